Background: an optimization exercise with open tools, aiming at small area and a short achievable clock period. Do not read the settings as production practice.
At most, simulation tests tie the RTL to the original design; equivalence was not proved.
Order is by start time. A run may have started before the one above it ended, and the first run may already hold edits.
Some runs may be left out. An edit can pass the tests and still lose a function that they never use.
Function not checked in runs 1 and 4: the RTL went through the layout flow alone.

[flow/run.sh]
#!/bin/bash
# synth_recipe.tcl (not shown) runs the flow's synth.tcl, then flattens the netlist and writes it again
# the make line also repeats each setting of config.mk as NAME=value (left out here)
make -C /OpenROAD-flow-scripts/flow DESIGN_CONFIG=/design/flow/config.mk WORK_HOME=/design/flow/orfs CLKGATE_MAP_FILE= SYNTH_SCRIPT=/design/flow/synth_recipe.tcl finish
[flow/config.mk]
export PLATFORM = sky130hd
export DESIGN_NAME = mac_array
export DESIGN_NICKNAME = mac_array
export VERILOG_FILES = /design/flow/design.v
export SDC_FILE = /design/flow/constraint.sdc
export NUM_CORES = 4
export LEC_CHECK = 0
export CAP_MARGIN = 20
export CORE_MARGIN = 2
export CORE_UTILIZATION = 40
export SLEW_MARGIN = 20
[flow/constraint.sdc]
create_clock -name core_clock -period 15.0 [get_ports {clk}]
set_input_delay 3.0000 -clock core_clock [delete_from_list [all_inputs] [get_ports {clk}]]
set_output_delay 3.0000 -clock core_clock [all_outputs]
set_load 0.01 [all_outputs]
[flow/design.v]
`timescale 1ns / 1ps
module fpmul_seq_pipeline(
    input clk,
    input rst_n,  
    input [31:0] A,
    input [31:0] B,
    output reg [31:0] O  
);
    reg [31:0] s0_result_comb;  
    reg [31:0] s1_result_reg;   
    wire a_sign, b_sign;
    wire [7:0] a_exponent, b_exponent;
    wire [22:0] a_fraction, b_fraction;
    assign a_sign = A[31];
    assign a_exponent = A[30:23];
    assign a_fraction = A[22:0];
    assign b_sign = B[31];
    assign b_exponent = B[30:23];
    assign b_fraction = B[22:0];
    wire [31:0] multiplier_out;
    gMultiplier M1 (
        .a(A),
        .b(B),
        .out(multiplier_out)
    );
    always @(*) begin
        if ((a_exponent == 8'hFF && a_fraction != 0) || (b_exponent == 8'hFF && b_fraction != 0)) begin
            s0_result_comb = 32'h7FC00000;  
        end else if (a_exponent == 8'hFF || b_exponent == 8'hFF) begin
            s0_result_comb = {(a_sign ^ b_sign), 8'hFF, 23'd0};
        end else if ((a_exponent == 0 && a_fraction == 0) || (b_exponent == 0 && b_fraction == 0)) begin
            s0_result_comb = {(a_sign ^ b_sign), 31'd0};
        end else begin
            s0_result_comb = multiplier_out;
        end
    end
    always @(posedge clk) begin
        if (!rst_n) begin
            s1_result_reg <= 32'd0;
        end else begin
            s1_result_reg <= s0_result_comb;
        end
    end
    always @(posedge clk) begin
        if (!rst_n) begin
            O <= 32'd0;
        end else begin
            O <= s1_result_reg;
        end
    end
endmodule
module gMultiplier(a, b, out);
    input  [31:0] a, b;
    output [31:0] out;
    wire [31:0] out;
    reg a_sign;
    reg [7:0] a_exponent;
    reg [23:0] a_mantissa;
    reg b_sign;
    reg [7:0] b_exponent;
    reg [23:0] b_mantissa;
    reg o_sign;
    reg [7:0] o_exponent;
    reg [24:0] o_mantissa;
    reg [47:0] product;
    assign out[31] = o_sign;
    assign out[30:23] = o_exponent;
    assign out[22:0] = o_mantissa[22:0];	 
    reg  [7:0] i_e;
    reg  [47:0] i_m;
    wire [7:0] o_e;
    wire [47:0] o_m;
    multiplication_normaliser norm1
    (
        .in_e(i_e),
        .in_m(i_m),
        .out_e(o_e),
        .out_m(o_m)
    );
    always @ ( * ) begin
        i_e = 8'd0;
        i_m = 48'd0;
        a_sign = a[31];
        if(a[30:23] == 0) begin
            a_exponent = 8'b00000001;
            a_mantissa = {1'b0, a[22:0]};
        end else begin
            a_exponent = a[30:23];
            a_mantissa = {1'b1, a[22:0]};
        end
        b_sign = b[31];
        if(b[30:23] == 0) begin
            b_exponent = 8'b00000001;
            b_mantissa = {1'b0, b[22:0]};
        end else begin
            b_exponent = b[30:23];
            b_mantissa = {1'b1, b[22:0]};
        end
        o_sign = a_sign ^ b_sign;
        o_exponent = a_exponent + b_exponent - 127;
        product = a_mantissa * b_mantissa;
        if(product[47] == 1) begin
            o_exponent = o_exponent + 1;
            product = product >> 1;
        end else if((product[46] != 1) && (o_exponent != 0)) begin
            i_e = o_exponent;
            i_m = product;
            o_exponent = o_e;
            product = o_m;
        end
        o_mantissa = product[47:23];
    end
endmodule
module multiplication_normaliser(in_e, in_m, out_e, out_m);
    input [7:0] in_e;
    input [47:0] in_m;
    output reg [7:0] out_e;
    output reg [47:0] out_m;
    always @ ( * ) begin
        if (in_m[46:41] == 6'b000001) begin
            out_e = in_e - 5;
            out_m = in_m << 5;
        end else if (in_m[46:42] == 5'b00001) begin
            out_e = in_e - 4;
            out_m = in_m << 4;
        end else if (in_m[46:43] == 4'b0001) begin
            out_e = in_e - 3;
            out_m = in_m << 3;
        end else if (in_m[46:44] == 3'b001) begin
            out_e = in_e - 2;
            out_m = in_m << 2;
        end else if (in_m[46:45] == 2'b01) begin
            out_e = in_e - 1;
            out_m = in_m << 1;
        end else begin
            out_e = in_e;
            out_m = in_m;
        end
    end
endmodule
`timescale 1ns / 1ps
module fpadd_seq(clk, rst_n, A, B, O);
  input [31:0] A, B;
  input clk;
  input rst_n;
  output reg [31:0] O;
  wire a_sign;
  wire b_sign;
  wire [7:0] a_exponent;
  wire [7:0] b_exponent; 
  wire [23:0] a_mantissa;  
  wire [23:0] b_mantissa;  
  reg o_sign;
  reg [7:0] o_exponent;
  reg [24:0] o_mantissa;   
  wire [31:0] adder_a_in;
  wire [31:0] adder_b_in;
  wire [31:0] adder_out;
  assign a_sign = A[31];
  assign a_exponent[7:0] = A[30:23];
  assign a_mantissa[23:0] = {1'b1, A[22:0]};
  assign b_sign = B[31];
  assign b_exponent[7:0] = B[30:23];
  assign b_mantissa[23:0] = {1'b1, B[22:0]};
  generalAdder gAdder (
    .a(adder_a_in),
    .b(adder_b_in),
    .out(adder_out)
  );
  assign adder_a_in = A;
  assign adder_b_in = B;
  always @ ( posedge clk ) begin
	if (rst_n == 1'b0) begin
		O <= 32'd0;
	end else begin
		if ((a_exponent == 255 && a_mantissa[22:0] != 0) || (b_exponent == 0) && (b_mantissa[22:0] == 0)) begin
			o_sign = a_sign;
			o_exponent = a_exponent;
			o_mantissa = a_mantissa;
			O <= {o_sign, o_exponent, o_mantissa[22:0]};
		end else if ((b_exponent == 255 && b_mantissa[22:0] != 0) || (a_exponent == 0) && (a_mantissa[22:0] == 0)) begin
			o_sign = b_sign;
			o_exponent = b_exponent;
			o_mantissa = b_mantissa;
			O <= {o_sign, o_exponent, o_mantissa[22:0]};
		end else if ((a_exponent == 255) || (b_exponent == 255)) begin
			o_sign = a_sign ^ b_sign;
			o_exponent = 255;
			o_mantissa = 0;
			O <= {o_sign, o_exponent, o_mantissa[22:0]};
		end else begin  
			o_sign = adder_out[31];
			o_exponent = adder_out[30:23];
			o_mantissa = adder_out[22:0];
			O <= {o_sign, o_exponent, o_mantissa[22:0]};
		end
	end
  end  
endmodule
module generalAdder(a, b, out);
  input [31:0] a, b;
  output [31:0] out;   
  wire [31:0] out;
  reg a_sign;
  reg b_sign;
  reg [7:0] a_exponent;
  reg [7:0] b_exponent;
  reg [23:0] a_mantissa;
  reg [23:0] b_mantissa;   
  reg o_sign;
  reg [7:0] o_exponent;
  reg [24:0] o_mantissa; 
  reg [7:0] diff;
  reg [23:0] tmp_mantissa;
  reg [7:0] i_e;
  reg [24:0] i_m;
  wire [7:0] o_e;
  wire [24:0] o_m;
  addition_normaliser norm1(
    .in_e(i_e),
    .in_m(i_m),
    .out_e(o_e),
    .out_m(o_m)
  );
  assign out[31] = o_sign;
  assign out[30:23] = o_exponent;
  assign out[22:0] = o_mantissa[22:0];
  always @ (*) begin
	  diff = 8'd0;
	  tmp_mantissa = 24'd0;
	  i_e = 8'd0;
	  i_m = 25'd0;
	  o_sign = 1'b0;
	  o_exponent = 8'd0;
	  o_mantissa = 25'd0;
	  a_sign = a[31];
	  if(a[30:23] == 0) begin
		  a_exponent = 8'b00000001;
		  a_mantissa = {1'b0, a[22:0]};
	  end else begin
		  a_exponent = a[30:23];
		  a_mantissa = {1'b1, a[22:0]};
	  end
	  b_sign = b[31];
	  if(b[30:23] == 0) begin
		  b_exponent = 8'b00000001;
		  b_mantissa = {1'b0, b[22:0]};
	  end else begin
		  b_exponent = b[30:23];
		  b_mantissa = {1'b1, b[22:0]};
	  end
    if (a_exponent == b_exponent) begin  
      	o_exponent = a_exponent;
      	if (a_sign == b_sign) begin  
        	o_mantissa = a_mantissa + b_mantissa;
        	o_mantissa[24] = 1;
        	o_sign = a_sign;
      	end else begin  
        	if(a_mantissa > b_mantissa) begin
          	o_mantissa = a_mantissa - b_mantissa;
          	o_sign = a_sign;
        	end else begin
       		  o_mantissa = b_mantissa - a_mantissa;
     		    o_sign = b_sign;
        	end
      	end
    end else begin  
      	if (a_exponent > b_exponent) begin  
        	o_exponent = a_exponent;
        	o_sign = a_sign;
			    diff = a_exponent - b_exponent;
        	tmp_mantissa = b_mantissa >> diff;
        	if (a_sign == b_sign)
          		o_mantissa = a_mantissa + tmp_mantissa;
        	else
          		o_mantissa = a_mantissa - tmp_mantissa;
     		end else if (a_exponent < b_exponent) begin  
     		  o_exponent = b_exponent;
     		  o_sign = b_sign;
       		diff = b_exponent - a_exponent;
       		tmp_mantissa = a_mantissa >> diff;
        	if (a_sign == b_sign)
          		o_mantissa = b_mantissa + tmp_mantissa;
     		  else
				      o_mantissa = b_mantissa - tmp_mantissa;
      	end
    end
    if(o_mantissa[24] == 1) begin
      	o_exponent = o_exponent + 1;
      	o_mantissa = o_mantissa >> 1;
    end else if((o_mantissa[23] != 1) && (o_exponent != 0)) begin
      	i_e = o_exponent;
      	i_m = o_mantissa;
      	o_exponent = o_e;
      	o_mantissa = o_m;
    end
  end
endmodule 
module addition_normaliser(in_e, in_m, out_e, out_m);
  input [7:0] in_e;
  input [24:0] in_m;
  output [7:0] out_e;
  output [24:0] out_m;
  wire [7:0] in_e;
  wire [24:0] in_m;
  reg [7:0] out_e;
  reg [24:0] out_m;
  always @ ( * ) begin
    out_e = in_e;
    out_m = in_m;
    if (in_m[23:3] == 21'b000000000000000000001) begin
	  out_e = in_e - 20;
	  out_m = in_m << 20;
	end else if (in_m[23:4] == 20'b00000000000000000001) begin
	  out_e = in_e - 19;
	  out_m = in_m << 19;
	end else if (in_m[23:5] == 19'b0000000000000000001) begin
	  out_e = in_e - 18;
	  out_m = in_m << 18;
	end else if (in_m[23:6] == 18'b000000000000000001) begin
	  out_e = in_e - 17;
	  out_m = in_m << 17;
	end else if (in_m[23:7] == 17'b00000000000000001) begin
	  out_e = in_e - 16;
	  out_m = in_m << 16;
	end else if (in_m[23:8] == 16'b0000000000000001) begin
	  out_e = in_e - 15;
	  out_m = in_m << 15;
	end else if (in_m[23:9] == 15'b000000000000001) begin
	  out_e = in_e - 14;
	  out_m = in_m << 14;
	end else if (in_m[23:10] == 14'b00000000000001) begin
	  out_e = in_e - 13;
	  out_m = in_m << 13;
	end else if (in_m[23:11] == 13'b0000000000001) begin
	  out_e = in_e - 12;
	  out_m = in_m << 12;
	end else if (in_m[23:12] == 12'b000000000001) begin
	  out_e = in_e - 11;
	  out_m = in_m << 11;
	end else if (in_m[23:13] == 11'b00000000001) begin
	  out_e = in_e - 10;
      out_m = in_m << 10;
	end else if (in_m[23:14] == 10'b0000000001) begin
	  out_e = in_e - 9;
	  out_m = in_m << 9;
	end else if (in_m[23:15] == 9'b000000001) begin
	  out_e = in_e - 8;
	  out_m = in_m << 8;
	end else if (in_m[23:16] == 8'b00000001) begin
	  out_e = in_e - 7;
	  out_m = in_m << 7;
	end else if (in_m[23:17] == 7'b0000001) begin
	  out_e = in_e - 6;
      out_m = in_m << 6;
	end else if (in_m[23:18] == 6'b000001) begin
	  out_e = in_e - 5;
	  out_m = in_m << 5;
	end else if (in_m[23:19] == 5'b00001) begin
	  out_e = in_e - 4;
	  out_m = in_m << 4;
	end else if (in_m[23:20] == 4'b0001) begin
	  out_e = in_e - 3;
	  out_m = in_m << 3;
	end else if (in_m[23:21] == 3'b001) begin
	  out_e = in_e - 2;
	  out_m = in_m << 2;
	end else if (in_m[23:22] == 2'b01) begin
	  out_e = in_e - 1;
	  out_m = in_m << 1;
	end
  end
endmodule
`timescale 1ns / 1ps
module PE_core#(
    parameter ARRAY_SIZE = 32,
    parameter SRAM_DATA_WIDTH = 1024,
    parameter DATA_WIDTH = 32,
    parameter K_ACCUM_DEPTH = 64,
    parameter OUTCOME_WIDTH = 32,
    parameter MAC_LATENCY = 4
)
(
    input clk,
    input srstn,  
    input alu_start,
    input [8:0] cycle_num,
    input [SRAM_DATA_WIDTH-1:0] sram_rdata_w,
    input [DATA_WIDTH-1:0] sram_rdata_v,
    output [(ARRAY_SIZE * OUTCOME_WIDTH) - 1:0] mul_outcome
);
    reg [DATA_WIDTH-1:0] weight_queue [0:ARRAY_SIZE-1];
    reg [DATA_WIDTH-1:0] vec_reg;
    integer i;
    always @(posedge clk) begin
        if (~srstn) begin
            for (i = 0; i < ARRAY_SIZE; i = i + 1) begin
                weight_queue[i] <= 32'b0;
            end
            vec_reg <= 32'b0;
        end else if (alu_start) begin
            for (i = 0; i < ARRAY_SIZE; i = i + 1) begin
                weight_queue[i] <= sram_rdata_w[i*DATA_WIDTH +: DATA_WIDTH];
            end
            vec_reg <= sram_rdata_v;
        end
    end
    reg rst_acc_pulse;
    always @(posedge clk) begin
        if (~srstn) begin
            rst_acc_pulse <= 1'b0;
        end else begin
            rst_acc_pulse <= (cycle_num == 0);
        end
    end
    wire [OUTCOME_WIDTH-1:0] mac_results_wire [0:ARRAY_SIZE-1];
    genvar gi;
    generate
        for (gi = 0; gi < ARRAY_SIZE; gi = gi + 1) begin: MAC_PIPE_INST
            fp_mac_pipelined_acc u_fp_mac_acc (
                .clk(clk),
                .rstn(srstn),
                .en(alu_start),
                .rst_acc(rst_acc_pulse),
                .a(weight_queue[gi]),
                .b(vec_reg),
                .result(mac_results_wire[gi])
            );
        end
    endgenerate
    reg [(ARRAY_SIZE * OUTCOME_WIDTH) - 1:0] mul_outcome_reg;
    always @(posedge clk) begin
        if (~srstn) begin
            mul_outcome_reg <= 0;
        end else if (cycle_num == K_ACCUM_DEPTH + MAC_LATENCY) begin
            for(i=0; i<ARRAY_SIZE; i=i+1) begin
                mul_outcome_reg[((ARRAY_SIZE-i) * OUTCOME_WIDTH) - 1 -: OUTCOME_WIDTH] <= mac_results_wire[i];
            end
        end
    end
    assign mul_outcome = mul_outcome_reg;
endmodule
module fp_mac_pipelined_acc (
    input clk,
    input rstn,       
    input en,         
    input rst_acc,    
    input [31:0] a,
    input [31:0] b,
    output [31:0] result
);
    wire [31:0] mul_out_wire;
    wire [31:0] add_out_wire;
    reg [31:0] acc_reg;
    fpmul_seq_pipeline u_multiplier (
        .clk(clk),
        .rst_n(rstn),  
        .A(a),
        .B(b),
        .O(mul_out_wire)
    );
    fpadd_seq u_adder (
        .clk(clk),
        .rst_n(rstn),
        .A(mul_out_wire),  
        .B(acc_reg),       
        .O(add_out_wire)   
    );
    always @(posedge clk) begin
        if (!rstn) begin
            acc_reg <= 32'b0;
        end else if (rst_acc) begin
            acc_reg <= 32'b0;
        end else if (en) begin
            acc_reg <= add_out_wire;
        end
    end
    assign result = acc_reg;
endmodule
module write_out#(
    parameter ARRAY_SIZE = 32,
    parameter DATA_WIDTH = 32,  
    parameter K_ACCUM_DEPTH = 64,
    parameter MAC_LATENCY = 4
)
(
    input clk,
    input srstn,
    input sram_write_enable,  
    input [8:0] cycle_num,    
    input [(ARRAY_SIZE*DATA_WIDTH)-1:0] parallel_data_in, 
    output reg sram_we,
    output reg [(ARRAY_SIZE*DATA_WIDTH)-1:0] sram_wdata,
    output reg [$clog2(ARRAY_SIZE)-1:0] sram_waddr
);
    always @(posedge clk or negedge srstn) begin
        if (~srstn) begin
            sram_we    <= 1'b0;
            sram_wdata <= 0;
            sram_waddr <= 0;
        end else begin
            sram_we <= 1'b0;
            if (sram_write_enable && (cycle_num == K_ACCUM_DEPTH + MAC_LATENCY + 1)) begin
                sram_we <= 1'b1;
                sram_waddr <=  0;
                sram_wdata <= parallel_data_in;
            end
        end
    end
endmodule
`timescale 1ns / 1ps
module mac_array #(
    parameter ARRAY_SIZE      = 4,
    parameter DATA_WIDTH      = 32,            
    parameter SRAM_DATA_WIDTH = ARRAY_SIZE*DATA_WIDTH,
    parameter K_ACCUM_DEPTH   = 64,            
    parameter OUTCOME_WIDTH   = 32,            
    parameter SRAM_W_DEPTH    = K_ACCUM_DEPTH, 
    parameter SRAM_V_DEPTH    = K_ACCUM_DEPTH,  
    parameter MAC_LATENCY = 4
)
(
    input  clk,
    input  srstn,
    input  start_processing,  
    output processing_done,
    output reg [$clog2(SRAM_W_DEPTH)-1:0] sram_w_addr,
    output reg [$clog2(SRAM_V_DEPTH)-1:0] sram_v_addr,
    input  [SRAM_DATA_WIDTH-1:0] sram_rdata_w,
    input  [DATA_WIDTH-1:0]      sram_rdata_v,
    output result_we,
    output [(ARRAY_SIZE * OUTCOME_WIDTH) - 1:0] result_data
);
    reg         alu_start_reg;
    reg  [8:0]  cycle_num_reg;
    wire [(ARRAY_SIZE * OUTCOME_WIDTH) - 1:0] final_result_wire;
    wire [$clog2(ARRAY_SIZE)-1:0] sram_waddr_wire;
    PE_core #(
        .ARRAY_SIZE(ARRAY_SIZE),
        .SRAM_DATA_WIDTH(SRAM_DATA_WIDTH),
        .DATA_WIDTH(DATA_WIDTH),
        .K_ACCUM_DEPTH(K_ACCUM_DEPTH),
        .OUTCOME_WIDTH(OUTCOME_WIDTH),
        .MAC_LATENCY(MAC_LATENCY)
    ) PE_core_inst (
        .clk(clk),
        .srstn(srstn),
        .alu_start(alu_start_reg),
        .cycle_num(cycle_num_reg),
        .sram_rdata_w(sram_rdata_w),
        .sram_rdata_v(sram_rdata_v),
        .mul_outcome(final_result_wire)
    );
    write_out #(
        .ARRAY_SIZE(ARRAY_SIZE),
        .DATA_WIDTH(DATA_WIDTH),
        .K_ACCUM_DEPTH(K_ACCUM_DEPTH),
        .MAC_LATENCY(MAC_LATENCY)
    ) write_out_inst (
        .clk(clk),
        .srstn(srstn),
        .sram_write_enable(alu_start_reg),
        .cycle_num(cycle_num_reg),
        .parallel_data_in(final_result_wire),
        .sram_we(result_we),
        .sram_wdata(result_data),
        .sram_waddr(sram_waddr_wire)
    );
    localparam ACCUM_DONE_CYCLE = K_ACCUM_DEPTH;
    localparam WRITE_DONE_CYCLE = K_ACCUM_DEPTH + MAC_LATENCY + 2;
    assign processing_done = (cycle_num_reg == WRITE_DONE_CYCLE);
    always @(posedge clk or negedge srstn) begin
        if (!srstn) begin
            cycle_num_reg <= 0;
            alu_start_reg <= 0;
            sram_w_addr   <= 0;
            sram_v_addr   <= 0;
        end else begin
            if (start_processing && cycle_num_reg == 0) begin
                alu_start_reg <= 1'b1;
                cycle_num_reg <= cycle_num_reg + 1;
                sram_w_addr   <= sram_w_addr + 1;
                sram_v_addr   <= sram_v_addr + 1;
            end else if (alu_start_reg) begin
                if (cycle_num_reg == WRITE_DONE_CYCLE) begin
                    alu_start_reg <= 1'b0;
                    cycle_num_reg <= 0;
                end else if (cycle_num_reg < ACCUM_DONE_CYCLE) begin
                    cycle_num_reg <= cycle_num_reg + 1;
                    sram_w_addr   <= sram_w_addr + 1;
                    sram_v_addr   <= sram_v_addr + 1;
                end else begin
                    cycle_num_reg <= cycle_num_reg + 1;
                end
            end
        end
    end
endmodule
==> results of run 1 <==
==> synthesized netlist by cell type, drive strengths merged, types with 48 or more instances <==
cell	n	area, µm²
nand2	3415	12800
inv	2583	9700
fa	1956	39200
nor2	1661	6260
clkbuf	1589	5970
a21oi	1581	7950
ha	1390	17400
o21ai	1262	6340
and2	980	6130
dfxtp	801	16000
mux2i	628	6300
xnor2	583	5150
nand3	511	2570
nor3	481	2580
a211oi	339	2580
buf	301	1540
o211ai	298	2240
a21o	296	2220
a31oi	276	1740
nor4	243	1690
o22ai	236	1480
nand4	233	1480
a221oi	217	1930
xor2	215	1980
mux2	213	2410
o31ai	166	1280
o221ai	157	1380
dfrtp	151	3780
o21a	143	1070
and3	140	876
nand2b	138	863
or3	127	795
a2111oi	124	1180
a22oi	117	878
nor2b	117	732
or2	92	576
o21bai	87	657
a211o	86	753
mux4	74	1670
o2111ai	71	622
or4	63	480
o311ai	58	508
a221o	56	561
o31a	48	420
==> area by class of cell <==
| cell class | instances | area share (%) |
|---|---|---|
| Multi-Input combinational cell | 19600 | 75.1 |
| Sequential cell | 952 | 9.61 |
| Inverter | 2591 | 4.70 |
| Timing Repair Buffer | 1167 | 4.60 |
| Tap cell | 6400 | 3.86 |
| Clock buffer | 161 | 1.71 |
| Clock inverter | 68 | 0.400 |
| Antenna cell | 35 | 0.0423 |
==> how the worst min path moves through the flow <==
stage	startpoint	to	slack, ps	depth (start not counted)
after global placement	flop	flop	420	1
after floorplan	flop	flop	410	1
after CTS	flop	flop	390	1
after detailed placement	flop	flop	420	1
after global routing	flop	flop	400	1
final	flop	flop	370	1
==> worst max-delay path, delay by kind of cell, from the launching register on <==
family	cells	cell delay (ps)
AO/OA/AOI/OAI	14	3840
XOR/XNOR	2	840
adder cells (fa/ha/maj)	4	1160
buffers and inverters	8	1390
flip-flops	1	370
multiplexers	2	1110
AND/OR/NAND/NOR	19	4770
==> stage by stage <==
stage / worst slack [ps] / instance area [µm²] / instances / util (%)
floorplan: 4320 / 192000 / 25100 / -
global placement: 1590 / 203000 / 30700 / 42.4
detailed placement: 1760 / 203000 / 30700 / 42.4
CTS: 1740 / 207000 / 31000 / 43.3
global route: 567 / 207000 / 31000 / 43.3
finish: 1370 / 207000 / 31000 / 43.4
==> cells by family (layout without fill, tap and decap cells) <==
group	Yosys count	in the layout	synth area share, %
flip-flops	952	952	10.3
XOR/XNOR	798	798	3.71
multiplexers	915	915	5.41
buffers and inverters	4481	3987	8.98
AND/OR/NAND/NOR	8397	8397	20.6
adder cells (fa/ha/maj)	3346	3346	29.5
AO/OA/AOI/OAI	6183	6183	21.4
other	0	35	0
==> metal layers <==
layer / vias up / global-route usage, %
met5: - / 0
met4: 28 / 17.6
met3: 2615 / 10.0
met2: 12500 / 52.6
met1: 96900 / 48.7
li1: 85200 / -
==> qor.csv, run 1 <==
stage;metric;value;unit
outcome;status;finished clean;
route;Via Count;197000;
cts;CTS root buf;clkbuf_16;
worst_setup_path;Worst Path Arrival;14460;ps
worst_setup_path;Startpoint Class;flop;
route;number of routed nets with antenna violations;0;
timing;final worst path period need;13630;ps
placed_design;port bufs;304;
route;met3 wire length;108000;µm
route;DRT Pass-1 Iters;10;
cts;Hold-fix buffers, CTS;0;
hold_path;HP Class;flop to flop;
cts;clk sinks;952;
timing;hold slack;369;ps
timing;Worst Clk Skew;158;ps
cts;TritonCTS Buffers;124;
timing;headroom to the max-slew limit;10.9;%
worst_setup_path;CP Class;flop to flop;
timing;Final setup viols;0;
yosys;#FFs+latches synth;952;
worst_setup_path;top fanout value on the critical path;17;
route;DRT met1 WL;370000;µm
timing;Final Cycle Share;90.8;%
timing;setup TNS;0;ps
placed_design;DP HPWL;676000;µm
cts;Clock Latency Late Sink;1000;ps
floorplan;Die Wd;696;µm
global_routing;vias in the first global route;190000;
timing;Hold Vio Cnt, Final;0;
global_routing;largest net degree at the start of global routing;98;
run;max-cap violations;0;
yosys;Post-synth ARST share;15.9;%
finish;P&R area growth vs syn;8.06;%
cts;TritonCTS clock tree;done;
route;routed length per instance;29.2;µm
timing;Final Max Tran Viols;0;
route;Initial DRC Count;25200;
cts;htree depth;3;
timing;Worst-Margin Slew;1330;ps
route;# DRC;0;
yosys;Synthesized Nets;28600;
yosys;post-synthesis sequential area ratio;10.3;%
route;vias per cell;6.36;
placed_design;gpl congestion;1.06;
timing;fmax;73.4;MHz
floorplan;FP Rows;254;
yosys;EDFF count, synth;0;
global_routing;gr usage total;36.0;%
yosys;Synth Flop Type;dfxtp_1;
finish;final net count;28000;
yosys;Cells after Synth;25100;
yosys;Mean Syn Cell Area;7.65;µm²
cts;setup bufs post-CTS;0;
floorplan;full die area;485000;µm²
yosys;Yosys cell types;141;
floorplan;Floorplan Core Area;478000;µm²
worst_setup_path;slowest stage delay, CP;690;ps
global_routing;remaining global-route overflow;0;
finish;most common cell after layout, fill and taps aside;nand2_1;
worst_setup_path;Most Frequent Cell on Critical Path;inv_1;
finish;layout cell share with drive strength beyond 1;7.47;%
finish;most frequent cells in the layout;3410 x nand2_1, 2573 x inv_1, 1954 x fa_1, 1644 x nor2_1, 1564 x a21oi_1;
timing;RSZ-0062 raised after global routing;no;
route;routed length on met2;372000;µm
worst_setup_path;Worst path slowest cell;xor2_2;
worst_setup_path;worst reg-to-reg setup slack;1370;ps
cts;Clock transition at path regs;70;ps
finish;Storage cell area;19900;µm²
route;Top Layer Used;met5;
finish;fill cell count;49000;
route;Final Routed Wirelength;904000;µm
floorplan;Chip Height;696;µm
yosys;cell area after synthesis;192000;µm²
worst_setup_path;reg2reg path depth;49;
worst_setup_path;CP Capture Type;flop;
global_routing;initial antenna violation count;45;
finish;area of the multi-input gates;156000;µm²
floorplan;io pins;305;
global_routing;first-pass GRT wire length;1320000;µm
cts;post-CTS sizing;0;
cts;Longest Clk Path Bufs;4;
worst_setup_path;worst path required time;15830;ps
floorplan;Initial Util;40.1;%
yosys;Synth warnings;12;
Power of run 1 is not shown: default switching activity piles up to over one toggle a cycle in this logic, so the estimate is an artifact.
==> run 2, diff against run 1 <==
==> flow/design.v (replaced) <==
`timescale 1ns / 1ps
module fpmul_seq_pipeline (
    input clk,
    input  [31:0] A,
    input  [31:0] B,
    output reg [31:0] O
);
    wire [41:0] m1;
    reg  [41:0] q1;
    wire [31:0] m2;
    fpmul_st1 u1 (.A(A), .B(B), .O(m1));
    fpmul_st2 u2 (.I(q1), .O(m2));
    always @(posedge clk) begin
        q1 <= m1;
        O  <= m2;
    end
endmodule
module fpmul_st1 (
    input  [31:0] A,
    input  [31:0] B,
    output [41:0] O
);
    wire [7:0] ae = A[30:23], be = B[30:23];
    wire a_ez = (ae == 8'd0), b_ez = (be == 8'd0);
    wire a_e1 = (ae == 8'hFF), b_e1 = (be == 8'hFF);
    wire a_fz = (A[22:0] == 23'd0), b_fz = (B[22:0] == 23'd0);
    wire nan  = (a_e1 & ~a_fz) | (b_e1 & ~b_fz);
    wire inf  = a_e1 | b_e1;
    wire zero = (a_ez & a_fz) | (b_ez & b_fz);
    wire [23:0] am = {~a_ez, A[22:0]};
    wire [23:0] bm = {~b_ez, B[22:0]};
    wire [7:0]  e0 = {ae[7:1], ae[0] | a_ez} + {be[7:1], be[0] | b_ez} + 8'd129;
    wire [47:0] p  = am * bm;
    assign O = {nan, inf, zero, A[31] ^ B[31], e0, p[47:18]};
endmodule
module fpmul_st2 (
    input  [41:0] I,
    output [31:0] O
);
    wire        nan = I[41], inf = I[40], zero = I[39], s = I[38];
    wire [7:0]  e0 = I[37:30];
    wire [29:0] p  = I[29:0];    
    reg  [7:0]  e;
    reg  [22:0] f;
    always @(*) begin
        e = e0;
        f = p[27:5];                              
        if (p[29]) begin                          
            e = e0 + 8'd1;
            f = p[28:6];
        end else if (!p[28] && e0 != 8'd0) begin
            if (p[27])      begin e = e0 - 8'd1; f = p[26:4]; end
            else if (p[26]) begin e = e0 - 8'd2; f = p[25:3]; end
            else if (p[25]) begin e = e0 - 8'd3; f = p[24:2]; end
            else if (p[24]) begin e = e0 - 8'd4; f = p[23:1]; end
            else if (p[23]) begin e = e0 - 8'd5; f = p[22:0]; end
        end
    end
    assign O = nan ? 32'h7FC00000 : inf ? {s, 8'hFF, 23'd0} : zero ? {s, 31'd0} : {s, e, f};
endmodule
`timescale 1ns / 1ps
module fpadd_st1 (
    input  [31:0] A,
    input  [31:0] B,
    input  pass_a,
    input  pass_b,
    output reg [33:0] O
);
    wire [7:0] ae = A[30:23], be = B[30:23];
    wire a_fz = (A[22:0] == 23'd0), b_fz = (B[22:0] == 23'd0);
    wire a_nan  = (ae == 8'hFF) & ~a_fz;
    wire b_nan  = (be == 8'hFF) & ~b_fz;
    wire a_zero = (ae == 8'd0) & a_fz;
    wire b_zero = (be == 8'd0) & b_fz;
    wire inf    = (ae == 8'hFF) | (be == 8'hFF);
    wire a_big = (A[30:0] > B[30:0]);
    wire [30:0] bg = a_big ? A[30:0] : B[30:0];
    wire [30:0] sm = a_big ? B[30:0] : A[30:0];
    wire        s  = a_big ? A[31] : B[31];
    wire [7:0]  eg = {bg[30:24], bg[23] | (bg[30:23] == 8'd0)};
    wire [7:0]  es = {sm[30:24], sm[23] | (sm[30:23] == 8'd0)};
    wire [23:0] mg = {(bg[30:23] != 8'd0), bg[22:0]};
    wire [23:0] ms = {(sm[30:23] != 8'd0), sm[22:0]};
    wire [7:0]  d  = eg - es;
    wire [23:0] t  = ms >> d;
    wire        same = (A[31] == B[31]);
    wire [24:0] m  = same ? ({1'b0, mg} + {1'b0, t}) : ({1'b0, mg} - {1'b0, t});
    always @(*) begin
        if (pass_a || (!pass_b && (a_nan || b_zero)))
            O = {A[31], ae, 2'b01, A[22:0]};
        else if (pass_b || b_nan || a_zero)
            O = {B[31], be, 2'b01, B[22:0]};
        else if (inf)
            O = {A[31] ^ B[31], 8'hFF, 2'b01, 23'd0};
        else
            O = {s, eg, m[24] | (same && d == 8'd0), m[23:0]};
    end
endmodule
module fpadd_st2 (
    input  [33:0] I,
    output reg [31:0] O
);
    wire        s = I[33];
    wire [7:0]  e = I[32:25];
    wire [24:0] m = I[24:0];
    integer k;
    reg [4:0] sh;
    always @(*) begin
        sh = 5'd0;
        for (k = 3; k <= 22; k = k + 1)
            if (m[k]) sh = 23 - k;
        if (m[24])
            O = {s, e + 8'd1, m[23:1]};
        else if (m[23] || sh == 5'd0)
            O = {s, e, m[22:0]};
        else
            O = {s, e - {3'd0, sh}, m[22:0] << sh};
    end
endmodule
`timescale 1ns / 1ps
module PE_core (
    input clk,
    input srstn,
    input cap,
    input sel_y,
    input pass_a,
    input pass_b,
    input wr,
    input  [31:0] in_x,
    input  [31:0] in_y,
    input  [31:0] vq,
    output [31:0] res_x,
    output [31:0] res_y
);
    reg [31:0] wx, wy;
    always @(posedge clk) begin
        if (!srstn) begin
            wx <= 32'd0;
            wy <= 32'd0;
        end else if (cap) begin
            wx <= in_x;
            wy <= in_y;
        end
    end
    wire [31:0] opa = sel_y ? wy : wx;
    wire [31:0] pr;
    fpmul_seq_pipeline u_mul (.clk(clk), .A(opa), .B(vq), .O(pr));
    wire [33:0] st1;
    reg  [33:0] r1;
    reg  [31:0] r2;
    wire [31:0] st2;
    fpadd_st1 u_add1 (.A(pr), .B(r2), .pass_a(pass_a), .pass_b(pass_b), .O(st1));
    fpadd_st2 u_add2 (.I(r1), .O(st2));
    always @(posedge clk) begin
        r1 <= st1;
        r2 <= st2;
    end
    write_out u_out (.clk(clk), .srstn(srstn), .wr(wr), .dx(st2), .dy(r2), .qx(res_x), .qy(res_y));
endmodule
`timescale 1ns / 1ps
module write_out (
    input clk,
    input srstn,
    input wr,
    input  [31:0] dx,
    input  [31:0] dy,
    output reg [31:0] qx,
    output reg [31:0] qy
);
    always @(posedge clk or negedge srstn) begin
        if (!srstn) begin
            qx <= 32'd0;
            qy <= 32'd0;
        end else if (wr) begin
            qx <= dx;
            qy <= dy;
        end
    end
endmodule
`timescale 1ns / 1ps
module mac_array (
    input  clk,
    input  srstn,
    input  start_processing,
    output processing_done,
    output [5:0] sram_w_addr,
    output [5:0] sram_v_addr,
    input  [127:0] sram_rdata_w,
    input  [31:0]  sram_rdata_v,
    output result_we,
    output [127:0] result_data
);
    reg [6:0] cyc;       
    reg [5:0] addr;      
    reg       done_r;    
    always @(posedge clk or negedge srstn) begin
        if (!srstn) begin
            cyc    <= 7'd0;
            addr   <= 6'd0;
            done_r <= 1'b0;
        end else begin
            done_r <= (cyc == 7'd69);
            if (cyc == 7'd0) begin
                if (start_processing) begin
                    cyc  <= 7'd1;
                    addr <= addr + 6'd1;
                end
            end else if (cyc == 7'd70) begin
                cyc <= 7'd0;
            end else begin
                cyc <= cyc + 7'd1;
                if (cyc < 7'd64) addr <= addr + 6'd1;
            end
        end
    end
    assign sram_w_addr     = addr;
    assign sram_v_addr     = addr;
    assign processing_done = done_r;
    assign result_we       = done_r;
    wire cap    = cyc[0] | done_r;      
    wire sel_y  = cyc[0];               
    wire pass_a = (cyc < 7'd4);         
    wire pass_b = (cyc >= 7'd68);       
    wire wr     = (cyc == 7'd69);
    reg [31:0] vq;
    always @(posedge clk) begin
        if (!srstn) vq <= 32'd0;
        else if (cap) vq <= sram_rdata_v;
    end
    PE_core pair0 (
        .clk(clk), .srstn(srstn), .cap(cap), .sel_y(sel_y),
        .pass_a(pass_a), .pass_b(pass_b), .wr(wr),
        .in_x(sram_rdata_w[31:0]), .in_y(sram_rdata_w[63:32]), .vq(vq),
        .res_x(result_data[127:96]), .res_y(result_data[95:64])
    );
    PE_core pair1 (
        .clk(clk), .srstn(srstn), .cap(cap), .sel_y(sel_y),
        .pass_a(pass_a), .pass_b(pass_b), .wr(wr),
        .in_x(sram_rdata_w[95:64]), .in_y(sram_rdata_w[127:96]), .vq(vq),
        .res_x(result_data[63:32]), .res_y(result_data[31:0])
    );
endmodule
==> qor.csv, run 2 <==
stage;metric;value;unit;change
worst_setup_path;Most Frequent Cell on Critical Path;o21ai_0;;
yosys;#FFs+latches synth;582;;-39%
route;DRT Pass-1 Iters;6;;-4
route;vias per cell;5.58;;-12%
floorplan;full die area;189000;µm²;-61%
floorplan;FP Rows;158;;-38%
timing;Final setup viols;0;;unchanged
cts;post-CTS sizing;0;;unchanged
worst_setup_path;CP Class;flop to flop;;
timing;Hold Vio Cnt, Final;0;;unchanged
finish;layout cell share with drive strength beyond 1;6.09;%;-1.4 points
global_routing;initial antenna violation count;16;;-64%
outcome;status;finished clean;;
floorplan;Floorplan Core Area;185000;µm²;-61%
cts;clk sinks;582;;-39%
cts;Hold-fix buffers, CTS;0;;unchanged
timing;final worst path period need;11050;ps;-2580 ps
timing;Final Max Tran Viols;0;;unchanged
finish;P&R area growth vs syn;10.1;%;
cts;Longest Clk Path Bufs;3;;-1
hold_path;HP Class;flop to flop;;
worst_setup_path;top fanout value on the critical path;65;;+48
global_routing;gr usage total;27.2;%;-8.8 points
cts;TritonCTS Buffers;73;;-41%
global_routing;remaining global-route overflow;0;;unchanged
timing;fmax;90.5;MHz;+23%
yosys;Synth Flop Type;dfxtp_1;;
global_routing;vias in the first global route;64300;;-66%
yosys;Cells after Synth;8815;;-65%
cts;CTS root buf;clkbuf_16;;
worst_setup_path;cell family with most CP delay;compound AO/OA/AOI/OAI gates;;
yosys;cell taking the most area after synthesis;fa_1;;
worst_setup_path;CP Capture Type;flop;;
yosys;Post-synth ARST share;24.4;%;+8.5 points
route;number of routed nets with antenna violations;0;;unchanged
finish;final net count;10400;;-63%
timing;Final Cycle Share;73.7;%;-17 points
cts;Clock Latency Late Sink;690;ps;-310 ps
placed_design;gpl congestion;0.966;;-9.2%
cts;htree depth;3;;unchanged
route;Final Routed Wirelength;259000;µm;-71%
placed_design;DP HPWL;194000;µm;-71%
global_routing;largest net degree at the start of global routing;162;;+65%
worst_setup_path;slowest stage delay, CP;760;ps;+70 ps
route;Initial DRC Count;5168;;-79%
cts;TritonCTS clock tree;done;;
finish;top flop regs;pair0.u_mul.q1 (42), pair1.u_mul.q1 (42);;
yosys;Synthesized Nets;10500;;-63%
worst_setup_path;Worst Path Arrival;11630;ps;-2830 ps
route;# DRC;0;;unchanged
worst_setup_path;worst path required time;15580;ps;-250 ps
worst_setup_path;Worst path slowest cell;nor2_1;;
global_routing;first-pass GRT wire length;398000;µm;-70%
floorplan;io pins;305;;unchanged
finish;fill cell count;18300;;-63%
worst_setup_path;Startpoint Class;flop;;
yosys;Mean Syn Cell Area;8.43;µm²;+10%
route;routed length per instance;23.0;µm;-21%
yosys;Yosys cell types;111;;-21%
cts;setup bufs post-CTS;0;;unchanged
yosys;post-synthesis sequential area ratio;16.6;%;+6.3 points
cts;Clock transition at path regs;60;ps;about the same
run;max-cap violations;0;;unchanged
floorplan;Initial Util;40.2;%;about the same
timing;RSZ-0062 raised after global routing;no;;
finish;most common cell after layout, fill and taps aside;nand2_1;;
placed_design;port bufs;304;;unchanged
yosys;EDFF count, synth;0;;unchanged
worst_setup_path;Buf+Inv Stages, Crit Path;3;;-5
yosys;Synth top area share;26.1;%;+5.7 points
yosys;most numerous cell in the Yosys netlist;nand2_1;;
yosys;cell area after synthesis;74300;µm²;-61%
route;Via Count;63000;;-68%
floorplan;Die Wd;435;µm;-38%
timing;Worst-Margin Slew;1100;ps;-226 ps
floorplan;Chip Height;435;µm;-38%
timing;headroom to the max-slew limit;26.6;%;+16 points
yosys;Post-synth top cells;1543 x nand2_1, 1143 x inv_1, 968 x fa_1, 521 x ha_1, 509 x clkbuf_1;;
yosys;Synth warnings;7;;-5
timing;setup TNS;0;ps;unchanged
timing;Worst Clk Skew;32.0;ps;-126 ps
finish;most frequent cells in the layout;1542 x nand2_1, 1142 x inv_1, 968 x fa_1, 520 x ha_1, 505 x nor2_1;;
yosys;cells taking the most area after synthesis;fa_1 26%, dfxtp_1 12%, ha_1 8.8%;;
[run 2: cell types whose count changed after synthesis, sizes merged, moves of 576 or more]
cell and change:
a21oi -1155, fa -988, ha -869, nor2 -1149, inv -1436, nand2 -1871
and2 -576, o21ai -931, clkbuf -1080
[run 2: path summary, 6_finish.rpt]
path | start | end | slack, ps | cells past startpoint
setup / recovery | pair0.r2[10] | pair0.r1[24] | 3950 | 42
hold / removal | pair1.r1[33] | pair1.r2[31] | 360 | 0
setup reg to reg | pair0.r2[10] | pair0.r1[24] | 3950 | 42
hold reg to reg | pair1.r1[33] | pair1.r2[31] | 360 | 0
max in group asynchronous | srstn | pair1.u_out.qy[7] | 10570 | 3
min in group asynchronous | srstn | pair0.u_out.qy[14] | 2260 | 1
[run 2: cell families (layout without fill, tap and decap cells)]
| kind of cell | count (synthesis) | in the layout | synth area share, % |
|---|---|---|---|
| compound gates | 1510 | 1510 | 13.2 |
| xor+xnor | 188 | 188 | 2.24 |
| fa+ha+maj | 1491 | 1491 | 34.9 |
| buf+inv | 1720 | 1691 | 8.85 |
| flops | 582 | 582 | 16.6 |
| mux | 337 | 337 | 6.09 |
| other cells | 0 | 11 | 0 |
| simple gates | 2987 | 2987 | 18.1 |
[run 2: area by class of cell]
| class | count | area [µm²] | area share, % |
|---|---|---|---|
| Antenna cell | 11 | 27.5 | 0.0337 |
| Inverter | 1148 | 4310 | 5.27 |
| Sequential cell | 582 | 12400 | 15.2 |
| Clock buffer | 96 | 2040 | 2.50 |
| Timing Repair Buffer | 407 | 3850 | 4.71 |
| Clock inverter | 40 | 609 | 0.745 |
| Tap cell | 2480 | 3100 | 3.79 |
| Multi-Input combinational cell | 6513 | 55500 | 67.8 |
[run 2: metal layers]
layer / track usage [%] / routed length [µm]
met3: 3.67 / 16800
met1: 36.2 / 110000
met5: 0 / 33
met4: 9.96 / 9920
met2: 45.1 / 122000
[run 2: metrics by stage]
stage,hold slack (ps),instance area (µm²),setup slack (ps),cells,utilization (%)
global route,371,81800,3150,11300,44.2
global placement,344,79100,4240,11100,42.7
detailed placement,346,79100,4160,11100,42.7
finish,357,81800,3950,11300,44.2
floorplan,331,74300,5710,8815,-
CTS,359,81700,4130,11300,44.2
Power of run 2 is not shown: the default activity estimate is doubtful for this run.
==> run 3, diff against run 2 <==
==> flow/design.v (replaced) <==
`timescale 1ns / 1ps
module fpmul_seq_pipeline (
    input clk,
    input  [31:0] A,
    input  [31:0] B,
    output reg [31:0] O
);
    wire [107:0] m1;
    reg  [107:0] q1;
    wire [31:0]  m2;
    fpmul_st1 u1 (.A(A), .B(B), .O(m1));
    fpmul_st2 u2 (.I(q1), .O(m2));
    always @(posedge clk) begin
        q1 <= m1;
        O  <= m2;
    end
endmodule
module fpmul_st1 (
    input  [31:0] A,
    input  [31:0] B,
    output [107:0] O
);
    wire [7:0] ae = A[30:23], be = B[30:23];
    wire a_ez = (ae == 8'd0), b_ez = (be == 8'd0);
    wire a_e1 = (ae == 8'hFF), b_e1 = (be == 8'hFF);
    wire a_fz = (A[22:0] == 23'd0), b_fz = (B[22:0] == 23'd0);
    wire nan  = (a_e1 & ~a_fz) | (b_e1 & ~b_fz);
    wire inf  = a_e1 | b_e1;
    wire zero = (a_ez & a_fz) | (b_ez & b_fz);
    wire [23:0] am = {~a_ez, A[22:0]};
    wire [23:0] bm = {~b_ez, B[22:0]};
    wire [7:0]  e0 = {ae[7:1], ae[0] | a_ez} + {be[7:1], be[0] | b_ez} + 8'd129;
    wire [47:0] ps, pc;
    mul24_rows u_rows (.a(am), .b(bm), .s(ps), .c(pc));
    assign O = {nan, inf, zero, A[31] ^ B[31], e0, ps, pc};
endmodule
module fpmul_st2 (
    input  [107:0] I,
    output [31:0] O
);
    wire        nan = I[107], inf = I[106], zero = I[105], s = I[104];
    wire [7:0]  e0  = I[103:96];
    wire [47:0] pf  = I[95:48] + I[47:0];
    wire [29:0] p   = pf[47:18];
    reg  [7:0]  e;
    reg  [22:0] f;
    always @(*) begin
        e = e0;
        f = p[27:5];                              
        if (p[29]) begin                          
            e = e0 + 8'd1;
            f = p[28:6];
        end else if (!p[28] && e0 != 8'd0) begin
            if (p[27])      begin e = e0 - 8'd1; f = p[26:4]; end
            else if (p[26]) begin e = e0 - 8'd2; f = p[25:3]; end
            else if (p[25]) begin e = e0 - 8'd3; f = p[24:2]; end
            else if (p[24]) begin e = e0 - 8'd4; f = p[23:1]; end
            else if (p[23]) begin e = e0 - 8'd5; f = p[22:0]; end
        end
    end
    assign O = nan ? 32'h7FC00000 : inf ? {s, 8'hFF, 23'd0} : zero ? {s, 31'd0} : {s, e, f};
endmodule
module mul24_rows (
    input  [23:0] a,
    input  [23:0] b,
    output [47:0] s,
    output [47:0] c
);
    wire one1 = b[0] ^ 1'b0;
    wire two2 = (b[1] & ~b[0] & ~1'b0) | (~b[1] & b[0] & 1'b0);
    wire neg3 = b[1];
    wire pp4 = ((one1 & a[0]) | (two2 & 1'b0)) ^ neg3;
    wire pp5 = ((one1 & a[1]) | (two2 & a[0])) ^ neg3;
    wire pp6 = ((one1 & a[2]) | (two2 & a[1])) ^ neg3;
    wire pp7 = ((one1 & a[3]) | (two2 & a[2])) ^ neg3;
    wire pp8 = ((one1 & a[4]) | (two2 & a[3])) ^ neg3;
    wire pp9 = ((one1 & a[5]) | (two2 & a[4])) ^ neg3;
    wire pp10 = ((one1 & a[6]) | (two2 & a[5])) ^ neg3;
    wire pp11 = ((one1 & a[7]) | (two2 & a[6])) ^ neg3;
    wire pp12 = ((one1 & a[8]) | (two2 & a[7])) ^ neg3;
    wire pp13 = ((one1 & a[9]) | (two2 & a[8])) ^ neg3;
    wire pp14 = ((one1 & a[10]) | (two2 & a[9])) ^ neg3;
    wire pp15 = ((one1 & a[11]) | (two2 & a[10])) ^ neg3;
    wire pp16 = ((one1 & a[12]) | (two2 & a[11])) ^ neg3;
    wire pp17 = ((one1 & a[13]) | (two2 & a[12])) ^ neg3;
    wire pp18 = ((one1 & a[14]) | (two2 & a[13])) ^ neg3;
    wire pp19 = ((one1 & a[15]) | (two2 & a[14])) ^ neg3;
    wire pp20 = ((one1 & a[16]) | (two2 & a[15])) ^ neg3;
    wire pp21 = ((one1 & a[17]) | (two2 & a[16])) ^ neg3;
    wire pp22 = ((one1 & a[18]) | (two2 & a[17])) ^ neg3;
    wire pp23 = ((one1 & a[19]) | (two2 & a[18])) ^ neg3;
    wire pp24 = ((one1 & a[20]) | (two2 & a[19])) ^ neg3;
    wire pp25 = ((one1 & a[21]) | (two2 & a[20])) ^ neg3;
    wire pp26 = ((one1 & a[22]) | (two2 & a[21])) ^ neg3;
    wire pp27 = ((one1 & a[23]) | (two2 & a[22])) ^ neg3;
    wire pp28 = ((one1 & 1'b0) | (two2 & a[23])) ^ neg3;
    wire nn29 = ~neg3;
    wire one30 = b[2] ^ b[1];
    wire two31 = (b[3] & ~b[2] & ~b[1]) | (~b[3] & b[2] & b[1]);
    wire neg32 = b[3];
    wire pp33 = ((one30 & a[0]) | (two31 & 1'b0)) ^ neg32;
    wire pp34 = ((one30 & a[1]) | (two31 & a[0])) ^ neg32;
    wire pp35 = ((one30 & a[2]) | (two31 & a[1])) ^ neg32;
    wire pp36 = ((one30 & a[3]) | (two31 & a[2])) ^ neg32;
    wire pp37 = ((one30 & a[4]) | (two31 & a[3])) ^ neg32;
    wire pp38 = ((one30 & a[5]) | (two31 & a[4])) ^ neg32;
    wire pp39 = ((one30 & a[6]) | (two31 & a[5])) ^ neg32;
    wire pp40 = ((one30 & a[7]) | (two31 & a[6])) ^ neg32;
    wire pp41 = ((one30 & a[8]) | (two31 & a[7])) ^ neg32;
    wire pp42 = ((one30 & a[9]) | (two31 & a[8])) ^ neg32;
    wire pp43 = ((one30 & a[10]) | (two31 & a[9])) ^ neg32;
    wire pp44 = ((one30 & a[11]) | (two31 & a[10])) ^ neg32;
    wire pp45 = ((one30 & a[12]) | (two31 & a[11])) ^ neg32;
    wire pp46 = ((one30 & a[13]) | (two31 & a[12])) ^ neg32;
    wire pp47 = ((one30 & a[14]) | (two31 & a[13])) ^ neg32;
    wire pp48 = ((one30 & a[15]) | (two31 & a[14])) ^ neg32;
    wire pp49 = ((one30 & a[16]) | (two31 & a[15])) ^ neg32;
    wire pp50 = ((one30 & a[17]) | (two31 & a[16])) ^ neg32;
    wire pp51 = ((one30 & a[18]) | (two31 & a[17])) ^ neg32;
    wire pp52 = ((one30 & a[19]) | (two31 & a[18])) ^ neg32;
    wire pp53 = ((one30 & a[20]) | (two31 & a[19])) ^ neg32;
    wire pp54 = ((one30 & a[21]) | (two31 & a[20])) ^ neg32;
    wire pp55 = ((one30 & a[22]) | (two31 & a[21])) ^ neg32;
    wire pp56 = ((one30 & a[23]) | (two31 & a[22])) ^ neg32;
    wire pp57 = ((one30 & 1'b0) | (two31 & a[23])) ^ neg32;
    wire nn58 = ~neg32;
    wire one59 = b[4] ^ b[3];
    wire two60 = (b[5] & ~b[4] & ~b[3]) | (~b[5] & b[4] & b[3]);
    wire neg61 = b[5];
    wire pp62 = ((one59 & a[0]) | (two60 & 1'b0)) ^ neg61;
    wire pp63 = ((one59 & a[1]) | (two60 & a[0])) ^ neg61;
    wire pp64 = ((one59 & a[2]) | (two60 & a[1])) ^ neg61;
    wire pp65 = ((one59 & a[3]) | (two60 & a[2])) ^ neg61;
    wire pp66 = ((one59 & a[4]) | (two60 & a[3])) ^ neg61;
    wire pp67 = ((one59 & a[5]) | (two60 & a[4])) ^ neg61;
    wire pp68 = ((one59 & a[6]) | (two60 & a[5])) ^ neg61;
    wire pp69 = ((one59 & a[7]) | (two60 & a[6])) ^ neg61;
    wire pp70 = ((one59 & a[8]) | (two60 & a[7])) ^ neg61;
    wire pp71 = ((one59 & a[9]) | (two60 & a[8])) ^ neg61;
    wire pp72 = ((one59 & a[10]) | (two60 & a[9])) ^ neg61;
    wire pp73 = ((one59 & a[11]) | (two60 & a[10])) ^ neg61;
    wire pp74 = ((one59 & a[12]) | (two60 & a[11])) ^ neg61;
    wire pp75 = ((one59 & a[13]) | (two60 & a[12])) ^ neg61;
    wire pp76 = ((one59 & a[14]) | (two60 & a[13])) ^ neg61;
    wire pp77 = ((one59 & a[15]) | (two60 & a[14])) ^ neg61;
    wire pp78 = ((one59 & a[16]) | (two60 & a[15])) ^ neg61;
    wire pp79 = ((one59 & a[17]) | (two60 & a[16])) ^ neg61;
    wire pp80 = ((one59 & a[18]) | (two60 & a[17])) ^ neg61;
    wire pp81 = ((one59 & a[19]) | (two60 & a[18])) ^ neg61;
    wire pp82 = ((one59 & a[20]) | (two60 & a[19])) ^ neg61;
    wire pp83 = ((one59 & a[21]) | (two60 & a[20])) ^ neg61;
    wire pp84 = ((one59 & a[22]) | (two60 & a[21])) ^ neg61;
    wire pp85 = ((one59 & a[23]) | (two60 & a[22])) ^ neg61;
    wire pp86 = ((one59 & 1'b0) | (two60 & a[23])) ^ neg61;
    wire nn87 = ~neg61;
    wire one88 = b[6] ^ b[5];
    wire two89 = (b[7] & ~b[6] & ~b[5]) | (~b[7] & b[6] & b[5]);
    wire neg90 = b[7];
    wire pp91 = ((one88 & a[0]) | (two89 & 1'b0)) ^ neg90;
    wire pp92 = ((one88 & a[1]) | (two89 & a[0])) ^ neg90;
    wire pp93 = ((one88 & a[2]) | (two89 & a[1])) ^ neg90;
    wire pp94 = ((one88 & a[3]) | (two89 & a[2])) ^ neg90;
    wire pp95 = ((one88 & a[4]) | (two89 & a[3])) ^ neg90;
    wire pp96 = ((one88 & a[5]) | (two89 & a[4])) ^ neg90;
    wire pp97 = ((one88 & a[6]) | (two89 & a[5])) ^ neg90;
    wire pp98 = ((one88 & a[7]) | (two89 & a[6])) ^ neg90;
    wire pp99 = ((one88 & a[8]) | (two89 & a[7])) ^ neg90;
    wire pp100 = ((one88 & a[9]) | (two89 & a[8])) ^ neg90;
    wire pp101 = ((one88 & a[10]) | (two89 & a[9])) ^ neg90;
    wire pp102 = ((one88 & a[11]) | (two89 & a[10])) ^ neg90;
    wire pp103 = ((one88 & a[12]) | (two89 & a[11])) ^ neg90;
    wire pp104 = ((one88 & a[13]) | (two89 & a[12])) ^ neg90;
    wire pp105 = ((one88 & a[14]) | (two89 & a[13])) ^ neg90;
    wire pp106 = ((one88 & a[15]) | (two89 & a[14])) ^ neg90;
    wire pp107 = ((one88 & a[16]) | (two89 & a[15])) ^ neg90;
    wire pp108 = ((one88 & a[17]) | (two89 & a[16])) ^ neg90;
    wire pp109 = ((one88 & a[18]) | (two89 & a[17])) ^ neg90;
    wire pp110 = ((one88 & a[19]) | (two89 & a[18])) ^ neg90;
    wire pp111 = ((one88 & a[20]) | (two89 & a[19])) ^ neg90;
    wire pp112 = ((one88 & a[21]) | (two89 & a[20])) ^ neg90;
    wire pp113 = ((one88 & a[22]) | (two89 & a[21])) ^ neg90;
    wire pp114 = ((one88 & a[23]) | (two89 & a[22])) ^ neg90;
    wire pp115 = ((one88 & 1'b0) | (two89 & a[23])) ^ neg90;
    wire nn116 = ~neg90;
    wire one117 = b[8] ^ b[7];
    wire two118 = (b[9] & ~b[8] & ~b[7]) | (~b[9] & b[8] & b[7]);
    wire neg119 = b[9];
    wire pp120 = ((one117 & a[0]) | (two118 & 1'b0)) ^ neg119;
    wire pp121 = ((one117 & a[1]) | (two118 & a[0])) ^ neg119;
    wire pp122 = ((one117 & a[2]) | (two118 & a[1])) ^ neg119;
    wire pp123 = ((one117 & a[3]) | (two118 & a[2])) ^ neg119;
    wire pp124 = ((one117 & a[4]) | (two118 & a[3])) ^ neg119;
    wire pp125 = ((one117 & a[5]) | (two118 & a[4])) ^ neg119;
    wire pp126 = ((one117 & a[6]) | (two118 & a[5])) ^ neg119;
    wire pp127 = ((one117 & a[7]) | (two118 & a[6])) ^ neg119;
    wire pp128 = ((one117 & a[8]) | (two118 & a[7])) ^ neg119;
    wire pp129 = ((one117 & a[9]) | (two118 & a[8])) ^ neg119;
    wire pp130 = ((one117 & a[10]) | (two118 & a[9])) ^ neg119;
    wire pp131 = ((one117 & a[11]) | (two118 & a[10])) ^ neg119;
    wire pp132 = ((one117 & a[12]) | (two118 & a[11])) ^ neg119;
    wire pp133 = ((one117 & a[13]) | (two118 & a[12])) ^ neg119;
    wire pp134 = ((one117 & a[14]) | (two118 & a[13])) ^ neg119;
    wire pp135 = ((one117 & a[15]) | (two118 & a[14])) ^ neg119;
    wire pp136 = ((one117 & a[16]) | (two118 & a[15])) ^ neg119;
    wire pp137 = ((one117 & a[17]) | (two118 & a[16])) ^ neg119;
    wire pp138 = ((one117 & a[18]) | (two118 & a[17])) ^ neg119;
    wire pp139 = ((one117 & a[19]) | (two118 & a[18])) ^ neg119;
    wire pp140 = ((one117 & a[20]) | (two118 & a[19])) ^ neg119;
    wire pp141 = ((one117 & a[21]) | (two118 & a[20])) ^ neg119;
    wire pp142 = ((one117 & a[22]) | (two118 & a[21])) ^ neg119;
    wire pp143 = ((one117 & a[23]) | (two118 & a[22])) ^ neg119;
    wire pp144 = ((one117 & 1'b0) | (two118 & a[23])) ^ neg119;
    wire nn145 = ~neg119;
    wire one146 = b[10] ^ b[9];
    wire two147 = (b[11] & ~b[10] & ~b[9]) | (~b[11] & b[10] & b[9]);
    wire neg148 = b[11];
    wire pp149 = ((one146 & a[0]) | (two147 & 1'b0)) ^ neg148;
    wire pp150 = ((one146 & a[1]) | (two147 & a[0])) ^ neg148;
    wire pp151 = ((one146 & a[2]) | (two147 & a[1])) ^ neg148;
    wire pp152 = ((one146 & a[3]) | (two147 & a[2])) ^ neg148;
    wire pp153 = ((one146 & a[4]) | (two147 & a[3])) ^ neg148;
    wire pp154 = ((one146 & a[5]) | (two147 & a[4])) ^ neg148;
    wire pp155 = ((one146 & a[6]) | (two147 & a[5])) ^ neg148;
    wire pp156 = ((one146 & a[7]) | (two147 & a[6])) ^ neg148;
    wire pp157 = ((one146 & a[8]) | (two147 & a[7])) ^ neg148;
    wire pp158 = ((one146 & a[9]) | (two147 & a[8])) ^ neg148;
    wire pp159 = ((one146 & a[10]) | (two147 & a[9])) ^ neg148;
    wire pp160 = ((one146 & a[11]) | (two147 & a[10])) ^ neg148;
    wire pp161 = ((one146 & a[12]) | (two147 & a[11])) ^ neg148;
    wire pp162 = ((one146 & a[13]) | (two147 & a[12])) ^ neg148;
    wire pp163 = ((one146 & a[14]) | (two147 & a[13])) ^ neg148;
    wire pp164 = ((one146 & a[15]) | (two147 & a[14])) ^ neg148;
    wire pp165 = ((one146 & a[16]) | (two147 & a[15])) ^ neg148;
    wire pp166 = ((one146 & a[17]) | (two147 & a[16])) ^ neg148;
    wire pp167 = ((one146 & a[18]) | (two147 & a[17])) ^ neg148;
    wire pp168 = ((one146 & a[19]) | (two147 & a[18])) ^ neg148;
    wire pp169 = ((one146 & a[20]) | (two147 & a[19])) ^ neg148;
    wire pp170 = ((one146 & a[21]) | (two147 & a[20])) ^ neg148;
    wire pp171 = ((one146 & a[22]) | (two147 & a[21])) ^ neg148;
    wire pp172 = ((one146 & a[23]) | (two147 & a[22])) ^ neg148;
    wire pp173 = ((one146 & 1'b0) | (two147 & a[23])) ^ neg148;
    wire nn174 = ~neg148;
    wire one175 = b[12] ^ b[11];
    wire two176 = (b[13] & ~b[12] & ~b[11]) | (~b[13] & b[12] & b[11]);
    wire neg177 = b[13];
    wire pp178 = ((one175 & a[0]) | (two176 & 1'b0)) ^ neg177;
    wire pp179 = ((one175 & a[1]) | (two176 & a[0])) ^ neg177;
    wire pp180 = ((one175 & a[2]) | (two176 & a[1])) ^ neg177;
    wire pp181 = ((one175 & a[3]) | (two176 & a[2])) ^ neg177;
    wire pp182 = ((one175 & a[4]) | (two176 & a[3])) ^ neg177;
    wire pp183 = ((one175 & a[5]) | (two176 & a[4])) ^ neg177;
    wire pp184 = ((one175 & a[6]) | (two176 & a[5])) ^ neg177;
    wire pp185 = ((one175 & a[7]) | (two176 & a[6])) ^ neg177;
    wire pp186 = ((one175 & a[8]) | (two176 & a[7])) ^ neg177;
    wire pp187 = ((one175 & a[9]) | (two176 & a[8])) ^ neg177;
    wire pp188 = ((one175 & a[10]) | (two176 & a[9])) ^ neg177;
    wire pp189 = ((one175 & a[11]) | (two176 & a[10])) ^ neg177;
    wire pp190 = ((one175 & a[12]) | (two176 & a[11])) ^ neg177;
    wire pp191 = ((one175 & a[13]) | (two176 & a[12])) ^ neg177;
    wire pp192 = ((one175 & a[14]) | (two176 & a[13])) ^ neg177;
    wire pp193 = ((one175 & a[15]) | (two176 & a[14])) ^ neg177;
    wire pp194 = ((one175 & a[16]) | (two176 & a[15])) ^ neg177;
    wire pp195 = ((one175 & a[17]) | (two176 & a[16])) ^ neg177;
    wire pp196 = ((one175 & a[18]) | (two176 & a[17])) ^ neg177;
    wire pp197 = ((one175 & a[19]) | (two176 & a[18])) ^ neg177;
    wire pp198 = ((one175 & a[20]) | (two176 & a[19])) ^ neg177;
    wire pp199 = ((one175 & a[21]) | (two176 & a[20])) ^ neg177;
    wire pp200 = ((one175 & a[22]) | (two176 & a[21])) ^ neg177;
    wire pp201 = ((one175 & a[23]) | (two176 & a[22])) ^ neg177;
    wire pp202 = ((one175 & 1'b0) | (two176 & a[23])) ^ neg177;
    wire nn203 = ~neg177;
    wire one204 = b[14] ^ b[13];
    wire two205 = (b[15] & ~b[14] & ~b[13]) | (~b[15] & b[14] & b[13]);
    wire neg206 = b[15];
    wire pp207 = ((one204 & a[0]) | (two205 & 1'b0)) ^ neg206;
    wire pp208 = ((one204 & a[1]) | (two205 & a[0])) ^ neg206;
    wire pp209 = ((one204 & a[2]) | (two205 & a[1])) ^ neg206;
    wire pp210 = ((one204 & a[3]) | (two205 & a[2])) ^ neg206;
    wire pp211 = ((one204 & a[4]) | (two205 & a[3])) ^ neg206;
    wire pp212 = ((one204 & a[5]) | (two205 & a[4])) ^ neg206;
    wire pp213 = ((one204 & a[6]) | (two205 & a[5])) ^ neg206;
    wire pp214 = ((one204 & a[7]) | (two205 & a[6])) ^ neg206;
    wire pp215 = ((one204 & a[8]) | (two205 & a[7])) ^ neg206;
    wire pp216 = ((one204 & a[9]) | (two205 & a[8])) ^ neg206;
    wire pp217 = ((one204 & a[10]) | (two205 & a[9])) ^ neg206;
    wire pp218 = ((one204 & a[11]) | (two205 & a[10])) ^ neg206;
    wire pp219 = ((one204 & a[12]) | (two205 & a[11])) ^ neg206;
    wire pp220 = ((one204 & a[13]) | (two205 & a[12])) ^ neg206;
    wire pp221 = ((one204 & a[14]) | (two205 & a[13])) ^ neg206;
    wire pp222 = ((one204 & a[15]) | (two205 & a[14])) ^ neg206;
    wire pp223 = ((one204 & a[16]) | (two205 & a[15])) ^ neg206;
    wire pp224 = ((one204 & a[17]) | (two205 & a[16])) ^ neg206;
    wire pp225 = ((one204 & a[18]) | (two205 & a[17])) ^ neg206;
    wire pp226 = ((one204 & a[19]) | (two205 & a[18])) ^ neg206;
    wire pp227 = ((one204 & a[20]) | (two205 & a[19])) ^ neg206;
    wire pp228 = ((one204 & a[21]) | (two205 & a[20])) ^ neg206;
    wire pp229 = ((one204 & a[22]) | (two205 & a[21])) ^ neg206;
    wire pp230 = ((one204 & a[23]) | (two205 & a[22])) ^ neg206;
    wire pp231 = ((one204 & 1'b0) | (two205 & a[23])) ^ neg206;
    wire nn232 = ~neg206;
    wire one233 = b[16] ^ b[15];
    wire two234 = (b[17] & ~b[16] & ~b[15]) | (~b[17] & b[16] & b[15]);
    wire neg235 = b[17];
    wire pp236 = ((one233 & a[0]) | (two234 & 1'b0)) ^ neg235;
    wire pp237 = ((one233 & a[1]) | (two234 & a[0])) ^ neg235;
    wire pp238 = ((one233 & a[2]) | (two234 & a[1])) ^ neg235;
    wire pp239 = ((one233 & a[3]) | (two234 & a[2])) ^ neg235;
    wire pp240 = ((one233 & a[4]) | (two234 & a[3])) ^ neg235;
    wire pp241 = ((one233 & a[5]) | (two234 & a[4])) ^ neg235;
    wire pp242 = ((one233 & a[6]) | (two234 & a[5])) ^ neg235;
    wire pp243 = ((one233 & a[7]) | (two234 & a[6])) ^ neg235;
    wire pp244 = ((one233 & a[8]) | (two234 & a[7])) ^ neg235;
    wire pp245 = ((one233 & a[9]) | (two234 & a[8])) ^ neg235;
    wire pp246 = ((one233 & a[10]) | (two234 & a[9])) ^ neg235;
    wire pp247 = ((one233 & a[11]) | (two234 & a[10])) ^ neg235;
    wire pp248 = ((one233 & a[12]) | (two234 & a[11])) ^ neg235;
    wire pp249 = ((one233 & a[13]) | (two234 & a[12])) ^ neg235;
    wire pp250 = ((one233 & a[14]) | (two234 & a[13])) ^ neg235;
    wire pp251 = ((one233 & a[15]) | (two234 & a[14])) ^ neg235;
    wire pp252 = ((one233 & a[16]) | (two234 & a[15])) ^ neg235;
    wire pp253 = ((one233 & a[17]) | (two234 & a[16])) ^ neg235;
    wire pp254 = ((one233 & a[18]) | (two234 & a[17])) ^ neg235;
    wire pp255 = ((one233 & a[19]) | (two234 & a[18])) ^ neg235;
    wire pp256 = ((one233 & a[20]) | (two234 & a[19])) ^ neg235;
    wire pp257 = ((one233 & a[21]) | (two234 & a[20])) ^ neg235;
    wire pp258 = ((one233 & a[22]) | (two234 & a[21])) ^ neg235;
    wire pp259 = ((one233 & a[23]) | (two234 & a[22])) ^ neg235;
    wire pp260 = ((one233 & 1'b0) | (two234 & a[23])) ^ neg235;
    wire nn261 = ~neg235;
    wire one262 = b[18] ^ b[17];
    wire two263 = (b[19] & ~b[18] & ~b[17]) | (~b[19] & b[18] & b[17]);
    wire neg264 = b[19];
    wire pp265 = ((one262 & a[0]) | (two263 & 1'b0)) ^ neg264;
    wire pp266 = ((one262 & a[1]) | (two263 & a[0])) ^ neg264;
    wire pp267 = ((one262 & a[2]) | (two263 & a[1])) ^ neg264;
    wire pp268 = ((one262 & a[3]) | (two263 & a[2])) ^ neg264;
    wire pp269 = ((one262 & a[4]) | (two263 & a[3])) ^ neg264;
    wire pp270 = ((one262 & a[5]) | (two263 & a[4])) ^ neg264;
    wire pp271 = ((one262 & a[6]) | (two263 & a[5])) ^ neg264;
    wire pp272 = ((one262 & a[7]) | (two263 & a[6])) ^ neg264;
    wire pp273 = ((one262 & a[8]) | (two263 & a[7])) ^ neg264;
    wire pp274 = ((one262 & a[9]) | (two263 & a[8])) ^ neg264;
    wire pp275 = ((one262 & a[10]) | (two263 & a[9])) ^ neg264;
    wire pp276 = ((one262 & a[11]) | (two263 & a[10])) ^ neg264;
    wire pp277 = ((one262 & a[12]) | (two263 & a[11])) ^ neg264;
    wire pp278 = ((one262 & a[13]) | (two263 & a[12])) ^ neg264;
    wire pp279 = ((one262 & a[14]) | (two263 & a[13])) ^ neg264;
    wire pp280 = ((one262 & a[15]) | (two263 & a[14])) ^ neg264;
    wire pp281 = ((one262 & a[16]) | (two263 & a[15])) ^ neg264;
    wire pp282 = ((one262 & a[17]) | (two263 & a[16])) ^ neg264;
    wire pp283 = ((one262 & a[18]) | (two263 & a[17])) ^ neg264;
    wire pp284 = ((one262 & a[19]) | (two263 & a[18])) ^ neg264;
    wire pp285 = ((one262 & a[20]) | (two263 & a[19])) ^ neg264;
    wire pp286 = ((one262 & a[21]) | (two263 & a[20])) ^ neg264;
    wire pp287 = ((one262 & a[22]) | (two263 & a[21])) ^ neg264;
    wire pp288 = ((one262 & a[23]) | (two263 & a[22])) ^ neg264;
    wire pp289 = ((one262 & 1'b0) | (two263 & a[23])) ^ neg264;
    wire nn290 = ~neg264;
    wire one291 = b[20] ^ b[19];
    wire two292 = (b[21] & ~b[20] & ~b[19]) | (~b[21] & b[20] & b[19]);
    wire neg293 = b[21];
    wire pp294 = ((one291 & a[0]) | (two292 & 1'b0)) ^ neg293;
    wire pp295 = ((one291 & a[1]) | (two292 & a[0])) ^ neg293;
    wire pp296 = ((one291 & a[2]) | (two292 & a[1])) ^ neg293;
    wire pp297 = ((one291 & a[3]) | (two292 & a[2])) ^ neg293;
    wire pp298 = ((one291 & a[4]) | (two292 & a[3])) ^ neg293;
    wire pp299 = ((one291 & a[5]) | (two292 & a[4])) ^ neg293;
    wire pp300 = ((one291 & a[6]) | (two292 & a[5])) ^ neg293;
    wire pp301 = ((one291 & a[7]) | (two292 & a[6])) ^ neg293;
    wire pp302 = ((one291 & a[8]) | (two292 & a[7])) ^ neg293;
    wire pp303 = ((one291 & a[9]) | (two292 & a[8])) ^ neg293;
    wire pp304 = ((one291 & a[10]) | (two292 & a[9])) ^ neg293;
    wire pp305 = ((one291 & a[11]) | (two292 & a[10])) ^ neg293;
    wire pp306 = ((one291 & a[12]) | (two292 & a[11])) ^ neg293;
    wire pp307 = ((one291 & a[13]) | (two292 & a[12])) ^ neg293;
    wire pp308 = ((one291 & a[14]) | (two292 & a[13])) ^ neg293;
    wire pp309 = ((one291 & a[15]) | (two292 & a[14])) ^ neg293;
    wire pp310 = ((one291 & a[16]) | (two292 & a[15])) ^ neg293;
    wire pp311 = ((one291 & a[17]) | (two292 & a[16])) ^ neg293;
    wire pp312 = ((one291 & a[18]) | (two292 & a[17])) ^ neg293;
    wire pp313 = ((one291 & a[19]) | (two292 & a[18])) ^ neg293;
    wire pp314 = ((one291 & a[20]) | (two292 & a[19])) ^ neg293;
    wire pp315 = ((one291 & a[21]) | (two292 & a[20])) ^ neg293;
    wire pp316 = ((one291 & a[22]) | (two292 & a[21])) ^ neg293;
    wire pp317 = ((one291 & a[23]) | (two292 & a[22])) ^ neg293;
    wire pp318 = ((one291 & 1'b0) | (two292 & a[23])) ^ neg293;
    wire nn319 = ~neg293;
    wire one320 = b[22] ^ b[21];
    wire two321 = (b[23] & ~b[22] & ~b[21]) | (~b[23] & b[22] & b[21]);
    wire neg322 = b[23];
    wire pp323 = ((one320 & a[0]) | (two321 & 1'b0)) ^ neg322;
    wire pp324 = ((one320 & a[1]) | (two321 & a[0])) ^ neg322;
    wire pp325 = ((one320 & a[2]) | (two321 & a[1])) ^ neg322;
    wire pp326 = ((one320 & a[3]) | (two321 & a[2])) ^ neg322;
    wire pp327 = ((one320 & a[4]) | (two321 & a[3])) ^ neg322;
    wire pp328 = ((one320 & a[5]) | (two321 & a[4])) ^ neg322;
    wire pp329 = ((one320 & a[6]) | (two321 & a[5])) ^ neg322;
    wire pp330 = ((one320 & a[7]) | (two321 & a[6])) ^ neg322;
    wire pp331 = ((one320 & a[8]) | (two321 & a[7])) ^ neg322;
    wire pp332 = ((one320 & a[9]) | (two321 & a[8])) ^ neg322;
    wire pp333 = ((one320 & a[10]) | (two321 & a[9])) ^ neg322;
    wire pp334 = ((one320 & a[11]) | (two321 & a[10])) ^ neg322;
    wire pp335 = ((one320 & a[12]) | (two321 & a[11])) ^ neg322;
    wire pp336 = ((one320 & a[13]) | (two321 & a[12])) ^ neg322;
    wire pp337 = ((one320 & a[14]) | (two321 & a[13])) ^ neg322;
    wire pp338 = ((one320 & a[15]) | (two321 & a[14])) ^ neg322;
    wire pp339 = ((one320 & a[16]) | (two321 & a[15])) ^ neg322;
    wire pp340 = ((one320 & a[17]) | (two321 & a[16])) ^ neg322;
    wire pp341 = ((one320 & a[18]) | (two321 & a[17])) ^ neg322;
    wire pp342 = ((one320 & a[19]) | (two321 & a[18])) ^ neg322;
    wire pp343 = ((one320 & a[20]) | (two321 & a[19])) ^ neg322;
    wire pp344 = ((one320 & a[21]) | (two321 & a[20])) ^ neg322;
    wire pp345 = ((one320 & a[22]) | (two321 & a[21])) ^ neg322;
    wire pp346 = ((one320 & a[23]) | (two321 & a[22])) ^ neg322;
    wire pp347 = ((one320 & 1'b0) | (two321 & a[23])) ^ neg322;
    wire nn348 = ~neg322;
    wire one349 = 1'b0 ^ b[23];
    wire two350 = (1'b0 & ~1'b0 & ~b[23]) | (~1'b0 & 1'b0 & b[23]);
    wire pp351 = ((one349 & a[0]) | (two350 & 1'b0));
    wire pp352 = ((one349 & a[1]) | (two350 & a[0]));
    wire pp353 = ((one349 & a[2]) | (two350 & a[1]));
    wire pp354 = ((one349 & a[3]) | (two350 & a[2]));
    wire pp355 = ((one349 & a[4]) | (two350 & a[3]));
    wire pp356 = ((one349 & a[5]) | (two350 & a[4]));
    wire pp357 = ((one349 & a[6]) | (two350 & a[5]));
    wire pp358 = ((one349 & a[7]) | (two350 & a[6]));
    wire pp359 = ((one349 & a[8]) | (two350 & a[7]));
    wire pp360 = ((one349 & a[9]) | (two350 & a[8]));
    wire pp361 = ((one349 & a[10]) | (two350 & a[9]));
    wire pp362 = ((one349 & a[11]) | (two350 & a[10]));
    wire pp363 = ((one349 & a[12]) | (two350 & a[11]));
    wire pp364 = ((one349 & a[13]) | (two350 & a[12]));
    wire pp365 = ((one349 & a[14]) | (two350 & a[13]));
    wire pp366 = ((one349 & a[15]) | (two350 & a[14]));
    wire pp367 = ((one349 & a[16]) | (two350 & a[15]));
    wire pp368 = ((one349 & a[17]) | (two350 & a[16]));
    wire pp369 = ((one349 & a[18]) | (two350 & a[17]));
    wire pp370 = ((one349 & a[19]) | (two350 & a[18]));
    wire pp371 = ((one349 & a[20]) | (two350 & a[19]));
    wire pp372 = ((one349 & a[21]) | (two350 & a[20]));
    wire pp373 = ((one349 & a[22]) | (two350 & a[21]));
    wire pp374 = ((one349 & a[23]) | (two350 & a[22]));
    wire s375 = nn29 ^ pp56;
    wire c376 = nn29 & pp56;
    wire s377 = pp57 ^ pp84;
    wire c378 = pp57 & pp84;
    wire s379 = pp20 ^ pp47;
    wire c380 = pp20 & pp47;
    wire s381 = pp21 ^ pp48;
    wire c382 = pp21 & pp48;
    wire s383 = pp22 ^ pp49 ^ pp76;
    wire c384 = (pp22 & pp49) | (pp76 & (pp22 ^ pp49));
    wire s385 = pp103 ^ pp130;
    wire c386 = pp103 & pp130;
    wire s387 = pp23 ^ pp50 ^ pp77;
    wire c388 = (pp23 & pp50) | (pp77 & (pp23 ^ pp50));
    wire s389 = pp104 ^ pp131;
    wire c390 = pp104 & pp131;
    wire s391 = pp24 ^ pp51 ^ pp78;
    wire c392 = (pp24 & pp51) | (pp78 & (pp24 ^ pp51));
    wire s393 = pp105 ^ pp132 ^ pp159;
    wire c394 = (pp105 & pp132) | (pp159 & (pp105 ^ pp132));
    wire s395 = pp186 ^ pp213;
    wire c396 = pp186 & pp213;
    wire s397 = pp25 ^ pp52 ^ pp79;
    wire c398 = (pp25 & pp52) | (pp79 & (pp25 ^ pp52));
    wire s399 = pp106 ^ pp133 ^ pp160;
    wire c400 = (pp106 & pp133) | (pp160 & (pp106 ^ pp133));
    wire s401 = pp187 ^ pp214;
    wire c402 = pp187 & pp214;
    wire s403 = pp26 ^ pp53 ^ pp80;
    wire c404 = (pp26 & pp53) | (pp80 & (pp26 ^ pp53));
    wire s405 = pp107 ^ pp134 ^ pp161;
    wire c406 = (pp107 & pp134) | (pp161 & (pp107 ^ pp134));
    wire s407 = pp188 ^ pp215 ^ pp242;
    wire c408 = (pp188 & pp215) | (pp242 & (pp188 ^ pp215));
    wire s409 = pp269 ^ pp296;
    wire c410 = pp269 & pp296;
    wire s411 = pp27 ^ pp54 ^ pp81;
    wire c412 = (pp27 & pp54) | (pp81 & (pp27 ^ pp54));
    wire s413 = pp108 ^ pp135 ^ pp162;
    wire c414 = (pp108 & pp135) | (pp162 & (pp108 ^ pp135));
    wire s415 = pp189 ^ pp216 ^ pp243;
    wire c416 = (pp189 & pp216) | (pp243 & (pp189 ^ pp216));
    wire s417 = pp270 ^ pp297;
    wire c418 = pp270 & pp297;
    wire s419 = pp28 ^ pp55 ^ pp82;
    wire c420 = (pp28 & pp55) | (pp82 & (pp28 ^ pp55));
    wire s421 = pp109 ^ pp136 ^ pp163;
    wire c422 = (pp109 & pp136) | (pp163 & (pp109 ^ pp136));
    wire s423 = pp190 ^ pp217 ^ pp244;
    wire c424 = (pp190 & pp217) | (pp244 & (pp190 ^ pp217));
    wire s425 = pp271 ^ pp298 ^ pp325;
    wire c426 = (pp271 & pp298) | (pp325 & (pp271 ^ pp298));
    wire s427 = pp83 ^ pp110 ^ pp137;
    wire c428 = (pp83 & pp110) | (pp137 & (pp83 ^ pp110));
    wire s429 = pp164 ^ pp191 ^ pp218;
    wire c430 = (pp164 & pp191) | (pp218 & (pp164 ^ pp191));
    wire s431 = pp245 ^ pp272 ^ pp299;
    wire c432 = (pp245 & pp272) | (pp299 & (pp245 ^ pp272));
    wire s433 = pp326 ^ pp352 ^ 1'b1;
    wire c434 = (pp326 & pp352) | (1'b1 & (pp326 ^ pp352));
    wire s435 = pp111 ^ pp138 ^ pp165;
    wire c436 = (pp111 & pp138) | (pp165 & (pp111 ^ pp138));
    wire s437 = pp192 ^ pp219 ^ pp246;
    wire c438 = (pp192 & pp219) | (pp246 & (pp192 ^ pp219));
    wire s439 = pp273 ^ pp300 ^ pp327;
    wire c440 = (pp273 & pp300) | (pp327 & (pp273 ^ pp300));
    wire s441 = pp353 ^ 1'b1 ^ c376;
    wire c442 = (pp353 & 1'b1) | (c376 & (pp353 ^ 1'b1));
    wire s443 = nn58 ^ pp85 ^ pp112;
    wire c444 = (nn58 & pp85) | (pp112 & (nn58 ^ pp85));
    wire s445 = pp139 ^ pp166 ^ pp193;
    wire c446 = (pp139 & pp166) | (pp193 & (pp139 ^ pp166));
    wire s447 = pp220 ^ pp247 ^ pp274;
    wire c448 = (pp220 & pp247) | (pp274 & (pp220 ^ pp247));
    wire s449 = pp301 ^ pp328 ^ pp354;
    wire c450 = (pp301 & pp328) | (pp354 & (pp301 ^ pp328));
    wire s451 = pp86 ^ pp113 ^ pp140;
    wire c452 = (pp86 & pp113) | (pp140 & (pp86 ^ pp113));
    wire s453 = pp167 ^ pp194 ^ pp221;
    wire c454 = (pp167 & pp194) | (pp221 & (pp167 ^ pp194));
    wire s455 = pp248 ^ pp275 ^ pp302;
    wire c456 = (pp248 & pp275) | (pp302 & (pp248 ^ pp275));
    wire s457 = pp329 ^ pp355;
    wire c458 = pp329 & pp355;
    wire s459 = nn87 ^ pp114 ^ pp141;
    wire c460 = (nn87 & pp114) | (pp141 & (nn87 ^ pp114));
    wire s461 = pp168 ^ pp195 ^ pp222;
    wire c462 = (pp168 & pp195) | (pp222 & (pp168 ^ pp195));
    wire s463 = pp249 ^ pp276 ^ pp303;
    wire c464 = (pp249 & pp276) | (pp303 & (pp249 ^ pp276));
    wire s465 = pp115 ^ pp142 ^ pp169;
    wire c466 = (pp115 & pp142) | (pp169 & (pp115 ^ pp142));
    wire s467 = pp196 ^ pp223 ^ pp250;
    wire c468 = (pp196 & pp223) | (pp250 & (pp196 ^ pp223));
    wire s469 = pp277 ^ pp304;
    wire c470 = pp277 & pp304;
    wire s471 = nn116 ^ pp143 ^ pp170;
    wire c472 = (nn116 & pp143) | (pp170 & (nn116 ^ pp143));
    wire s473 = pp197 ^ pp224 ^ pp251;
    wire c474 = (pp197 & pp224) | (pp251 & (pp197 ^ pp224));
    wire s475 = pp144 ^ pp171 ^ pp198;
    wire c476 = (pp144 & pp171) | (pp198 & (pp144 ^ pp171));
    wire s477 = pp225 ^ pp252;
    wire c478 = pp225 & pp252;
    wire s479 = nn145 ^ pp172 ^ pp199;
    wire c480 = (nn145 & pp172) | (pp199 & (nn145 ^ pp172));
    wire s481 = pp173 ^ pp200;
    wire c482 = pp173 & pp200;
    wire s483 = pp14 ^ pp41;
    wire c484 = pp14 & pp41;
    wire s485 = pp15 ^ pp42;
    wire c486 = pp15 & pp42;
    wire s487 = pp16 ^ pp43 ^ pp70;
    wire c488 = (pp16 & pp43) | (pp70 & (pp16 ^ pp43));
    wire s489 = pp97 ^ pp124;
    wire c490 = pp97 & pp124;
    wire s491 = pp17 ^ pp44 ^ pp71;
    wire c492 = (pp17 & pp44) | (pp71 & (pp17 ^ pp44));
    wire s493 = pp98 ^ pp125;
    wire c494 = pp98 & pp125;
    wire s495 = pp18 ^ pp45 ^ pp72;
    wire c496 = (pp18 & pp45) | (pp72 & (pp18 ^ pp45));
    wire s497 = pp99 ^ pp126 ^ pp153;
    wire c498 = (pp99 & pp126) | (pp153 & (pp99 ^ pp126));
    wire s499 = pp180 ^ pp207;
    wire c500 = pp180 & pp207;
    wire s501 = pp19 ^ pp46 ^ pp73;
    wire c502 = (pp19 & pp46) | (pp73 & (pp19 ^ pp46));
    wire s503 = pp100 ^ pp127 ^ pp154;
    wire c504 = (pp100 & pp127) | (pp154 & (pp100 ^ pp127));
    wire s505 = pp181 ^ pp208;
    wire c506 = pp181 & pp208;
    wire s507 = pp74 ^ pp101 ^ pp128;
    wire c508 = (pp74 & pp101) | (pp128 & (pp74 ^ pp101));
    wire s509 = pp155 ^ pp182 ^ pp209;
    wire c510 = (pp155 & pp182) | (pp209 & (pp155 ^ pp182));
    wire s511 = pp236 ^ neg235 ^ s379;
    wire c512 = (pp236 & neg235) | (s379 & (pp236 ^ neg235));
    wire s513 = pp75 ^ pp102 ^ pp129;
    wire c514 = (pp75 & pp102) | (pp129 & (pp75 ^ pp102));
    wire s515 = pp156 ^ pp183 ^ pp210;
    wire c516 = (pp156 & pp183) | (pp210 & (pp156 ^ pp183));
    wire s517 = pp237 ^ c380 ^ s381;
    wire c518 = (pp237 & c380) | (s381 & (pp237 ^ c380));
    wire s519 = pp157 ^ pp184 ^ pp211;
    wire c520 = (pp157 & pp184) | (pp211 & (pp157 ^ pp184));
    wire s521 = pp238 ^ pp265 ^ neg264;
    wire c522 = (pp238 & pp265) | (neg264 & (pp238 ^ pp265));
    wire s523 = c382 ^ s383 ^ s385;
    wire c524 = (c382 & s383) | (s385 & (c382 ^ s383));
    wire s525 = pp158 ^ pp185 ^ pp212;
    wire c526 = (pp158 & pp185) | (pp212 & (pp158 ^ pp185));
    wire s527 = pp239 ^ pp266 ^ c384;
    wire c528 = (pp239 & pp266) | (c384 & (pp239 ^ pp266));
    wire s529 = c386 ^ s387 ^ s389;
    wire c530 = (c386 & s387) | (s389 & (c386 ^ s387));
    wire s531 = pp240 ^ pp267 ^ pp294;
    wire c532 = (pp240 & pp267) | (pp294 & (pp240 ^ pp267));
    wire s533 = neg293 ^ c388 ^ c390;
    wire c534 = (neg293 & c388) | (c390 & (neg293 ^ c388));
    wire s535 = s391 ^ s393 ^ s395;
    wire c536 = (s391 & s393) | (s395 & (s391 ^ s393));
    wire s537 = pp241 ^ pp268 ^ pp295;
    wire c538 = (pp241 & pp268) | (pp295 & (pp241 ^ pp268));
    wire s539 = c392 ^ c394 ^ c396;
    wire c540 = (c392 & c394) | (c396 & (c392 ^ c394));
    wire s541 = s397 ^ s399 ^ s401;
    wire c542 = (s397 & s399) | (s401 & (s397 ^ s399));
    wire s543 = pp323 ^ neg322 ^ c398;
    wire c544 = (pp323 & neg322) | (c398 & (pp323 ^ neg322));
    wire s545 = c400 ^ c402 ^ s403;
    wire c546 = (c400 & c402) | (s403 & (c400 ^ c402));
    wire s547 = s405 ^ s407 ^ s409;
    wire c548 = (s405 & s407) | (s409 & (s405 ^ s407));
    wire s549 = pp324 ^ c404 ^ c406;
    wire c550 = (pp324 & c404) | (c406 & (pp324 ^ c404));
    wire s551 = c408 ^ c410 ^ s411;
    wire c552 = (c408 & c410) | (s411 & (c408 ^ c410));
    wire s553 = s413 ^ s415 ^ s417;
    wire c554 = (s413 & s415) | (s417 & (s413 ^ s415));
    wire s555 = pp351 ^ c412 ^ c414;
    wire c556 = (pp351 & c412) | (c414 & (pp351 ^ c412));
    wire s557 = c416 ^ c418 ^ s419;
    wire c558 = (c416 & c418) | (s419 & (c416 ^ c418));
    wire s559 = s421 ^ s423 ^ s425;
    wire c560 = (s421 & s423) | (s425 & (s421 ^ s423));
    wire s561 = s375 ^ c420 ^ c422;
    wire c562 = (s375 & c420) | (c422 & (s375 ^ c420));
    wire s563 = c424 ^ c426 ^ s427;
    wire c564 = (c424 & c426) | (s427 & (c424 ^ c426));
    wire s565 = s429 ^ s431 ^ s433;
    wire c566 = (s429 & s431) | (s433 & (s429 ^ s431));
    wire s567 = s377 ^ c428 ^ c430;
    wire c568 = (s377 & c428) | (c430 & (s377 ^ c428));
    wire s569 = c432 ^ c434 ^ s435;
    wire c570 = (c432 & c434) | (s435 & (c432 ^ c434));
    wire s571 = s437 ^ s439 ^ s441;
    wire c572 = (s437 & s439) | (s441 & (s437 ^ s439));
    wire s573 = c378 ^ c436 ^ c438;
    wire c574 = (c378 & c436) | (c438 & (c378 ^ c436));
    wire s575 = c440 ^ c442 ^ s443;
    wire c576 = (c440 & c442) | (s443 & (c440 ^ c442));
    wire s577 = s445 ^ s447 ^ s449;
    wire c578 = (s445 & s447) | (s449 & (s445 ^ s447));
    wire s579 = 1'b1 ^ c444 ^ c446;
    wire c580 = (1'b1 & c444) | (c446 & (1'b1 ^ c444));
    wire s581 = c448 ^ c450 ^ s451;
    wire c582 = (c448 & c450) | (s451 & (c448 ^ c450));
    wire s583 = s453 ^ s455 ^ s457;
    wire c584 = (s453 & s455) | (s457 & (s453 ^ s455));
    wire s585 = pp330 ^ pp356 ^ c452;
    wire c586 = (pp330 & pp356) | (c452 & (pp330 ^ pp356));
    wire s587 = c454 ^ c456 ^ c458;
    wire c588 = (c454 & c456) | (c458 & (c454 ^ c456));
    wire s589 = s459 ^ s461 ^ s463;
    wire c590 = (s459 & s461) | (s463 & (s459 ^ s461));
    wire s591 = pp331 ^ pp357 ^ 1'b1;
    wire c592 = (pp331 & pp357) | (1'b1 & (pp331 ^ pp357));
    wire s593 = c460 ^ c462 ^ c464;
    wire c594 = (c460 & c462) | (c464 & (c460 ^ c462));
    wire s595 = s465 ^ s467 ^ s469;
    wire c596 = (s465 & s467) | (s469 & (s465 ^ s467));
    wire s597 = pp278 ^ pp305 ^ pp332;
    wire c598 = (pp278 & pp305) | (pp332 & (pp278 ^ pp305));
    wire s599 = pp358 ^ c466 ^ c468;
    wire c600 = (pp358 & c466) | (c468 & (pp358 ^ c466));
    wire s601 = c470 ^ s471 ^ s473;
    wire c602 = (c470 & s471) | (s473 & (c470 ^ s471));
    wire s603 = pp279 ^ pp306 ^ pp333;
    wire c604 = (pp279 & pp306) | (pp333 & (pp279 ^ pp306));
    wire s605 = pp359 ^ 1'b1 ^ c472;
    wire c606 = (pp359 & 1'b1) | (c472 & (pp359 ^ 1'b1));
    wire s607 = c474 ^ s475 ^ s477;
    wire c608 = (c474 & s475) | (s477 & (c474 ^ s475));
    wire s609 = pp226 ^ pp253 ^ pp280;
    wire c610 = (pp226 & pp253) | (pp280 & (pp226 ^ pp253));
    wire s611 = pp307 ^ pp334 ^ pp360;
    wire c612 = (pp307 & pp334) | (pp360 & (pp307 ^ pp334));
    wire s613 = c476 ^ c478 ^ s479;
    wire c614 = (c476 & c478) | (s479 & (c476 ^ c478));
    wire s615 = pp227 ^ pp254 ^ pp281;
    wire c616 = (pp227 & pp254) | (pp281 & (pp227 ^ pp254));
    wire s617 = pp308 ^ pp335 ^ pp361;
    wire c618 = (pp308 & pp335) | (pp361 & (pp308 ^ pp335));
    wire s619 = 1'b1 ^ c480 ^ s481;
    wire c620 = (1'b1 & c480) | (s481 & (1'b1 ^ c480));
    wire s621 = nn174 ^ pp201 ^ pp228;
    wire c622 = (nn174 & pp201) | (pp228 & (nn174 ^ pp201));
    wire s623 = pp255 ^ pp282 ^ pp309;
    wire c624 = (pp255 & pp282) | (pp309 & (pp255 ^ pp282));
    wire s625 = pp336 ^ pp362 ^ c482;
    wire c626 = (pp336 & pp362) | (c482 & (pp336 ^ pp362));
    wire s627 = pp202 ^ pp229 ^ pp256;
    wire c628 = (pp202 & pp229) | (pp256 & (pp202 ^ pp229));
    wire s629 = pp283 ^ pp310 ^ pp337;
    wire c630 = (pp283 & pp310) | (pp337 & (pp283 ^ pp310));
    wire s631 = pp363 ^ 1'b1;
    wire c632 = pp363 & 1'b1;
    wire s633 = nn203 ^ pp230 ^ pp257;
    wire c634 = (nn203 & pp230) | (pp257 & (nn203 ^ pp230));
    wire s635 = pp284 ^ pp311 ^ pp338;
    wire c636 = (pp284 & pp311) | (pp338 & (pp284 ^ pp311));
    wire s637 = pp231 ^ pp258 ^ pp285;
    wire c638 = (pp231 & pp258) | (pp285 & (pp231 ^ pp258));
    wire s639 = pp312 ^ pp339;
    wire c640 = pp312 & pp339;
    wire s641 = nn232 ^ pp259 ^ pp286;
    wire c642 = (nn232 & pp259) | (pp286 & (nn232 ^ pp259));
    wire s643 = pp260 ^ pp287;
    wire c644 = pp260 & pp287;
    wire s645 = pp10 ^ pp37;
    wire c646 = pp10 & pp37;
    wire s647 = pp11 ^ pp38;
    wire c648 = pp11 & pp38;
    wire s649 = pp12 ^ pp39 ^ pp66;
    wire c650 = (pp12 & pp39) | (pp66 & (pp12 ^ pp39));
    wire s651 = pp93 ^ pp120;
    wire c652 = pp93 & pp120;
    wire s653 = pp13 ^ pp40 ^ pp67;
    wire c654 = (pp13 & pp40) | (pp67 & (pp13 ^ pp40));
    wire s655 = pp94 ^ pp121;
    wire c656 = pp94 & pp121;
    wire s657 = pp68 ^ pp95 ^ pp122;
    wire c658 = (pp68 & pp95) | (pp122 & (pp68 ^ pp95));
    wire s659 = pp149 ^ neg148 ^ s483;
    wire c660 = (pp149 & neg148) | (s483 & (pp149 ^ neg148));
    wire s661 = pp69 ^ pp96 ^ pp123;
    wire c662 = (pp69 & pp96) | (pp123 & (pp69 ^ pp96));
    wire s663 = pp150 ^ c484 ^ s485;
    wire c664 = (pp150 & c484) | (s485 & (pp150 ^ c484));
    wire s665 = pp151 ^ pp178 ^ neg177;
    wire c666 = (pp151 & pp178) | (neg177 & (pp151 ^ pp178));
    wire s667 = c486 ^ s487 ^ s489;
    wire c668 = (c486 & s487) | (s489 & (c486 ^ s487));
    wire s669 = pp152 ^ pp179 ^ c488;
    wire c670 = (pp152 & pp179) | (c488 & (pp152 ^ pp179));
    wire s671 = c490 ^ s491 ^ s493;
    wire c672 = (c490 & s491) | (s493 & (c490 ^ s491));
    wire s673 = neg206 ^ c492 ^ c494;
    wire c674 = (neg206 & c492) | (c494 & (neg206 ^ c492));
    wire s675 = s495 ^ s497 ^ s499;
    wire c676 = (s495 & s497) | (s499 & (s495 ^ s497));
    wire s677 = c496 ^ c498 ^ c500;
    wire c678 = (c496 & c498) | (c500 & (c496 ^ c498));
    wire s679 = s501 ^ s503 ^ s505;
    wire c680 = (s501 & s503) | (s505 & (s501 ^ s503));
    wire s681 = c502 ^ c504 ^ c506;
    wire c682 = (c502 & c504) | (c506 & (c502 ^ c504));
    wire s683 = s507 ^ s509 ^ s511;
    wire c684 = (s507 & s509) | (s511 & (s507 ^ s509));
    wire s685 = c508 ^ c510 ^ c512;
    wire c686 = (c508 & c510) | (c512 & (c508 ^ c510));
    wire s687 = s513 ^ s515 ^ s517;
    wire c688 = (s513 & s515) | (s517 & (s513 ^ s515));
    wire s689 = c514 ^ c516 ^ c518;
    wire c690 = (c514 & c516) | (c518 & (c514 ^ c516));
    wire s691 = s519 ^ s521 ^ s523;
    wire c692 = (s519 & s521) | (s523 & (s519 ^ s521));
    wire s693 = c520 ^ c522 ^ c524;
    wire c694 = (c520 & c522) | (c524 & (c520 ^ c522));
    wire s695 = s525 ^ s527 ^ s529;
    wire c696 = (s525 & s527) | (s529 & (s525 ^ s527));
    wire s697 = c526 ^ c528 ^ c530;
    wire c698 = (c526 & c528) | (c530 & (c526 ^ c528));
    wire s699 = s531 ^ s533 ^ s535;
    wire c700 = (s531 & s533) | (s535 & (s531 ^ s533));
    wire s701 = c532 ^ c534 ^ c536;
    wire c702 = (c532 & c534) | (c536 & (c532 ^ c534));
    wire s703 = s537 ^ s539 ^ s541;
    wire c704 = (s537 & s539) | (s541 & (s537 ^ s539));
    wire s705 = c538 ^ c540 ^ c542;
    wire c706 = (c538 & c540) | (c542 & (c538 ^ c540));
    wire s707 = s543 ^ s545 ^ s547;
    wire c708 = (s543 & s545) | (s547 & (s543 ^ s545));
    wire s709 = c544 ^ c546 ^ c548;
    wire c710 = (c544 & c546) | (c548 & (c544 ^ c546));
    wire s711 = s549 ^ s551 ^ s553;
    wire c712 = (s549 & s551) | (s553 & (s549 ^ s551));
    wire s713 = c550 ^ c552 ^ c554;
    wire c714 = (c550 & c552) | (c554 & (c550 ^ c552));
    wire s715 = s555 ^ s557 ^ s559;
    wire c716 = (s555 & s557) | (s559 & (s555 ^ s557));
    wire s717 = c556 ^ c558 ^ c560;
    wire c718 = (c556 & c558) | (c560 & (c556 ^ c558));
    wire s719 = s561 ^ s563 ^ s565;
    wire c720 = (s561 & s563) | (s565 & (s561 ^ s563));
    wire s721 = c562 ^ c564 ^ c566;
    wire c722 = (c562 & c564) | (c566 & (c562 ^ c564));
    wire s723 = s567 ^ s569 ^ s571;
    wire c724 = (s567 & s569) | (s571 & (s567 ^ s569));
    wire s725 = c568 ^ c570 ^ c572;
    wire c726 = (c568 & c570) | (c572 & (c568 ^ c570));
    wire s727 = s573 ^ s575 ^ s577;
    wire c728 = (s573 & s575) | (s577 & (s573 ^ s575));
    wire s729 = c574 ^ c576 ^ c578;
    wire c730 = (c574 & c576) | (c578 & (c574 ^ c576));
    wire s731 = s579 ^ s581 ^ s583;
    wire c732 = (s579 & s581) | (s583 & (s579 ^ s581));
    wire s733 = c580 ^ c582 ^ c584;
    wire c734 = (c580 & c582) | (c584 & (c580 ^ c582));
    wire s735 = s585 ^ s587 ^ s589;
    wire c736 = (s585 & s587) | (s589 & (s585 ^ s587));
    wire s737 = c586 ^ c588 ^ c590;
    wire c738 = (c586 & c588) | (c590 & (c586 ^ c588));
    wire s739 = s591 ^ s593 ^ s595;
    wire c740 = (s591 & s593) | (s595 & (s591 ^ s593));
    wire s741 = c592 ^ c594 ^ c596;
    wire c742 = (c592 & c594) | (c596 & (c592 ^ c594));
    wire s743 = s597 ^ s599 ^ s601;
    wire c744 = (s597 & s599) | (s601 & (s597 ^ s599));
    wire s745 = c598 ^ c600 ^ c602;
    wire c746 = (c598 & c600) | (c602 & (c598 ^ c600));
    wire s747 = s603 ^ s605 ^ s607;
    wire c748 = (s603 & s605) | (s607 & (s603 ^ s605));
    wire s749 = c604 ^ c606 ^ c608;
    wire c750 = (c604 & c606) | (c608 & (c604 ^ c606));
    wire s751 = s609 ^ s611 ^ s613;
    wire c752 = (s609 & s611) | (s613 & (s609 ^ s611));
    wire s753 = c610 ^ c612 ^ c614;
    wire c754 = (c610 & c612) | (c614 & (c610 ^ c612));
    wire s755 = s615 ^ s617 ^ s619;
    wire c756 = (s615 & s617) | (s619 & (s615 ^ s617));
    wire s757 = c616 ^ c618 ^ c620;
    wire c758 = (c616 & c618) | (c620 & (c616 ^ c618));
    wire s759 = s621 ^ s623 ^ s625;
    wire c760 = (s621 & s623) | (s625 & (s621 ^ s623));
    wire s761 = c622 ^ c624 ^ c626;
    wire c762 = (c622 & c624) | (c626 & (c622 ^ c624));
    wire s763 = s627 ^ s629 ^ s631;
    wire c764 = (s627 & s629) | (s631 & (s627 ^ s629));
    wire s765 = pp364 ^ c628 ^ c630;
    wire c766 = (pp364 & c628) | (c630 & (pp364 ^ c628));
    wire s767 = c632 ^ s633 ^ s635;
    wire c768 = (c632 & s633) | (s635 & (c632 ^ s633));
    wire s769 = pp365 ^ 1'b1 ^ c634;
    wire c770 = (pp365 & 1'b1) | (c634 & (pp365 ^ 1'b1));
    wire s771 = c636 ^ s637 ^ s639;
    wire c772 = (c636 & s637) | (s639 & (c636 ^ s637));
    wire s773 = pp313 ^ pp340 ^ pp366;
    wire c774 = (pp313 & pp340) | (pp366 & (pp313 ^ pp340));
    wire s775 = c638 ^ c640 ^ s641;
    wire c776 = (c638 & c640) | (s641 & (c638 ^ c640));
    wire s777 = pp314 ^ pp341 ^ pp367;
    wire c778 = (pp314 & pp341) | (pp367 & (pp314 ^ pp341));
    wire s779 = 1'b1 ^ c642 ^ s643;
    wire c780 = (1'b1 & c642) | (s643 & (1'b1 ^ c642));
    wire s781 = nn261 ^ pp288 ^ pp315;
    wire c782 = (nn261 & pp288) | (pp315 & (nn261 ^ pp288));
    wire s783 = pp342 ^ pp368 ^ c644;
    wire c784 = (pp342 & pp368) | (c644 & (pp342 ^ pp368));
    wire s785 = pp289 ^ pp316 ^ pp343;
    wire c786 = (pp289 & pp316) | (pp343 & (pp289 ^ pp316));
    wire s787 = pp369 ^ 1'b1;
    wire c788 = pp369 & 1'b1;
    wire s789 = nn290 ^ pp317 ^ pp344;
    wire c790 = (nn290 & pp317) | (pp344 & (nn290 ^ pp317));
    wire s791 = pp318 ^ pp345;
    wire c792 = pp318 & pp345;
    wire s793 = pp8 ^ pp35;
    wire c794 = pp8 & pp35;
    wire s795 = pp9 ^ pp36;
    wire c796 = pp9 & pp36;
    wire s797 = pp64 ^ pp91 ^ neg90;
    wire c798 = (pp64 & pp91) | (neg90 & (pp64 ^ pp91));
    wire s799 = pp65 ^ pp92 ^ c646;
    wire c800 = (pp65 & pp92) | (c646 & (pp65 ^ pp92));
    wire s801 = neg119 ^ c648 ^ s649;
    wire c802 = (neg119 & c648) | (s649 & (neg119 ^ c648));
    wire s803 = c650 ^ c652 ^ s653;
    wire c804 = (c650 & c652) | (s653 & (c650 ^ c652));
    wire s805 = c654 ^ c656 ^ s657;
    wire c806 = (c654 & c656) | (s657 & (c654 ^ c656));
    wire s807 = c658 ^ c660 ^ s661;
    wire c808 = (c658 & c660) | (s661 & (c658 ^ c660));
    wire s809 = c662 ^ c664 ^ s665;
    wire c810 = (c662 & c664) | (s665 & (c662 ^ c664));
    wire s811 = c666 ^ c668 ^ s669;
    wire c812 = (c666 & c668) | (s669 & (c666 ^ c668));
    wire s813 = c670 ^ c672 ^ s673;
    wire c814 = (c670 & c672) | (s673 & (c670 ^ c672));
    wire s815 = c674 ^ c676 ^ s677;
    wire c816 = (c674 & c676) | (s677 & (c674 ^ c676));
    wire s817 = c678 ^ c680 ^ s681;
    wire c818 = (c678 & c680) | (s681 & (c678 ^ c680));
    wire s819 = c682 ^ c684 ^ s685;
    wire c820 = (c682 & c684) | (s685 & (c682 ^ c684));
    wire s821 = c686 ^ c688 ^ s689;
    wire c822 = (c686 & c688) | (s689 & (c686 ^ c688));
    wire s823 = c690 ^ c692 ^ s693;
    wire c824 = (c690 & c692) | (s693 & (c690 ^ c692));
    wire s825 = c694 ^ c696 ^ s697;
    wire c826 = (c694 & c696) | (s697 & (c694 ^ c696));
    wire s827 = c698 ^ c700 ^ s701;
    wire c828 = (c698 & c700) | (s701 & (c698 ^ c700));
    wire s829 = c702 ^ c704 ^ s705;
    wire c830 = (c702 & c704) | (s705 & (c702 ^ c704));
    wire s831 = c706 ^ c708 ^ s709;
    wire c832 = (c706 & c708) | (s709 & (c706 ^ c708));
    wire s833 = c710 ^ c712 ^ s713;
    wire c834 = (c710 & c712) | (s713 & (c710 ^ c712));
    wire s835 = c714 ^ c716 ^ s717;
    wire c836 = (c714 & c716) | (s717 & (c714 ^ c716));
    wire s837 = c718 ^ c720 ^ s721;
    wire c838 = (c718 & c720) | (s721 & (c718 ^ c720));
    wire s839 = c722 ^ c724 ^ s725;
    wire c840 = (c722 & c724) | (s725 & (c722 ^ c724));
    wire s841 = c726 ^ c728 ^ s729;
    wire c842 = (c726 & c728) | (s729 & (c726 ^ c728));
    wire s843 = c730 ^ c732 ^ s733;
    wire c844 = (c730 & c732) | (s733 & (c730 ^ c732));
    wire s845 = c734 ^ c736 ^ s737;
    wire c846 = (c734 & c736) | (s737 & (c734 ^ c736));
    wire s847 = c738 ^ c740 ^ s741;
    wire c848 = (c738 & c740) | (s741 & (c738 ^ c740));
    wire s849 = c742 ^ c744 ^ s745;
    wire c850 = (c742 & c744) | (s745 & (c742 ^ c744));
    wire s851 = c746 ^ c748 ^ s749;
    wire c852 = (c746 & c748) | (s749 & (c746 ^ c748));
    wire s853 = c750 ^ c752 ^ s753;
    wire c854 = (c750 & c752) | (s753 & (c750 ^ c752));
    wire s855 = c754 ^ c756 ^ s757;
    wire c856 = (c754 & c756) | (s757 & (c754 ^ c756));
    wire s857 = c758 ^ c760 ^ s761;
    wire c858 = (c758 & c760) | (s761 & (c758 ^ c760));
    wire s859 = c762 ^ c764 ^ s765;
    wire c860 = (c762 & c764) | (s765 & (c762 ^ c764));
    wire s861 = c766 ^ c768 ^ s769;
    wire c862 = (c766 & c768) | (s769 & (c766 ^ c768));
    wire s863 = c770 ^ c772 ^ s773;
    wire c864 = (c770 & c772) | (s773 & (c770 ^ c772));
    wire s865 = c774 ^ c776 ^ s777;
    wire c866 = (c774 & c776) | (s777 & (c774 ^ c776));
    wire s867 = c778 ^ c780 ^ s781;
    wire c868 = (c778 & c780) | (s781 & (c778 ^ c780));
    wire s869 = c782 ^ c784 ^ s785;
    wire c870 = (c782 & c784) | (s785 & (c782 ^ c784));
    wire s871 = pp370 ^ c786 ^ c788;
    wire c872 = (pp370 & c786) | (c788 & (pp370 ^ c786));
    wire s873 = pp371 ^ 1'b1 ^ c790;
    wire c874 = (pp371 & 1'b1) | (c790 & (pp371 ^ 1'b1));
    wire s875 = nn319 ^ pp346 ^ pp372;
    wire c876 = (nn319 & pp346) | (pp372 & (nn319 ^ pp346));
    wire s877 = pp347 ^ pp373;
    wire c878 = pp347 & pp373;
    wire s879 = pp6 ^ pp33;
    wire c880 = pp6 & pp33;
    wire s881 = pp7 ^ pp34;
    wire c882 = pp7 & pp34;
    wire s883 = pp62 ^ neg61 ^ s793;
    wire c884 = (pp62 & neg61) | (s793 & (pp62 ^ neg61));
    wire s885 = pp63 ^ c794 ^ s795;
    wire c886 = (pp63 & c794) | (s795 & (pp63 ^ c794));
    wire s887 = s645 ^ c796 ^ s797;
    wire c888 = (s645 & c796) | (s797 & (s645 ^ c796));
    wire s889 = s647 ^ c798 ^ s799;
    wire c890 = (s647 & c798) | (s799 & (s647 ^ c798));
    wire s891 = s651 ^ c800 ^ s801;
    wire c892 = (s651 & c800) | (s801 & (s651 ^ c800));
    wire s893 = s655 ^ c802 ^ s803;
    wire c894 = (s655 & c802) | (s803 & (s655 ^ c802));
    wire s895 = s659 ^ c804 ^ s805;
    wire c896 = (s659 & c804) | (s805 & (s659 ^ c804));
    wire s897 = s663 ^ c806 ^ s807;
    wire c898 = (s663 & c806) | (s807 & (s663 ^ c806));
    wire s899 = s667 ^ c808 ^ s809;
    wire c900 = (s667 & c808) | (s809 & (s667 ^ c808));
    wire s901 = s671 ^ c810 ^ s811;
    wire c902 = (s671 & c810) | (s811 & (s671 ^ c810));
    wire s903 = s675 ^ c812 ^ s813;
    wire c904 = (s675 & c812) | (s813 & (s675 ^ c812));
    wire s905 = s679 ^ c814 ^ s815;
    wire c906 = (s679 & c814) | (s815 & (s679 ^ c814));
    wire s907 = s683 ^ c816 ^ s817;
    wire c908 = (s683 & c816) | (s817 & (s683 ^ c816));
    wire s909 = s687 ^ c818 ^ s819;
    wire c910 = (s687 & c818) | (s819 & (s687 ^ c818));
    wire s911 = s691 ^ c820 ^ s821;
    wire c912 = (s691 & c820) | (s821 & (s691 ^ c820));
    wire s913 = s695 ^ c822 ^ s823;
    wire c914 = (s695 & c822) | (s823 & (s695 ^ c822));
    wire s915 = s699 ^ c824 ^ s825;
    wire c916 = (s699 & c824) | (s825 & (s699 ^ c824));
    wire s917 = s703 ^ c826 ^ s827;
    wire c918 = (s703 & c826) | (s827 & (s703 ^ c826));
    wire s919 = s707 ^ c828 ^ s829;
    wire c920 = (s707 & c828) | (s829 & (s707 ^ c828));
    wire s921 = s711 ^ c830 ^ s831;
    wire c922 = (s711 & c830) | (s831 & (s711 ^ c830));
    wire s923 = s715 ^ c832 ^ s833;
    wire c924 = (s715 & c832) | (s833 & (s715 ^ c832));
    wire s925 = s719 ^ c834 ^ s835;
    wire c926 = (s719 & c834) | (s835 & (s719 ^ c834));
    wire s927 = s723 ^ c836 ^ s837;
    wire c928 = (s723 & c836) | (s837 & (s723 ^ c836));
    wire s929 = s727 ^ c838 ^ s839;
    wire c930 = (s727 & c838) | (s839 & (s727 ^ c838));
    wire s931 = s731 ^ c840 ^ s841;
    wire c932 = (s731 & c840) | (s841 & (s731 ^ c840));
    wire s933 = s735 ^ c842 ^ s843;
    wire c934 = (s735 & c842) | (s843 & (s735 ^ c842));
    wire s935 = s739 ^ c844 ^ s845;
    wire c936 = (s739 & c844) | (s845 & (s739 ^ c844));
    wire s937 = s743 ^ c846 ^ s847;
    wire c938 = (s743 & c846) | (s847 & (s743 ^ c846));
    wire s939 = s747 ^ c848 ^ s849;
    wire c940 = (s747 & c848) | (s849 & (s747 ^ c848));
    wire s941 = s751 ^ c850 ^ s851;
    wire c942 = (s751 & c850) | (s851 & (s751 ^ c850));
    wire s943 = s755 ^ c852 ^ s853;
    wire c944 = (s755 & c852) | (s853 & (s755 ^ c852));
    wire s945 = s759 ^ c854 ^ s855;
    wire c946 = (s759 & c854) | (s855 & (s759 ^ c854));
    wire s947 = s763 ^ c856 ^ s857;
    wire c948 = (s763 & c856) | (s857 & (s763 ^ c856));
    wire s949 = s767 ^ c858 ^ s859;
    wire c950 = (s767 & c858) | (s859 & (s767 ^ c858));
    wire s951 = s771 ^ c860 ^ s861;
    wire c952 = (s771 & c860) | (s861 & (s771 ^ c860));
    wire s953 = s775 ^ c862 ^ s863;
    wire c954 = (s775 & c862) | (s863 & (s775 ^ c862));
    wire s955 = s779 ^ c864 ^ s865;
    wire c956 = (s779 & c864) | (s865 & (s779 ^ c864));
    wire s957 = s783 ^ c866 ^ s867;
    wire c958 = (s783 & c866) | (s867 & (s783 ^ c866));
    wire s959 = s787 ^ c868 ^ s869;
    wire c960 = (s787 & c868) | (s869 & (s787 ^ c868));
    wire s961 = s789 ^ c870 ^ s871;
    wire c962 = (s789 & c870) | (s871 & (s789 ^ c870));
    wire s963 = s791 ^ c872 ^ s873;
    wire c964 = (s791 & c872) | (s873 & (s791 ^ c872));
    wire s965 = c792 ^ c874 ^ s875;
    wire c966 = (c792 & c874) | (s875 & (c792 ^ c874));
    wire s967 = 1'b1 ^ c876 ^ s877;
    wire c968 = (1'b1 & c876) | (s877 & (1'b1 ^ c876));
    wire s969 = nn348 ^ pp374 ^ c878;
    wire c970 = (nn348 & pp374) | (c878 & (nn348 ^ pp374));
    assign s[0] = pp4;
    assign c[0] = neg3;
    assign s[1] = pp5;
    assign c[1] = 1'b0;
    assign s[2] = neg32;
    assign c[2] = s879;
    assign s[3] = c880;
    assign c[3] = s881;
    assign s[4] = c882;
    assign c[4] = s883;
    assign s[5] = c884;
    assign c[5] = s885;
    assign s[6] = c886;
    assign c[6] = s887;
    assign s[7] = c888;
    assign c[7] = s889;
    assign s[8] = c890;
    assign c[8] = s891;
    assign s[9] = c892;
    assign c[9] = s893;
    assign s[10] = c894;
    assign c[10] = s895;
    assign s[11] = c896;
    assign c[11] = s897;
    assign s[12] = c898;
    assign c[12] = s899;
    assign s[13] = c900;
    assign c[13] = s901;
    assign s[14] = c902;
    assign c[14] = s903;
    assign s[15] = c904;
    assign c[15] = s905;
    assign s[16] = c906;
    assign c[16] = s907;
    assign s[17] = c908;
    assign c[17] = s909;
    assign s[18] = c910;
    assign c[18] = s911;
    assign s[19] = c912;
    assign c[19] = s913;
    assign s[20] = c914;
    assign c[20] = s915;
    assign s[21] = c916;
    assign c[21] = s917;
    assign s[22] = c918;
    assign c[22] = s919;
    assign s[23] = c920;
    assign c[23] = s921;
    assign s[24] = c922;
    assign c[24] = s923;
    assign s[25] = c924;
    assign c[25] = s925;
    assign s[26] = c926;
    assign c[26] = s927;
    assign s[27] = c928;
    assign c[27] = s929;
    assign s[28] = c930;
    assign c[28] = s931;
    assign s[29] = c932;
    assign c[29] = s933;
    assign s[30] = c934;
    assign c[30] = s935;
    assign s[31] = c936;
    assign c[31] = s937;
    assign s[32] = c938;
    assign c[32] = s939;
    assign s[33] = c940;
    assign c[33] = s941;
    assign s[34] = c942;
    assign c[34] = s943;
    assign s[35] = c944;
    assign c[35] = s945;
    assign s[36] = c946;
    assign c[36] = s947;
    assign s[37] = c948;
    assign c[37] = s949;
    assign s[38] = c950;
    assign c[38] = s951;
    assign s[39] = c952;
    assign c[39] = s953;
    assign s[40] = c954;
    assign c[40] = s955;
    assign s[41] = c956;
    assign c[41] = s957;
    assign s[42] = c958;
    assign c[42] = s959;
    assign s[43] = c960;
    assign c[43] = s961;
    assign s[44] = c962;
    assign c[44] = s963;
    assign s[45] = c964;
    assign c[45] = s965;
    assign s[46] = c966;
    assign c[46] = s967;
    assign s[47] = c968;
    assign c[47] = s969;
endmodule
`timescale 1ns / 1ps
module fpadd_st1 (
    input  [31:0] A,
    input  [31:0] B,
    input  pass_a,
    input  pass_b,
    output [58:0] O
);
    wire [7:0] ae = A[30:23], be = B[30:23];
    wire a_ez = (ae == 8'd0), b_ez = (be == 8'd0);
    wire a_fz = (A[22:0] == 23'd0), b_fz = (B[22:0] == 23'd0);
    wire a_nan  = (ae == 8'hFF) & ~a_fz;
    wire b_nan  = (be == 8'hFF) & ~b_fz;
    wire a_zero = a_ez & a_fz;
    wire b_zero = b_ez & b_fz;
    wire inf    = (ae == 8'hFF) | (be == 8'hFF);
    wire sel_a = pass_a | (~pass_b & (a_nan | b_zero));
    wire sel_b = ~sel_a & (pass_b | b_nan | a_zero);
    wire spec  = sel_a | sel_b | inf;
    wire [7:0]  ea = {ae[7:1], ae[0] | a_ez};
    wire [7:0]  eb = {be[7:1], be[0] | b_ez};
    wire [23:0] ma = {~a_ez, A[22:0]};
    wire [23:0] mb = {~b_ez, B[22:0]};
    wire        a_gt = (A[30:0] > B[30:0]);
    wire [8:0]  dab  = {1'b0, ea} - {1'b0, eb};
    wire [7:0]  dba  = eb - ea;
    wire [7:0]  d    = dab[8] ? dba : dab[7:0];
    wire [23:0] mg   = a_gt ? ma : mb;
    wire [23:0] ms   = a_gt ? mb : ma;
    wire [7:0]  eg   = a_gt ? ea : eb;
    wire        sg   = a_gt ? A[31] : B[31];
    wire        same = (A[31] == B[31]);
    wire [23:0] t = (spec || d[7:5] != 3'd0) ? 24'd0 : (ms >> d[4:0]);
    wire [22:0] fx = sel_a ? A[22:0] : sel_b ? B[22:0] : 23'd0;
    wire [7:0]  ex = sel_a ? ae : sel_b ? be : 8'hFF;
    wire        sx = sel_a ? A[31] : sel_b ? B[31] : (A[31] ^ B[31]);
    wire        sub   = ~spec & ~same;
    wire        frc = ~spec & same & (d == 8'd0);
    assign O = {sub, frc, spec ? sx : sg, spec ? ex : eg, spec ? {1'b1, fx} : mg, t};
endmodule
module fpadd_st2 (
    input  [58:0] I,
    output reg [31:0] O
);
    wire        sub   = I[58];
    wire        frc = I[57];
    wire        s     = I[56];
    wire [7:0]  e     = I[55:48];
    wire [23:0] x     = I[47:24];
    wire [23:0] y     = I[23:0];
    wire [24:0] m     = sub ? ({1'b0, x} - {1'b0, y}) : ({1'b0, x} + {1'b0, y});
    integer k;
    reg [4:0] sh;
    always @(*) begin
        sh = 5'd0;
        for (k = 3; k <= 22; k = k + 1)
            if (m[k]) sh = 23 - k;
        if (m[24] | frc)
            O = {s, e + 8'd1, m[23:1]};
        else if (m[23] || sh == 5'd0)
            O = {s, e, m[22:0]};
        else
            O = {s, e - {3'd0, sh}, m[22:0] << sh};
    end
endmodule
`timescale 1ns / 1ps
module PE_core (
    input clk,
    input srstn,
    input cap,
    input adv,
    input pass_a,
    input pass_b,
    input wr,
    input  [31:0] in_x,
    input  [31:0] in_y,
    input  [31:0] vq,
    output [31:0] res_x,
    output [31:0] res_y
);
    reg [31:0] wa, wy;
    always @(posedge clk) begin
        if (!srstn) begin
            wa <= 32'd0;
            wy <= 32'd0;
        end else if (cap) begin
            wa <= in_x;
            wy <= in_y;
        end else if (adv) begin
            wa <= wy;
        end
    end
    wire [31:0] pr;
    fpmul_seq_pipeline u_mul (.clk(clk), .A(wa), .B(vq), .O(pr));
    wire [58:0] st1;
    reg  [58:0] r1;
    reg  [31:0] r2;
    wire [31:0] st2;
    fpadd_st1 u_add1 (.A(pr), .B(r2), .pass_a(pass_a), .pass_b(pass_b), .O(st1));
    fpadd_st2 u_add2 (.I(r1), .O(st2));
    always @(posedge clk) begin
        r1 <= st1;
        r2 <= st2;
    end
    write_out u_out (.clk(clk), .srstn(srstn), .wr(wr), .dx(st2), .dy(r2), .qx(res_x), .qy(res_y));
endmodule
`timescale 1ns / 1ps
module write_out (
    input clk,
    input srstn,
    input wr,
    input  [31:0] dx,
    input  [31:0] dy,
    output reg [31:0] qx,
    output reg [31:0] qy
);
    always @(posedge clk or negedge srstn) begin
        if (!srstn) begin
            qx <= 32'd0;
            qy <= 32'd0;
        end else if (wr) begin
            qx <= dx;
            qy <= dy;
        end
    end
endmodule
`timescale 1ns / 1ps
module mac_array (
    input  clk,
    input  srstn,
    input  start_processing,
    output processing_done,
    output [5:0] sram_w_addr,
    output [5:0] sram_v_addr,
    input  [127:0] sram_rdata_w,
    input  [31:0]  sram_rdata_v,
    output result_we,
    output [127:0] result_data
);
    reg [6:0] cyc;       
    reg [5:0] addr;      
    reg       done_r;    
    always @(posedge clk or negedge srstn) begin
        if (!srstn) begin
            cyc    <= 7'd0;
            addr   <= 6'd0;
            done_r <= 1'b0;
        end else begin
            done_r <= (cyc == 7'd69);
            if (cyc == 7'd0) begin
                if (start_processing) begin
                    cyc  <= 7'd1;
                    addr <= addr + 6'd1;
                end
            end else if (cyc == 7'd70) begin
                cyc <= 7'd0;
            end else begin
                cyc <= cyc + 7'd1;
                if (cyc < 7'd64) addr <= addr + 6'd1;
            end
        end
    end
    assign sram_w_addr     = addr;
    assign sram_v_addr     = addr;
    assign processing_done = done_r;
    assign result_we       = done_r;
    wire cap    = cyc[0] | done_r;                  
    wire adv    = (cyc != 7'd0) | start_processing;  
    wire pass_a = (cyc < 7'd4);                     
    wire pass_b = (cyc >= 7'd68);                   
    wire wr     = (cyc == 7'd69);
    reg [31:0] vq;
    always @(posedge clk) begin
        if (!srstn) vq <= 32'd0;
        else if (cap) vq <= sram_rdata_v;
    end
    PE_core pair0 (
        .clk(clk), .srstn(srstn), .cap(cap), .adv(adv),
        .pass_a(pass_a), .pass_b(pass_b), .wr(wr),
        .in_x(sram_rdata_w[31:0]), .in_y(sram_rdata_w[63:32]), .vq(vq),
        .res_x(result_data[127:96]), .res_y(result_data[95:64])
    );
    PE_core pair1 (
        .clk(clk), .srstn(srstn), .cap(cap), .adv(adv),
        .pass_a(pass_a), .pass_b(pass_b), .wr(wr),
        .in_x(sram_rdata_w[95:64]), .in_y(sram_rdata_w[127:96]), .vq(vq),
        .res_x(result_data[63:32]), .res_y(result_data[31:0])
    );
endmodule
--- a/flow/config.mk
+++ b/flow/config.mk
@@ -5,6 +5,7 @@
 export SDC_FILE = /design/flow/constraint.sdc
 export NUM_CORES = 4
 export LEC_CHECK = 0
+export ABC_AREA = 1
 export CAP_MARGIN = 20
 export CORE_MARGIN = 2
 export CORE_UTILIZATION = 40
==> qor.csv, run 3 <==
stage;metric;value;unit;change
floorplan;Die Wd;421;µm;-3.2%
yosys;Post-synth top cells;1751 x nand2_1, 1170 x inv_1, 688 x xor2_1, 649 x o21ai_0, 618 x dfxtp_1;;
route;Via Count;67200;;+6.7%
floorplan;full die area;177000;µm²;-6.2%
timing;fmax;142;MHz;+57%
run;max-cap violations;0;;unchanged
timing;Final Cycle Share;46.9;%;-27 points
cts;clk sinks;760;;+31%
worst_setup_path;Worst path slowest cell;nand2_1;;
global_routing;largest net degree at the start of global routing;105;;-35%
placed_design;DP HPWL;194000;µm;-0.16%
route;met3 wire length;22100;µm;+32%
worst_setup_path;CP Class;flop to flop;;
finish;most frequent cells in the layout;1748 x nand2_1, 1164 x inv_1, 686 x xor2_1, 648 x o21ai_0, 614 x dfxtp_1;;
yosys;Synth Flop Type;dfxtp_1;;
yosys;Synthesized Nets;10400;;-0.61%
finish;most common cell after layout, fill and taps aside;nand2_1;;
floorplan;io pins;305;;unchanged
global_routing;gr usage total;29.1;%;+1.9 points
route;Top Layer Used;met4;;
worst_setup_path;slowest stage delay, CP;730;ps;-30 ps
timing;final setup margin;7960;ps;+4010 ps
yosys;cell taking the most area after synthesis;dfxtp_1;;
floorplan;Floorplan Core Area;173000;µm²;-6.3%
worst_setup_path;Worst R2R End;pair1.u_out.qx[29];;
yosys;Cells after Synth;9371;;+6.3%
cts;Clock Latency Late Sink;750;ps;+60 ps
route;Initial DRC Count;6601;;+28%
worst_setup_path;Reg2Reg Launch Point;pair1.r1[1];;
worst_setup_path;reg2reg path depth;33;;-21%
cts;TritonCTS Buffers;93;;+27%
worst_setup_path;CP Launch Point;pair1.r1[1];;
global_routing;initial antenna violation count;1;;-15
yosys;Synth top area share;17.8;%;-8.3 points
yosys;cells taking the most area after synthesis;dfxtp_1 18%, fa_1 14%, nand2_1 9.4%;;
yosys;Post-synth ARST share;18.7;%;-5.7 points
timing;Worst-Margin Slew;1160;ps;+62.0 ps
timing;Worst Clk Skew;37.2;ps;+5.12 ps
cts;CTS root buf;clkbuf_16;;
cts;Longest Clk Path Bufs;3;;unchanged
worst_setup_path;Worst Path Arrival;7650;ps;-3980 ps
route;vias per cell;5.73;;+2.6%
global_routing;vias in the first global route;66300;;+3.2%
cts;Clock transition at path regs;60;ps;about the same
finish;Reg with most FFs;pair1.u_mul.q1;;
worst_setup_path;CP Capture Type;flop;;
route;DRT Pass-1 Iters;8;;+2
placed_design;gpl congestion;0.972;;+0.69%
timing;RSZ-0062 raised after global routing;no;;
cts;setup bufs post-CTS;0;;unchanged
hold_path;HP Class;flop to flop;;
worst_setup_path;Startpoint Class;flop;;
yosys;#FFs+latches synth;760;;+31%
floorplan;Initial Util;40.2;%;about the same
cts;post-CTS sizing;0;;unchanged
cts;TritonCTS clock tree;done;;
yosys;EDFF count, synth;0;;unchanged
finish;P&R area growth vs syn;11.6;%;
timing;headroom to the max-slew limit;22.0;%;-4.6 points
worst_setup_path;worst reg-to-reg setup slack;7960;ps;+4010 ps
timing;Hold Vio Cnt, Final;0;;unchanged
route;Final Routed Wirelength;266000;µm;+2.6%
yosys;Mean Syn Cell Area;7.43;µm²;-12%
outcome;status;finished clean;;
yosys;most numerous cell in the Yosys netlist;nand2_1;;
floorplan;Chip Height;421;µm;-3.2%
route;routed length per instance;22.7;µm;-1.4%
yosys;Yosys cell types;77;;-31%
route;DRT met1 WL;110000;µm;-0.80%
timing;Final Max Tran Viols;0;;unchanged
timing;Final setup viols;0;;unchanged
timing;hold slack;363;ps;+6.15 ps
placed_design;Post-Place Setup Slack;8030;ps;+3870 ps
route;routed length on met2;118000;µm;-3.2%
floorplan;FP Rows;153;;-3.2%
cts;htree depth;3;;unchanged
worst_setup_path;Critical Path Sink;pair1.u_out.qx[29];;
route;number of routed nets with antenna violations;0;;unchanged
worst_setup_path;worst path required time;15620;ps;+40 ps
finish;top flop regs;pair1.u_mul.q1 (107), pair0.u_mul.q1 (105);;
finish;max reg flops;107;;
placed_design;port bufs;304;;unchanged
timing;final worst path period need;7040;ps;-4010 ps
global_routing;remaining global-route overflow;0;;unchanged
cts;Hold-fix buffers, CTS;0;;unchanged
finish;final net count;10400;;-0.20%
yosys;Synth warnings;6;;-1
worst_setup_path;Most Frequent Cell on Critical Path;nand2_1;;
global_routing;first-pass GRT wire length;403000;µm;+1.1%
yosys;cell area after synthesis;69600;µm²;-6.3%
worst_setup_path;top fanout value on the critical path;23;;-65%
timing;setup TNS;0;ps;unchanged
finish;layout cell share with drive strength beyond 1;4.51;%;-1.6 points
yosys;post-synthesis sequential area ratio;22.9;%;+6.2 points
route;# DRC;0;;unchanged
-- run 3: how the worst min path moves through the flow --
stage,from,cells past startpoint,slack (ps),endpoint
2_1_floorplan,vq[1],0,330,pair1.u_mul.q1[0]
3_3_place_gp,pair1.r1[56],0,350,pair1.r2[31]
3_5_place_dp,pair1.r1[56],0,360,pair1.r2[31]
4_1_cts,pair1.r1[56],0,370,pair1.r2[31]
5_1_grt,pair1.r1[56],0,370,pair1.r2[31]
6_report,pair1.r1[56],0,360,pair1.r2[31]
-- run 3: area by class of cell --
class                           count  area [µm²]
Sequential cell                   760       15900
Tap cell                         2325        2910
Clock buffer                      130        2640
Multi-Input combinational cell   6807       47100
Inverter                         1233        4640
Clock inverter                     41         529
Fill cell                       17700       95700
Antenna cell                        3        7.51
Timing Repair Buffer              429        4010
-- run 3: critical path, delay by kind of cell (launching register included) --
| kind | cells | cell delay, ps |
|---|---|---|
| flip-flops | 1 | 300 |
| AND/OR/NAND/NOR | 21 | 3940 |
| buffers and inverters | 3 | 280 |
| XOR/XNOR | 2 | 330 |
| AO/OA/AOI/OAI | 3 | 510 |
| adder cells (fa/ha/maj) | 4 | 1530 |
-- run 3: per-stage QoR --
step / cells / utilization [%] / area, µm²
final: 11700 / 44.8 / 77700
after global placement: 11600 / 43.0 / 74500
after CTS: 11700 / 44.8 / 77700
after global routing: 11700 / 44.8 / 77700
after detailed placement: 11600 / 43.0 / 74500
after floorplan: 9371 / - / 69600
-- run 3: per-layer routing --
metal / vias up / GRT usage [%]
met5: - / 0
met4: 0 / 15.5
met3: 785 / 5.17
met2: 3315 / 46.1
met1: 32100 / 37.7
li1: 31000 / -
-- run 3: cells by family (layout without fill, tap and decap cells) --
group,Yosys count,after routing,share of synthesized area [%]
simple gates,2931,2931,17.6
flops,760,760,22.9
buf+inv,1804,1833,9.85
mux,20,20,0.289
fa+ha+maj,869,869,21.0
other cells,0,3,0
xor+xnor,754,754,9.56
compound gates,2233,2233,18.8
Power of run 3 is not shown: default switching activity piles up to over one toggle a cycle in this logic, so the estimate is an artifact.
==> run 4, diff against run 3 <==
==> flow/design.v (replaced) <==
`timescale 1ns / 1ps
module fpmul_seq_pipeline (
    input clk,
    input  [31:0] A,
    input  [47:0] B,
    output reg [31:0] O
);
    wire [107:0] m1;
    reg  [107:0] q1;
    wire [31:0]  m2;
    fpmul_st1 u1 (.A(A), .B(B), .O(m1));
    fpmul_st2 u2 (.I(q1), .O(m2));
    always @(posedge clk) begin
        q1 <= m1;
        O  <= m2;
    end
endmodule
module fpmul_st1 (
    input  [31:0] A,
    input  [47:0] B,
    output [107:0] O
);
    wire        bs   = B[47];
    wire [7:0]  beff = B[46:39];
    wire        b_h  = B[38];           
    wire        b_e1 = B[37];
    wire        b_nf = B[36];           
    wire [11:0] bneg = B[35:24];
    wire [11:0] btwo = B[23:12];
    wire [11:0] bone = B[11:0];
    wire [7:0] ae = A[30:23];
    wire a_ez = (ae == 8'd0);
    wire a_e1 = (ae == 8'hFF);
    wire a_fz = (A[22:0] == 23'd0);
    wire nan  = (a_e1 & ~a_fz) | (b_e1 & b_nf);
    wire inf  = a_e1 | b_e1;
    wire zero = (a_ez & a_fz) | (~b_h & ~b_nf);
    wire [23:0] am = {~a_ez, A[22:0]};
    wire [7:0]  e0 = {ae[7:1], ae[0] | a_ez} + beff + 8'd129;
    wire [47:0] ps, pc;
    mul24_rows u_rows (.a(am), .bone({b_h, bone}), .btwo({1'b0, btwo}), .bneg(bneg), .s(ps), .c(pc));
    assign O = {nan, inf, zero, A[31] ^ bs, e0, ps, pc};
endmodule
module fpmul_st2 (
    input  [107:0] I,
    output [31:0] O
);
    wire        nan = I[107], inf = I[106], zero = I[105], s = I[104];
    wire [7:0]  e0  = I[103:96];
    wire [47:0] pf  = I[95:48] + I[47:0];
    wire [29:0] p   = pf[47:18];
    reg  [7:0]  e;
    reg  [22:0] f;
    always @(*) begin
        e = e0;
        f = p[27:5];                              
        if (p[29]) begin                          
            e = e0 + 8'd1;
            f = p[28:6];
        end else if (!p[28] && e0 != 8'd0) begin
            if (p[27])      begin e = e0 - 8'd1; f = p[26:4]; end
            else if (p[26]) begin e = e0 - 8'd2; f = p[25:3]; end
            else if (p[25]) begin e = e0 - 8'd3; f = p[24:2]; end
            else if (p[24]) begin e = e0 - 8'd4; f = p[23:1]; end
            else if (p[23]) begin e = e0 - 8'd5; f = p[22:0]; end
        end
    end
    assign O = nan ? 32'h7FC00000 : inf ? {s, 8'hFF, 23'd0} : zero ? {s, 31'd0} : {s, e, f};
endmodule
module mul24_rows (
    input  [23:0] a,
    input  [12:0] bone,
    input  [12:0] btwo,
    input  [11:0] bneg,
    output [47:0] s,
    output [47:0] c
);
    wire pp1 = ((bone[0] & a[0]) | (btwo[0] & 1'b0)) ^ bneg[0];
    wire pp2 = ((bone[0] & a[1]) | (btwo[0] & a[0])) ^ bneg[0];
    wire pp3 = ((bone[0] & a[2]) | (btwo[0] & a[1])) ^ bneg[0];
    wire pp4 = ((bone[0] & a[3]) | (btwo[0] & a[2])) ^ bneg[0];
    wire pp5 = ((bone[0] & a[4]) | (btwo[0] & a[3])) ^ bneg[0];
    wire pp6 = ((bone[0] & a[5]) | (btwo[0] & a[4])) ^ bneg[0];
    wire pp7 = ((bone[0] & a[6]) | (btwo[0] & a[5])) ^ bneg[0];
    wire pp8 = ((bone[0] & a[7]) | (btwo[0] & a[6])) ^ bneg[0];
    wire pp9 = ((bone[0] & a[8]) | (btwo[0] & a[7])) ^ bneg[0];
    wire pp10 = ((bone[0] & a[9]) | (btwo[0] & a[8])) ^ bneg[0];
    wire pp11 = ((bone[0] & a[10]) | (btwo[0] & a[9])) ^ bneg[0];
    wire pp12 = ((bone[0] & a[11]) | (btwo[0] & a[10])) ^ bneg[0];
    wire pp13 = ((bone[0] & a[12]) | (btwo[0] & a[11])) ^ bneg[0];
    wire pp14 = ((bone[0] & a[13]) | (btwo[0] & a[12])) ^ bneg[0];
    wire pp15 = ((bone[0] & a[14]) | (btwo[0] & a[13])) ^ bneg[0];
    wire pp16 = ((bone[0] & a[15]) | (btwo[0] & a[14])) ^ bneg[0];
    wire pp17 = ((bone[0] & a[16]) | (btwo[0] & a[15])) ^ bneg[0];
    wire pp18 = ((bone[0] & a[17]) | (btwo[0] & a[16])) ^ bneg[0];
    wire pp19 = ((bone[0] & a[18]) | (btwo[0] & a[17])) ^ bneg[0];
    wire pp20 = ((bone[0] & a[19]) | (btwo[0] & a[18])) ^ bneg[0];
    wire pp21 = ((bone[0] & a[20]) | (btwo[0] & a[19])) ^ bneg[0];
    wire pp22 = ((bone[0] & a[21]) | (btwo[0] & a[20])) ^ bneg[0];
    wire pp23 = ((bone[0] & a[22]) | (btwo[0] & a[21])) ^ bneg[0];
    wire pp24 = ((bone[0] & a[23]) | (btwo[0] & a[22])) ^ bneg[0];
    wire pp25 = ((bone[0] & 1'b0) | (btwo[0] & a[23])) ^ bneg[0];
    wire nn26 = ~bneg[0];
    wire pp27 = ((bone[1] & a[0]) | (btwo[1] & 1'b0)) ^ bneg[1];
    wire pp28 = ((bone[1] & a[1]) | (btwo[1] & a[0])) ^ bneg[1];
    wire pp29 = ((bone[1] & a[2]) | (btwo[1] & a[1])) ^ bneg[1];
    wire pp30 = ((bone[1] & a[3]) | (btwo[1] & a[2])) ^ bneg[1];
    wire pp31 = ((bone[1] & a[4]) | (btwo[1] & a[3])) ^ bneg[1];
    wire pp32 = ((bone[1] & a[5]) | (btwo[1] & a[4])) ^ bneg[1];
    wire pp33 = ((bone[1] & a[6]) | (btwo[1] & a[5])) ^ bneg[1];
    wire pp34 = ((bone[1] & a[7]) | (btwo[1] & a[6])) ^ bneg[1];
    wire pp35 = ((bone[1] & a[8]) | (btwo[1] & a[7])) ^ bneg[1];
    wire pp36 = ((bone[1] & a[9]) | (btwo[1] & a[8])) ^ bneg[1];
    wire pp37 = ((bone[1] & a[10]) | (btwo[1] & a[9])) ^ bneg[1];
    wire pp38 = ((bone[1] & a[11]) | (btwo[1] & a[10])) ^ bneg[1];
    wire pp39 = ((bone[1] & a[12]) | (btwo[1] & a[11])) ^ bneg[1];
    wire pp40 = ((bone[1] & a[13]) | (btwo[1] & a[12])) ^ bneg[1];
    wire pp41 = ((bone[1] & a[14]) | (btwo[1] & a[13])) ^ bneg[1];
    wire pp42 = ((bone[1] & a[15]) | (btwo[1] & a[14])) ^ bneg[1];
    wire pp43 = ((bone[1] & a[16]) | (btwo[1] & a[15])) ^ bneg[1];
    wire pp44 = ((bone[1] & a[17]) | (btwo[1] & a[16])) ^ bneg[1];
    wire pp45 = ((bone[1] & a[18]) | (btwo[1] & a[17])) ^ bneg[1];
    wire pp46 = ((bone[1] & a[19]) | (btwo[1] & a[18])) ^ bneg[1];
    wire pp47 = ((bone[1] & a[20]) | (btwo[1] & a[19])) ^ bneg[1];
    wire pp48 = ((bone[1] & a[21]) | (btwo[1] & a[20])) ^ bneg[1];
    wire pp49 = ((bone[1] & a[22]) | (btwo[1] & a[21])) ^ bneg[1];
    wire pp50 = ((bone[1] & a[23]) | (btwo[1] & a[22])) ^ bneg[1];
    wire pp51 = ((bone[1] & 1'b0) | (btwo[1] & a[23])) ^ bneg[1];
    wire nn52 = ~bneg[1];
    wire pp53 = ((bone[2] & a[0]) | (btwo[2] & 1'b0)) ^ bneg[2];
    wire pp54 = ((bone[2] & a[1]) | (btwo[2] & a[0])) ^ bneg[2];
    wire pp55 = ((bone[2] & a[2]) | (btwo[2] & a[1])) ^ bneg[2];
    wire pp56 = ((bone[2] & a[3]) | (btwo[2] & a[2])) ^ bneg[2];
    wire pp57 = ((bone[2] & a[4]) | (btwo[2] & a[3])) ^ bneg[2];
    wire pp58 = ((bone[2] & a[5]) | (btwo[2] & a[4])) ^ bneg[2];
    wire pp59 = ((bone[2] & a[6]) | (btwo[2] & a[5])) ^ bneg[2];
    wire pp60 = ((bone[2] & a[7]) | (btwo[2] & a[6])) ^ bneg[2];
    wire pp61 = ((bone[2] & a[8]) | (btwo[2] & a[7])) ^ bneg[2];
    wire pp62 = ((bone[2] & a[9]) | (btwo[2] & a[8])) ^ bneg[2];
    wire pp63 = ((bone[2] & a[10]) | (btwo[2] & a[9])) ^ bneg[2];
    wire pp64 = ((bone[2] & a[11]) | (btwo[2] & a[10])) ^ bneg[2];
    wire pp65 = ((bone[2] & a[12]) | (btwo[2] & a[11])) ^ bneg[2];
    wire pp66 = ((bone[2] & a[13]) | (btwo[2] & a[12])) ^ bneg[2];
    wire pp67 = ((bone[2] & a[14]) | (btwo[2] & a[13])) ^ bneg[2];
    wire pp68 = ((bone[2] & a[15]) | (btwo[2] & a[14])) ^ bneg[2];
    wire pp69 = ((bone[2] & a[16]) | (btwo[2] & a[15])) ^ bneg[2];
    wire pp70 = ((bone[2] & a[17]) | (btwo[2] & a[16])) ^ bneg[2];
    wire pp71 = ((bone[2] & a[18]) | (btwo[2] & a[17])) ^ bneg[2];
    wire pp72 = ((bone[2] & a[19]) | (btwo[2] & a[18])) ^ bneg[2];
    wire pp73 = ((bone[2] & a[20]) | (btwo[2] & a[19])) ^ bneg[2];
    wire pp74 = ((bone[2] & a[21]) | (btwo[2] & a[20])) ^ bneg[2];
    wire pp75 = ((bone[2] & a[22]) | (btwo[2] & a[21])) ^ bneg[2];
    wire pp76 = ((bone[2] & a[23]) | (btwo[2] & a[22])) ^ bneg[2];
    wire pp77 = ((bone[2] & 1'b0) | (btwo[2] & a[23])) ^ bneg[2];
    wire nn78 = ~bneg[2];
    wire pp79 = ((bone[3] & a[0]) | (btwo[3] & 1'b0)) ^ bneg[3];
    wire pp80 = ((bone[3] & a[1]) | (btwo[3] & a[0])) ^ bneg[3];
    wire pp81 = ((bone[3] & a[2]) | (btwo[3] & a[1])) ^ bneg[3];
    wire pp82 = ((bone[3] & a[3]) | (btwo[3] & a[2])) ^ bneg[3];
    wire pp83 = ((bone[3] & a[4]) | (btwo[3] & a[3])) ^ bneg[3];
    wire pp84 = ((bone[3] & a[5]) | (btwo[3] & a[4])) ^ bneg[3];
    wire pp85 = ((bone[3] & a[6]) | (btwo[3] & a[5])) ^ bneg[3];
    wire pp86 = ((bone[3] & a[7]) | (btwo[3] & a[6])) ^ bneg[3];
    wire pp87 = ((bone[3] & a[8]) | (btwo[3] & a[7])) ^ bneg[3];
    wire pp88 = ((bone[3] & a[9]) | (btwo[3] & a[8])) ^ bneg[3];
    wire pp89 = ((bone[3] & a[10]) | (btwo[3] & a[9])) ^ bneg[3];
    wire pp90 = ((bone[3] & a[11]) | (btwo[3] & a[10])) ^ bneg[3];
    wire pp91 = ((bone[3] & a[12]) | (btwo[3] & a[11])) ^ bneg[3];
    wire pp92 = ((bone[3] & a[13]) | (btwo[3] & a[12])) ^ bneg[3];
    wire pp93 = ((bone[3] & a[14]) | (btwo[3] & a[13])) ^ bneg[3];
    wire pp94 = ((bone[3] & a[15]) | (btwo[3] & a[14])) ^ bneg[3];
    wire pp95 = ((bone[3] & a[16]) | (btwo[3] & a[15])) ^ bneg[3];
    wire pp96 = ((bone[3] & a[17]) | (btwo[3] & a[16])) ^ bneg[3];
    wire pp97 = ((bone[3] & a[18]) | (btwo[3] & a[17])) ^ bneg[3];
    wire pp98 = ((bone[3] & a[19]) | (btwo[3] & a[18])) ^ bneg[3];
    wire pp99 = ((bone[3] & a[20]) | (btwo[3] & a[19])) ^ bneg[3];
    wire pp100 = ((bone[3] & a[21]) | (btwo[3] & a[20])) ^ bneg[3];
    wire pp101 = ((bone[3] & a[22]) | (btwo[3] & a[21])) ^ bneg[3];
    wire pp102 = ((bone[3] & a[23]) | (btwo[3] & a[22])) ^ bneg[3];
    wire pp103 = ((bone[3] & 1'b0) | (btwo[3] & a[23])) ^ bneg[3];
    wire nn104 = ~bneg[3];
    wire pp105 = ((bone[4] & a[0]) | (btwo[4] & 1'b0)) ^ bneg[4];
    wire pp106 = ((bone[4] & a[1]) | (btwo[4] & a[0])) ^ bneg[4];
    wire pp107 = ((bone[4] & a[2]) | (btwo[4] & a[1])) ^ bneg[4];
    wire pp108 = ((bone[4] & a[3]) | (btwo[4] & a[2])) ^ bneg[4];
    wire pp109 = ((bone[4] & a[4]) | (btwo[4] & a[3])) ^ bneg[4];
    wire pp110 = ((bone[4] & a[5]) | (btwo[4] & a[4])) ^ bneg[4];
    wire pp111 = ((bone[4] & a[6]) | (btwo[4] & a[5])) ^ bneg[4];
    wire pp112 = ((bone[4] & a[7]) | (btwo[4] & a[6])) ^ bneg[4];
    wire pp113 = ((bone[4] & a[8]) | (btwo[4] & a[7])) ^ bneg[4];
    wire pp114 = ((bone[4] & a[9]) | (btwo[4] & a[8])) ^ bneg[4];
    wire pp115 = ((bone[4] & a[10]) | (btwo[4] & a[9])) ^ bneg[4];
    wire pp116 = ((bone[4] & a[11]) | (btwo[4] & a[10])) ^ bneg[4];
    wire pp117 = ((bone[4] & a[12]) | (btwo[4] & a[11])) ^ bneg[4];
    wire pp118 = ((bone[4] & a[13]) | (btwo[4] & a[12])) ^ bneg[4];
    wire pp119 = ((bone[4] & a[14]) | (btwo[4] & a[13])) ^ bneg[4];
    wire pp120 = ((bone[4] & a[15]) | (btwo[4] & a[14])) ^ bneg[4];
    wire pp121 = ((bone[4] & a[16]) | (btwo[4] & a[15])) ^ bneg[4];
    wire pp122 = ((bone[4] & a[17]) | (btwo[4] & a[16])) ^ bneg[4];
    wire pp123 = ((bone[4] & a[18]) | (btwo[4] & a[17])) ^ bneg[4];
    wire pp124 = ((bone[4] & a[19]) | (btwo[4] & a[18])) ^ bneg[4];
    wire pp125 = ((bone[4] & a[20]) | (btwo[4] & a[19])) ^ bneg[4];
    wire pp126 = ((bone[4] & a[21]) | (btwo[4] & a[20])) ^ bneg[4];
    wire pp127 = ((bone[4] & a[22]) | (btwo[4] & a[21])) ^ bneg[4];
    wire pp128 = ((bone[4] & a[23]) | (btwo[4] & a[22])) ^ bneg[4];
    wire pp129 = ((bone[4] & 1'b0) | (btwo[4] & a[23])) ^ bneg[4];
    wire nn130 = ~bneg[4];
    wire pp131 = ((bone[5] & a[0]) | (btwo[5] & 1'b0)) ^ bneg[5];
    wire pp132 = ((bone[5] & a[1]) | (btwo[5] & a[0])) ^ bneg[5];
    wire pp133 = ((bone[5] & a[2]) | (btwo[5] & a[1])) ^ bneg[5];
    wire pp134 = ((bone[5] & a[3]) | (btwo[5] & a[2])) ^ bneg[5];
    wire pp135 = ((bone[5] & a[4]) | (btwo[5] & a[3])) ^ bneg[5];
    wire pp136 = ((bone[5] & a[5]) | (btwo[5] & a[4])) ^ bneg[5];
    wire pp137 = ((bone[5] & a[6]) | (btwo[5] & a[5])) ^ bneg[5];
    wire pp138 = ((bone[5] & a[7]) | (btwo[5] & a[6])) ^ bneg[5];
    wire pp139 = ((bone[5] & a[8]) | (btwo[5] & a[7])) ^ bneg[5];
    wire pp140 = ((bone[5] & a[9]) | (btwo[5] & a[8])) ^ bneg[5];
    wire pp141 = ((bone[5] & a[10]) | (btwo[5] & a[9])) ^ bneg[5];
    wire pp142 = ((bone[5] & a[11]) | (btwo[5] & a[10])) ^ bneg[5];
    wire pp143 = ((bone[5] & a[12]) | (btwo[5] & a[11])) ^ bneg[5];
    wire pp144 = ((bone[5] & a[13]) | (btwo[5] & a[12])) ^ bneg[5];
    wire pp145 = ((bone[5] & a[14]) | (btwo[5] & a[13])) ^ bneg[5];
    wire pp146 = ((bone[5] & a[15]) | (btwo[5] & a[14])) ^ bneg[5];
    wire pp147 = ((bone[5] & a[16]) | (btwo[5] & a[15])) ^ bneg[5];
    wire pp148 = ((bone[5] & a[17]) | (btwo[5] & a[16])) ^ bneg[5];
    wire pp149 = ((bone[5] & a[18]) | (btwo[5] & a[17])) ^ bneg[5];
    wire pp150 = ((bone[5] & a[19]) | (btwo[5] & a[18])) ^ bneg[5];
    wire pp151 = ((bone[5] & a[20]) | (btwo[5] & a[19])) ^ bneg[5];
    wire pp152 = ((bone[5] & a[21]) | (btwo[5] & a[20])) ^ bneg[5];
    wire pp153 = ((bone[5] & a[22]) | (btwo[5] & a[21])) ^ bneg[5];
    wire pp154 = ((bone[5] & a[23]) | (btwo[5] & a[22])) ^ bneg[5];
    wire pp155 = ((bone[5] & 1'b0) | (btwo[5] & a[23])) ^ bneg[5];
    wire nn156 = ~bneg[5];
    wire pp157 = ((bone[6] & a[0]) | (btwo[6] & 1'b0)) ^ bneg[6];
    wire pp158 = ((bone[6] & a[1]) | (btwo[6] & a[0])) ^ bneg[6];
    wire pp159 = ((bone[6] & a[2]) | (btwo[6] & a[1])) ^ bneg[6];
    wire pp160 = ((bone[6] & a[3]) | (btwo[6] & a[2])) ^ bneg[6];
    wire pp161 = ((bone[6] & a[4]) | (btwo[6] & a[3])) ^ bneg[6];
    wire pp162 = ((bone[6] & a[5]) | (btwo[6] & a[4])) ^ bneg[6];
    wire pp163 = ((bone[6] & a[6]) | (btwo[6] & a[5])) ^ bneg[6];
    wire pp164 = ((bone[6] & a[7]) | (btwo[6] & a[6])) ^ bneg[6];
    wire pp165 = ((bone[6] & a[8]) | (btwo[6] & a[7])) ^ bneg[6];
    wire pp166 = ((bone[6] & a[9]) | (btwo[6] & a[8])) ^ bneg[6];
    wire pp167 = ((bone[6] & a[10]) | (btwo[6] & a[9])) ^ bneg[6];
    wire pp168 = ((bone[6] & a[11]) | (btwo[6] & a[10])) ^ bneg[6];
    wire pp169 = ((bone[6] & a[12]) | (btwo[6] & a[11])) ^ bneg[6];
    wire pp170 = ((bone[6] & a[13]) | (btwo[6] & a[12])) ^ bneg[6];
    wire pp171 = ((bone[6] & a[14]) | (btwo[6] & a[13])) ^ bneg[6];
    wire pp172 = ((bone[6] & a[15]) | (btwo[6] & a[14])) ^ bneg[6];
    wire pp173 = ((bone[6] & a[16]) | (btwo[6] & a[15])) ^ bneg[6];
    wire pp174 = ((bone[6] & a[17]) | (btwo[6] & a[16])) ^ bneg[6];
    wire pp175 = ((bone[6] & a[18]) | (btwo[6] & a[17])) ^ bneg[6];
    wire pp176 = ((bone[6] & a[19]) | (btwo[6] & a[18])) ^ bneg[6];
    wire pp177 = ((bone[6] & a[20]) | (btwo[6] & a[19])) ^ bneg[6];
    wire pp178 = ((bone[6] & a[21]) | (btwo[6] & a[20])) ^ bneg[6];
    wire pp179 = ((bone[6] & a[22]) | (btwo[6] & a[21])) ^ bneg[6];
    wire pp180 = ((bone[6] & a[23]) | (btwo[6] & a[22])) ^ bneg[6];
    wire pp181 = ((bone[6] & 1'b0) | (btwo[6] & a[23])) ^ bneg[6];
    wire nn182 = ~bneg[6];
    wire pp183 = ((bone[7] & a[0]) | (btwo[7] & 1'b0)) ^ bneg[7];
    wire pp184 = ((bone[7] & a[1]) | (btwo[7] & a[0])) ^ bneg[7];
    wire pp185 = ((bone[7] & a[2]) | (btwo[7] & a[1])) ^ bneg[7];
    wire pp186 = ((bone[7] & a[3]) | (btwo[7] & a[2])) ^ bneg[7];
    wire pp187 = ((bone[7] & a[4]) | (btwo[7] & a[3])) ^ bneg[7];
    wire pp188 = ((bone[7] & a[5]) | (btwo[7] & a[4])) ^ bneg[7];
    wire pp189 = ((bone[7] & a[6]) | (btwo[7] & a[5])) ^ bneg[7];
    wire pp190 = ((bone[7] & a[7]) | (btwo[7] & a[6])) ^ bneg[7];
    wire pp191 = ((bone[7] & a[8]) | (btwo[7] & a[7])) ^ bneg[7];
    wire pp192 = ((bone[7] & a[9]) | (btwo[7] & a[8])) ^ bneg[7];
    wire pp193 = ((bone[7] & a[10]) | (btwo[7] & a[9])) ^ bneg[7];
    wire pp194 = ((bone[7] & a[11]) | (btwo[7] & a[10])) ^ bneg[7];
    wire pp195 = ((bone[7] & a[12]) | (btwo[7] & a[11])) ^ bneg[7];
    wire pp196 = ((bone[7] & a[13]) | (btwo[7] & a[12])) ^ bneg[7];
    wire pp197 = ((bone[7] & a[14]) | (btwo[7] & a[13])) ^ bneg[7];
    wire pp198 = ((bone[7] & a[15]) | (btwo[7] & a[14])) ^ bneg[7];
    wire pp199 = ((bone[7] & a[16]) | (btwo[7] & a[15])) ^ bneg[7];
    wire pp200 = ((bone[7] & a[17]) | (btwo[7] & a[16])) ^ bneg[7];
    wire pp201 = ((bone[7] & a[18]) | (btwo[7] & a[17])) ^ bneg[7];
    wire pp202 = ((bone[7] & a[19]) | (btwo[7] & a[18])) ^ bneg[7];
    wire pp203 = ((bone[7] & a[20]) | (btwo[7] & a[19])) ^ bneg[7];
    wire pp204 = ((bone[7] & a[21]) | (btwo[7] & a[20])) ^ bneg[7];
    wire pp205 = ((bone[7] & a[22]) | (btwo[7] & a[21])) ^ bneg[7];
    wire pp206 = ((bone[7] & a[23]) | (btwo[7] & a[22])) ^ bneg[7];
    wire pp207 = ((bone[7] & 1'b0) | (btwo[7] & a[23])) ^ bneg[7];
    wire nn208 = ~bneg[7];
    wire pp209 = ((bone[8] & a[0]) | (btwo[8] & 1'b0)) ^ bneg[8];
    wire pp210 = ((bone[8] & a[1]) | (btwo[8] & a[0])) ^ bneg[8];
    wire pp211 = ((bone[8] & a[2]) | (btwo[8] & a[1])) ^ bneg[8];
    wire pp212 = ((bone[8] & a[3]) | (btwo[8] & a[2])) ^ bneg[8];
    wire pp213 = ((bone[8] & a[4]) | (btwo[8] & a[3])) ^ bneg[8];
    wire pp214 = ((bone[8] & a[5]) | (btwo[8] & a[4])) ^ bneg[8];
    wire pp215 = ((bone[8] & a[6]) | (btwo[8] & a[5])) ^ bneg[8];
    wire pp216 = ((bone[8] & a[7]) | (btwo[8] & a[6])) ^ bneg[8];
    wire pp217 = ((bone[8] & a[8]) | (btwo[8] & a[7])) ^ bneg[8];
    wire pp218 = ((bone[8] & a[9]) | (btwo[8] & a[8])) ^ bneg[8];
    wire pp219 = ((bone[8] & a[10]) | (btwo[8] & a[9])) ^ bneg[8];
    wire pp220 = ((bone[8] & a[11]) | (btwo[8] & a[10])) ^ bneg[8];
    wire pp221 = ((bone[8] & a[12]) | (btwo[8] & a[11])) ^ bneg[8];
    wire pp222 = ((bone[8] & a[13]) | (btwo[8] & a[12])) ^ bneg[8];
    wire pp223 = ((bone[8] & a[14]) | (btwo[8] & a[13])) ^ bneg[8];
    wire pp224 = ((bone[8] & a[15]) | (btwo[8] & a[14])) ^ bneg[8];
    wire pp225 = ((bone[8] & a[16]) | (btwo[8] & a[15])) ^ bneg[8];
    wire pp226 = ((bone[8] & a[17]) | (btwo[8] & a[16])) ^ bneg[8];
    wire pp227 = ((bone[8] & a[18]) | (btwo[8] & a[17])) ^ bneg[8];
    wire pp228 = ((bone[8] & a[19]) | (btwo[8] & a[18])) ^ bneg[8];
    wire pp229 = ((bone[8] & a[20]) | (btwo[8] & a[19])) ^ bneg[8];
    wire pp230 = ((bone[8] & a[21]) | (btwo[8] & a[20])) ^ bneg[8];
    wire pp231 = ((bone[8] & a[22]) | (btwo[8] & a[21])) ^ bneg[8];
    wire pp232 = ((bone[8] & a[23]) | (btwo[8] & a[22])) ^ bneg[8];
    wire pp233 = ((bone[8] & 1'b0) | (btwo[8] & a[23])) ^ bneg[8];
    wire nn234 = ~bneg[8];
    wire pp235 = ((bone[9] & a[0]) | (btwo[9] & 1'b0)) ^ bneg[9];
    wire pp236 = ((bone[9] & a[1]) | (btwo[9] & a[0])) ^ bneg[9];
    wire pp237 = ((bone[9] & a[2]) | (btwo[9] & a[1])) ^ bneg[9];
    wire pp238 = ((bone[9] & a[3]) | (btwo[9] & a[2])) ^ bneg[9];
    wire pp239 = ((bone[9] & a[4]) | (btwo[9] & a[3])) ^ bneg[9];
    wire pp240 = ((bone[9] & a[5]) | (btwo[9] & a[4])) ^ bneg[9];
    wire pp241 = ((bone[9] & a[6]) | (btwo[9] & a[5])) ^ bneg[9];
    wire pp242 = ((bone[9] & a[7]) | (btwo[9] & a[6])) ^ bneg[9];
    wire pp243 = ((bone[9] & a[8]) | (btwo[9] & a[7])) ^ bneg[9];
    wire pp244 = ((bone[9] & a[9]) | (btwo[9] & a[8])) ^ bneg[9];
    wire pp245 = ((bone[9] & a[10]) | (btwo[9] & a[9])) ^ bneg[9];
    wire pp246 = ((bone[9] & a[11]) | (btwo[9] & a[10])) ^ bneg[9];
    wire pp247 = ((bone[9] & a[12]) | (btwo[9] & a[11])) ^ bneg[9];
    wire pp248 = ((bone[9] & a[13]) | (btwo[9] & a[12])) ^ bneg[9];
    wire pp249 = ((bone[9] & a[14]) | (btwo[9] & a[13])) ^ bneg[9];
    wire pp250 = ((bone[9] & a[15]) | (btwo[9] & a[14])) ^ bneg[9];
    wire pp251 = ((bone[9] & a[16]) | (btwo[9] & a[15])) ^ bneg[9];
    wire pp252 = ((bone[9] & a[17]) | (btwo[9] & a[16])) ^ bneg[9];
    wire pp253 = ((bone[9] & a[18]) | (btwo[9] & a[17])) ^ bneg[9];
    wire pp254 = ((bone[9] & a[19]) | (btwo[9] & a[18])) ^ bneg[9];
    wire pp255 = ((bone[9] & a[20]) | (btwo[9] & a[19])) ^ bneg[9];
    wire pp256 = ((bone[9] & a[21]) | (btwo[9] & a[20])) ^ bneg[9];
    wire pp257 = ((bone[9] & a[22]) | (btwo[9] & a[21])) ^ bneg[9];
    wire pp258 = ((bone[9] & a[23]) | (btwo[9] & a[22])) ^ bneg[9];
    wire pp259 = ((bone[9] & 1'b0) | (btwo[9] & a[23])) ^ bneg[9];
    wire nn260 = ~bneg[9];
    wire pp261 = ((bone[10] & a[0]) | (btwo[10] & 1'b0)) ^ bneg[10];
    wire pp262 = ((bone[10] & a[1]) | (btwo[10] & a[0])) ^ bneg[10];
    wire pp263 = ((bone[10] & a[2]) | (btwo[10] & a[1])) ^ bneg[10];
    wire pp264 = ((bone[10] & a[3]) | (btwo[10] & a[2])) ^ bneg[10];
    wire pp265 = ((bone[10] & a[4]) | (btwo[10] & a[3])) ^ bneg[10];
    wire pp266 = ((bone[10] & a[5]) | (btwo[10] & a[4])) ^ bneg[10];
    wire pp267 = ((bone[10] & a[6]) | (btwo[10] & a[5])) ^ bneg[10];
    wire pp268 = ((bone[10] & a[7]) | (btwo[10] & a[6])) ^ bneg[10];
    wire pp269 = ((bone[10] & a[8]) | (btwo[10] & a[7])) ^ bneg[10];
    wire pp270 = ((bone[10] & a[9]) | (btwo[10] & a[8])) ^ bneg[10];
    wire pp271 = ((bone[10] & a[10]) | (btwo[10] & a[9])) ^ bneg[10];
    wire pp272 = ((bone[10] & a[11]) | (btwo[10] & a[10])) ^ bneg[10];
    wire pp273 = ((bone[10] & a[12]) | (btwo[10] & a[11])) ^ bneg[10];
    wire pp274 = ((bone[10] & a[13]) | (btwo[10] & a[12])) ^ bneg[10];
    wire pp275 = ((bone[10] & a[14]) | (btwo[10] & a[13])) ^ bneg[10];
    wire pp276 = ((bone[10] & a[15]) | (btwo[10] & a[14])) ^ bneg[10];
    wire pp277 = ((bone[10] & a[16]) | (btwo[10] & a[15])) ^ bneg[10];
    wire pp278 = ((bone[10] & a[17]) | (btwo[10] & a[16])) ^ bneg[10];
    wire pp279 = ((bone[10] & a[18]) | (btwo[10] & a[17])) ^ bneg[10];
    wire pp280 = ((bone[10] & a[19]) | (btwo[10] & a[18])) ^ bneg[10];
    wire pp281 = ((bone[10] & a[20]) | (btwo[10] & a[19])) ^ bneg[10];
    wire pp282 = ((bone[10] & a[21]) | (btwo[10] & a[20])) ^ bneg[10];
    wire pp283 = ((bone[10] & a[22]) | (btwo[10] & a[21])) ^ bneg[10];
    wire pp284 = ((bone[10] & a[23]) | (btwo[10] & a[22])) ^ bneg[10];
    wire pp285 = ((bone[10] & 1'b0) | (btwo[10] & a[23])) ^ bneg[10];
    wire nn286 = ~bneg[10];
    wire pp287 = ((bone[11] & a[0]) | (btwo[11] & 1'b0)) ^ bneg[11];
    wire pp288 = ((bone[11] & a[1]) | (btwo[11] & a[0])) ^ bneg[11];
    wire pp289 = ((bone[11] & a[2]) | (btwo[11] & a[1])) ^ bneg[11];
    wire pp290 = ((bone[11] & a[3]) | (btwo[11] & a[2])) ^ bneg[11];
    wire pp291 = ((bone[11] & a[4]) | (btwo[11] & a[3])) ^ bneg[11];
    wire pp292 = ((bone[11] & a[5]) | (btwo[11] & a[4])) ^ bneg[11];
    wire pp293 = ((bone[11] & a[6]) | (btwo[11] & a[5])) ^ bneg[11];
    wire pp294 = ((bone[11] & a[7]) | (btwo[11] & a[6])) ^ bneg[11];
    wire pp295 = ((bone[11] & a[8]) | (btwo[11] & a[7])) ^ bneg[11];
    wire pp296 = ((bone[11] & a[9]) | (btwo[11] & a[8])) ^ bneg[11];
    wire pp297 = ((bone[11] & a[10]) | (btwo[11] & a[9])) ^ bneg[11];
    wire pp298 = ((bone[11] & a[11]) | (btwo[11] & a[10])) ^ bneg[11];
    wire pp299 = ((bone[11] & a[12]) | (btwo[11] & a[11])) ^ bneg[11];
    wire pp300 = ((bone[11] & a[13]) | (btwo[11] & a[12])) ^ bneg[11];
    wire pp301 = ((bone[11] & a[14]) | (btwo[11] & a[13])) ^ bneg[11];
    wire pp302 = ((bone[11] & a[15]) | (btwo[11] & a[14])) ^ bneg[11];
    wire pp303 = ((bone[11] & a[16]) | (btwo[11] & a[15])) ^ bneg[11];
    wire pp304 = ((bone[11] & a[17]) | (btwo[11] & a[16])) ^ bneg[11];
    wire pp305 = ((bone[11] & a[18]) | (btwo[11] & a[17])) ^ bneg[11];
    wire pp306 = ((bone[11] & a[19]) | (btwo[11] & a[18])) ^ bneg[11];
    wire pp307 = ((bone[11] & a[20]) | (btwo[11] & a[19])) ^ bneg[11];
    wire pp308 = ((bone[11] & a[21]) | (btwo[11] & a[20])) ^ bneg[11];
    wire pp309 = ((bone[11] & a[22]) | (btwo[11] & a[21])) ^ bneg[11];
    wire pp310 = ((bone[11] & a[23]) | (btwo[11] & a[22])) ^ bneg[11];
    wire pp311 = ((bone[11] & 1'b0) | (btwo[11] & a[23])) ^ bneg[11];
    wire nn312 = ~bneg[11];
    wire pp313 = ((bone[12] & a[0]) | (btwo[12] & 1'b0));
    wire pp314 = ((bone[12] & a[1]) | (btwo[12] & a[0]));
    wire pp315 = ((bone[12] & a[2]) | (btwo[12] & a[1]));
    wire pp316 = ((bone[12] & a[3]) | (btwo[12] & a[2]));
    wire pp317 = ((bone[12] & a[4]) | (btwo[12] & a[3]));
    wire pp318 = ((bone[12] & a[5]) | (btwo[12] & a[4]));
    wire pp319 = ((bone[12] & a[6]) | (btwo[12] & a[5]));
    wire pp320 = ((bone[12] & a[7]) | (btwo[12] & a[6]));
    wire pp321 = ((bone[12] & a[8]) | (btwo[12] & a[7]));
    wire pp322 = ((bone[12] & a[9]) | (btwo[12] & a[8]));
    wire pp323 = ((bone[12] & a[10]) | (btwo[12] & a[9]));
    wire pp324 = ((bone[12] & a[11]) | (btwo[12] & a[10]));
    wire pp325 = ((bone[12] & a[12]) | (btwo[12] & a[11]));
    wire pp326 = ((bone[12] & a[13]) | (btwo[12] & a[12]));
    wire pp327 = ((bone[12] & a[14]) | (btwo[12] & a[13]));
    wire pp328 = ((bone[12] & a[15]) | (btwo[12] & a[14]));
    wire pp329 = ((bone[12] & a[16]) | (btwo[12] & a[15]));
    wire pp330 = ((bone[12] & a[17]) | (btwo[12] & a[16]));
    wire pp331 = ((bone[12] & a[18]) | (btwo[12] & a[17]));
    wire pp332 = ((bone[12] & a[19]) | (btwo[12] & a[18]));
    wire pp333 = ((bone[12] & a[20]) | (btwo[12] & a[19]));
    wire pp334 = ((bone[12] & a[21]) | (btwo[12] & a[20]));
    wire pp335 = ((bone[12] & a[22]) | (btwo[12] & a[21]));
    wire pp336 = ((bone[12] & a[23]) | (btwo[12] & a[22]));
    wire s337 = nn26 ^ pp50;
    wire c338 = nn26 & pp50;
    wire s339 = pp51 ^ pp75;
    wire c340 = pp51 & pp75;
    wire s341 = pp17 ^ pp41;
    wire c342 = pp17 & pp41;
    wire s343 = pp18 ^ pp42;
    wire c344 = pp18 & pp42;
    wire s345 = c346_v[0];
    wire [1:0] c346_v = pp19 + pp43 + pp67;
    wire c346 = c346_v[1];
    wire s347 = pp91 ^ pp115;
    wire c348 = pp91 & pp115;
    wire s349 = c350_v[0];
    wire [1:0] c350_v = pp20 + pp44 + pp68;
    wire c350 = c350_v[1];
    wire s351 = pp92 ^ pp116;
    wire c352 = pp92 & pp116;
    wire s353 = c354_v[0];
    wire [1:0] c354_v = pp21 + pp45 + pp69;
    wire c354 = c354_v[1];
    wire s355 = c356_v[0];
    wire [1:0] c356_v = pp93 + pp117 + pp141;
    wire c356 = c356_v[1];
    wire s357 = pp165 ^ pp189;
    wire c358 = pp165 & pp189;
    wire s359 = c360_v[0];
    wire [1:0] c360_v = pp22 + pp46 + pp70;
    wire c360 = c360_v[1];
    wire s361 = c362_v[0];
    wire [1:0] c362_v = pp94 + pp118 + pp142;
    wire c362 = c362_v[1];
    wire s363 = pp166 ^ pp190;
    wire c364 = pp166 & pp190;
    wire s365 = c366_v[0];
    wire [1:0] c366_v = pp23 + pp47 + pp71;
    wire c366 = c366_v[1];
    wire s367 = c368_v[0];
    wire [1:0] c368_v = pp95 + pp119 + pp143;
    wire c368 = c368_v[1];
    wire s369 = c370_v[0];
    wire [1:0] c370_v = pp167 + pp191 + pp215;
    wire c370 = c370_v[1];
    wire s371 = pp239 ^ pp263;
    wire c372 = pp239 & pp263;
    wire s373 = c374_v[0];
    wire [1:0] c374_v = pp24 + pp48 + pp72;
    wire c374 = c374_v[1];
    wire s375 = c376_v[0];
    wire [1:0] c376_v = pp96 + pp120 + pp144;
    wire c376 = c376_v[1];
    wire s377 = c378_v[0];
    wire [1:0] c378_v = pp168 + pp192 + pp216;
    wire c378 = c378_v[1];
    wire s379 = pp240 ^ pp264;
    wire c380 = pp240 & pp264;
    wire s381 = c382_v[0];
    wire [1:0] c382_v = pp25 + pp49 + pp73;
    wire c382 = c382_v[1];
    wire s383 = c384_v[0];
    wire [1:0] c384_v = pp97 + pp121 + pp145;
    wire c384 = c384_v[1];
    wire s385 = c386_v[0];
    wire [1:0] c386_v = pp169 + pp193 + pp217;
    wire c386 = c386_v[1];
    wire s387 = c388_v[0];
    wire [1:0] c388_v = pp241 + pp265 + pp289;
    wire c388 = c388_v[1];
    wire s389 = c390_v[0];
    wire [1:0] c390_v = pp74 + pp98 + pp122;
    wire c390 = c390_v[1];
    wire s391 = c392_v[0];
    wire [1:0] c392_v = pp146 + pp170 + pp194;
    wire c392 = c392_v[1];
    wire s393 = c394_v[0];
    wire [1:0] c394_v = pp218 + pp242 + pp266;
    wire c394 = c394_v[1];
    wire s395 = c396_v[0];
    wire [1:0] c396_v = pp290 + pp314 + 1'b1;
    wire c396 = c396_v[1];
    wire s397 = c398_v[0];
    wire [1:0] c398_v = pp99 + pp123 + pp147;
    wire c398 = c398_v[1];
    wire s399 = c400_v[0];
    wire [1:0] c400_v = pp171 + pp195 + pp219;
    wire c400 = c400_v[1];
    wire s401 = c402_v[0];
    wire [1:0] c402_v = pp243 + pp267 + pp291;
    wire c402 = c402_v[1];
    wire s403 = c404_v[0];
    wire [1:0] c404_v = pp315 + 1'b1 + c338;
    wire c404 = c404_v[1];
    wire s405 = c406_v[0];
    wire [1:0] c406_v = nn52 + pp76 + pp100;
    wire c406 = c406_v[1];
    wire s407 = c408_v[0];
    wire [1:0] c408_v = pp124 + pp148 + pp172;
    wire c408 = c408_v[1];
    wire s409 = c410_v[0];
    wire [1:0] c410_v = pp196 + pp220 + pp244;
    wire c410 = c410_v[1];
    wire s411 = c412_v[0];
    wire [1:0] c412_v = pp268 + pp292 + pp316;
    wire c412 = c412_v[1];
    wire s413 = c414_v[0];
    wire [1:0] c414_v = pp77 + pp101 + pp125;
    wire c414 = c414_v[1];
    wire s415 = c416_v[0];
    wire [1:0] c416_v = pp149 + pp173 + pp197;
    wire c416 = c416_v[1];
    wire s417 = c418_v[0];
    wire [1:0] c418_v = pp221 + pp245 + pp269;
    wire c418 = c418_v[1];
    wire s419 = pp293 ^ pp317;
    wire c420 = pp293 & pp317;
    wire s421 = c422_v[0];
    wire [1:0] c422_v = nn78 + pp102 + pp126;
    wire c422 = c422_v[1];
    wire s423 = c424_v[0];
    wire [1:0] c424_v = pp150 + pp174 + pp198;
    wire c424 = c424_v[1];
    wire s425 = c426_v[0];
    wire [1:0] c426_v = pp222 + pp246 + pp270;
    wire c426 = c426_v[1];
    wire s427 = c428_v[0];
    wire [1:0] c428_v = pp103 + pp127 + pp151;
    wire c428 = c428_v[1];
    wire s429 = c430_v[0];
    wire [1:0] c430_v = pp175 + pp199 + pp223;
    wire c430 = c430_v[1];
    wire s431 = pp247 ^ pp271;
    wire c432 = pp247 & pp271;
    wire s433 = c434_v[0];
    wire [1:0] c434_v = nn104 + pp128 + pp152;
    wire c434 = c434_v[1];
    wire s435 = c436_v[0];
    wire [1:0] c436_v = pp176 + pp200 + pp224;
    wire c436 = c436_v[1];
    wire s437 = c438_v[0];
    wire [1:0] c438_v = pp129 + pp153 + pp177;
    wire c438 = c438_v[1];
    wire s439 = pp201 ^ pp225;
    wire c440 = pp201 & pp225;
    wire s441 = c442_v[0];
    wire [1:0] c442_v = nn130 + pp154 + pp178;
    wire c442 = c442_v[1];
    wire s443 = pp155 ^ pp179;
    wire c444 = pp155 & pp179;
    wire s445 = pp11 ^ pp35;
    wire c446 = pp11 & pp35;
    wire s447 = pp12 ^ pp36;
    wire c448 = pp12 & pp36;
    wire s449 = c450_v[0];
    wire [1:0] c450_v = pp13 + pp37 + pp61;
    wire c450 = c450_v[1];
    wire s451 = pp85 ^ pp109;
    wire c452 = pp85 & pp109;
    wire s453 = c454_v[0];
    wire [1:0] c454_v = pp14 + pp38 + pp62;
    wire c454 = c454_v[1];
    wire s455 = pp86 ^ pp110;
    wire c456 = pp86 & pp110;
    wire s457 = c458_v[0];
    wire [1:0] c458_v = pp15 + pp39 + pp63;
    wire c458 = c458_v[1];
    wire s459 = c460_v[0];
    wire [1:0] c460_v = pp87 + pp111 + pp135;
    wire c460 = c460_v[1];
    wire s461 = pp159 ^ pp183;
    wire c462 = pp159 & pp183;
    wire s463 = c464_v[0];
    wire [1:0] c464_v = pp16 + pp40 + pp64;
    wire c464 = c464_v[1];
    wire s465 = c466_v[0];
    wire [1:0] c466_v = pp88 + pp112 + pp136;
    wire c466 = c466_v[1];
    wire s467 = pp160 ^ pp184;
    wire c468 = pp160 & pp184;
    wire s469 = c470_v[0];
    wire [1:0] c470_v = pp65 + pp89 + pp113;
    wire c470 = c470_v[1];
    wire s471 = c472_v[0];
    wire [1:0] c472_v = pp137 + pp161 + pp185;
    wire c472 = c472_v[1];
    wire s473 = c474_v[0];
    wire [1:0] c474_v = pp209 + bneg[8] + s341;
    wire c474 = c474_v[1];
    wire s475 = c476_v[0];
    wire [1:0] c476_v = pp66 + pp90 + pp114;
    wire c476 = c476_v[1];
    wire s477 = c478_v[0];
    wire [1:0] c478_v = pp138 + pp162 + pp186;
    wire c478 = c478_v[1];
    wire s479 = c480_v[0];
    wire [1:0] c480_v = pp210 + c342 + s343;
    wire c480 = c480_v[1];
    wire s481 = c482_v[0];
    wire [1:0] c482_v = pp139 + pp163 + pp187;
    wire c482 = c482_v[1];
    wire s483 = c484_v[0];
    wire [1:0] c484_v = pp211 + pp235 + bneg[9];
    wire c484 = c484_v[1];
    wire s485 = c486_v[0];
    wire [1:0] c486_v = c344 + s345 + s347;
    wire c486 = c486_v[1];
    wire s487 = c488_v[0];
    wire [1:0] c488_v = pp140 + pp164 + pp188;
    wire c488 = c488_v[1];
    wire s489 = c490_v[0];
    wire [1:0] c490_v = pp212 + pp236 + c346;
    wire c490 = c490_v[1];
    wire s491 = c492_v[0];
    wire [1:0] c492_v = c348 + s349 + s351;
    wire c492 = c492_v[1];
    wire s493 = c494_v[0];
    wire [1:0] c494_v = pp213 + pp237 + pp261;
    wire c494 = c494_v[1];
    wire s495 = c496_v[0];
    wire [1:0] c496_v = bneg[10] + c350 + c352;
    wire c496 = c496_v[1];
    wire s497 = c498_v[0];
    wire [1:0] c498_v = s353 + s355 + s357;
    wire c498 = c498_v[1];
    wire s499 = c500_v[0];
    wire [1:0] c500_v = pp214 + pp238 + pp262;
    wire c500 = c500_v[1];
    wire s501 = c502_v[0];
    wire [1:0] c502_v = c354 + c356 + c358;
    wire c502 = c502_v[1];
    wire s503 = c504_v[0];
    wire [1:0] c504_v = s359 + s361 + s363;
    wire c504 = c504_v[1];
    wire s505 = c506_v[0];
    wire [1:0] c506_v = pp287 + bneg[11] + c360;
    wire c506 = c506_v[1];
    wire s507 = c508_v[0];
    wire [1:0] c508_v = c362 + c364 + s365;
    wire c508 = c508_v[1];
    wire s509 = c510_v[0];
    wire [1:0] c510_v = s367 + s369 + s371;
    wire c510 = c510_v[1];
    wire s511 = c512_v[0];
    wire [1:0] c512_v = pp288 + c366 + c368;
    wire c512 = c512_v[1];
    wire s513 = c514_v[0];
    wire [1:0] c514_v = c370 + c372 + s373;
    wire c514 = c514_v[1];
    wire s515 = c516_v[0];
    wire [1:0] c516_v = s375 + s377 + s379;
    wire c516 = c516_v[1];
    wire s517 = c518_v[0];
    wire [1:0] c518_v = pp313 + c374 + c376;
    wire c518 = c518_v[1];
    wire s519 = c520_v[0];
    wire [1:0] c520_v = c378 + c380 + s381;
    wire c520 = c520_v[1];
    wire s521 = c522_v[0];
    wire [1:0] c522_v = s383 + s385 + s387;
    wire c522 = c522_v[1];
    wire s523 = c524_v[0];
    wire [1:0] c524_v = s337 + c382 + c384;
    wire c524 = c524_v[1];
    wire s525 = c526_v[0];
    wire [1:0] c526_v = c386 + c388 + s389;
    wire c526 = c526_v[1];
    wire s527 = c528_v[0];
    wire [1:0] c528_v = s391 + s393 + s395;
    wire c528 = c528_v[1];
    wire s529 = c530_v[0];
    wire [1:0] c530_v = s339 + c390 + c392;
    wire c530 = c530_v[1];
    wire s531 = c532_v[0];
    wire [1:0] c532_v = c394 + c396 + s397;
    wire c532 = c532_v[1];
    wire s533 = c534_v[0];
    wire [1:0] c534_v = s399 + s401 + s403;
    wire c534 = c534_v[1];
    wire s535 = c536_v[0];
    wire [1:0] c536_v = c340 + c398 + c400;
    wire c536 = c536_v[1];
    wire s537 = c538_v[0];
    wire [1:0] c538_v = c402 + c404 + s405;
    wire c538 = c538_v[1];
    wire s539 = c540_v[0];
    wire [1:0] c540_v = s407 + s409 + s411;
    wire c540 = c540_v[1];
    wire s541 = c542_v[0];
    wire [1:0] c542_v = 1'b1 + c406 + c408;
    wire c542 = c542_v[1];
    wire s543 = c544_v[0];
    wire [1:0] c544_v = c410 + c412 + s413;
    wire c544 = c544_v[1];
    wire s545 = c546_v[0];
    wire [1:0] c546_v = s415 + s417 + s419;
    wire c546 = c546_v[1];
    wire s547 = c548_v[0];
    wire [1:0] c548_v = pp294 + pp318 + c414;
    wire c548 = c548_v[1];
    wire s549 = c550_v[0];
    wire [1:0] c550_v = c416 + c418 + c420;
    wire c550 = c550_v[1];
    wire s551 = c552_v[0];
    wire [1:0] c552_v = s421 + s423 + s425;
    wire c552 = c552_v[1];
    wire s553 = c554_v[0];
    wire [1:0] c554_v = pp295 + pp319 + 1'b1;
    wire c554 = c554_v[1];
    wire s555 = c556_v[0];
    wire [1:0] c556_v = c422 + c424 + c426;
    wire c556 = c556_v[1];
    wire s557 = c558_v[0];
    wire [1:0] c558_v = s427 + s429 + s431;
    wire c558 = c558_v[1];
    wire s559 = c560_v[0];
    wire [1:0] c560_v = pp248 + pp272 + pp296;
    wire c560 = c560_v[1];
    wire s561 = c562_v[0];
    wire [1:0] c562_v = pp320 + c428 + c430;
    wire c562 = c562_v[1];
    wire s563 = c564_v[0];
    wire [1:0] c564_v = c432 + s433 + s435;
    wire c564 = c564_v[1];
    wire s565 = c566_v[0];
    wire [1:0] c566_v = pp249 + pp273 + pp297;
    wire c566 = c566_v[1];
    wire s567 = c568_v[0];
    wire [1:0] c568_v = pp321 + 1'b1 + c434;
    wire c568 = c568_v[1];
    wire s569 = c570_v[0];
    wire [1:0] c570_v = c436 + s437 + s439;
    wire c570 = c570_v[1];
    wire s571 = c572_v[0];
    wire [1:0] c572_v = pp202 + pp226 + pp250;
    wire c572 = c572_v[1];
    wire s573 = c574_v[0];
    wire [1:0] c574_v = pp274 + pp298 + pp322;
    wire c574 = c574_v[1];
    wire s575 = c576_v[0];
    wire [1:0] c576_v = c438 + c440 + s441;
    wire c576 = c576_v[1];
    wire s577 = c578_v[0];
    wire [1:0] c578_v = pp203 + pp227 + pp251;
    wire c578 = c578_v[1];
    wire s579 = c580_v[0];
    wire [1:0] c580_v = pp275 + pp299 + pp323;
    wire c580 = c580_v[1];
    wire s581 = c582_v[0];
    wire [1:0] c582_v = 1'b1 + c442 + s443;
    wire c582 = c582_v[1];
    wire s583 = c584_v[0];
    wire [1:0] c584_v = nn156 + pp180 + pp204;
    wire c584 = c584_v[1];
    wire s585 = c586_v[0];
    wire [1:0] c586_v = pp228 + pp252 + pp276;
    wire c586 = c586_v[1];
    wire s587 = c588_v[0];
    wire [1:0] c588_v = pp300 + pp324 + c444;
    wire c588 = c588_v[1];
    wire s589 = c590_v[0];
    wire [1:0] c590_v = pp181 + pp205 + pp229;
    wire c590 = c590_v[1];
    wire s591 = c592_v[0];
    wire [1:0] c592_v = pp253 + pp277 + pp301;
    wire c592 = c592_v[1];
    wire s593 = pp325 ^ 1'b1;
    wire c594 = pp325 & 1'b1;
    wire s595 = c596_v[0];
    wire [1:0] c596_v = nn182 + pp206 + pp230;
    wire c596 = c596_v[1];
    wire s597 = c598_v[0];
    wire [1:0] c598_v = pp254 + pp278 + pp302;
    wire c598 = c598_v[1];
    wire s599 = c600_v[0];
    wire [1:0] c600_v = pp207 + pp231 + pp255;
    wire c600 = c600_v[1];
    wire s601 = pp279 ^ pp303;
    wire c602 = pp279 & pp303;
    wire s603 = c604_v[0];
    wire [1:0] c604_v = nn208 + pp232 + pp256;
    wire c604 = c604_v[1];
    wire s605 = pp233 ^ pp257;
    wire c606 = pp233 & pp257;
    wire s607 = pp7 ^ pp31;
    wire c608 = pp7 & pp31;
    wire s609 = pp8 ^ pp32;
    wire c610 = pp8 & pp32;
    wire s611 = c612_v[0];
    wire [1:0] c612_v = pp9 + pp33 + pp57;
    wire c612 = c612_v[1];
    wire s613 = pp81 ^ pp105;
    wire c614 = pp81 & pp105;
    wire s615 = c616_v[0];
    wire [1:0] c616_v = pp10 + pp34 + pp58;
    wire c616 = c616_v[1];
    wire s617 = pp82 ^ pp106;
    wire c618 = pp82 & pp106;
    wire s619 = c620_v[0];
    wire [1:0] c620_v = pp59 + pp83 + pp107;
    wire c620 = c620_v[1];
    wire s621 = c622_v[0];
    wire [1:0] c622_v = pp131 + bneg[5] + s445;
    wire c622 = c622_v[1];
    wire s623 = c624_v[0];
    wire [1:0] c624_v = pp60 + pp84 + pp108;
    wire c624 = c624_v[1];
    wire s625 = c626_v[0];
    wire [1:0] c626_v = pp132 + c446 + s447;
    wire c626 = c626_v[1];
    wire s627 = c628_v[0];
    wire [1:0] c628_v = pp133 + pp157 + bneg[6];
    wire c628 = c628_v[1];
    wire s629 = c630_v[0];
    wire [1:0] c630_v = c448 + s449 + s451;
    wire c630 = c630_v[1];
    wire s631 = c632_v[0];
    wire [1:0] c632_v = pp134 + pp158 + c450;
    wire c632 = c632_v[1];
    wire s633 = c634_v[0];
    wire [1:0] c634_v = c452 + s453 + s455;
    wire c634 = c634_v[1];
    wire s635 = c636_v[0];
    wire [1:0] c636_v = bneg[7] + c454 + c456;
    wire c636 = c636_v[1];
    wire s637 = c638_v[0];
    wire [1:0] c638_v = s457 + s459 + s461;
    wire c638 = c638_v[1];
    wire s639 = c640_v[0];
    wire [1:0] c640_v = c458 + c460 + c462;
    wire c640 = c640_v[1];
    wire s641 = c642_v[0];
    wire [1:0] c642_v = s463 + s465 + s467;
    wire c642 = c642_v[1];
    wire s643 = c644_v[0];
    wire [1:0] c644_v = c464 + c466 + c468;
    wire c644 = c644_v[1];
    wire s645 = c646_v[0];
    wire [1:0] c646_v = s469 + s471 + s473;
    wire c646 = c646_v[1];
    wire s647 = c648_v[0];
    wire [1:0] c648_v = c470 + c472 + c474;
    wire c648 = c648_v[1];
    wire s649 = c650_v[0];
    wire [1:0] c650_v = s475 + s477 + s479;
    wire c650 = c650_v[1];
    wire s651 = c652_v[0];
    wire [1:0] c652_v = c476 + c478 + c480;
    wire c652 = c652_v[1];
    wire s653 = c654_v[0];
    wire [1:0] c654_v = s481 + s483 + s485;
    wire c654 = c654_v[1];
    wire s655 = c656_v[0];
    wire [1:0] c656_v = c482 + c484 + c486;
    wire c656 = c656_v[1];
    wire s657 = c658_v[0];
    wire [1:0] c658_v = s487 + s489 + s491;
    wire c658 = c658_v[1];
    wire s659 = c660_v[0];
    wire [1:0] c660_v = c488 + c490 + c492;
    wire c660 = c660_v[1];
    wire s661 = c662_v[0];
    wire [1:0] c662_v = s493 + s495 + s497;
    wire c662 = c662_v[1];
    wire s663 = c664_v[0];
    wire [1:0] c664_v = c494 + c496 + c498;
    wire c664 = c664_v[1];
    wire s665 = c666_v[0];
    wire [1:0] c666_v = s499 + s501 + s503;
    wire c666 = c666_v[1];
    wire s667 = c668_v[0];
    wire [1:0] c668_v = c500 + c502 + c504;
    wire c668 = c668_v[1];
    wire s669 = c670_v[0];
    wire [1:0] c670_v = s505 + s507 + s509;
    wire c670 = c670_v[1];
    wire s671 = c672_v[0];
    wire [1:0] c672_v = c506 + c508 + c510;
    wire c672 = c672_v[1];
    wire s673 = c674_v[0];
    wire [1:0] c674_v = s511 + s513 + s515;
    wire c674 = c674_v[1];
    wire s675 = c676_v[0];
    wire [1:0] c676_v = c512 + c514 + c516;
    wire c676 = c676_v[1];
    wire s677 = c678_v[0];
    wire [1:0] c678_v = s517 + s519 + s521;
    wire c678 = c678_v[1];
    wire s679 = c680_v[0];
    wire [1:0] c680_v = c518 + c520 + c522;
    wire c680 = c680_v[1];
    wire s681 = c682_v[0];
    wire [1:0] c682_v = s523 + s525 + s527;
    wire c682 = c682_v[1];
    wire s683 = c684_v[0];
    wire [1:0] c684_v = c524 + c526 + c528;
    wire c684 = c684_v[1];
    wire s685 = c686_v[0];
    wire [1:0] c686_v = s529 + s531 + s533;
    wire c686 = c686_v[1];
    wire s687 = c688_v[0];
    wire [1:0] c688_v = c530 + c532 + c534;
    wire c688 = c688_v[1];
    wire s689 = c690_v[0];
    wire [1:0] c690_v = s535 + s537 + s539;
    wire c690 = c690_v[1];
    wire s691 = c692_v[0];
    wire [1:0] c692_v = c536 + c538 + c540;
    wire c692 = c692_v[1];
    wire s693 = c694_v[0];
    wire [1:0] c694_v = s541 + s543 + s545;
    wire c694 = c694_v[1];
    wire s695 = c696_v[0];
    wire [1:0] c696_v = c542 + c544 + c546;
    wire c696 = c696_v[1];
    wire s697 = c698_v[0];
    wire [1:0] c698_v = s547 + s549 + s551;
    wire c698 = c698_v[1];
    wire s699 = c700_v[0];
    wire [1:0] c700_v = c548 + c550 + c552;
    wire c700 = c700_v[1];
    wire s701 = c702_v[0];
    wire [1:0] c702_v = s553 + s555 + s557;
    wire c702 = c702_v[1];
    wire s703 = c704_v[0];
    wire [1:0] c704_v = c554 + c556 + c558;
    wire c704 = c704_v[1];
    wire s705 = c706_v[0];
    wire [1:0] c706_v = s559 + s561 + s563;
    wire c706 = c706_v[1];
    wire s707 = c708_v[0];
    wire [1:0] c708_v = c560 + c562 + c564;
    wire c708 = c708_v[1];
    wire s709 = c710_v[0];
    wire [1:0] c710_v = s565 + s567 + s569;
    wire c710 = c710_v[1];
    wire s711 = c712_v[0];
    wire [1:0] c712_v = c566 + c568 + c570;
    wire c712 = c712_v[1];
    wire s713 = c714_v[0];
    wire [1:0] c714_v = s571 + s573 + s575;
    wire c714 = c714_v[1];
    wire s715 = c716_v[0];
    wire [1:0] c716_v = c572 + c574 + c576;
    wire c716 = c716_v[1];
    wire s717 = c718_v[0];
    wire [1:0] c718_v = s577 + s579 + s581;
    wire c718 = c718_v[1];
    wire s719 = c720_v[0];
    wire [1:0] c720_v = c578 + c580 + c582;
    wire c720 = c720_v[1];
    wire s721 = c722_v[0];
    wire [1:0] c722_v = s583 + s585 + s587;
    wire c722 = c722_v[1];
    wire s723 = c724_v[0];
    wire [1:0] c724_v = c584 + c586 + c588;
    wire c724 = c724_v[1];
    wire s725 = c726_v[0];
    wire [1:0] c726_v = s589 + s591 + s593;
    wire c726 = c726_v[1];
    wire s727 = c728_v[0];
    wire [1:0] c728_v = pp326 + c590 + c592;
    wire c728 = c728_v[1];
    wire s729 = c730_v[0];
    wire [1:0] c730_v = c594 + s595 + s597;
    wire c730 = c730_v[1];
    wire s731 = c732_v[0];
    wire [1:0] c732_v = pp327 + 1'b1 + c596;
    wire c732 = c732_v[1];
    wire s733 = c734_v[0];
    wire [1:0] c734_v = c598 + s599 + s601;
    wire c734 = c734_v[1];
    wire s735 = c736_v[0];
    wire [1:0] c736_v = pp280 + pp304 + pp328;
    wire c736 = c736_v[1];
    wire s737 = c738_v[0];
    wire [1:0] c738_v = c600 + c602 + s603;
    wire c738 = c738_v[1];
    wire s739 = c740_v[0];
    wire [1:0] c740_v = pp281 + pp305 + pp329;
    wire c740 = c740_v[1];
    wire s741 = c742_v[0];
    wire [1:0] c742_v = 1'b1 + c604 + s605;
    wire c742 = c742_v[1];
    wire s743 = c744_v[0];
    wire [1:0] c744_v = nn234 + pp258 + pp282;
    wire c744 = c744_v[1];
    wire s745 = c746_v[0];
    wire [1:0] c746_v = pp306 + pp330 + c606;
    wire c746 = c746_v[1];
    wire s747 = c748_v[0];
    wire [1:0] c748_v = pp259 + pp283 + pp307;
    wire c748 = c748_v[1];
    wire s749 = pp331 ^ 1'b1;
    wire c750 = pp331 & 1'b1;
    wire s751 = c752_v[0];
    wire [1:0] c752_v = nn260 + pp284 + pp308;
    wire c752 = c752_v[1];
    wire s753 = pp285 ^ pp309;
    wire c754 = pp285 & pp309;
    wire s755 = pp5 ^ pp29;
    wire c756 = pp5 & pp29;
    wire s757 = pp6 ^ pp30;
    wire c758 = pp6 & pp30;
    wire s759 = c760_v[0];
    wire [1:0] c760_v = pp55 + pp79 + bneg[3];
    wire c760 = c760_v[1];
    wire s761 = c762_v[0];
    wire [1:0] c762_v = pp56 + pp80 + c608;
    wire c762 = c762_v[1];
    wire s763 = c764_v[0];
    wire [1:0] c764_v = bneg[4] + c610 + s611;
    wire c764 = c764_v[1];
    wire s765 = c766_v[0];
    wire [1:0] c766_v = c612 + c614 + s615;
    wire c766 = c766_v[1];
    wire s767 = c768_v[0];
    wire [1:0] c768_v = c616 + c618 + s619;
    wire c768 = c768_v[1];
    wire s769 = c770_v[0];
    wire [1:0] c770_v = c620 + c622 + s623;
    wire c770 = c770_v[1];
    wire s771 = c772_v[0];
    wire [1:0] c772_v = c624 + c626 + s627;
    wire c772 = c772_v[1];
    wire s773 = c774_v[0];
    wire [1:0] c774_v = c628 + c630 + s631;
    wire c774 = c774_v[1];
    wire s775 = c776_v[0];
    wire [1:0] c776_v = c632 + c634 + s635;
    wire c776 = c776_v[1];
    wire s777 = c778_v[0];
    wire [1:0] c778_v = c636 + c638 + s639;
    wire c778 = c778_v[1];
    wire s779 = c780_v[0];
    wire [1:0] c780_v = c640 + c642 + s643;
    wire c780 = c780_v[1];
    wire s781 = c782_v[0];
    wire [1:0] c782_v = c644 + c646 + s647;
    wire c782 = c782_v[1];
    wire s783 = c784_v[0];
    wire [1:0] c784_v = c648 + c650 + s651;
    wire c784 = c784_v[1];
    wire s785 = c786_v[0];
    wire [1:0] c786_v = c652 + c654 + s655;
    wire c786 = c786_v[1];
    wire s787 = c788_v[0];
    wire [1:0] c788_v = c656 + c658 + s659;
    wire c788 = c788_v[1];
    wire s789 = c790_v[0];
    wire [1:0] c790_v = c660 + c662 + s663;
    wire c790 = c790_v[1];
    wire s791 = c792_v[0];
    wire [1:0] c792_v = c664 + c666 + s667;
    wire c792 = c792_v[1];
    wire s793 = c794_v[0];
    wire [1:0] c794_v = c668 + c670 + s671;
    wire c794 = c794_v[1];
    wire s795 = c796_v[0];
    wire [1:0] c796_v = c672 + c674 + s675;
    wire c796 = c796_v[1];
    wire s797 = c798_v[0];
    wire [1:0] c798_v = c676 + c678 + s679;
    wire c798 = c798_v[1];
    wire s799 = c800_v[0];
    wire [1:0] c800_v = c680 + c682 + s683;
    wire c800 = c800_v[1];
    wire s801 = c802_v[0];
    wire [1:0] c802_v = c684 + c686 + s687;
    wire c802 = c802_v[1];
    wire s803 = c804_v[0];
    wire [1:0] c804_v = c688 + c690 + s691;
    wire c804 = c804_v[1];
    wire s805 = c806_v[0];
    wire [1:0] c806_v = c692 + c694 + s695;
    wire c806 = c806_v[1];
    wire s807 = c808_v[0];
    wire [1:0] c808_v = c696 + c698 + s699;
    wire c808 = c808_v[1];
    wire s809 = c810_v[0];
    wire [1:0] c810_v = c700 + c702 + s703;
    wire c810 = c810_v[1];
    wire s811 = c812_v[0];
    wire [1:0] c812_v = c704 + c706 + s707;
    wire c812 = c812_v[1];
    wire s813 = c814_v[0];
    wire [1:0] c814_v = c708 + c710 + s711;
    wire c814 = c814_v[1];
    wire s815 = c816_v[0];
    wire [1:0] c816_v = c712 + c714 + s715;
    wire c816 = c816_v[1];
    wire s817 = c818_v[0];
    wire [1:0] c818_v = c716 + c718 + s719;
    wire c818 = c818_v[1];
    wire s819 = c820_v[0];
    wire [1:0] c820_v = c720 + c722 + s723;
    wire c820 = c820_v[1];
    wire s821 = c822_v[0];
    wire [1:0] c822_v = c724 + c726 + s727;
    wire c822 = c822_v[1];
    wire s823 = c824_v[0];
    wire [1:0] c824_v = c728 + c730 + s731;
    wire c824 = c824_v[1];
    wire s825 = c826_v[0];
    wire [1:0] c826_v = c732 + c734 + s735;
    wire c826 = c826_v[1];
    wire s827 = c828_v[0];
    wire [1:0] c828_v = c736 + c738 + s739;
    wire c828 = c828_v[1];
    wire s829 = c830_v[0];
    wire [1:0] c830_v = c740 + c742 + s743;
    wire c830 = c830_v[1];
    wire s831 = c832_v[0];
    wire [1:0] c832_v = c744 + c746 + s747;
    wire c832 = c832_v[1];
    wire s833 = c834_v[0];
    wire [1:0] c834_v = pp332 + c748 + c750;
    wire c834 = c834_v[1];
    wire s835 = c836_v[0];
    wire [1:0] c836_v = pp333 + 1'b1 + c752;
    wire c836 = c836_v[1];
    wire s837 = c838_v[0];
    wire [1:0] c838_v = nn286 + pp310 + pp334;
    wire c838 = c838_v[1];
    wire s839 = pp311 ^ pp335;
    wire c840 = pp311 & pp335;
    wire s841 = pp3 ^ pp27;
    wire c842 = pp3 & pp27;
    wire s843 = pp4 ^ pp28;
    wire c844 = pp4 & pp28;
    wire s845 = c846_v[0];
    wire [1:0] c846_v = pp53 + bneg[2] + s755;
    wire c846 = c846_v[1];
    wire s847 = c848_v[0];
    wire [1:0] c848_v = pp54 + c756 + s757;
    wire c848 = c848_v[1];
    wire s849 = c850_v[0];
    wire [1:0] c850_v = s607 + c758 + s759;
    wire c850 = c850_v[1];
    wire s851 = c852_v[0];
    wire [1:0] c852_v = s609 + c760 + s761;
    wire c852 = c852_v[1];
    wire s853 = c854_v[0];
    wire [1:0] c854_v = s613 + c762 + s763;
    wire c854 = c854_v[1];
    wire s855 = c856_v[0];
    wire [1:0] c856_v = s617 + c764 + s765;
    wire c856 = c856_v[1];
    wire s857 = c858_v[0];
    wire [1:0] c858_v = s621 + c766 + s767;
    wire c858 = c858_v[1];
    wire s859 = c860_v[0];
    wire [1:0] c860_v = s625 + c768 + s769;
    wire c860 = c860_v[1];
    wire s861 = c862_v[0];
    wire [1:0] c862_v = s629 + c770 + s771;
    wire c862 = c862_v[1];
    wire s863 = c864_v[0];
    wire [1:0] c864_v = s633 + c772 + s773;
    wire c864 = c864_v[1];
    wire s865 = c866_v[0];
    wire [1:0] c866_v = s637 + c774 + s775;
    wire c866 = c866_v[1];
    wire s867 = c868_v[0];
    wire [1:0] c868_v = s641 + c776 + s777;
    wire c868 = c868_v[1];
    wire s869 = c870_v[0];
    wire [1:0] c870_v = s645 + c778 + s779;
    wire c870 = c870_v[1];
    wire s871 = c872_v[0];
    wire [1:0] c872_v = s649 + c780 + s781;
    wire c872 = c872_v[1];
    wire s873 = c874_v[0];
    wire [1:0] c874_v = s653 + c782 + s783;
    wire c874 = c874_v[1];
    wire s875 = c876_v[0];
    wire [1:0] c876_v = s657 + c784 + s785;
    wire c876 = c876_v[1];
    wire s877 = c878_v[0];
    wire [1:0] c878_v = s661 + c786 + s787;
    wire c878 = c878_v[1];
    wire s879 = c880_v[0];
    wire [1:0] c880_v = s665 + c788 + s789;
    wire c880 = c880_v[1];
    wire s881 = c882_v[0];
    wire [1:0] c882_v = s669 + c790 + s791;
    wire c882 = c882_v[1];
    wire s883 = c884_v[0];
    wire [1:0] c884_v = s673 + c792 + s793;
    wire c884 = c884_v[1];
    wire s885 = c886_v[0];
    wire [1:0] c886_v = s677 + c794 + s795;
    wire c886 = c886_v[1];
    wire s887 = c888_v[0];
    wire [1:0] c888_v = s681 + c796 + s797;
    wire c888 = c888_v[1];
    wire s889 = c890_v[0];
    wire [1:0] c890_v = s685 + c798 + s799;
    wire c890 = c890_v[1];
    wire s891 = c892_v[0];
    wire [1:0] c892_v = s689 + c800 + s801;
    wire c892 = c892_v[1];
    wire s893 = c894_v[0];
    wire [1:0] c894_v = s693 + c802 + s803;
    wire c894 = c894_v[1];
    wire s895 = c896_v[0];
    wire [1:0] c896_v = s697 + c804 + s805;
    wire c896 = c896_v[1];
    wire s897 = c898_v[0];
    wire [1:0] c898_v = s701 + c806 + s807;
    wire c898 = c898_v[1];
    wire s899 = c900_v[0];
    wire [1:0] c900_v = s705 + c808 + s809;
    wire c900 = c900_v[1];
    wire s901 = c902_v[0];
    wire [1:0] c902_v = s709 + c810 + s811;
    wire c902 = c902_v[1];
    wire s903 = c904_v[0];
    wire [1:0] c904_v = s713 + c812 + s813;
    wire c904 = c904_v[1];
    wire s905 = c906_v[0];
    wire [1:0] c906_v = s717 + c814 + s815;
    wire c906 = c906_v[1];
    wire s907 = c908_v[0];
    wire [1:0] c908_v = s721 + c816 + s817;
    wire c908 = c908_v[1];
    wire s909 = c910_v[0];
    wire [1:0] c910_v = s725 + c818 + s819;
    wire c910 = c910_v[1];
    wire s911 = c912_v[0];
    wire [1:0] c912_v = s729 + c820 + s821;
    wire c912 = c912_v[1];
    wire s913 = c914_v[0];
    wire [1:0] c914_v = s733 + c822 + s823;
    wire c914 = c914_v[1];
    wire s915 = c916_v[0];
    wire [1:0] c916_v = s737 + c824 + s825;
    wire c916 = c916_v[1];
    wire s917 = c918_v[0];
    wire [1:0] c918_v = s741 + c826 + s827;
    wire c918 = c918_v[1];
    wire s919 = c920_v[0];
    wire [1:0] c920_v = s745 + c828 + s829;
    wire c920 = c920_v[1];
    wire s921 = c922_v[0];
    wire [1:0] c922_v = s749 + c830 + s831;
    wire c922 = c922_v[1];
    wire s923 = c924_v[0];
    wire [1:0] c924_v = s751 + c832 + s833;
    wire c924 = c924_v[1];
    wire s925 = c926_v[0];
    wire [1:0] c926_v = s753 + c834 + s835;
    wire c926 = c926_v[1];
    wire s927 = c928_v[0];
    wire [1:0] c928_v = c754 + c836 + s837;
    wire c928 = c928_v[1];
    wire s929 = c930_v[0];
    wire [1:0] c930_v = 1'b1 + c838 + s839;
    wire c930 = c930_v[1];
    wire s931 = c932_v[0];
    wire [1:0] c932_v = nn312 + pp336 + c840;
    wire c932 = c932_v[1];
    assign s[0] = pp1;
    assign c[0] = bneg[0];
    assign s[1] = pp2;
    assign c[1] = 1'b0;
    assign s[2] = bneg[1];
    assign c[2] = s841;
    assign s[3] = c842;
    assign c[3] = s843;
    assign s[4] = c844;
    assign c[4] = s845;
    assign s[5] = c846;
    assign c[5] = s847;
    assign s[6] = c848;
    assign c[6] = s849;
    assign s[7] = c850;
    assign c[7] = s851;
    assign s[8] = c852;
    assign c[8] = s853;
    assign s[9] = c854;
    assign c[9] = s855;
    assign s[10] = c856;
    assign c[10] = s857;
    assign s[11] = c858;
    assign c[11] = s859;
    assign s[12] = c860;
    assign c[12] = s861;
    assign s[13] = c862;
    assign c[13] = s863;
    assign s[14] = c864;
    assign c[14] = s865;
    assign s[15] = c866;
    assign c[15] = s867;
    assign s[16] = c868;
    assign c[16] = s869;
    assign s[17] = c870;
    assign c[17] = s871;
    assign s[18] = c872;
    assign c[18] = s873;
    assign s[19] = c874;
    assign c[19] = s875;
    assign s[20] = c876;
    assign c[20] = s877;
    assign s[21] = c878;
    assign c[21] = s879;
    assign s[22] = c880;
    assign c[22] = s881;
    assign s[23] = c882;
    assign c[23] = s883;
    assign s[24] = c884;
    assign c[24] = s885;
    assign s[25] = c886;
    assign c[25] = s887;
    assign s[26] = c888;
    assign c[26] = s889;
    assign s[27] = c890;
    assign c[27] = s891;
    assign s[28] = c892;
    assign c[28] = s893;
    assign s[29] = c894;
    assign c[29] = s895;
    assign s[30] = c896;
    assign c[30] = s897;
    assign s[31] = c898;
    assign c[31] = s899;
    assign s[32] = c900;
    assign c[32] = s901;
    assign s[33] = c902;
    assign c[33] = s903;
    assign s[34] = c904;
    assign c[34] = s905;
    assign s[35] = c906;
    assign c[35] = s907;
    assign s[36] = c908;
    assign c[36] = s909;
    assign s[37] = c910;
    assign c[37] = s911;
    assign s[38] = c912;
    assign c[38] = s913;
    assign s[39] = c914;
    assign c[39] = s915;
    assign s[40] = c916;
    assign c[40] = s917;
    assign s[41] = c918;
    assign c[41] = s919;
    assign s[42] = c920;
    assign c[42] = s921;
    assign s[43] = c922;
    assign c[43] = s923;
    assign s[44] = c924;
    assign c[44] = s925;
    assign s[45] = c926;
    assign c[45] = s927;
    assign s[46] = c928;
    assign c[46] = s929;
    assign s[47] = c930;
    assign c[47] = s931;
endmodule
`timescale 1ns / 1ps
module fpadd_st1 (
    input  [31:0] A,
    input  [31:0] B,
    input  pass_a,
    input  pass_b,
    output [58:0] O
);
    wire [7:0] ae = A[30:23], be = B[30:23];
    wire a_ez = (ae == 8'd0), b_ez = (be == 8'd0);
    wire a_fz = (A[22:0] == 23'd0), b_fz = (B[22:0] == 23'd0);
    wire a_nan  = (ae == 8'hFF) & ~a_fz;
    wire b_nan  = (be == 8'hFF) & ~b_fz;
    wire a_zero = a_ez & a_fz;
    wire b_zero = b_ez & b_fz;
    wire inf    = (ae == 8'hFF) | (be == 8'hFF);
    wire sel_a = pass_a | (~pass_b & (a_nan | b_zero));
    wire sel_b = ~sel_a & (pass_b | b_nan | a_zero);
    wire spec  = sel_a | sel_b | inf;
    wire [7:0]  ea = {ae[7:1], ae[0] | a_ez};
    wire [7:0]  eb = {be[7:1], be[0] | b_ez};
    wire [23:0] ma = {~a_ez, A[22:0]};
    wire [23:0] mb = {~b_ez, B[22:0]};
    wire        a_gt = (A[30:0] > B[30:0]);
    wire [8:0]  dab  = {1'b0, ea} - {1'b0, eb};
    wire [7:0]  dba  = eb - ea;
    wire [7:0]  d    = dab[8] ? dba : dab[7:0];
    wire [23:0] mg   = a_gt ? ma : mb;
    wire [23:0] ms   = a_gt ? mb : ma;
    wire [7:0]  eg   = a_gt ? ea : eb;
    wire        sg   = a_gt ? A[31] : B[31];
    wire        same = (A[31] == B[31]);
    wire [23:0] t = (spec || d[7:5] != 3'd0) ? 24'd0 : (ms >> d[4:0]);
    wire [22:0] fx = sel_a ? A[22:0] : sel_b ? B[22:0] : 23'd0;
    wire [7:0]  ex = sel_a ? ae : sel_b ? be : 8'hFF;
    wire        sx = sel_a ? A[31] : sel_b ? B[31] : (A[31] ^ B[31]);
    wire        sub   = ~spec & ~same;
    wire        frc = ~spec & same & (d == 8'd0);
    assign O = {sub, frc, spec ? sx : sg, spec ? ex : eg, spec ? {1'b1, fx} : mg, t ^ {24{sub}}};
endmodule
module fpadd_st2 (
    input  [58:0] I,
    output [31:0] O
);
    wire        sub   = I[58];
    wire        frc   = I[57];
    wire        s     = I[56];
    wire [7:0]  e     = I[55:48];
    wire [23:0] x     = I[47:24];
    wire [23:0] y     = I[23:0];
    wire [23:0] yy = y;
    wire [23:0] g0 = x & yy, p0 = x ^ yy;
    wire [24:0] c;           
    assign c[0] = sub;
    wire [23:0] g1, p1, g2, p2, g3, p3, g4, p4, g5, p5;
    genvar k;
    generate
        for (k = 0; k < 24; k = k + 1) begin : l1
            wire gk = (k == 0) ? (g0[0] | (p0[0] & sub)) : g0[k];
            if (k >= 1) begin
                assign g1[k] = gk | (p0[k] & ((k == 1) ? (g0[0] | (p0[0] & sub)) : g0[k-1]));
                assign p1[k] = p0[k] & p0[k-1];
            end else begin
                assign g1[k] = gk;
                assign p1[k] = p0[k];
            end
        end
        for (k = 0; k < 24; k = k + 1) begin : l2
            if (k >= 2) begin assign g2[k] = g1[k] | (p1[k] & g1[k-2]); assign p2[k] = p1[k] & p1[k-2]; end
            else begin assign g2[k] = g1[k]; assign p2[k] = p1[k]; end
        end
        for (k = 0; k < 24; k = k + 1) begin : l3
            if (k >= 4) begin assign g3[k] = g2[k] | (p2[k] & g2[k-4]); assign p3[k] = p2[k] & p2[k-4]; end
            else begin assign g3[k] = g2[k]; assign p3[k] = p2[k]; end
        end
        for (k = 0; k < 24; k = k + 1) begin : l4
            if (k >= 8) begin assign g4[k] = g3[k] | (p3[k] & g3[k-8]); assign p4[k] = p3[k] & p3[k-8]; end
            else begin assign g4[k] = g3[k]; assign p4[k] = p3[k]; end
        end
        for (k = 0; k < 24; k = k + 1) begin : l5
            if (k >= 16) begin assign g5[k] = g4[k] | (p4[k] & g4[k-16]); assign p5[k] = p4[k] & p4[k-16]; end
            else begin assign g5[k] = g4[k]; assign p5[k] = p4[k]; end
        end
        for (k = 1; k < 25; k = k + 1) begin : cc
            assign c[k] = g5[k-1];
        end
    endgenerate
    wire [23:0] sm = p0 ^ c[23:0];
    wire        m24 = ~sub & c[24];
    wire [22:0] v = sm[22:0];
    wire z16 = ~|v[22:7];
    wire [22:0] v1 = z16 ? {v[6:0], 16'd0} : v;
    wire z8  = ~|v1[22:15];
    wire [22:0] v2 = z8 ? {v1[14:0], 8'd0} : v1;
    wire z4  = ~|v2[22:19];
    wire [22:0] v3 = z4 ? {v2[18:0], 4'd0} : v2;
    wire z2  = ~|v3[22:21];
    wire [22:0] v4 = z2 ? {v3[20:0], 2'd0} : v3;
    wire z1  = ~v4[22];
    wire [22:0] v5 = z1 ? {v4[21:0], 1'b0} : v4;
    wire [4:0] sh = {z16, z8, z4, z2, z1};
    wire nz = |v[22:3];
    wire [7:0] ep = e + 8'd1;
    wire [7:0] em = e - 8'd1 - {3'd0, sh};
    assign O = (m24 | frc) ? {s, ep, sm[23:1]} :
               (sm[23] | ~nz) ? {s, e, sm[22:0]} :
               {s, em, v5[21:0], 1'b0};
endmodule
`timescale 1ns / 1ps
module PE_core (
    input clk,
    input srstn,
    input cap,
    input adv,
    input pass_a,
    input pass_b,
    input wr,
    input  [31:0] in_x,
    input  [31:0] in_y,
    input  [47:0] vq,
    output [31:0] res_x,
    output [31:0] res_y
);
    reg [31:0] wa, wy;
    always @(posedge clk) begin
        if (!srstn) begin
            wa <= 32'd0;
            wy <= 32'd0;
        end else if (cap) begin
            wa <= in_x;
            wy <= in_y;
        end else if (adv) begin
            wa <= wy;
        end
    end
    wire [31:0] pr;
    fpmul_seq_pipeline u_mul (.clk(clk), .A(wa), .B(vq), .O(pr));
    wire [58:0] st1;
    reg  [58:0] r1;
    reg  [31:0] r2;
    wire [31:0] st2;
    fpadd_st1 u_add1 (.A(pr), .B(r2), .pass_a(pass_a), .pass_b(pass_b), .O(st1));
    fpadd_st2 u_add2 (.I(r1), .O(st2));
    always @(posedge clk) begin
        r1 <= st1;
        r2 <= st2;
    end
    write_out u_out (.clk(clk), .srstn(srstn), .wr(wr), .dx(st2), .dy(r2), .qx(res_x), .qy(res_y));
endmodule
`timescale 1ns / 1ps
module write_out (
    input clk,
    input srstn,
    input wr,
    input  [31:0] dx,
    input  [31:0] dy,
    output reg [31:0] qx,
    output reg [31:0] qy
);
    always @(posedge clk or negedge srstn) begin
        if (!srstn) begin
            qx <= 32'd0;
            qy <= 32'd0;
        end else if (wr) begin
            qx <= dx;
            qy <= dy;
        end
    end
endmodule
`timescale 1ns / 1ps
module mac_array (
    input  clk,
    input  srstn,
    input  start_processing,
    output processing_done,
    output [5:0] sram_w_addr,
    output [5:0] sram_v_addr,
    input  [127:0] sram_rdata_w,
    input  [31:0]  sram_rdata_v,
    output result_we,
    output [127:0] result_data
);
    reg [6:0] cyc;       
    reg [5:0] addr;      
    reg       done_r;    
    always @(posedge clk or negedge srstn) begin
        if (!srstn) begin
            cyc    <= 7'd0;
            addr   <= 6'd0;
            done_r <= 1'b0;
        end else begin
            done_r <= (cyc == 7'd69);
            if (cyc == 7'd0) begin
                if (start_processing) begin
                    cyc  <= 7'd1;
                    addr <= addr + 6'd1;
                end
            end else if (cyc == 7'd70) begin
                cyc <= 7'd0;
            end else begin
                cyc <= cyc + 7'd1;
                if (cyc < 7'd64) addr <= addr + 6'd1;
            end
        end
    end
    assign sram_w_addr     = addr;
    assign sram_v_addr     = addr;
    assign processing_done = done_r;
    assign result_we       = done_r;
    wire cap    = cyc[0] | done_r;                  
    wire adv    = (cyc != 7'd0) | start_processing;  
    wire pass_a = (cyc < 7'd4);                     
    wire pass_b = (cyc >= 7'd68);                   
    wire wr     = (cyc == 7'd69);
    wire [7:0]  ve   = sram_rdata_v[30:23];
    wire        v_ez = (ve == 8'd0);
    wire [25:0] vm   = {2'b00, ~v_ez, sram_rdata_v[22:0]};
    wire [11:0] b_one, b_two, b_neg;
    genvar gi;
    generate
        for (gi = 0; gi < 12; gi = gi + 1) begin : benc
            wire b2 = vm[2*gi+1];
            wire b1 = vm[2*gi];
            wire b0 = (gi == 0) ? 1'b0 : vm[2*gi-1];
            assign b_one[gi] = b1 ^ b0;
            assign b_two[gi] = (b2 & ~b1 & ~b0) | (~b2 & b1 & b0);
            assign b_neg[gi] = b2;
        end
    endgenerate
    wire [47:0] vq_d = {sram_rdata_v[31], ve[7:1], ve[0] | v_ez, ~v_ez, (ve == 8'hFF),
                        (sram_rdata_v[22:0] != 23'd0), b_neg, b_two, b_one};
    reg [47:0] vq;
    always @(posedge clk) begin
        if (!srstn) vq <= 48'd0;
        else if (cap) vq <= vq_d;
    end
    PE_core pair0 (
        .clk(clk), .srstn(srstn), .cap(cap), .adv(adv),
        .pass_a(pass_a), .pass_b(pass_b), .wr(wr),
        .in_x(sram_rdata_w[31:0]), .in_y(sram_rdata_w[63:32]), .vq(vq),
        .res_x(result_data[127:96]), .res_y(result_data[95:64])
    );
    PE_core pair1 (
        .clk(clk), .srstn(srstn), .cap(cap), .adv(adv),
        .pass_a(pass_a), .pass_b(pass_b), .wr(wr),
        .in_x(sram_rdata_w[95:64]), .in_y(sram_rdata_w[127:96]), .vq(vq),
        .res_x(result_data[63:32]), .res_y(result_data[31:0])
    );
endmodule
--- a/flow/config.mk
+++ b/flow/config.mk
@@ -6,7 +6,7 @@
 export NUM_CORES = 4
 export LEC_CHECK = 0
 export ABC_AREA = 1
-export CAP_MARGIN = 20
+export CAP_MARGIN = 60
 export CORE_MARGIN = 2
 export CORE_UTILIZATION = 40
-export SLEW_MARGIN = 20
+export SLEW_MARGIN = 60
==> qor.csv, run 4 <==
stage;metric;value;unit;change
floorplan;FP Rows;153;;unchanged
route;Initial DRC Count;6856;;+3.9%
finish;layout cell share with drive strength beyond 1;5.84;%;+1.3 points
finish;Storage cell area;16200;µm²;+1.9%
worst_setup_path;slowest stage delay, CP;500;ps;-230 ps
worst_setup_path;Reg2Reg Launch Point;pair1.r1[0];;
finish;top flop regs;pair1.u_mul.q1 (107), pair0.u_mul.q1 (105);;
yosys;Synth Flop Type;dfxtp_1;;
yosys;#FFs+latches synth;775;;+2.0%
cts;htree depth;3;;unchanged
timing;final worst path period need;5730;ps;-1310 ps
yosys;cell taking the most area after synthesis;dfxtp_1;;
placed_design;port bufs;304;;unchanged
worst_setup_path;Startpoint Class;flop;;
route;Via Count;67400;;+0.31%
timing;Final Max Tran Viols;0;;unchanged
finish;max reg flops;107;;unchanged
floorplan;Die Wd;422;µm;+0.15%
hold_path;WHS Path Cells;0;;unchanged
run;max-cap violations;0;;unchanged
route;number of routed nets with antenna violations;0;;unchanged
route;Final Routed Wirelength;270000;µm;+1.5%
yosys;Synthesized Nets;10500;;+0.57%
placed_design;DP HPWL;199000;µm;+2.6%
yosys;Post-synth top cells;1857 x nand2_1, 1189 x inv_1, 716 x xor2_1, 633 x dfxtp_1, 581 x o21ai_0;;
placed_design;placed cell areas;75200;µm²;+0.94%
worst_setup_path;Worst path slowest cell;fa_1;;
worst_setup_path;top fanout value on the critical path;23;;unchanged
cts;CTS root buf;clkbuf_16;;
timing;RSZ-0062 raised after global routing;no;;
outcome;status;finished clean;;
hold_path;Endpoint, Worst Hold;pair1.r2[31];;
finish;fill cell count;17500;;-1.3%
cts;Longest Clk Path Bufs;3;;unchanged
finish;P&R area growth vs syn;12.8;%;
cts;setup bufs post-CTS;0;;unchanged
floorplan;Initial Util;40.2;%;+0.077 points
worst_setup_path;Buf+Inv Stages, Crit Path;2;;-1
timing;Worst Clk Skew;52.2;ps;+15.1 ps
cts;post-CTS sizing;0;;unchanged
yosys;post-synthesis sequential area ratio;23.2;%;+0.36 points
global_routing;initial antenna violation count;3;;+2
worst_setup_path;CP Class;flop to flop;;
global_routing;remaining global-route overflow;0;;unchanged
worst_setup_path;CP Capture Type;flop;;
global_routing;gr usage total;29.5;%;+0.42 points
worst_setup_path;cell family with most CP delay;simple AND/OR/NAND/NOR gates;;
route;vias per cell;5.71;;-0.33%
finish;final net count;10400;;+0.64%
cts;Clock Latency Late Sink;760;ps;about the same
worst_setup_path;worst path required time;15650;ps;+30 ps
route;# DRC;0;;unchanged
cts;TritonCTS clock tree;done;;
timing;setup TNS;0;ps;unchanged
route;routed length per instance;22.9;µm;+0.83%
yosys;Post-synth ARST share;18.3;%;-0.36 points
yosys;Cells after Synth;9436;;+0.69%
timing;headroom to the max-slew limit;56.1;%;+34 points
finish;design area;78800;µm²;+1.4%
yosys;Yosys cell types;73;;-5.2%
finish;most common cell after layout, fill and taps aside;nand2_1;;
yosys;EDFF count, synth;0;;unchanged
cts;clk sinks;775;;+2.0%
finish;most frequent cells in the layout;1847 x nand2_1, 1159 x inv_1, 700 x xor2_1, 631 x dfxtp_1, 573 x a21oi_1;;
timing;fmax;175;MHz;+23%
yosys;cells taking the most area after synthesis;dfxtp_1 18%, fa_1 14%, nand2_1 10%;;
timing;Final setup viols;0;;unchanged
cts;Hold-fix buffers, CTS;0;;unchanged
global_routing;vias in the first global route;66300;;-0.068%
cts;TritonCTS Buffers;95;;+2.2%
global_routing;first-pass GRT wire length;409000;µm;+1.4%
floorplan;full die area;178000;µm²;+0.30%
worst_setup_path;reg2reg path depth;36;;+9.1%
worst_setup_path;Worst R2R End;pair1.u_out.qx[27];;
worst_setup_path;Most Frequent Cell on Critical Path;nand2_1;;
timing;Hold Vio Cnt, Final;0;;unchanged
placed_design;gpl congestion;0.956;;-1.7%
floorplan;Chip Height;422;µm;+0.15%
cts;Clock transition at path regs;60;ps;about the same
route;DRT Pass-1 Iters;6;;-2
yosys;Synth warnings;5;;-1
yosys;most numerous cell in the Yosys netlist;nand2_1;;
floorplan;io pins;305;;unchanged
yosys;Synth top area share;18.1;%;+0.38 points
floorplan;Floorplan Core Area;174000;µm²;+0.11%
timing;Final Cycle Share;38.2;%;-8.7 points
finish;area of the multi-input gates;47100;µm²;about the same
yosys;Mean Syn Cell Area;7.40;µm²;-0.39%
global_routing;largest net degree at the start of global routing;108;;+2.9%
yosys;cell area after synthesis;69900;µm²;+0.30%
worst_setup_path;Worst Path Arrival;6380;ps;-1270 ps
timing;Worst-Margin Slew;651;ps;-512 ps
hold_path;Hold Startpoint;pair1.r1[56];;
hold_path;HP Class;flop to flop;;
worst_setup_path;worst reg-to-reg setup slack;9270;ps;+1310 ps
finish;Reg with most FFs;pair1.u_mul.q1;;
run 4: changes by cell type after synthesis, moves of 20 or more:
cell and delta:
nand2_1 +106, o21ai_0 -68, o21ai_1 +63, buf_1 +35, o221ai_1 -32, xor2_1 +28
clkbuf_1 -27, nand4_1 +22, inv_2 +20, xnor2_1 -20
run 4: final cells by class:
cell class,count,area share [%]
antenna,2,0.00635
clock buffer,118,3.32
clock inverter,59,1.01
inverter,1255,6.11
multi-input combinational,6828,59.7
sequential,775,20.6
tap,2325,3.69
timing repair buffer,441,5.53
run 4: metal layers:
metal  global-route usage (%)  up-vias  wire, µm
met5                        0        -         0
li1                         -    31000         -
met2                     47.8     3162    123000
met3                     4.78      787     19900
met4                     15.7        0     16500
met1                     37.7    32400    110000
run 4: cells by family (layout without fill, tap and decap cells):
| family | count (synthesis) | in the layout | share of synthesized area (%) |
|---|---|---|---|
| compound gates | 2173 | 2173 | 18.0 |
| buf+inv | 1833 | 1873 | 10.0 |
| mux | 16 | 16 | 0.240 |
| flops | 775 | 775 | 23.2 |
| simple gates | 3021 | 3021 | 18.2 |
| other cells | 0 | 2 | 0 |
| fa+ha+maj | 863 | 863 | 20.9 |
| xor+xnor | 755 | 755 | 9.47 |
run 4: worst max-delay path by stage:
stage,end,start,depth (start not counted)
4_1_cts,pair1.u_out.qx[27],pair1.r1[0],36
3_3_place_gp,pair1.u_out.qx[29],pair1.r1[0],36
2_1_floorplan,pair1.u_out.qx[27],pair1.r1[0],36
5_1_grt,pair1.u_out.qx[27],pair1.r1[0],36
6_report,pair1.u_out.qx[27],pair1.r1[0],36
3_5_place_dp,pair1.u_out.qx[27],pair1.r1[0],36
run 4: metrics by stage:
stage / instances / setup WS (ps) / hold slack, ps / util, %
2_1_floorplan: 9436 / 10440 / 329 / -
3_3_place_gp: 11600 / 8990 / 356 / 42.9
3_5_place_dp: 11600 / 9320 / 358 / 43.3
4_1_cts: 11800 / 9290 / 366 / 45.3
5_1_grt: 11800 / 8650 / 370 / 45.4
6_report: 11800 / 9270 / 366 / 45.4
Power of run 4 is not shown: the default activity estimate is doubtful for this run.
==> run 5, diff against run 4 <==
--- a/flow/design.v
+++ b/flow/design.v
@@ -1,14 +1,15 @@
 `timescale 1ns / 1ps
 module fpmul_seq_pipeline (
     input clk,
-    input  [31:0] A,
+    input  [32:0] A,
     input  [47:0] B,
+    input  Z,
     output reg [31:0] O
 );
     wire [107:0] m1;
     reg  [107:0] q1;
     wire [31:0]  m2;
-    fpmul_st1 u1 (.A(A), .B(B), .O(m1));
+    fpmul_st1 u1 (.A(A), .B(B), .Z(Z), .O(m1));
     fpmul_st2 u2 (.I(q1), .O(m2));
     always @(posedge clk) begin
         q1 <= m1;
@@ -16,8 +17,9 @@
     end
 endmodule
 module fpmul_st1 (
-    input  [31:0] A,
+    input  [32:0] A,
     input  [47:0] B,
+    input  Z,
     output [107:0] O
 );
     wire        bs   = B[47];
@@ -29,7 +31,7 @@
     wire [11:0] btwo = B[23:12];
     wire [11:0] bone = B[11:0];
     wire [7:0] ae = A[30:23];
-    wire a_ez = (ae == 8'd0);
+    wire a_ez = ~A[32];
     wire a_e1 = (ae == 8'hFF);
     wire a_fz = (A[22:0] == 23'd0);
     wire nan  = (a_e1 & ~a_fz) | (b_e1 & b_nf);
@@ -39,7 +41,7 @@
     wire [7:0]  e0 = {ae[7:1], ae[0] | a_ez} + beff + 8'd129;
     wire [47:0] ps, pc;
     mul24_rows u_rows (.a(am), .bone({b_h, bone}), .btwo({1'b0, btwo}), .bneg(bneg), .s(ps), .c(pc));
-    assign O = {nan, inf, zero, A[31] ^ bs, e0, ps, pc};
+    assign O = {nan & ~Z, inf & ~Z, zero | Z, (A[31] ^ bs) & ~Z, e0, ps, pc};
 endmodule
 module fpmul_st2 (
     input  [107:0] I,
@@ -1406,7 +1408,9 @@
     wire        sx = sel_a ? A[31] : sel_b ? B[31] : (A[31] ^ B[31]);
     wire        sub   = ~spec & ~same;
     wire        frc = ~spec & same & (d == 8'd0);
-    assign O = {sub, frc, spec ? sx : sg, spec ? ex : eg, spec ? {1'b1, fx} : mg, t ^ {24{sub}}};
+    wire [23:0] x = spec ? {1'b1, fx} : mg;
+    wire [23:0] y = t ^ {24{sub}};
+    assign O = {sub, frc, spec ? sx : sg, spec ? ex : eg, x & y, x ^ y};
 endmodule
 module fpadd_st2 (
     input  [58:0] I,
@@ -1416,10 +1420,8 @@
     wire        frc   = I[57];
     wire        s     = I[56];
     wire [7:0]  e     = I[55:48];
-    wire [23:0] x     = I[47:24];
-    wire [23:0] y     = I[23:0];
-    wire [23:0] yy = y;
-    wire [23:0] g0 = x & yy, p0 = x ^ yy;
+    wire [23:0] g0    = I[47:24];    
+    wire [23:0] p0    = I[23:0];     
     wire [24:0] c;           
     assign c[0] = sub;
     wire [23:0] g1, p1, g2, p2, g3, p3, g4, p4, g5, p5;
@@ -1482,6 +1484,7 @@
     input srstn,
     input cap,
     input adv,
+    input z0,
     input pass_a,
     input pass_b,
     input wr,
@@ -1491,20 +1494,17 @@
     output [31:0] res_x,
     output [31:0] res_y
 );
-    reg [31:0] wa, wy;
+    reg [32:0] wa, wy;
     always @(posedge clk) begin
-        if (!srstn) begin
-            wa <= 32'd0;
-            wy <= 32'd0;
-        end else if (cap) begin
-            wa <= in_x;
-            wy <= in_y;
+        if (cap) begin
+            wa <= {(in_x[30:23] != 8'd0), in_x};
+            wy <= {(in_y[30:23] != 8'd0), in_y};
         end else if (adv) begin
             wa <= wy;
         end
     end
     wire [31:0] pr;
-    fpmul_seq_pipeline u_mul (.clk(clk), .A(wa), .B(vq), .O(pr));
+    fpmul_seq_pipeline u_mul (.clk(clk), .A(wa), .B(vq), .Z(z0), .O(pr));
     wire [58:0] st1;
     reg  [58:0] r1;
     reg  [31:0] r2;
@@ -1601,18 +1601,22 @@
                         (sram_rdata_v[22:0] != 23'd0), b_neg, b_two, b_one};
     reg [47:0] vq;
     always @(posedge clk) begin
-        if (!srstn) vq <= 48'd0;
-        else if (cap) vq <= vq_d;
+        if (cap) vq <= vq_d;
+    end
+    reg z0;
+    always @(posedge clk) begin
+        if (!srstn) z0 <= 1'b1;
+        else if (cap) z0 <= 1'b0;
     end
     PE_core pair0 (
         .clk(clk), .srstn(srstn), .cap(cap), .adv(adv),
-        .pass_a(pass_a), .pass_b(pass_b), .wr(wr),
+        .z0(z0), .pass_a(pass_a), .pass_b(pass_b), .wr(wr),
         .in_x(sram_rdata_w[31:0]), .in_y(sram_rdata_w[63:32]), .vq(vq),
         .res_x(result_data[127:96]), .res_y(result_data[95:64])
     );
     PE_core pair1 (
         .clk(clk), .srstn(srstn), .cap(cap), .adv(adv),
-        .pass_a(pass_a), .pass_b(pass_b), .wr(wr),
+        .z0(z0), .pass_a(pass_a), .pass_b(pass_b), .wr(wr),
         .in_x(sram_rdata_w[95:64]), .in_y(sram_rdata_w[127:96]), .vq(vq),
         .res_x(result_data[63:32]), .res_y(result_data[31:0])
     );
==> flow/flow/run.sh (new file) <==
#!/bin/bash
# Layout flow: the standard layout (standard.sh: ORFS synthesis, floorplan,
# placement, CTS, routing, finish) with the timing repair of the floorplan,
# CTS and global-route steps aimed at a setup slack margin, so that repair
# sizes and buffers the paths to a short clock period.  The SDC, clock period
# and I/O constraints are the standard flow's, unchanged.  Gate cloning is off so that
# every register stays as the standard synthesis made it.
set -euo pipefail
MARGIN=$(cat "$(dirname "$0")/margin.txt")
bash standard.sh SETUP_SLACK_MARGIN="$MARGIN" SKIP_GATE_CLONING=1 finish > flow_make.log 2>&1
==> flow/flow/margin.txt (new file) <==
10.6
==> flow/standard.sh (new file) <==
#!/bin/bash
# synth_recipe.tcl (not shown) runs the flow's synth.tcl, then flattens the netlist and writes it again
# the make line also repeats each setting of config.mk as NAME=value (left out here)
make -C /OpenROAD-flow-scripts/flow DESIGN_CONFIG=/design/flow/config.mk WORK_HOME=/design/flow/orfs CLKGATE_MAP_FILE= SYNTH_SCRIPT=/design/flow/synth_recipe.tcl "${@:-finish}"
--- a/flow/config.mk
+++ b/flow/config.mk
@@ -6,7 +6,7 @@
 export NUM_CORES = 4
 export LEC_CHECK = 0
 export ABC_AREA = 1
-export CAP_MARGIN = 60
+export CAP_MARGIN = 20
 export CORE_MARGIN = 2
 export CORE_UTILIZATION = 40
-export SLEW_MARGIN = 60
+export SLEW_MARGIN = 20
removed: flow/run.sh
==> qor.csv, run 5 <==
stage;metric;value;unit;change
outcome;status;finished clean;;
timing;Worst-Margin Slew;1070;ps;+415 ps
yosys;post-synthesis sequential area ratio;25.9;%;+2.6 points
route;Top Layer Used;met5;;
worst_setup_path;cell family with most CP delay;flip-flops;;
floorplan;Floorplan Core Area;174000;µm²;+0.22%
finish;most common cell after layout, fill and taps aside;nand2_1;;
floorplan;io pins;305;;unchanged
route;Final Routed Wirelength;269000;µm;-0.39%
yosys;Synthesized Nets;10100;;-3.2%
yosys;Synth warnings;5;;unchanged
cts;TritonCTS Buffers;92;;-3.2%
yosys;Post-synth top cells;1838 x nand2_1, 1185 x inv_1, 718 x xor2_1, 608 x o22ai_1, 549 x o21ai_0;;
worst_setup_path;slowest stage delay, CP;560;ps;+60 ps
timing;fmax;224;MHz;+28%
route;Via Count;66700;;-1.0%
yosys;cell taking the most area after synthesis;fa_1;;
timing;Final setup viols;0;;unchanged
worst_setup_path;worst path required time;12000;ps;-3650 ps
cts;Clock Latency Late Sink;750;ps;about the same
route;number of routed nets with antenna violations;0;;unchanged
cts;clk sinks;780;;+0.65%
yosys;EDFF count, synth;179;;+179
finish;max reg flops;107;;unchanged
worst_setup_path;top fanout value on the critical path;3;;-87%
yosys;cells taking the most area after synthesis;fa_1 14%, dfxtp_1 13%, nand2_1 9.8%;;
yosys;Yosys cell types;73;;unchanged
timing;Final Cycle Share;29.8;%;-8.4 points
route;met3 wire length;25200;µm;+27%
floorplan;Initial Util;40.3;%;about the same
yosys;Mean Syn Cell Area;7.70;µm²;+4.0%
worst_setup_path;CP Capture Type;output pin;;
worst_setup_path;CP Class;flop to output pin;;
placed_design;gpl congestion;0.954;;-0.23%
global_routing;gr usage total;29.0;%;-0.49 points
timing;headroom to the max-slew limit;29.0;%;-27 points
timing;Final Max Tran Viols;0;;unchanged
placed_design;DP HPWL;191000;µm;-4.0%
finish;final core area utilization;46.9;%;+1.6 points
yosys;#FFs+latches synth;780;;+0.65%
timing;Worst Clk Skew;38.3;ps;-13.9 ps
run;max-cap violations;0;;unchanged
route;Initial DRC Count;6572;;-4.1%
finish;P&R area growth vs syn;16.6;%;
floorplan;FP Rows;153;;unchanged
yosys;Synth top area share;14.2;%;-3.9 points
yosys;cell area after synthesis;70100;µm²;+0.32%
worst_setup_path;Buf+Inv Stages, Crit Path;1;;-1
finish;top flop regs;pair1.u_mul.q1 (107), pair0.u_mul.q1 (105);;
route;# DRC;0;;unchanged
global_routing;remaining global-route overflow;0;;unchanged
cts;htree depth;3;;unchanged
route;DRT Pass-1 Iters;7;;+1
finish;layout cell share with drive strength beyond 1;12.9;%;+7.1 points
cts;Hold-fix buffers, CTS;0;;unchanged
route;DRT met1 WL;106000;µm;-4.1%
cts;CTS root buf;clkbuf_16;;
yosys;Post-synth ARST share;18.2;%;-0.12 points
timing;Hold Vio Cnt, Final;0;;unchanged
floorplan;Chip Height;423;µm;+0.16%
global_routing;first-pass GRT wire length;401000;µm;-2.0%
floorplan;Die Wd;423;µm;+0.16%
floorplan;full die area;179000;µm²;+0.32%
worst_setup_path;Startpoint Class;flop;;
global_routing;largest net degree at the start of global routing;112;;+3.7%
worst_setup_path;Worst path slowest cell;dfrtp_4;;
timing;setup TNS;0;ps;unchanged
global_routing;initial antenna violation count;4;;+1
route;routed length per instance;22.9;µm;+0.20%
route;routed length on met2;120000;µm;-2.4%
worst_setup_path;Worst Path Arrival;1460;ps;-4920 ps
cts;Longest Clk Path Bufs;3;;unchanged
placed_design;port bufs;304;;unchanged
timing;final worst path period need;4460;ps;-1260 ps
route;vias per cell;5.68;;-0.46%
yosys;Cells after Synth;9098;;-3.6%
global_routing;vias in the first global route;65200;;-1.5%
yosys;Synth Flop Type;dfxtp_1;;
finish;most frequent cells in the layout;1727 x nand2_1, 1131 x inv_1, 713 x xor2_1, 606 x o22ai_1, 508 x o21ai_0;;
worst_setup_path;CP Cell Sequence;buf_6;;
cts;Clock transition at path regs;60;ps;about the same
yosys;most numerous cell in the Yosys netlist;nand2_1;;
finish;Reg with most FFs;pair1.u_mul.q1;;
timing;RSZ-0062 raised after global routing;yes;;
cts;TritonCTS clock tree;done;;
hold_path;HP Class;flop to flop;;
finish;final net count;10400;;-0.64%
run 5: cell count changes in the layout (fill, tap and decap cells not counted), moves of 47 or more:
cell             delta
edfxtp_1          +179
a31oi_1            -63
o21ai_0            -61
clkdlybuf4s50_1   -142
buf_4             +146
buf_2              +96
buf_6              +47
nand3_1            -85
nor2_1             -83
dfxtp_1           -205
nand2_1           -120
nand2_2            +71
a21oi_1           -113
run 5: layout make-up:
cell class	instances	area [µm²]
antenna	4	10.0
clock buffer	120	2550
clock inverter	51	604
fill	17300	92300
inverter	1269	5040
multi-input combinational	6551	46800
sequential	780	18200
tap	2325	2910
timing repair buffer	633	5630
run 5: final timing paths:
check	from	to	depth (start not counted)	slack [ps]
worst max-delay path	addr[0]	sram_w_addr[0]	1	10540
max in group asynchronous	srstn	addr[2]	3	11000
worst max register to register	pair1.wa[0]	pair1.u_mul.q1[22]	8	10610
min in group asynchronous	srstn	pair1.u_out.qx[21]	1	2200
worst min-delay path	pair0.r1[56]	pair0.r2[31]	0	350
worst min register to register	pair0.r1[56]	pair0.r2[31]	0	350
run 5: repair_timing:
| item | in CTS | in global routing |
|---|---|---|
| buffers inserted | 145 | 79 |
| resized for setup | 815 | 398 |
| pin swaps | 67 | 142 |
| setup endpoints to repair | 495 | 349 |
run 5: worst register-to-register path, stage by stage (launching register included):
cell and delay [ps]:
edfxtp_1 1040, clkinv_2 670, o22ai_1 340, xor2_1 220, fa_1 470, fa_1 440
fa_1 490, fa_1 540, inv_1 70
run 5: per-layer routing:
layer / global-route usage [%] / up-vias
met2: 46.0 / 3554
li1: - / 30400
met3: 6.36 / 901
met5: 0.376 / -
met1: 36.7 / 31800
met4: 15.9 / 8
run 5: cells by family (layout without fill, tap and decap cells):
kind of cell | after synthesis | count (layout) | share of synthesized area (%)
compound gates | 1999 | 1999 | 16.4
xor+xnor | 760 | 760 | 9.50
fa+ha+maj | 865 | 865 | 20.8
buf+inv | 1767 | 2073 | 9.62
flops | 780 | 780 | 25.9
mux | 20 | 20 | 0.309
other cells | 0 | 4 | 0
simple gates | 2907 | 2907 | 17.5
run 5: metrics by stage:
stage | setup WS [ps] | instance area [µm²] | hold slack (ps) | instances
2_1_floorplan | 10630 | 70100 | 331 | 9098
3_3_place_gp | 9340 | 74900 | 341 | 11300
3_5_place_dp | 9310 | 74900 | 341 | 11300
4_1_cts | 10470 | 79600 | 352 | 11600
5_1_grt | 10420 | 81700 | 361 | 11700
6_report | 10540 | 81700 | 350 | 11700
Power of run 5 is not shown: the default activity estimate is doubtful for this run.
==> run 6, diff against run 5 <==
--- a/flow/design.v
+++ b/flow/design.v
@@ -1515,7 +1515,8 @@
         r1 <= st1;
         r2 <= st2;
     end
-    write_out u_out (.clk(clk), .srstn(srstn), .wr(wr), .dx(st2), .dy(r2), .qx(res_x), .qy(res_y));
+    write_out u_out (.clk(clk), .srstn(srstn), .wr(wr), .dx({r1[56:48], r1[22:0]}), .dy(r2),
+                     .qx(res_x), .qy(res_y));
 endmodule
 `timescale 1ns / 1ps
 module write_out (
@@ -1551,33 +1552,46 @@
     output [127:0] result_data
 );
     reg [6:0] cyc;       
-    reg [5:0] addr;      
-    reg       done_r;    
+    reg       busy;      
+    reg [5:0] waddr;     
+    reg [5:0] vaddr;     
+    reg       done_q;    
+    reg       we_q;      
     always @(posedge clk or negedge srstn) begin
         if (!srstn) begin
             cyc    <= 7'd0;
-            addr   <= 6'd0;
-            done_r <= 1'b0;
+            busy   <= 1'b0;
+            waddr  <= 6'd0;
+            vaddr  <= 6'd0;
+            done_q <= 1'b0;
+            we_q   <= 1'b0;
         end else begin
-            done_r <= (cyc == 7'd69);
+            done_q <= (cyc == 7'd69);
+            we_q   <= busy & (cyc == 7'd69);
             if (cyc == 7'd0) begin
                 if (start_processing) begin
-                    cyc  <= 7'd1;
-                    addr <= addr + 6'd1;
+                    cyc   <= 7'd1;
+                    busy  <= 1'b1;
+                    waddr <= waddr + 6'd1;
+                    vaddr <= vaddr + 6'd1;
                 end
             end else if (cyc == 7'd70) begin
-                cyc <= 7'd0;
+                cyc  <= 7'd0;
+                busy <= 1'b0;
             end else begin
                 cyc <= cyc + 7'd1;
-                if (cyc < 7'd64) addr <= addr + 6'd1;
+                if (cyc < 7'd64) begin
+                    waddr <= waddr + 6'd1;
+                    vaddr <= vaddr + 6'd1;
+                end
             end
         end
     end
-    assign sram_w_addr     = addr;
-    assign sram_v_addr     = addr;
-    assign processing_done = done_r;
-    assign result_we       = done_r;
-    wire cap    = cyc[0] | done_r;                  
+    assign sram_w_addr     = waddr;
+    assign sram_v_addr     = vaddr;
+    assign processing_done = done_q;
+    assign result_we       = we_q;
+    wire cap    = cyc[0] | (cyc == 7'd70);          
     wire adv    = (cyc != 7'd0) | start_processing;  
     wire pass_a = (cyc < 7'd4);                     
     wire pass_b = (cyc >= 7'd68);                   
==> flow/flow/run.sh (replaced) <==
#!/bin/bash
# Layout flow: the standard layout (standard.sh: ORFS synthesis, floorplan,
# placement, CTS, routing, finish) with the timing repair of the floorplan,
# CTS and global-route steps aimed at a setup slack margin, so that repair
# sizes and buffers the paths to a short clock period.  The SDC, clock period
# and I/O constraints are the standard flow's, unchanged; every port still gets a buffer
# (a plain buf_1, which repair resizes where timing needs it).  Gate cloning
# is off so that every register stays as the standard synthesis made it.
set -euo pipefail
MARGIN=$(cat "$(dirname "$0")/margin.txt")
bash standard.sh SETUP_SLACK_MARGIN="$MARGIN" SKIP_GATE_CLONING=1 \
    "BUFFER_PORTS_ARGS=-buffer_cell sky130_fd_sc_hd__buf_1" finish > flow_make.log 2>&1
==> flow/flow/margin.txt (replaced) <==
10.7
--- a/flow/config.mk
+++ b/flow/config.mk
@@ -8,5 +8,5 @@
 export ABC_AREA = 1
 export CAP_MARGIN = 20
 export CORE_MARGIN = 2
-export CORE_UTILIZATION = 40
+export CORE_UTILIZATION = 60
 export SLEW_MARGIN = 20
==> qor.csv, run 6 <==
stage;metric;value;unit;change
yosys;post-synthesis sequential area ratio;26.1;%;+0.20 points
yosys;Cells after Synth;9079;;-0.21%
finish;final core area utilization;68.2;%;+21 points
route;Via Count;68400;;+2.6%
placed_design;gpl congestion;1.01;;+5.9%
route;routed length per instance;23.4;µm;+2.0%
floorplan;FP Rows;125;;-18%
timing;final worst path period need;4380;ps;-80.1 ps
route;# DRC;0;;unchanged
worst_setup_path;slowest stage delay, CP;470;ps;-90 ps
yosys;cells taking the most area after synthesis;fa_1 14%, dfxtp_1 13%, nand2_1 9.4%;;
floorplan;Chip Height;346;µm;-18%
timing;setup TNS;0;ps;unchanged
worst_setup_path;CP Class;flop to output pin;;
cts;Longest Clk Path Bufs;3;;unchanged
finish;max reg flops;107;;unchanged
route;met3 wire length;30600;µm;+21%
worst_setup_path;Buf+Inv Stages, Crit Path;1;;unchanged
route;DRT Pass-1 Iters;9;;+2
floorplan;io pins;305;;unchanged
cts;TritonCTS clock tree;done;;
yosys;#FFs+latches synth;788;;+1.0%
floorplan;full die area;120000;µm²;-33%
timing;Worst-Margin Slew;1070;ps;+3.45 ps
cts;clk sinks;788;;+1.0%
route;routed length on met2;110000;µm;-8.5%
timing;Worst Clk Skew;42.0;ps;+3.75 ps
cts;Clock Latency Late Sink;760;ps;about the same
cts;htree depth;3;;unchanged
route;DRT met1 WL;93600;µm;-12%
worst_setup_path;CP Capture Type;output pin;;
yosys;EDFF count, synth;179;;unchanged
timing;fmax;228;MHz;+1.8%
yosys;cell taking the most area after synthesis;fa_1;;
worst_setup_path;Worst path slowest cell;dfrtp_2;;
placed_design;port bufs;304;;unchanged
placed_design;placed instance count;10500;;-7.4%
yosys;Post-synth top cells;1756 x nand2_1, 1189 x inv_1, 722 x xor2_1, 622 x o22ai_1, 588 x o21ai_0;;
cts;Clock transition at path regs;60;ps;about the same
worst_setup_path;top fanout value on the critical path;2;;-1
global_routing;initial antenna violation count;12;;+8
global_routing;gr usage total;40.5;%;+11 points
finish;layout cell share with drive strength beyond 1;11.5;%;-1.4 points
worst_setup_path;worst path required time;12000;ps;about the same
global_routing;first-pass GRT wire length;380000;µm;-5.2%
hold_path;HP Class;flop to flop;;
yosys;Synth top area share;14.2;%;-0.047 points
global_routing;remaining global-route overflow;0;;unchanged
cts;Hold-fix buffers, CTS;0;;unchanged
finish;Finished Layout Cells;10900;;-7.2%
outcome;status;finished clean;;
timing;Final Max Tran Viols;0;;unchanged
yosys;most numerous cell in the Yosys netlist;nand2_1;;
finish;most frequent cells in the layout;1664 x nand2_1, 1133 x inv_1, 713 x xor2_1, 622 x o22ai_1, 544 x o21ai_0;;
run;max-cap violations;0;;unchanged
route;vias per cell;6.29;;+11%
yosys;Mean Syn Cell Area;7.74;µm²;+0.54%
placed_design;DP HPWL;175000;µm;-8.4%
yosys;cell area after synthesis;70300;µm²;+0.33%
floorplan;Initial Util;60.5;%;+20 points
timing;Final Cycle Share;29.2;%;-0.53 points
worst_setup_path;CP Cell Sequence;buf_6;;
floorplan;Die Wd;346;µm;-18%
yosys;Post-synth ARST share;19.0;%;+0.83 points
timing;RSZ-0062 raised after global routing;yes;;
floorplan;Floorplan Core Area;116000;µm²;-33%
global_routing;largest net degree at the start of global routing;114;;+1.8%
timing;Hold Vio Cnt, Final;0;;unchanged
timing;hold slack;358;ps;+7.75 ps
worst_setup_path;Worst Path Arrival;1380;ps;-80 ps
yosys;Synth Flop Type;dfxtp_1;;
finish;top flop regs;pair1.u_mul.q1 (107), pair0.u_mul.q1 (105);;
finish;P&R area growth vs syn;12.7;%;
timing;Final setup viols;0;;unchanged
worst_setup_path;Startpoint Class;flop;;
route;Final Routed Wirelength;254000;µm;-5.4%
finish;Reg with most FFs;pair1.u_mul.q1;;
yosys;Yosys cell types;70;;-4.1%
finish;final net count;10300;;-0.39%
yosys;Synth warnings;5;;unchanged
route;Initial DRC Count;8491;;+29%
route;Top Layer Used;met5;;
timing;headroom to the max-slew limit;28.5;%;-0.47 points
global_routing;vias in the first global route;65600;;+0.62%
finish;most common cell after layout, fill and taps aside;nand2_1;;
yosys;Synthesized Nets;10100;;-0.18%
route;number of routed nets with antenna violations;0;;unchanged
cts;TritonCTS Buffers;86;;-6.5%
worst_setup_path;cell family with most CP delay;flip-flops;;
cts;CTS root buf;clkbuf_16;;
==> run 6: layer usage <==
| metal | up-vias | GRT usage [%] |
|---|---|---|
| met5 | - | 0.600 |
| met4 | 10 | 25.6 |
| met3 | 1310 | 10.1 |
| met2 | 4830 | 61.9 |
| met1 | 31800 | 51.4 |
| li1 | 30400 | - |
==> run 6: worst paths after layout <==
kind / start / end / slack, ps / cells past startpoint
worst min register to register: pair0.r1[56] / pair0.r2[31] / 360 / 0
max in group asynchronous: srstn / pair0.u_out.qy[21] / 11570 / 2
worst max register to register: vq[3] / pair0.u_mul.q1[21] / 10700 / 9
min in group asynchronous: srstn / pair1.u_out.qx[20] / 2320 / 1
worst min-delay path: pair0.r1[56] / pair0.r2[31] / 360 / 0
worst max-delay path: pair1.u_out.qy[29] / result_data[29] / 10620 / 1
==> run 6: area by class of cell <==
| cell class | count | area [µm²] |
|---|---|---|
| Fill cell | 9739 | 37000 |
| Clock buffer | 119 | 2470 |
| Inverter | 1272 | 5140 |
| Multi-Input combinational cell | 6516 | 46600 |
| Tap cell | 1524 | 1910 |
| Antenna cell | 3 | 7.51 |
| Sequential cell | 788 | 18400 |
| Clock inverter | 41 | 474 |
| Timing Repair Buffer | 622 | 4210 |
==> run 6: metrics by stage <==
stage                     instance area [µm²]  setup slack (ps)
final                                   79200             10620
after global routing                    79200             10510
after CTS                               76800             10620
after detailed placement                72100              9450
after global placement                  72100              9470
after floorplan                         70300             10710
==> run 6: timing repair <==
action	in CTS	in global routing
setup buffers	98	131
resized for setup	289	434
endpoints found under the setup margin	330	337
pin swaps	64	129
==> run 6: cells by family after synthesis <==
kind of cell	share of synthesized area [%]
flip-flops	26.1
multiplexers	0.313
XOR/XNOR	9.55
adder cells (fa/ha/maj)	20.7
AND/OR/NAND/NOR	17.0
buffers and inverters	9.61
AO/OA/AOI/OAI	16.7
Power of run 6 is not shown: the default activity estimate is doubtful for this run.
==> run 7, diff against run 6 <==
==> flow/flow/margin.txt (replaced) <==
10.8
--- a/flow/config.mk
+++ b/flow/config.mk
@@ -8,5 +8,5 @@
 export ABC_AREA = 1
 export CAP_MARGIN = 20
 export CORE_MARGIN = 2
-export CORE_UTILIZATION = 60
+export CORE_UTILIZATION = 55
 export SLEW_MARGIN = 20
==> qor.csv, run 7 <==
stage;metric;value;unit;change
cts;htree depth;3;;unchanged
worst_setup_path;CP Class;flop to output pin;;
route;number of routed nets with antenna violations;0;;unchanged
floorplan;full die area;131000;µm²;+9.0%
hold_path;HP Class;flop to flop;;
timing;headroom to the max-slew limit;24.2;%;-4.3 points
route;# DRC;0;;unchanged
cts;CTS root buf;clkbuf_16;;
route;DRT Pass-1 Iters;7;;-2
route;Final Routed Wirelength;259000;µm;+1.7%
finish;P&R area growth vs syn;16.2;%;
global_routing;largest net degree at the start of global routing;95;;-17%
cts;TritonCTS clock tree;done;;
worst_setup_path;cell family with most CP delay;flip-flops;;
cts;TritonCTS Buffers;87;;+1.2%
floorplan;Floorplan Core Area;127000;µm²;+9.5%
global_routing;initial antenna violation count;5;;-7
cts;clk sinks;788;;unchanged
global_routing;remaining global-route overflow;0;;unchanged
cts;Longest Clk Path Bufs;3;;unchanged
timing;Hold Vio Cnt, Final;0;;unchanged
finish;top flop regs;pair1.u_mul.q1 (107), pair0.u_mul.q1 (105);;
timing;final worst path period need;4320;ps;-62.6 ps
yosys;Yosys cell types;70;;unchanged
yosys;most numerous cell in the Yosys netlist;nand2_1;;
yosys;cell area after synthesis;70300;µm²;unchanged
worst_setup_path;worst path required time;12000;ps;about the same
global_routing;vias in the first global route;65300;;-0.45%
floorplan;Chip Height;362;µm;+4.4%
global_routing;gr usage total;37.9;%;-2.6 points
route;Initial DRC Count;7263;;-14%
floorplan;FP Rows;131;;+4.8%
yosys;Synth top area share;14.2;%;unchanged
route;Via Count;67800;;-0.84%
placed_design;DP HPWL;178000;µm;+2.0%
timing;fmax;231;MHz;+1.4%
timing;Worst Clk Skew;28.9;ps;-13.1 ps
timing;RSZ-0062 raised after global routing;yes;;
finish;final net count;10500;;+1.3%
finish;most common cell after layout, fill and taps aside;nand2_1;;
timing;setup TNS;0;ps;unchanged
finish;most frequent cells in the layout;1650 x nand2_1, 1132 x inv_1, 710 x xor2_1, 616 x o22ai_1, 529 x o21ai_0;;
timing;Final setup viols;0;;unchanged
worst_setup_path;Startpoint Class;flop;;
worst_setup_path;top fanout value on the critical path;2;;unchanged
finish;Reg with most FFs;pair1.u_mul.q1;;
worst_setup_path;CP Cell Sequence;buf_6;;
worst_setup_path;Worst path slowest cell;dfrtp_2;;
yosys;Post-synth ARST share;19.0;%;unchanged
yosys;Synth warnings;5;;unchanged
floorplan;Die Wd;362;µm;+4.4%
yosys;Synth Flop Type;dfxtp_1;;
outcome;status;finished clean;;
global_routing;first-pass GRT wire length;385000;µm;+1.3%
yosys;Post-synth top cells;1756 x nand2_1, 1189 x inv_1, 722 x xor2_1, 622 x o22ai_1, 588 x o21ai_0;;
timing;Final Max Tran Viols;0;;unchanged
finish;layout cell share with drive strength beyond 1;14.8;%;+3.3 points
finish;max reg flops;107;;unchanged
timing;Worst-Margin Slew;1140;ps;+68.1 ps
yosys;cell taking the most area after synthesis;fa_1;;
floorplan;io pins;305;;unchanged
worst_setup_path;slowest stage delay, CP;450;ps;-20 ps
yosys;#FFs+latches synth;788;;unchanged
yosys;post-synthesis sequential area ratio;26.1;%;unchanged
yosys;Synthesized Nets;10100;;unchanged
route;routed length per instance;23.2;µm;-0.84%
worst_setup_path;Worst Path Arrival;1320;ps;-60 ps
placed_design;gpl congestion;0.975;;-3.4%
worst_setup_path;CP Capture Type;output pin;;
floorplan;Initial Util;55.3;%;-5.2 points
placed_design;port bufs;304;;unchanged
finish;fill cell count;11100;;+14%
cts;Clock Latency Late Sink;730;ps;-30 ps
yosys;cells taking the most area after synthesis;fa_1 14%, dfxtp_1 13%, nand2_1 9.4%;;
worst_setup_path;Buf+Inv Stages, Crit Path;1;;unchanged
yosys;Mean Syn Cell Area;7.74;µm²;unchanged
yosys;Cells after Synth;9079;;unchanged
yosys;EDFF count, synth;179;;unchanged
timing;Final Cycle Share;28.8;%;-0.42 points
route;vias per cell;6.08;;-3.3%
run;max-cap violations;0;;unchanged
cts;Clock transition at path regs;70;ps;about the same
-- run 7: cell counts after synthesis --
No cell type changed its count.
-- run 7: per-stage QoR --
stage	cell area (µm²)	hold slack, ps	setup WS (ps)	cells	util, %
floorplan	70300	331	10820	9079	-
global placement	72300	339	9270	10600	56.9
detailed placement	72300	341	9330	10600	56.9
CTS	78200	357	10630	11000	61.5
global route	81700	371	10510	11200	64.2
finish	81700	359	10680	11200	64.2
-- run 7: area by class of cell --
cell class | instances | area [µm²] | share of cell area (%)
multi-input cells | 6516 | 47300 | 57.9
flip-flops and latches | 788 | 18400 | 22.5
repair buffers | 758 | 5740 | 7.03
inverters | 1272 | 5150 | 6.31
clock buffers | 123 | 2510 | 3.08
well taps | 1662 | 2080 | 2.55
clock inverters | 41 | 479 | 0.587
diodes | 4 | 10.0 | 0.0123
-- run 7: logic make-up after synthesis --
family / after synthesis / synth area share [%]
simple gates: 2836 / 17.0
buf+inv: 1775 / 9.61
compound gates: 2028 / 16.7
xor+xnor: 766 / 9.55
mux: 20 / 0.313
fa+ha+maj: 866 / 20.7
flops: 788 / 26.1
-- run 7: path summary, 6_finish.rpt --
kind / start / end / slack [ps] / cells past startpoint
setup / recovery: pair1.u_out.qy[29] / result_data[29] / 10680 / 1
hold / removal: pair0.r1[56] / pair0.r2[31] / 360 / 0
setup reg to reg: pair0.r2[26] / pair0.r1[5] / 10700 / 22
hold reg to reg: pair0.r1[56] / pair0.r2[31] / 360 / 0
max in group asynchronous: srstn / pair0.u_out.qy[27] / 11440 / 3
min in group asynchronous: srstn / pair1.u_out.qy[29] / 2220 / 1
-- run 7: timing repair --
item | 4_1_cts | 5_1_grt
hold buffers | 0 | 0
pin swaps | 103 | 179
resized for setup | 439 | 633
endpoints found under the setup margin | 491 | 402
setup buffers | 177 | 180
-- run 7: routing by layer --
layer	share of wire [%]	wire length, µm	up-vias	GRT usage (%)
met2	44	114000	3886	58.7
met3	9.9	25600	994	8.70
met1	39	101000	32200	48.9
met4	6.8	17700	6	21.1
li1	-	-	30700	-
met5	0.071	184	-	0.407
Power of run 7 is not shown: the default activity estimate is doubtful for this run.
==> run 8, diff against run 7 <==
==> flow/flow/margin.txt (replaced) <==
10.55
--- a/flow/config.mk
+++ b/flow/config.mk
@@ -8,5 +8,5 @@
 export ABC_AREA = 1
 export CAP_MARGIN = 20
 export CORE_MARGIN = 2
-export CORE_UTILIZATION = 55
+export CORE_UTILIZATION = 60
 export SLEW_MARGIN = 20
==> qor.csv, run 8 <==
stage;metric;value;unit;change
outcome;status;finished clean;;
finish;Reg with most FFs;pair1.u_mul.q1;;
yosys;cell taking the most area after synthesis;fa_1;;
timing;hold slack;354;ps;-5.42 ps
placed_design;port bufs;304;;unchanged
cts;htree depth;3;;unchanged
finish;fill cell count;10000;;-10%
worst_setup_path;Worst Path Arrival;5070;ps;+3750 ps
route;routed length per instance;23.3;µm;+0.45%
route;routed length on met2;109000;µm;-3.9%
placed_design;Post-Place Setup Slack;9500;ps;+168 ps
cts;clk sinks;788;;unchanged
timing;Worst Clk Skew;42.9;ps;+14.0 ps
yosys;most numerous cell in the Yosys netlist;nand2_1;;
global_routing;largest net degree at the start of global routing;119;;+25%
timing;Hold Vio Cnt, Final;0;;unchanged
route;Via Count;67600;;-0.38%
global_routing;remaining global-route overflow;0;;unchanged
finish;layout cell share with drive strength beyond 1;8.76;%;-6.0 points
yosys;Cells after Synth;9079;;unchanged
worst_setup_path;top fanout value on the critical path;46;;+44
yosys;cells taking the most area after synthesis;fa_1 14%, dfxtp_1 13%, nand2_1 9.4%;;
floorplan;FP Rows;125;;-4.6%
route;vias per cell;6.26;;+3.0%
worst_setup_path;CP Class;flop to flop;;
yosys;Synth warnings;5;;unchanged
timing;Final Max Tran Viols;0;;unchanged
hold_path;HP Class;flop to flop;;
timing;final setup margin;10530;ps;-146 ps
cts;Clock Latency Late Sink;750;ps;+20 ps
route;met3 wire length;28500;µm;+11%
yosys;Mean Syn Cell Area;7.74;µm²;unchanged
finish;most frequent cells in the layout;1680 x nand2_1, 1148 x inv_1, 720 x xor2_1, 622 x o22ai_1, 564 x o21ai_0;;
global_routing;first-pass GRT wire length;378000;µm;-1.8%
worst_setup_path;Startpoint Class;flop;;
floorplan;Initial Util;60.5;%;+5.2 points
timing;RSZ-0062 raised after global routing;yes;;
timing;headroom to the max-slew limit;23.7;%;-0.47 points
floorplan;Die Wd;346;µm;-4.2%
route;number of routed nets with antenna violations;0;;unchanged
finish;final core area utilization;66.8;%;+2.6 points
worst_setup_path;worst path required time;15600;ps;+3600 ps
yosys;Post-synth ARST share;19.0;%;unchanged
finish;max reg flops;107;;unchanged
global_routing;vias in the first global route;65400;;+0.043%
route;Initial DRC Count;8643;;+19%
timing;final worst path period need;4470;ps;+146 ps
worst_setup_path;CP Capture Type;flop;;
timing;Final Cycle Share;29.8;%;+0.97 points
floorplan;full die area;120000;µm²;-8.2%
placed_design;gpl congestion;1.02;;+4.4%
finish;final net count;10200;;-2.1%
run;max-cap violations;0;;unchanged
worst_setup_path;reg2reg path depth;9;;-59%
global_routing;gr usage total;40.4;%;+2.5 points
route;Top Layer Used;met5;;
cts;TritonCTS Buffers;84;;-3.4%
yosys;Synth Flop Type;dfxtp_1;;
yosys;Yosys cell types;70;;unchanged
placed_design;DP HPWL;177000;µm;-1.1%
yosys;cell area after synthesis;70300;µm²;unchanged
hold_path;WHS Path Cells;0;;unchanged
cts;Clock transition at path regs;70;ps;about the same
finish;P&R area growth vs syn;10.4;%;
floorplan;Floorplan Core Area;116000;µm²;-8.6%
route;Final Routed Wirelength;251000;µm;-2.8%
finish;most common cell after layout, fill and taps aside;nand2_1;;
timing;setup TNS;0;ps;unchanged
timing;Worst-Margin Slew;1140;ps;+5.81 ps
yosys;post-synthesis sequential area ratio;26.1;%;unchanged
floorplan;Chip Height;346;µm;-4.2%
cts;TritonCTS clock tree;done;;
route;DRT Pass-1 Iters;8;;+1
yosys;Synthesized Nets;10100;;unchanged
route;DRT met1 WL;94700;µm;-6.6%
cts;CTS root buf;clkbuf_16;;
yosys;Post-synth top cells;1756 x nand2_1, 1189 x inv_1, 722 x xor2_1, 622 x o22ai_1, 588 x o21ai_0;;
cts;Longest Clk Path Bufs;3;;unchanged
global_routing;initial antenna violation count;7;;+2
floorplan;io pins;305;;unchanged
timing;fmax;224;MHz;-3.3%
yosys;EDFF count, synth;179;;unchanged
yosys;#FFs+latches synth;788;;unchanged
yosys;Synth top area share;14.2;%;unchanged
finish;top flop regs;pair1.u_mul.q1 (107), pair0.u_mul.q1 (105);;
timing;Final setup viols;0;;unchanged
route;# DRC;0;;unchanged
run 8: cell counts after synthesis:
Identical to the previous run, type by type.
run 8: cell type report:
type	count	area, µm²	area share (%)
timing repair buffer	537	3240	4.17
antenna	4	10.0	0.0129
multi-input combinational	6516	46200	59.5
inverter	1272	5030	6.48
clock inverter	44	553	0.712
tap	1524	1910	2.46
clock buffer	112	2370	3.05
sequential	788	18300	23.6
run 8: timing repair:
action | in CTS | in global routing
hold buffers | 0 | 0
resized for setup | 126 | 281
setup buffers | 49 | 90
endpoints found under the setup margin | 260 | 262
pin swaps | 32 | 96
run 8: worst paths after layout:
kind | from | end | slack (ps)
setup / recovery | vq[4] | pair1.u_mul.q1[28] | 10530
hold / removal | pair0.r1[56] | pair0.r2[31] | 350
setup reg to reg | vq[4] | pair1.u_mul.q1[28] | 10530
hold reg to reg | pair0.r1[56] | pair0.r2[31] | 350
max in group asynchronous | srstn | pair0.u_out.qy[11] | 11240
min in group asynchronous | srstn | pair1.u_out.qx[20] | 2310
run 8: worst max-delay path: stages, from the launching register on:
cell	delay (ps)
edfxtp_1	600
inv_4	620
o22ai_1	210
xor2_1	210
fa_1	530
fa_1	460
fa_1	490
fa_1	530
fa_1	580
inv_1	50
run 8: through the flow:
step / cell area (µm²) / cells
after floorplan: 70300 / 9079
after global placement: 72100 / 10500
after detailed placement: 72100 / 10500
after CTS: 75900 / 10700
after global routing: 77600 / 10800
final: 77600 / 10800
run 8: cell families (layout without fill, tap and decap cells):
group	count (synthesis)	after routing	share of synthesized area [%]
and+or+nand+nor	2836	2836	17.0
AOI/OAI and AO/OA	2028	2028	16.7
buffers and inverters	1775	1965	9.61
adders and majority gates	866	866	20.7
DFF	788	788	26.1
xor gates and xnor gates	766	766	9.55
muxes	20	20	0.313
other	0	4	0
run 8: metal layers:
metal  global-route usage [%]  up-vias
met5                        0        -
met4                     24.5       10
met3                     9.94     1205
met2                     62.3     4453
met1                     51.3    31600
li1                         -    30300
Power of run 8 is not shown: the default activity estimate is doubtful for this run.
==> run 9, diff against run 8 <==
==> flow/flow/margin.txt (replaced) <==
10.7
--- a/flow/config.mk
+++ b/flow/config.mk
@@ -8,5 +8,5 @@
 export ABC_AREA = 1
 export CAP_MARGIN = 20
 export CORE_MARGIN = 2
-export CORE_UTILIZATION = 60
+export CORE_UTILIZATION = 66
 export SLEW_MARGIN = 20
==> qor.csv, run 9 <==
stage;metric;value;unit;change
global_routing;gr usage total;44.6;%;+4.2 points
placed_design;DP HPWL;175000;µm;-1.0%
yosys;most numerous cell in the Yosys netlist;nand2_1;;
hold_path;Hold Startpoint;pair0.r1[56];;
timing;Final Cycle Share;29.7;%;-0.084 points
timing;setup TNS;0;ps;unchanged
cts;TritonCTS clock tree;done;;
floorplan;Floorplan Core Area;105000;µm²;-9.3%
timing;RSZ-0062 raised after global routing;yes;;
finish;Reg with most FFs;pair1.u_mul.q1;;
finish;fill cell count;7897;;-21%
cts;Clock transition at path regs;70;ps;about the same
route;Final Routed Wirelength;257000;µm;+2.2%
timing;Hold Vio Cnt, Final;0;;unchanged
global_routing;initial antenna violation count;8;;+1
route;# DRC;0;;unchanged
route;DRT met1 WL;90000;µm;-4.9%
timing;Final Max Tran Viols;0;;unchanged
floorplan;Die Wd;330;µm;-4.6%
yosys;Synthesized Nets;10100;;unchanged
timing;final worst path period need;4450;ps;-12.6 ps
floorplan;FP Rows;119;;-4.8%
run;max-cap violations;0;;unchanged
route;Top Layer Used;met5;;
cts;Longest Clk Path Bufs;3;;unchanged
global_routing;remaining global-route overflow;0;;unchanged
finish;most common cell after layout, fill and taps aside;nand2_1;;
route;Initial DRC Count;10900;;+27%
cts;clk sinks;788;;unchanged
finish;max reg flops;107;;unchanged
worst_setup_path;Startpoint Class;flop;;
global_routing;first-pass GRT wire length;377000;µm;-0.30%
worst_setup_path;worst path required time;15570;ps;-30 ps
floorplan;io pins;305;;unchanged
placed_design;port bufs;304;;unchanged
yosys;cells taking the most area after synthesis;fa_1 14%, dfxtp_1 13%, nand2_1 9.4%;;
route;routed length on met2;109000;µm;-0.26%
route;vias per cell;6.54;;+4.4%
worst_setup_path;cell family with most CP delay;adder cells;;
timing;Final setup viols;0;;unchanged
cts;CTS root buf;clkbuf_16;;
yosys;cell area after synthesis;70300;µm²;unchanged
finish;layout cell share with drive strength beyond 1;10.5;%;+1.8 points
yosys;Cells after Synth;9079;;unchanged
placed_design;gpl congestion;1.04;;+2.6%
yosys;Yosys cell types;70;;unchanged
worst_setup_path;top fanout value on the critical path;19;;-59%
route;Via Count;70200;;+3.8%
yosys;Synth warnings;5;;unchanged
placed_design;Post-Place Setup Slack;9510;ps;+11.4 ps
yosys;Post-synth ARST share;19.0;%;unchanged
route;routed length per instance;23.9;µm;+2.8%
yosys;EDFF count, synth;179;;unchanged
yosys;Mean Syn Cell Area;7.74;µm²;unchanged
finish;most frequent cells in the layout;1662 x nand2_1, 1140 x inv_1, 718 x xor2_1, 621 x o22ai_1, 554 x o21ai_0;;
yosys;post-synthesis sequential area ratio;26.1;%;unchanged
yosys;Synth Flop Type;dfxtp_1;;
floorplan;Chip Height;330;µm;-4.6%
cts;TritonCTS Buffers;84;;unchanged
hold_path;HP Class;flop to flop;;
timing;Worst-Margin Slew;1050;ps;-90.9 ps
worst_setup_path;Most Frequent Cell on Critical Path;fa_1;;
route;DRT Pass-1 Iters;30;;+22
worst_setup_path;Buf+Inv Stages, Crit Path;2;;unchanged
yosys;Synth top area share;14.2;%;unchanged
cts;Clock Latency Late Sink;720;ps;-30 ps
worst_setup_path;Reg2Reg Launch Point;pair1.wa[0];;
floorplan;full die area;109000;µm²;-9.0%
yosys;Post-synth top cells;1756 x nand2_1, 1189 x inv_1, 722 x xor2_1, 622 x o22ai_1, 588 x o21ai_0;;
timing;headroom to the max-slew limit;29.6;%;+5.9 points
finish;final net count;10300;;+0.64%
finish;P&R area growth vs syn;11.9;%;
global_routing;largest net degree at the start of global routing;120;;+0.84%
cts;htree depth;3;;unchanged
global_routing;vias in the first global route;66100;;+1.1%
worst_setup_path;Worst path slowest cell;edfxtp_1;;
yosys;#FFs+latches synth;788;;unchanged
worst_setup_path;slowest stage delay, CP;980;ps;+360 ps
timing;fmax;225;MHz;+0.28%
worst_setup_path;CP Class;flop to flop;;
worst_setup_path;CP Cell Sequence;clkinv_2, o22ai_1, xor2_1, fa_1, fa_1, fa_1, fa_1, inv_1;;
yosys;cell taking the most area after synthesis;fa_1;;
worst_setup_path;Worst Path Arrival;5030;ps;-40 ps
cts;Hold-fix buffers, CTS;0;;unchanged
route;number of routed nets with antenna violations;0;;unchanged
worst_setup_path;CP Launch Point;pair1.wa[0];;
timing;final setup margin;10550;ps;+12.6 ps
route;met3 wire length;33800;µm;+19%
finish;top flop regs;pair1.u_mul.q1 (107), pair0.u_mul.q1 (105);;
floorplan;Initial Util;66.7;%;+6.2 points
outcome;status;finished clean;;
worst_setup_path;CP Capture Type;flop;;
timing;Worst Clk Skew;27.5;ps;-15.5 ps
timing;hold slack;374;ps;+20.0 ps
[run 9: cell count changes in the layout (fill, tap and decap cells not counted), sizes merged]
cell	change
buf	+49
bufinv	-2
clkbuf	+10
clkinv	-1
clkinvlp	+11
diode	+3
inv	-1
[run 9: worst paths after layout]
check,end,slack [ps],depth (start not counted)
setup reg to reg,pair1.u_mul.q1[20],10550,8
setup / recovery,pair1.u_mul.q1[20],10550,8
min in group asynchronous,pair1.u_out.qx[13],2260,1
max in group asynchronous,pair0.u_out.qx[25],11380,3
hold / removal,pair0.r2[31],370,0
hold reg to reg,pair0.r2[31],370,0
[run 9: timing repair]
item	in CTS	in global routing
setup buffers	78	131
pin swaps	48	129
gates resized for setup	207	402
endpoints found under the setup margin	354	295
endpoints found under the hold margin	0	0
[run 9: through the flow]
| stage | instances | utilization (%) | instance area, µm² |
|---|---|---|---|
| after detailed placement | 10400 | 68.2 | 71900 |
| final | 10700 | 74.6 | 78700 |
| after global placement | 10400 | 68.2 | 71900 |
| after floorplan | 9079 | - | 70300 |
| after global routing | 10700 | 74.6 | 78700 |
| after CTS | 10600 | 72.3 | 76200 |
[run 9: routing by layer]
| metal | GRT usage [%] | vias to the layer above |
|---|---|---|
| met3 | 13.6 | 1805 |
| met5 | 0.783 | - |
| met1 | 54.7 | 32300 |
| met4 | 30.6 | 18 |
| li1 | - | 30400 |
| met2 | 67.6 | 5607 |
[run 9: layout make-up]
class | instances | area, µm² | area share [%]
Antenna cell | 7 | 17.5 | 0.0223
Tap cell | 1391 | 1740 | 2.21
Multi-Input combinational cell | 6516 | 46500 | 59.1
Inverter | 1272 | 5110 | 6.49
Clock inverter | 51 | 573 | 0.728
Sequential cell | 788 | 18400 | 23.3
Clock buffer | 106 | 2400 | 3.05
Timing Repair Buffer | 602 | 3950 | 5.02
[run 9: logic make-up after synthesis]
kind of cell | count (synthesis) | share of synthesized area (%)
AOI/OAI and AO/OA | 2028 | 16.7
muxes | 20 | 0.313
and+or+nand+nor | 2836 | 17.0
xor gates and xnor gates | 766 | 9.55
adders and majority gates | 866 | 20.7
DFF | 788 | 26.1
buffers and inverters | 1775 | 9.61
Power of run 9 is not shown: the default activity estimate is doubtful for this run.

==> static timing again, ports no longer ideal <==
How much do the figures lean on ideal ports? The routed layouts below were timed once more, with nothing changed but the port constraints. Step 1: set_driving_cell puts a clkbuf_16 on clk and a buf_2 on each other input, an assumption about the parent block. Step 2 also shifts input and output timing later by t, the mid clock arrival at the registers, as if the neighbouring blocks saw the same clock. Three values: no drivers, after step 1, after step 2; two values: the first two.
| run | t, ns | slack for setup (ns) | slew at the worst register clock pin (ns) |
|---|---|---|---|
| run 1 | 1.045 | 1.373 / 1.373 / 1.373 | 0.08 / 0.08 |
| run 2 | 0.768 | 3.950 / 3.950 / 3.950 | 0.07 / 0.07 |
| run 3 | 0.817 | 7.964 / 7.964 / 7.964 | 0.07 / 0.07 |
| run 4 | 0.821 | 9.275 / 9.275 / 9.275 | 0.07 / 0.07 |
| run 5 | 0.815 | 10.538 / 10.457 / 10.014 | 0.07 / 0.07 |
| run 6 | 0.826 | 10.618 / 10.532 / 10.345 | 0.08 / 0.08 |
| run 7 | 0.794 | 10.680 / 10.594 / 10.280 | 0.07 / 0.07 |
| run 8 | 0.817 | 10.534 / 10.532 / 10.067 | 0.08 / 0.08 |
| run 9 | 0.783 | 10.547 / 10.547 / 10.221 | 0.07 / 0.07 |
After both steps setup and hold are still met in every run listed. The setup slack of run 5, which loses most, moves by -0.081 ns with the drivers and by -0.524 ns with both steps.
